Background: an optimization exercise with open tools, aiming at small area and few clock cycles per item. Do not read the settings as production practice. At most, simulation tests tie the RTL to the original design; equivalence was not proved. Order is by start time. A run may have started before the one above it ended, and the first run may already hold edits. The series may have gaps, and a smaller design here may also do less where the tests do not look. Only the layout flow was run in run 4; the RTL was not checked for function there. Power figures rest on the tool's default switching activity, not on a simulated workload.

===== flow/run.sh =====
#!/bin/bash
# synth_recipe.tcl (not shown) runs the flow's synth.tcl, then flattens the netlist and writes it again
# the make line also repeats each setting of config.mk as NAME=value (left out here)
make -C /OpenROAD-flow-scripts/flow DESIGN_CONFIG=/design/flow/config.mk WORK_HOME=/design/flow/orfs CLKGATE_MAP_FILE= SYNTH_SCRIPT=/design/flow/synth_recipe.tcl finish

===== flow/config.mk =====
export PLATFORM = sky130hd
export DESIGN_NAME = dblcordicpll
export DESIGN_NICKNAME = dblcordicpll
export VERILOG_FILES = /design/flow/design.v
export SDC_FILE = /design/flow/constraint.sdc
export NUM_CORES = 4
export LEC_CHECK = 0
export CAP_MARGIN = 20
export CORE_MARGIN = 2
export CORE_UTILIZATION = 40
export PLACE_DENSITY = 0.6
export SLEW_MARGIN = 20

===== flow/constraint.sdc =====
create_clock -name core_clock -period 10.0 [get_ports {i_clk}]
set_input_delay 2.0000 -clock core_clock [delete_from_list [all_inputs] [get_ports {i_clk}]]
set_output_delay 2.0000 -clock core_clock [all_outputs]
set_load 0.01 [all_outputs]

===== flow/design.v =====
module	seqcordic (
		input	wire				i_clk, i_reset, i_stb,
		input	wire	signed	[15:0]	i_xval, i_yval,
		input	wire		[31:0]	i_phase,
		output	wire				o_busy,
		output	reg				o_done,
		output	reg	signed	[15:0]	o_xval, o_yval
	);
	parameter	IW = 16;	 
	parameter	OW = 16;	 
	parameter	WW = 19;	 
	parameter	PW = 32;	 
	parameter	itercnt = 19; 
	wire	signed [18:0]	e_xval, e_yval;
	assign	e_xval = { {i_xval[15]}, i_xval, 2'b00 };
	assign	e_yval = { {i_yval[15]}, i_yval, 2'b00 };
	reg	signed	[18:0]	xv, prex, yv, prey;
	reg		[31:0]	ph, preph;
	reg				idle, pre_valid;
	reg		[4:0]		state;
	wire [31:0] cordic_angle [0:31];
	assign cordic_angle[ 0] = 32'h12e4051d;  
	assign cordic_angle[ 1] = 32'h09fb385b;  
	assign cordic_angle[ 2] = 32'h051111d4;  
	assign cordic_angle[ 3] = 32'h028b0d43;  
	assign cordic_angle[ 4] = 32'h0145d7e1;  
	assign cordic_angle[ 5] = 32'h00a2f61e;  
	assign cordic_angle[ 6] = 32'h00517c55;  
	assign cordic_angle[ 7] = 32'h0028be53;  
	assign cordic_angle[ 8] = 32'h00145f2e;  
	assign cordic_angle[ 9] = 32'h000a2f98;  
	assign cordic_angle[10] = 32'h000517cc;  
	assign cordic_angle[11] = 32'h00028be6;  
	assign cordic_angle[12] = 32'h000145f3;  
	assign cordic_angle[13] = 32'h0000a2f9;  
	assign cordic_angle[14] = 32'h0000517c;  
	assign cordic_angle[15] = 32'h000028be;  
	assign cordic_angle[16] = 32'h0000145f;  
	assign cordic_angle[17] = 32'h00000a2f;  
	assign cordic_angle[18] = 32'h00000517;  
	assign cordic_angle[19] = 32'h0000028b;  
	assign cordic_angle[20] = 32'h00000145;  
	assign cordic_angle[21] = 32'h000000a2;  
	assign cordic_angle[22] = 32'h00000051;  
	assign cordic_angle[23] = 32'h00000028;  
	assign cordic_angle[24] = 32'h00000014;  
	assign cordic_angle[25] = 32'h0000000a;  
	assign cordic_angle[26] = 32'h00000005;  
	assign cordic_angle[27] = 32'h00000002;  
	assign cordic_angle[28] = 32'h00000001;  
	assign cordic_angle[29] = 32'h00000000;  
	assign cordic_angle[30] = 32'h00000000;  
	assign cordic_angle[31] = 32'h00000000;  
	reg [31:0] cangle;
	always @(posedge i_clk) begin
		case(i_phase[31:29])
		3'b000: begin	 
			prex  <=  e_xval;
			prey  <=  e_yval;
			preph <= i_phase;
			end
		3'b001: begin	 
			prex  <= -e_yval;
			prey  <=  e_xval;
			preph <= i_phase - 32'h40000000;
			end
		3'b010: begin	 
			prex  <= -e_yval;
			prey  <=  e_xval;
			preph <= i_phase - 32'h40000000;
			end
		3'b011: begin	 
			prex  <= -e_xval;
			prey  <= -e_yval;
			preph <= i_phase - 32'h80000000;
			end
		3'b100: begin	 
			prex  <= -e_xval;
			prey  <= -e_yval;
			preph <= i_phase - 32'h80000000;
			end
		3'b101: begin	 
			prex  <=  e_yval;
			prey  <= -e_xval;
			preph <= i_phase - 32'hc0000000;
			end
		3'b110: begin	 
			prex  <=  e_yval;
			prey  <= -e_xval;
			preph <= i_phase - 32'hc0000000;
			end
		3'b111: begin	 
			prex  <=  e_xval;
			prey  <=  e_yval;
			preph <= i_phase;
			end
		endcase
	end
	always @(posedge i_clk) begin
		if (i_reset) begin
			idle <= 1'b1;
		end else if (i_stb) begin
			idle <= 1'b0;
		end else if (state == itercnt - 1) begin
			idle <= 1'b1;
		end
	end
	always @(posedge i_clk) begin
		if (i_reset) begin
			pre_valid <= 1'b0;
		end else begin
			pre_valid <= (i_stb) && (idle);
		end
	end
    always @(posedge i_clk) begin
        case (state)
            5'd0:  cangle <= cordic_angle[0];
            5'd1:  cangle <= cordic_angle[1];
            5'd2:  cangle <= cordic_angle[2];
            5'd3:  cangle <= cordic_angle[3];
            5'd4:  cangle <= cordic_angle[4];
            5'd5:  cangle <= cordic_angle[5];
            5'd6:  cangle <= cordic_angle[6];
            5'd7:  cangle <= cordic_angle[7];
            5'd8:  cangle <= cordic_angle[8];
            5'd9:  cangle <= cordic_angle[9];
            5'd10: cangle <= cordic_angle[10];
            5'd11: cangle <= cordic_angle[11];
            5'd12: cangle <= cordic_angle[12];
            5'd13: cangle <= cordic_angle[13];
            5'd14: cangle <= cordic_angle[14];
            5'd15: cangle <= cordic_angle[15];
            5'd16: cangle <= cordic_angle[16];
            5'd17: cangle <= cordic_angle[17];
            5'd18: cangle <= cordic_angle[18];
            default: cangle <= 32'h00000000;
        endcase
    end
	always @(posedge i_clk) begin
		if (i_reset) begin
			state <= 5'd0;
		end else if (idle) begin
			state <= 5'd0;
		end else if (state == itercnt - 1) begin
			state <= 5'd0;
		end else begin
			state <= state + 5'd1;
		end
	end
	always @(posedge i_clk)
	if (pre_valid)
	begin
		xv <= prex;
		yv <= prey;
		ph <= preph;
	end else if (ph[PW-1])
	begin
		xv <= xv + (yv >>> state);
		yv <= yv - (xv >>> state);
		ph <= ph + (cangle);
	end else begin
		xv <= xv - (yv >>> state);
		yv <= yv + (xv >>> state);
		ph <= ph - (cangle);
	end
	wire	[(WW-1):0]	final_xv, final_yv;
	assign	final_xv = xv + $signed({{(OW){1'b0}},
				xv[(WW-OW)],
				{(WW-OW-1){!xv[WW-OW]}} });
	assign	final_yv = yv + $signed({{(OW){1'b0}},
				yv[(WW-OW)],
				{(WW-OW-1){!yv[WW-OW]}} });
	always @(posedge i_clk) begin
		if (i_reset) begin
			o_done <= 1'b0;
		end else begin
			o_done <= (state >= itercnt - 1);
		end
	end
	always @(posedge i_clk) begin
		if (state >= itercnt - 1) begin
			o_xval <= final_xv[18:3];
			o_yval <= final_yv[18:3];
		end
	end
	assign	o_busy = !idle;
endmodule
module	seqpolar (
		input	wire				i_clk, i_reset, i_stb,
		input	wire	signed	[15:0]	i_xval, i_yval,
		output	wire				o_busy,
		output	reg				o_done,
		output	reg	signed	[15:0]	o_mag,
		output	reg		[31:0]	o_phase
	);
	parameter	IW = 16;	 
	parameter	OW = 16;	 
	parameter	WW = 24;	 
	parameter	PW = 32;	 
	wire	signed [23:0]	e_xval, e_yval;
	assign	e_xval = { {2{i_xval[15]}}, i_xval, 6'b000000 };
	assign	e_yval = { {2{i_yval[15]}}, i_yval, 6'b000000 };
	reg	signed	[23:0]	xv, yv, prex, prey;
	reg		[31:0]	ph, preph;
	reg		idle, pre_valid;
	reg	[4:0]	state;
	wire		last_state;
	always @(posedge i_clk) begin
		case({i_xval[15], i_yval[15]})
		2'b01: begin  
			prex <=  e_xval - e_yval;
			prey <=  e_xval + e_yval;
			preph <= 32'he0000000;
			end
		2'b10: begin  
			prex <= -e_xval + e_yval;
			prey <= -e_xval - e_yval;
			preph <= 32'h60000000;
			end
		2'b11: begin  
			prex <= -e_xval - e_yval;
			prey <=  e_xval - e_yval;
			preph <= 32'ha0000000;
			end
		default: begin  
			prex <=  e_xval + e_yval;
			prey <= -e_xval + e_yval;
			preph <= 32'h20000000;
			end
		endcase
	end
	wire [31:0] cordic_angle [0:31];
	assign cordic_angle[ 0] = 32'h12e4051d;  
	assign cordic_angle[ 1] = 32'h09fb385b;  
	assign cordic_angle[ 2] = 32'h051111d4;  
	assign cordic_angle[ 3] = 32'h028b0d43;  
	assign cordic_angle[ 4] = 32'h0145d7e1;  
	assign cordic_angle[ 5] = 32'h00a2f61e;  
	assign cordic_angle[ 6] = 32'h00517c55;  
	assign cordic_angle[ 7] = 32'h0028be53;  
	assign cordic_angle[ 8] = 32'h00145f2e;  
	assign cordic_angle[ 9] = 32'h000a2f98;  
	assign cordic_angle[10] = 32'h000517cc;  
	assign cordic_angle[11] = 32'h00028be6;  
	assign cordic_angle[12] = 32'h000145f3;  
	assign cordic_angle[13] = 32'h0000a2f9;  
	assign cordic_angle[14] = 32'h0000517c;  
	assign cordic_angle[15] = 32'h000028be;  
	assign cordic_angle[16] = 32'h0000145f;  
	assign cordic_angle[17] = 32'h00000a2f;  
	assign cordic_angle[18] = 32'h00000517;  
	assign cordic_angle[19] = 32'h0000028b;  
	assign cordic_angle[20] = 32'h00000145;  
	assign cordic_angle[21] = 32'h000000a2;  
	assign cordic_angle[22] = 32'h00000051;  
	assign cordic_angle[23] = 32'h00000028;  
	assign cordic_angle[24] = 32'h00000014;  
	assign cordic_angle[25] = 32'h0000000a;  
	assign cordic_angle[26] = 32'h00000005;  
	assign cordic_angle[27] = 32'h00000002;  
	assign cordic_angle[28] = 32'h00000001;  
	assign cordic_angle[29] = 32'h00000000;  
	assign cordic_angle[30] = 32'h00000000;  
	assign cordic_angle[31] = 32'h00000000;  
	reg [31:0] cangle;
	assign	last_state = (state >= 30);
	always @(posedge i_clk) begin
		if (i_reset) begin
			idle <= 1'b1;
		end else if (i_stb) begin
			idle <= 1'b0;
		end else if (last_state) begin
			idle <= 1'b1;
		end
	end
	always @(posedge i_clk) begin
		if (i_reset) begin
			pre_valid <= 1'b0;
		end else begin
			pre_valid <= (i_stb) && (idle);
		end
	end
	always @(posedge i_clk) begin
		if (i_reset) begin
			state <= 5'd0;
		end else if (idle) begin
			state <= 5'd0;
		end else if (last_state) begin
			state <= 5'd0;
		end else begin
			state <= state + 5'd1;
		end
	end
	always @(*) begin
		case (state)
			5'd0:  cangle = cordic_angle[0];
			5'd1:  cangle = cordic_angle[1];
			5'd2:  cangle = cordic_angle[2];
			5'd3:  cangle = cordic_angle[3];
			5'd4:  cangle = cordic_angle[4];
			5'd5:  cangle = cordic_angle[5];
			5'd6:  cangle = cordic_angle[6];
			5'd7:  cangle = cordic_angle[7];
			5'd8:  cangle = cordic_angle[8];
			5'd9:  cangle = cordic_angle[9];
			5'd10: cangle = cordic_angle[10];
			5'd11: cangle = cordic_angle[11];
			5'd12: cangle = cordic_angle[12];
			5'd13: cangle = cordic_angle[13];
			5'd14: cangle = cordic_angle[14];
			5'd15: cangle = cordic_angle[15];
			5'd16: cangle = cordic_angle[16];
			5'd17: cangle = cordic_angle[17];
			5'd18: cangle = cordic_angle[18];
			5'd19: cangle = cordic_angle[19];
			5'd20: cangle = cordic_angle[20];
			5'd21: cangle = cordic_angle[21];
			5'd22: cangle = cordic_angle[22];
			5'd23: cangle = cordic_angle[23];
			5'd24: cangle = cordic_angle[24];
			5'd25: cangle = cordic_angle[25];
			5'd26: cangle = cordic_angle[26];
			5'd27: cangle = cordic_angle[27];
			5'd28: cangle = cordic_angle[28];
			5'd29: cangle = cordic_angle[29];
			5'd30: cangle = cordic_angle[30];
			5'd31: cangle = cordic_angle[31];
			default: cangle = 32'h00000000;
		endcase
	end
	always @(posedge i_clk)
	if (pre_valid)
	begin
		xv <= prex;
		yv <= prey;
		ph <= preph;
	end else if (yv[(WW-1)])  
	begin
		xv <= xv - (yv>>>state);
		yv <= yv + (xv>>>state);
		ph <= ph - cangle;
	end else begin
		xv <= xv + (yv>>>state);
		yv <= yv - (xv>>>state);
		ph <= ph + cangle;
	end
	always @(posedge i_clk) begin
		if (i_reset) begin
			o_done <= 1'b0;
		end else begin
			o_done <= (last_state);
		end
	end
	wire	[(WW-1):0]	final_mag;
	assign	final_mag = xv + $signed({{(OW){1'b0}},
				xv[(WW-OW)],
				{(WW-OW-1){!xv[WW-OW]}} });
	always @(posedge i_clk) begin
		if (last_state) begin
			o_mag   <= final_mag[23:8];
			o_phase <= ph;
		end
	end
	assign	o_busy = !idle;
	/*verilator lint_off UNUSED*/
	wire	 unused_val;
	assign	unused_val = &{ 1'b0,  final_mag[WW-1],
			final_mag[(WW-OW-1):0] };
	/*verilator lint_on UNUSED*/
endmodule
module	dblcordicpll (
		input	wire				i_clk,
		input	wire				i_reset,  
		input	wire				i_ld,
		input	wire		[31:0]	i_step,
		input	wire				i_ce,
		input	wire	signed	[15:0]	i_input,
		input	wire	[4:0]			i_lgcoeff,
		output	wire	[15:0]			o_err,
		output	wire	[31:0]			o_phase,
        output  wire                pd_done
	);
	parameter	IW = 16;  
	parameter	PW = 32;  
	parameter	OW = 16;  
	parameter	OPT_TRACK_FREQUENCY = 1'b1;
	parameter	OPT_FILTER = 1'b1;
	reg	[31:0]		r_phase, r_step;
	wire			pm_busy, pm_done;
	wire	signed	[15:0]	pm_sin, pm_cos;
	wire			fil_ce;
	reg	signed	[15:0]	fil_sin, fil_cos;
	wire			pd_busy;
	wire	[15:0]		pd_mag;
	wire	signed [31:0]	pd_phase;
	reg	[4:0]		log_gamma;
	reg	signed [31:0]	phase_correction;
	wire s_reset = i_reset;
	seqcordic phasemultiply (
		.i_clk(i_clk),
		.i_reset(s_reset),
		.i_stb(i_ce),
		.i_xval(16'd0),
		.i_yval(i_input),
		.i_phase(~r_phase),   
		.o_busy(pm_busy),
		.o_done(pm_done),
		.o_xval(pm_cos),
		.o_yval(pm_sin)
	);
	generate if (OPT_FILTER && OPT_TRACK_FREQUENCY)
	begin : TRACKING_SIN_COS
		reg		[2:0]		shift_ce;
		reg	signed	[15:0]	diff_sin, diff_cos,
						tripl_sin, tripl_cos;
		reg	[5:0]			log_alpha;
		always @(*) begin
			log_alpha = i_lgcoeff - 1;
		end
		always @(posedge i_clk) begin
			if (s_reset) begin
				shift_ce <= 3'b000;
			end else begin
				shift_ce <= { shift_ce[1:0], pm_done };
			end
		end
		always @(posedge i_clk) begin
			if (s_reset) begin
				diff_sin <= 16'd0;
				diff_cos <= 16'd0;
			end else if (pm_done) begin
				diff_sin <= pm_sin - fil_sin;
				diff_cos <= pm_cos - fil_cos;
			end
		end
		always @(posedge i_clk) begin
			if (s_reset) begin
				tripl_sin <= 16'd0;
				tripl_cos <= 16'd0;
			end else if (shift_ce[0]) begin
				tripl_sin <= diff_sin + (diff_sin >>> 1);
				tripl_cos <= diff_cos + (diff_cos >>> 1);
			end
		end
		always @(posedge i_clk) begin
			if (s_reset) begin
				fil_sin <= 16'd0;
				fil_cos <= 16'd0;
			end else if (shift_ce[1]) begin
				fil_sin <= fil_sin + (tripl_sin >>> log_alpha);
				fil_cos <= fil_cos + (tripl_cos >>> log_alpha);
			end
		end
		assign	fil_ce = shift_ce[2];
	end else if (OPT_FILTER)
	begin : FILTER_SIN_COS
		reg		[1:0]		shift_ce;
		reg	signed	[15:0]	diff_sin, diff_cos;
		reg	[5:0]			log_alpha;
		always @(*) begin
			log_alpha = i_lgcoeff - 2;
		end
		always @(posedge i_clk) begin
			if (s_reset) begin
				shift_ce <= 2'b00;
			end else begin
				shift_ce <= { shift_ce[0], pm_done };
			end
		end
		always @(posedge i_clk) begin
			if (s_reset) begin
				diff_sin <= 16'd0;
				diff_cos <= 16'd0;
			end else if (pm_done) begin
				diff_sin <= pm_sin - fil_sin;
				diff_cos <= pm_cos - fil_cos;
			end
		end
		wire signed [16:0] diff_sin_rnd = diff_sin + (1 << (log_alpha - 1));
		wire signed [16:0] diff_cos_rnd = diff_cos + (1 << (log_alpha - 1));
		always @(posedge i_clk) begin
			if (s_reset) begin
				fil_sin <= 16'd0;
				fil_cos <= 16'd0;
			end else if (shift_ce[0]) begin
				fil_sin <= fil_sin + (diff_sin_rnd >>> log_alpha);
				fil_cos <= fil_cos + (diff_cos_rnd >>> log_alpha);
			end
		end
		assign	fil_ce = shift_ce[1];
	end else begin : OTHER
		assign	fil_ce  = pm_done;
		always @(posedge i_clk) begin
			if (s_reset) begin
				fil_sin <= 16'd0;
				fil_cos <= 16'd0;
			end else begin
				fil_sin <= pm_sin;
				fil_cos <= pm_cos;
			end
		end
	end endgenerate
	seqpolar phasedet (
		.i_clk(i_clk),
		.i_reset(s_reset),
		.i_stb(fil_ce),
		.i_xval(fil_cos),
		.i_yval(fil_sin),
		.o_busy(pd_busy),
		.o_done(pd_done),
		.o_mag(pd_mag),
		.o_phase(pd_phase)
	);
	always @(*) begin
		log_gamma = i_lgcoeff;
	end
	generate if (OPT_TRACK_FREQUENCY)
	begin : FREQ_CORRECTION
		reg	[5:0]			log_beta;
		reg	signed [31:0]		freq_correction;
		always @(*) begin
			log_beta = { i_lgcoeff, 1'b0 } + 2;
		end
		always @(*) begin
			freq_correction = pd_phase >>> log_beta;
		end
		always @(posedge i_clk) begin
			if (s_reset) begin
				r_step <= 32'd0;
			end else if (i_ld) begin
				r_step <= i_step;
			end else if (pd_done) begin
				r_step <= r_step - freq_correction;
			end
		end
	end else begin : PHASE_CORRECTION_ONLY
		always @(posedge i_clk) begin
			if (s_reset) begin
				r_step <= 32'd0;
			end else if (i_ld) begin
				r_step <= i_step;
			end
		end
	end endgenerate
	assign	o_err = pd_phase[31:16];
	always @(*) begin
		phase_correction = pd_phase >>> log_gamma;
	end
	always @(posedge i_clk) begin
		if (s_reset) begin
			r_phase <= 32'd0;
		end else if (pd_done) begin
			r_phase <= r_phase + r_step - phase_correction;
		end
	end
	/*verilator lint_off UNUSED*/
	wire	unused;
	assign	unused = &{ 1'b0, pm_busy, pd_busy, pd_mag };
	/*verilator lint_on UNUSED*/
	assign o_phase = r_phase;
endmodule

==> flow_metrics.env, run 1 <==
export IMPL_grtUsageMet2=0.379
export IMPL_skew_ns=0.0467
export IMPL_rows=129
export IMPL_drtPass1Iterations=6
export IMPL_antenna_cells=0
export IMPL_gr_usage_met3=0.0297
export IMPL_die_x_um=356
export IMPL_fin_nets=6619
export IMPL_synth_seq_cells=524
export IMPL_num_fill_cells=12400
export IMPL_hold_buffers=0
export IMPL_p_comb_frac=0.595
export IMPL_tightest_slew_ns=1.07
export IMPL_fp_dieArea_sq_um=127000
export IMPL_final_common_cell="nor2_1"
export IMPL_met1_usage=0.331
export IMPL_power_density_nw_per_um2=263
export IMPL_p_leak_nw=21.7
export IMPL_io_pins=106
export IMPL_p_total_w=0.0142
export IMPL_tns_ns=0
export IMPL_routabilityCongestion=0.953
export IMPL_cts_setup_buffers=0
export IMPL_start_util=0.402
export IMPL_synth_async_reset_ratio=0
export IMPL_cts_buffers=67
export IMPL_drt_initial_drc_count=3873
export IMPL_startpoint_type="primary input"
export IMPL_fin_crit_sh=0.770
export IMPL_cts_sink_count=524
export IMPL_syn_num_nets=6747
export IMPL_grt_busiest_layer="met2"
export IMPL_clkPwrFrac=0.180
export IMPL_hpwl_mm=119
export IMPL_synth_area_top_cells="dfxtp_1 (19%), ha_1 (10%), a21oi_1 (5.2%)"
export IMPL_port_buffers=105
export IMPL_crit_fanout=36
export IMPL_antenna_found_initial=1
export IMPL_root_buffer="clkbuf_16"
export IMPL_drive_gt1_frac=0.0727
export IMPL_grt_pass1_wl_mm=241
export IMPL_drc=0
export IMPL_dr_total_vias=45500
export IMPL_fmax_ghz=0.130
export IMPL_htree_levels=3
export IMPL_avgSynthCellArea_sq_um=7.94
export IMPL_yosysUniqueCellTypes=103
export IMPL_required_ns=10.55
export IMPL_setup_violations=0
export IMPL_synth_top_area_share=0.186
export IMPL_power_internal_w=0.00791
export IMPL_ctsResizeCount=0
export IMPL_syn_instance_count=6247
export IMPL_yosys_warnings=3
export IMPL_path_class="primary input to flip-flop"
export IMPL_wl_per_cell_um=19.9
export IMPL_critical_path_arrival_ns=8.25
export IMPL_synthFlopType="dfxtp_1"
export IMPL_synth_edf_count=64
export IMPL_layout_min_cycle_time_ns=7.70
export IMPL_hold_viol=0
export IMPL_crit_path_end_kind="flip-flop"
export IMPL_irDropWorstVdd_mv=0.195
export IMPL_syn_area_sq_um=49600
export IMPL_grt_max_degree=76
export IMPL_grt_pass1_vias=42600
export IMPL_routed_wl_mm=156
export IMPL_max_slew_margin_rel=0.283
export IMPL_p_seq_frac=0.225
export IMPL_status="timing/DRC/antenna clean"
export IMPL_tritoncts="yes"
export IMPL_final_max_slew_viol_count=0
export IMPL_worstSkewPairLatency_ns=0.68
export IMPL_rsz0062_at_grt="no"
export IMPL_coreArea_sq_um=123000
export IMPL_grt_overflow=0
export IMPL_vias_per_cell=5.82
export IMPL_syn_to_final_growth_pct=9.01
export IMPL_cts_buffer_depth=3
export IMPL_final_cell_mix="nor2_1 (600), nand2_1 (576), a21oi_1 (516)"
export IMPL_dieHeight_um=356
export IMPL_hold_path_class="flip-flop to flip-flop"
export IMPL_maxCapViolations=0
export IMPL_clk_pin_slew_worst_paths_ns=0.06
export IMPL_synth_top_cell_by_area="dfxtp_1"
export IMPL_p_sw_frac=0.444
export IMPL_ys_seq_area_frac=0.225
export IMPL_ant_nets=0
export IMPL_p_sw_w=0.00632
export IMPL_grt_total_usage=0.237
[through the flow]
| stage | hold slack [ns] | instances | area [sq um] | util | worst slack [ns] |
|---|---|---|---|---|---|
| global route | 0.446 | 7811 | 54000 | 0.438 | 1.89 |
| global placement | 0.413 | 7686 | 51700 | 0.419 | 1.87 |
| CTS | 0.433 | 7810 | 54000 | 0.438 | 2.44 |
| floorplan | 0.406 | 6247 | 49600 | - | 2.57 |
| detailed placement | 0.419 | 7686 | 51700 | 0.419 | 1.72 |
| finish | 0.429 | 7811 | 54000 | 0.438 | 2.30 |
[critical path: stages]
cell             delay [ns]
clkdlybuf4s50_1        0.46
buf_4                  0.35
clkinv_1               0.77
nand3_1                0.53
o21ai_0                0.16
mux4_2                 0.51
fa_1                   0.38
inv_1                  0.07
ha_1                   0.27
a21o_1                 0.20
a21oi_1                0.30
o21ai_0                0.20
o2111a_1               0.29
a2111oi_0              0.55
o31a_1                 0.32
o21ai_0                0.20
mux2i_1                0.15
or4_1                  0.51
[Yosys cell counts, types with 21 or more instances]
library cell  instances
xor2_1              149
or2_2                32
and2_1               38
o21a_1               57
nand3_1             142
nor3_1              184
edfxtp_1             64
dfxtp_1             460
fa_1                 48
clkbuf_1            260
nor2_1              603
mux4_2              111
o21ai_0             409
a211oi_1            102
nor2b_1              89
a31oi_1              85
mux2i_1             234
or3_1                54
a221oi_1             39
o21bai_1             38
nand3b_1             29
nand2_1             576
a21o_1              102
o31ai_1              42
nand2b_1             77
ha_1                395
nand4_1              27
buf_1                52
a21boi_0             26
o211ai_1             39
a22oi_1              21
a21oi_1             517
inv_1               342
buf_2                24
mux2_2               57
and3_1               56
o22ai_1              32
nor3b_1              32
xnor2_1             278
[cell type report]
| cell class | instances | area, sq um | area share |
|---|---|---|---|
| multi-input combinational | 5013 | 35700 | 0.660 |
| clock buffer | 81 | 1850 | 0.0343 |
| clock inverter | 43 | 494 | 0.00914 |
| timing repair buffer | 165 | 1510 | 0.0279 |
| inverter | 348 | 1310 | 0.0242 |
| tap | 1637 | 2050 | 0.0379 |
| sequential | 524 | 11200 | 0.206 |
[logic make-up after synthesis]
logic type                 synth area share
AOI/OAI and AO/OA                     0.222
xor gates and xnor gates             0.0754
adders and majority gates             0.119
buffers and inverters                0.0567
DFF                                   0.225
muxes                                 0.113
and+or+nand+nor                       0.190
[state kept, by name (all words and copies together) (netlist names), 17 cells and up]
register              flops
r_step                   32
phasedet.prex            17
phasedet.ph              32
phasemultiply.prey       17
phasedet.yv              24
phasedet.xv              24
phasemultiply.cangle     29
phasemultiply.prex       17
phasemultiply.preph      31
phasemultiply.yv         19
r_phase                  32
phasedet.o_phase         32
phasemultiply.ph         32
phasemultiply.xv         19
phasedet.prey            18
[worst paths after layout]
kind	to	depth (start not counted)	slack, ns	start
worst max-delay path	r_phase[31]	18	2.30	i_lgcoeff[2]
worst min-delay path	phasemultiply.xv[5]	2	0.43	phasemultiply.prex[5]
worst max register to register	phasedet.ph[24]	20	2.85	phasedet.state[0]
worst min register to register	phasemultiply.xv[5]	2	0.43	phasemultiply.prex[5]
[power groups by stage]
stage	sequential [W]	clock, W	combinational, W
2_1_floorplan	0.00294	0	0.00677
3_3_place_gp	0.00323	0	0.00821
3_5_place_dp	0.00323	0	0.00832
4_1_cts	0.00319	0.00263	0.00838
5_1_grt	0.00325	0.00270	0.00948
6_report	0.00321	0.00256	0.00846
[metal layers]
layer / up-vias / routed length [um] / share of wire
met4: 0 / 4140 / 0.027
met3: 215 / 9640 / 0.062
met1: 21500 / 71800 / 0.46
met5: - / 0 / 0
met2: 1451 / 70100 / 0.45
li1: 22400 / - / -
Testbench counts, summed over its fixed seeds: cycles 215,040, items 3,840.
==> run 2: changes to the inputs <==
==> flow/design.v (replaced) <==
module	dblcordicpll (
		input	wire			i_clk,
		input	wire			i_reset,
		input	wire			i_ld,
		input	wire	[31:0]		i_step,
		input	wire			i_ce,
		input	wire	signed	[15:0]	i_input,
		input	wire	[4:0]		i_lgcoeff,
		output	wire	[15:0]		o_err,
		output	wire	[31:0]		o_phase,
		output	wire			pd_done
	);
	reg	[31:0]		r_phase, r_step;
	reg	signed	[15:0]	fil_sin, fil_cos;
	reg	[3:0]		lg;
	reg			st_rot, st_fil, st_vpre, st_vec, st_done, st_post;
	reg	[4:0]		cnt;
	reg	signed	[23:0]	xv, yv;
	reg	signed	[31:0]	ph;
	wire	last_rot = (cnt == 5'd17);
	wire	last_vec = (cnt == 5'd23);
	always @(posedge i_clk)
	if (i_reset)
	begin
		st_rot  <= 1'b0;
		st_fil  <= 1'b0;
		st_vpre <= 1'b0;
		st_vec  <= 1'b0;
		st_done <= 1'b0;
		st_post <= 1'b0;
	end else begin
		st_rot  <= i_ce || (st_rot && !last_rot);
		st_fil  <= st_rot && last_rot;
		st_vpre <= st_fil;
		st_vec  <= st_vpre || (st_vec && !last_vec);
		st_done <= st_vec && last_vec;
		st_post <= st_done;
	end
	always @(posedge i_clk)
	if (i_ce || st_vpre || (st_rot && last_rot))
		cnt <= 5'd1;
	else
		cnt <= cnt + 5'd1;
	always @(posedge i_clk)
	if (i_ce)
		lg <= i_lgcoeff[3:0];
	reg	[31:0]	cangle;
	always @(*)
	case ({ st_rot, cnt })
	6'h21: cangle = 32'h12e4051d;
	6'h22: cangle = 32'h09fb385b;
	6'h23: cangle = 32'h051111d4;
	6'h24: cangle = 32'h028b0d43;
	6'h25: cangle = 32'h0145d7e1;
	6'h26: cangle = 32'h00a2f61e;
	6'h27: cangle = 32'h00517c55;
	6'h28: cangle = 32'h0028be53;
	6'h29: cangle = 32'h00145f2e;
	6'h2a: cangle = 32'h000a2f98;
	6'h2b: cangle = 32'h000517cc;
	6'h2c: cangle = 32'h00028be6;
	6'h2d: cangle = 32'h000145f3;
	6'h2e: cangle = 32'h0000a2f9;
	6'h2f: cangle = 32'h0000517c;
	6'h30: cangle = 32'h000028be;
	6'h31: cangle = 32'h0000145f;
	6'h01: cangle = 32'h09fb385b;
	6'h02: cangle = 32'h051111d4;
	6'h03: cangle = 32'h028b0d43;
	6'h04: cangle = 32'h0145d7e1;
	6'h05: cangle = 32'h00a2f61e;
	6'h06: cangle = 32'h00517c55;
	6'h07: cangle = 32'h0028be53;
	6'h08: cangle = 32'h00145f2e;
	6'h09: cangle = 32'h000a2f98;
	6'h0a: cangle = 32'h000517cc;
	6'h0b: cangle = 32'h00028be6;
	6'h0c: cangle = 32'h000145f3;
	6'h0d: cangle = 32'h0000a2f9;
	6'h0e: cangle = 32'h0000517c;
	6'h0f: cangle = 32'h000028be;
	6'h10: cangle = 32'h0000145f;
	6'h11: cangle = 32'h00000a2f;
	6'h12: cangle = 32'h00000517;
	6'h13: cangle = 32'h0000028b;
	6'h14: cangle = 32'h00000145;
	6'h15: cangle = 32'h000000a2;
	6'h16: cangle = 32'h00000051;
	6'h17: cangle = 32'h0000004e;
	default: cangle = 32'h0;
	endcase
	wire		e = st_rot ? !ph[31] : yv[23];
	wire	signed [23:0]	xshf = xv >>> cnt;
	wire	signed [23:0]	yshf = yv >>> cnt;
	wire	signed [23:0]	xsh = { xshf[23:5], st_rot ? 5'd0 : xshf[4:0] };
	wire	signed [23:0]	ysh = { yshf[23:5], st_rot ? 5'd0 : yshf[4:0] };
	wire	signed [23:0]	cx = e ? (xv - ysh) : (xv + ysh);
	wire	signed [23:0]	cy = e ? (yv + xsh) : (yv - xsh);
	wire	signed [31:0]	cp = e ? (ph - cangle) : (ph + cangle);
	wire	[31:0]	nco = ~r_phase;
	wire	[2:0]	q = nco[31:29];
	wire	[3:0]	q1 = { 1'b0, q } + 4'd1;
	wire	[1:0]	qk = q1[2:1];
	wire	signed [23:0]	ey = { i_input[15], i_input, 7'd0 };
	wire	signed [23:0]	ney = -ey;
	reg	signed [23:0]	rx, ry;
	always @(*)
	case (q)
	3'b001, 3'b010: begin rx = ney; ry = 24'd0; end
	3'b011, 3'b100: begin rx = 24'd0; ry = ney; end
	3'b101, 3'b110: begin rx = ey; ry = 24'd0; end
	default:        begin rx = 24'd0; ry = ey; end
	endcase
	wire	[31:0]	rp = { nco[31:30] - qk, nco[29:0] };
	wire	[18:0]	x19 = xv[23:5];
	wire	[18:0]	y19 = yv[23:5];
	wire	[18:0]	rnd_x = x19 + { 16'd0, x19[3], {2{!x19[3]}} };
	wire	[18:0]	rnd_y = y19 + { 16'd0, y19[3], {2{!y19[3]}} };
	wire	signed [15:0]	diff_cos = rnd_x[18:3] - fil_cos;
	wire	signed [15:0]	diff_sin = rnd_y[18:3] - fil_sin;
	wire	signed [15:0]	tripl_cos = diff_cos + (diff_cos >>> 1);
	wire	signed [15:0]	tripl_sin = diff_sin + (diff_sin >>> 1);
	wire	[3:0]		lg_alpha = lg - 4'd1;
	wire	signed [15:0]	nfil_cos = fil_cos + (tripl_cos >>> lg_alpha);
	wire	signed [15:0]	nfil_sin = fil_sin + (tripl_sin >>> lg_alpha);
	always @(posedge i_clk)
	if (i_reset)
	begin
		fil_cos <= 16'd0;
		fil_sin <= 16'd0;
	end else if (st_fil)
	begin
		fil_cos <= nfil_cos;
		fil_sin <= nfil_sin;
	end
	wire	signed [23:0]	fx = { {2{fil_cos[15]}}, fil_cos, 6'd0 };
	wire	signed [23:0]	fy = { {2{fil_sin[15]}}, fil_sin, 6'd0 };
	reg	signed [23:0]	vx, vy;
	reg	[2:0]		vp;
	always @(*)
	case ({ fil_cos[15], fil_sin[15] })
	2'b01: begin vx =  fx - fy; vy =  fx + fy; vp = 3'h7; end
	2'b10: begin vx = -fx + fy; vy = -fx - fy; vp = 3'h3; end
	2'b11: begin vx = -fx - fy; vy =  fx - fy; vp = 3'h5; end
	default: begin vx = fx + fy; vy = -fx + fy; vp = 3'h1; end
	endcase
	wire	signed [31:0]	pcorr = ph >>> lg;
	always @(posedge i_clk)
	if (i_ce)
	begin
		xv <= rx;
		yv <= ry;
		ph <= rp;
	end else if (st_vpre)
	begin
		xv <= vx;
		yv <= vy;
		ph <= { vp, 29'd0 };
	end else if (st_done)
		ph <= pcorr >>> 2;
	else begin
		xv <= cx;
		yv <= cy;
		ph <= cp;
	end
	always @(posedge i_clk)
	if (i_reset)
		r_phase <= 32'd0;
	else if (st_done)
		r_phase <= r_phase + r_step - pcorr;
	always @(posedge i_clk)
	if (i_reset)
		r_step <= 32'd0;
	else if (i_ld)
		r_step <= i_step;
	else if (st_post)
		r_step <= r_step - pcorr;
	assign	pd_done = st_done;
	assign	o_err   = ph[31:16];
	assign	o_phase = r_phase;
endmodule
==> flow_metrics.env, run 2 <==
export IMPL_synthTopCellsByCount="nor2_1 (432), a21oi_1 (402), nand2_1 (330), ha_1 (320), o21ai_0 (264)"
export IMPL_syn_num_nets=4650
export IMPL_hold_viol=0
export IMPL_syn_instance_count=4228
export IMPL_grt_total_usage=0.271
export IMPL_dieHeight_um=288
export IMPL_rsz0062_at_grt="no"
export IMPL_skew_ns=0.0199
export IMPL_fp_dieArea_sq_um=82700
export IMPL_r2r_end="fil_cos[15]"
export IMPL_coreArea_sq_um=79300
export IMPL_root_buffer="clkbuf_16"
export IMPL_dp_cells=5173
export IMPL_critical_path_buf_inv_count=1
export IMPL_grt_overflow=0
export IMPL_gr_usage_met3=0.0512
export IMPL_grt_max_degree=82
export IMPL_yosysUniqueCellTypes=89
export IMPL_synthFlopType="dfxtp_1"
export IMPL_synth_top_cell_by_area="ha_1"
export IMPL_hpwl_mm=87.8
export IMPL_crit_family="compound AO/OA/AOI/OAI gates"
export IMPL_ctsResizeCount=0
export IMPL_layout_min_cycle_time_ns=9.23
export IMPL_vias_per_cell=6.13
export IMPL_tritoncts="yes"
export IMPL_cts_sink_count=191
export IMPL_io_pins=106
export IMPL_syn_to_final_growth_pct=7.02
export IMPL_antenna_cells=0
export IMPL_start_util=0.406
export IMPL_whs_path_depth=1
export IMPL_crit_path_end_kind="flip-flop"
export IMPL_max_slew_margin_rel=0.250
export IMPL_final_cell_mix="nor2_1 (430), a21oi_1 (401), nand2_1 (328)"
export IMPL_ant_nets=0
export IMPL_drt_initial_drc_count=3548
export IMPL_grt_pass1_wl_mm=175
export IMPL_cts_buffers=17
export IMPL_min_to="st_done"
export IMPL_fmax_ghz=0.108
export IMPL_cp_common_cell="o21ai_0"
export IMPL_drc=0
export IMPL_routed_wl_mm=114
export IMPL_synth_area_top_cells="ha_1 (12%), dfxtp_1 (8.6%), xnor2_1 (6.8%)"
export IMPL_critical_path_arrival_ns=9.60
export IMPL_routabilityCongestion=0.953
export IMPL_tns_ns=0
export IMPL_rows=103
export IMPL_setup_violations=0
export IMPL_hold_start="st_vec"
export IMPL_port_buffers=104
export IMPL_regToRegSetupSlack_ns=0.77
export IMPL_tightest_slew_ns=1.13
export IMPL_ys_seq_area_frac=0.135
export IMPL_grt_pass1_vias=29100
export IMPL_drtPass1Iterations=8
export IMPL_dr_total_vias=31900
export IMPL_synth_seq_cells=191
export IMPL_top_regs="ph: 32 flops, r_phase: 32 flops, r_step: 32 flops"
export IMPL_fin_nets=4567
export IMPL_met1_usage=0.383
export IMPL_hold_path_class="flip-flop to flip-flop"
export IMPL_final_max_slew_viol_count=0
export IMPL_path_class="flip-flop to flip-flop"
export IMPL_status="timing/DRC/antenna clean"
export IMPL_antenna_found_initial=1
export IMPL_final_common_cell="nor2_1"
export IMPL_avgSynthCellArea_sq_um=7.61
export IMPL_slowest_delay_ns=0.66
export IMPL_worstSkewPairLatency_ns=0.52
export IMPL_htree_levels=4
export IMPL_reg2regPathDepth=37
export IMPL_clk_pin_slew_worst_paths_ns=0.09
export IMPL_wl_per_cell_um=21.9
export IMPL_grtUsageMet2=0.413
export IMPL_die_x_um=288
export IMPL_crit_fanout=12
export IMPL_maxCapViolations=0
export IMPL_synth_edf_count=53
export IMPL_yosys_warnings=1
export IMPL_r2r_start="xv[8]"
export IMPL_syn_area_sq_um=32200
export IMPL_fin_crit_sh=0.923
export IMPL_cts_buffer_depth=2
export IMPL_layout_cells_non_filler=5208
export IMPL_required_ns=10.37
export IMPL_synth_most_common_cell="nor2_1"
export IMPL_grt_busiest_layer="met2"
export IMPL_synth_top_area_share=0.124
export IMPL_cp_slowest_cell="edfxtp_1"
export IMPL_startpoint_type="flip-flop"
export IMPL_drive_gt1_frac=0.0589
export IMPL_synth_async_reset_ratio=0
[run 2: area by class of cell]
cell class | count | area [sq um]
clock inverters | 14 | 146
fillers | 8062 | 44800
well taps | 1050 | 1310
flip-flops and latches | 191 | 4370
multi-input cells | 3583 | 26000
inverters | 195 | 732
clock buffers | 18 | 429
repair buffers | 157 | 1430
[run 2: per-stage QoR]
| stage | area [sq um] | hold slack, ns | util | worst slack [ns] |
|---|---|---|---|---|
| 2_1_floorplan | 32200 | 0.448 | - | 2.17 |
| 3_5_place_dp | 33800 | 0.467 | 0.427 | 0.829 |
| 3_3_place_gp | 33800 | 0.460 | 0.427 | 0.946 |
| 4_1_cts | 34400 | 0.474 | 0.434 | 0.769 |
| 5_1_grt | 34400 | 0.497 | 0.434 | 0.0649 |
| 6_report | 34400 | 0.473 | 0.434 | 0.768 |
[run 2: worst max path at each step]
stage                      from          end  depth (start not counted)
after CTS                 yv[8]  fil_sin[14]                         41
after global routing      xv[8]  fil_cos[15]                         39
final                     xv[8]  fil_cos[15]                         37
after global placement    yv[8]  fil_sin[14]                         41
after detailed placement  yv[8]  fil_sin[14]                         41
after floorplan           xv[8]  fil_cos[15]                         39
[run 2: worst reg2reg max path, delay by kind of cell, from the launching register on]
kind                     cells  cell delay (ns)
buffers and inverters        1             0.17
XOR/XNOR                     3             0.60
AND/OR/NAND/NOR             10             1.65
flip-flops                   1             0.66
multiplexers                 1             0.53
AO/OA/AOI/OAI               18             4.25
adder cells (fa/ha/maj)      4             1.24
[run 2: kinds of logic (layout without fill, tap and decap cells)]
group	after synthesis	in the layout	synth area share
AO/OA/AOI/OAI	1345	1345	0.269
AND/OR/NAND/NOR	1234	1234	0.176
buffers and inverters	454	384	0.0573
XOR/XNOR	376	376	0.102
adder cells (fa/ha/maj)	365	365	0.152
multiplexers	263	263	0.107
flip-flops	191	191	0.135
[run 2: timing repair]
action	CTS	global route
setup buffers	0	3
endpoints found under the setup margin	0	1
hold buffers	0	0
[run 2: layer usage]
layer  vias to the layer above  share of wire  routed length (um)
met1                     15300           0.46               52500
met2                      1201           0.43               49300
met3                       179          0.080                9120
li1                      15300              -                   -
met5                         -              0                   0
met4                         0          0.030                3440
Testbench counts for the RTL of run 2, summed over its fixed seeds: cycles 168,960, items 3,840.
Power of run 2 is not shown: the default activity estimate is doubtful for this run.
==> run 3: changes to the inputs <==
==> flow/design.v (replaced) <==
module	dblcordicpll (
		input	wire			i_clk,
		input	wire			i_reset,
		input	wire			i_ld,
		input	wire	[31:0]		i_step,
		input	wire			i_ce,
		input	wire	signed	[15:0]	i_input,
		input	wire	[4:0]		i_lgcoeff,
		output	wire	[15:0]		o_err,
		output	wire	[31:0]		o_phase,
		output	wire			pd_done
	);
	reg	[31:0]		r_phase, r_step;
	reg	signed	[15:0]	fil_sin, fil_cos;
	reg	[3:0]		lg;
	reg			st_rot, st_f1, st_f2, st_vld, st_vec, st_done, st_post;
	reg	[4:0]		cnt;
	reg	signed	[23:0]	xv, yv;
	reg	signed	[31:0]	ph;
	wire	last_rot = (cnt == 5'd17);
	wire	last_vec = (cnt == 5'd23);
	always @(posedge i_clk)
	if (i_reset)
	begin
		st_rot  <= 1'b0;
		st_f1   <= 1'b0;
		st_f2   <= 1'b0;
		st_vld  <= 1'b0;
		st_vec  <= 1'b0;
		st_done <= 1'b0;
		st_post <= 1'b0;
	end else begin
		st_rot  <= i_ce || (st_rot && !last_rot);
		st_f1   <= st_rot && last_rot;
		st_f2   <= st_f1;
		st_vld  <= st_f2;
		st_vec  <= st_vld || (st_vec && !last_vec);
		st_done <= st_vec && last_vec;
		st_post <= st_done;
	end
	always @(posedge i_clk)
	if (i_ce)
		cnt <= 5'd1;
	else if (st_f1)
		cnt <= { 1'b0, lg - 4'd1 };
	else if (st_vld)
		cnt <= 5'd0;
	else
		cnt <= cnt + 5'd1;
	always @(posedge i_clk)
	if (i_ce)
		lg <= i_lgcoeff[3:0];
	wire	[4:0]	aidx = cnt - { 4'd0, st_rot };
	reg	[29:0]	cangle;
	always @(*)
	case (aidx)
	5'd0:  cangle = st_rot ? 30'h12e4051d : 30'h0;
	5'd1:  cangle = 30'h09fb385b;
	5'd2:  cangle = 30'h051111d4;
	5'd3:  cangle = 30'h028b0d43;
	5'd4:  cangle = 30'h0145d7e1;
	5'd5:  cangle = 30'h00a2f61e;
	5'd6:  cangle = 30'h00517c55;
	5'd7:  cangle = 30'h0028be53;
	5'd8:  cangle = 30'h00145f2e;
	5'd9:  cangle = 30'h000a2f98;
	5'd10: cangle = 30'h000517cc;
	5'd11: cangle = 30'h00028be6;
	5'd12: cangle = 30'h000145f3;
	5'd13: cangle = 30'h0000a2f9;
	5'd14: cangle = 30'h0000517c;
	5'd15: cangle = 30'h000028be;
	5'd16: cangle = 30'h0000145f;
	5'd17: cangle = 30'h00000a2f;
	5'd18: cangle = 30'h00000517;
	5'd19: cangle = 30'h0000028b;
	5'd20: cangle = 30'h00000145;
	5'd21: cangle = 30'h000000a2;
	5'd22: cangle = 30'h00000051;
	5'd23: cangle = 30'h0000004e;
	default: cangle = 30'h0;
	endcase
	wire		e = st_rot ? !ph[31] : yv[23];
	wire	signed [23:0]	xshf = xv >>> cnt;
	wire	signed [23:0]	yshf = yv >>> cnt;
	wire	[23:0]	xsh = { xshf[23:4], st_rot ? 4'd0 : xshf[3:0] };
	wire	[23:0]	ysh = { yshf[23:4], st_rot ? 4'd0 : yshf[3:0] };
	wire	[23:0]	cx, cy;
	wire	[31:0]	cp;
	csadd #(.W(24), .S(12)) addx (.a(xv), .b(ysh ^ {24{e}}),  .ci(e),  .s(cx));
	csadd #(.W(24), .S(12)) addy (.a(yv), .b(xsh ^ {24{!e}}), .ci(!e), .s(cy));
	csadd #(.W(32), .S(11)) addp (.a(ph), .b({ 2'b00, cangle } ^ {32{e}}), .ci(e), .s(cp));
	wire	[31:0]	nco = ~r_phase;
	wire	[2:0]	q = nco[31:29];
	wire	[3:0]	q1 = { 1'b0, q } + 4'd1;
	wire	[31:0]	rp = { nco[31:30] - q1[2:1], nco[29:0] };
	wire	[1:0]	vq = { fil_cos[15], fil_sin[15] };
	wire	signed [15:0]	nsrc = i_ce ? i_input : (vq == 2'b10) ? fil_cos : fil_sin;
	wire	signed [17:0]	nval = -{ {2{nsrc[15]}}, nsrc };
	wire	signed [23:0]	nv = { nval, 6'd0 };
	wire	signed [23:0]	ey = { {2{i_input[15]}}, i_input, 6'd0 };
	wire	signed [23:0]	fx = { {2{fil_cos[15]}}, fil_cos, 6'd0 };
	wire	signed [23:0]	fy = { {2{fil_sin[15]}}, fil_sin, 6'd0 };
	reg	signed [23:0]	lx, ly;
	always @(*)
	if (i_ce)
		case (q)
		3'b001, 3'b010: begin lx = nv;    ly = 24'd0; end
		3'b011, 3'b100: begin lx = 24'd0; ly = nv; end
		3'b101, 3'b110: begin lx = ey;    ly = 24'd0; end
		default:        begin lx = 24'd0; ly = ey; end
		endcase
	else
		case (vq)
		2'b10:   begin lx = fy; ly = nv; end
		2'b11:   begin lx = nv; ly = fx; end
		default: begin lx = fx; ly = fy; end
		endcase
	reg	[2:0]	vp;
	always @(*)
	case (vq)
	2'b01: vp = 3'h7;
	2'b10: vp = 3'h3;
	2'b11: vp = 3'h5;
	default: vp = 3'h1;
	endcase
	wire	[15:0]	tr_cos, tr_sin;
	filt1 fc (.v(xv), .f(fil_cos), .t(tr_cos));
	filt1 fs (.v(yv), .f(fil_sin), .t(tr_sin));
	wire	[15:0]	nfil_cos, nfil_sin;
	rcadd #(.W(16)) afc (.a(fil_cos), .b(xshf[23:8]), .ci(1'b0), .s(nfil_cos));
	rcadd #(.W(16)) afs (.a(fil_sin), .b(yshf[23:8]), .ci(1'b0), .s(nfil_sin));
	always @(posedge i_clk)
	if (i_reset)
	begin
		fil_cos <= 16'd0;
		fil_sin <= 16'd0;
	end else if (st_f2)
	begin
		fil_cos <= nfil_cos;
		fil_sin <= nfil_sin;
	end
	wire	signed [31:0]	pcorr = ph >>> lg;
	always @(posedge i_clk)
	if (i_ce || st_vld)
	begin
		xv <= lx;
		yv <= ly;
	end else if (st_f1)
	begin
		xv <= { tr_cos, 8'd0 };
		yv <= { tr_sin, 8'd0 };
	end else begin
		xv <= cx;
		yv <= cy;
	end
	always @(posedge i_clk)
	if (i_ce)
		ph <= rp;
	else if (st_vld)
		ph <= { vp, 29'd0 };
	else if (st_done)
		ph <= pcorr >>> 2;
	else
		ph <= cp;
	wire		lsub = st_done || st_post;
	wire	[31:0]	la = st_post ? r_step : r_phase;
	wire	[31:0]	lb = lsub ? ~pcorr : r_step;
	wire	[31:0]	lsum;
	csadd #(.W(32), .S(11)) aloop (.a(la), .b(lb), .ci(lsub), .s(lsum));
	always @(posedge i_clk)
	if (i_reset)
		r_phase <= 32'd0;
	else if (st_done || st_f1)
		r_phase <= lsum;
	always @(posedge i_clk)
	if (i_reset)
		r_step <= 32'd0;
	else if (i_ld)
		r_step <= i_step;
	else if (st_post)
		r_step <= lsum;
	assign	pd_done = st_done;
	assign	o_err   = ph[31:16];
	assign	o_phase = r_phase;
endmodule
module	filt1 (
		input	wire	[23:0]	v,
		input	wire	[15:0]	f,
		output	wire	[15:0]	t
	);
	wire		c = v[6] & (v[7] | v[5] | v[4]);
	wire	[15:0]	pm, d;
	rcadd #(.W(16)) ar (.a(v[22:7]), .b(16'd0), .ci(c), .s(pm));
	rcadd #(.W(16)) ad (.a(pm), .b(~f), .ci(1'b1), .s(d));
	rcadd #(.W(16)) at (.a(d), .b({ d[15], d[15:1] }), .ci(1'b0), .s(t));
endmodule
module rcadd #(parameter W = 16) (input [W-1:0] a, b, input ci, output [W-1:0] s, output co);
	wire [W:0] c; assign c[0] = ci;
	genvar i;
	generate for (i = 0; i < W; i = i + 1) begin : BIT
		assign s[i] = a[i] ^ b[i] ^ c[i];
		assign c[i+1] = (a[i] & b[i]) | (c[i] & (a[i] ^ b[i]));
	end endgenerate
	assign co = c[W];
endmodule
module rcaddn #(parameter W = 16) (input [W-1:0] a, b, input ci, output [W-1:0] s, output co);
	wire [W:0] cn; assign cn[0] = !ci;
	genvar i;
	generate for (i = 0; i < W; i = i + 1) begin : BIT
		assign s[i] = ~(a[i] ^ b[i] ^ cn[i]);
		assign cn[i+1] = (~a[i] & ~b[i]) | (cn[i] & ~(a[i] & b[i]));
	end endgenerate
	assign co = !cn[W];
endmodule
module csadd #(parameter W = 24, parameter S = 8) (input [W-1:0] a, b, input ci, output [W-1:0] s);
	localparam N = (W + S - 1) / S;
	wire [N:0] c; assign c[0] = ci;
	genvar k;
	generate for (k = 0; k < N; k = k + 1) begin : BLK
		localparam LO = k * S;
		localparam WB = (W - LO < S) ? (W - LO) : S;
		if (k == 0) begin : FIRST
			rcadd #(.W(WB)) a0 (.a(a[LO +: WB]), .b(b[LO +: WB]), .ci(c[0]), .s(s[LO +: WB]), .co(c[1]));
		end else begin : SEL
			wire [WB-1:0] r0, r1; wire c0, c1;
			rcadd  #(.W(WB)) a0 (.a(a[LO +: WB]), .b(b[LO +: WB]), .ci(1'b0), .s(r0), .co(c0));
			rcaddn #(.W(WB)) a1 (.a(a[LO +: WB]), .b(b[LO +: WB]), .ci(1'b1), .s(r1), .co(c1));
			assign s[LO +: WB] = c[k] ? r1 : r0;
			assign c[k+1] = c[k] ? c1 : c0;
		end
	end endgenerate
endmodule
==> flow_metrics.env, run 3 <==
export IMPL_p_seq_frac=0.175
export IMPL_p_sw_frac=0.490
export IMPL_tns_ns=0
export IMPL_hold_buffers=0
export IMPL_dp_cells=3083
export IMPL_cp_slowest_cell="dfxtp_2"
export IMPL_avgSynthCellArea_sq_um=9.13
export IMPL_top_regs="ph: 32 flops, r_phase: 32 flops, r_step: 32 flops"
export IMPL_setup_violations=0
export IMPL_htree_levels=4
export IMPL_start_util=0.407
export IMPL_regToRegSetupSlack_ns=0.72
export IMPL_root_buffer="clkbuf_16"
export IMPL_syn_area_sq_um=22000
export IMPL_startpoint_type="flip-flop"
export IMPL_grt_pass1_vias=18900
export IMPL_layout_cells_non_filler=3116
export IMPL_synth_top_cell_by_area="fa_1"
export IMPL_cts_buffer_depth=2
export IMPL_clkPwrFrac=0.099
export IMPL_routed_wl_mm=73.2
export IMPL_grt_overflow=0
export IMPL_crit_path_end_kind="flip-flop"
export IMPL_grt_max_degree=68
export IMPL_crit_fanout=22
export IMPL_wl_per_cell_um=23.5
export IMPL_slowest_delay_ns=0.78
export IMPL_power_density_nw_per_um2=308
export IMPL_synth_async_reset_ratio=0
export IMPL_yosysUniqueCellTypes=76
export IMPL_power_internal_w=0.00381
export IMPL_max_slew_margin_rel=0.240
export IMPL_drt_initial_drc_count=1438
export IMPL_dr_total_vias=18500
export IMPL_port_buffers=104
export IMPL_p_leak_nw=9.25
export IMPL_skew_ns=0.0141
export IMPL_path_class="flip-flop to flip-flop"
export IMPL_drive_gt1_frac=0.117
export IMPL_hold_path_class="flip-flop to flip-flop"
export IMPL_place_area_sq_um=23600
export IMPL_rsz0062_at_grt="no"
export IMPL_fin_nets=2766
export IMPL_ys_seq_area_frac=0.177
export IMPL_synthTopCellsByCount="nor2_1 (295), fa_1 (235), dfxtp_1 (187), nand2_1 (176), inv_1 (167)"
export IMPL_maxCapViolations=0
export IMPL_grt_pass1_wl_mm=113
export IMPL_layout_min_cycle_time_ns=9.28
export IMPL_vias_per_cell=5.93
export IMPL_design_area_sq_um=24200
export IMPL_critical_path_arrival_ns=9.61
export IMPL_final_cell_mix="nor2_1 (294), fa_1 (235), dfxtp_1 (180)"
export IMPL_synth_top_area_share=0.214
export IMPL_worstSkewPairLatency_ns=0.48
export IMPL_synth_seq_cells=192
export IMPL_cts_buffers=17
export IMPL_multi_input_area_sq_um=16700
export IMPL_hold_viol=0
export IMPL_syn_num_nets=2771
export IMPL_fp_dieArea_sq_um=56900
export IMPL_io_pins=106
export IMPL_die_x_um=239
export IMPL_yosys_warnings=1
export IMPL_drtPass1Iterations=7
export IMPL_required_ns=10.33
export IMPL_status="timing/DRC/antenna clean"
export IMPL_clk_pin_slew_worst_paths_ns=0.08
export IMPL_cts_setup_buffers=0
export IMPL_fmax_ghz=0.108
export IMPL_pre_cts_slack_ns=0.747
export IMPL_routabilityCongestion=0.979
export IMPL_synth_most_common_cell="nor2_1"
export IMPL_grt_total_usage=0.262
export IMPL_rows=85
export IMPL_synth_edf_count=5
export IMPL_crit_family="adder cells"
export IMPL_seqCellArea_sq_um=3910
export IMPL_dieHeight_um=239
export IMPL_irDropWorstVdd_mv=0.216
export IMPL_synth_area_top_cells="fa_1 (21%), dfxtp_1 (17%), mux4_2 (7.3%)"
export IMPL_fin_crit_sh=0.928
export IMPL_synthFlopType="dfxtp_1"
export IMPL_final_common_cell="nor2_1"
export IMPL_num_fill_cells=5250
export IMPL_cts_sink_count=192
export IMPL_p_comb_frac=0.726
export IMPL_syn_instance_count=2411
export IMPL_tritoncts="yes"
export IMPL_hpwl_mm=56.8
export IMPL_cp_common_cell="fa_1"
export IMPL_ctsResizeCount=0
export IMPL_p_sw_w=0.00366
export IMPL_antenna_found_initial=1
export IMPL_final_max_slew_viol_count=0
export IMPL_syn_to_final_growth_pct=10.0
export IMPL_drc=0
export IMPL_coreArea_sq_um=54100
export IMPL_critical_path_buf_inv_count=3
export IMPL_setup_ws_ns=0.718
export IMPL_ant_nets=0
export IMPL_tightest_slew_ns=1.11
[run 3: cell count changes after synthesis, moves of 154 or more]
| cell | before | now |
|---|---|---|
| a21oi_1 | 402 | 162 |
| nand2_1 | 330 | 176 |
| o21ai_0 | 264 | 107 |
| fa_1 | 45 | 235 |
| ha_1 | 320 | 68 |
| xnor2_1 | 251 | 70 |
[run 3: path summary, 6_finish.rpt]
check	start	cells after the start	to
worst max-delay path	cnt[0]	25	fil_sin[15]
worst min-delay path	st_vec	2	st_done
worst max register to register	cnt[0]	25	fil_sin[15]
worst min register to register	st_vec	2	st_done
[run 3: logic make-up (layout without fill, tap and decap cells)]
| logic type | Yosys count | in the layout | share of synthesized area |
|---|---|---|---|
| other | 0 | 1 | 0 |
| AND/OR/NAND/NOR | 588 | 588 | 0.113 |
| multiplexers | 314 | 314 | 0.189 |
| buffers and inverters | 363 | 371 | 0.0657 |
| XOR/XNOR | 128 | 128 | 0.0509 |
| AO/OA/AOI/OAI | 523 | 523 | 0.152 |
| flip-flops | 192 | 192 | 0.177 |
| adder cells (fa/ha/maj) | 303 | 303 | 0.252 |
[run 3: area by class of cell]
cell class                      instances  area share
Timing Repair Buffer                  167      0.0622
Inverter                              172      0.0267
Sequential cell                       192       0.161
Multi-Input combinational cell       1856       0.690
Clock buffer                           19      0.0183
Clock inverter                         13     0.00599
Antenna cell                            1    0.000103
Tap cell                              696      0.0360
[run 3: metal layers]
layer	wire, um	global-route usage	vias up
met5	0	0	-
met1	27900	0.309	9175
met2	37100	0.459	720
met4	4400	0.150	0
met3	3890	0.0307	189
li1	-	-	8397
[run 3: metrics by stage]
| step | hold slack, ns | total power [W] | utilization |
|---|---|---|---|
| finish | 0.494 | 0.00747 | 0.447 |
| global route | 0.515 | 0.00824 | 0.447 |
| CTS | 0.496 | 0.00751 | 0.447 |
| detailed placement | 0.488 | 0.00675 | 0.436 |
| global placement | 0.476 | 0.00652 | 0.436 |
| floorplan | 0.444 | 0.00517 | - |
[run 3: power by group through the flow]
stage          sequential (W)  clock [W]  combinational, W
2_1_floorplan         0.00115          0           0.00402
3_3_place_gp          0.00130          0           0.00522
3_5_place_dp          0.00132          0           0.00543
4_1_cts               0.00130   0.000744           0.00546
5_1_grt               0.00133   0.000774           0.00613
6_report              0.00131   0.000737           0.00542
[run 3: worst reg2reg max path: cells and delay by family (launching register included)]
kind | cells | cell delay (ns)
buf+inv | 3 | 0.44
mux | 2 | 0.73
simple gates | 2 | 0.13
fa+ha+maj | 14 | 6.29
xor+xnor | 2 | 0.34
compound gates | 2 | 0.41
flops | 1 | 0.78
Testbench counts for the RTL of run 3, summed over its fixed seeds: cycles 176,640, items 3,840.
==> run 4: changes to the inputs <==
--- a/flow/design.v
+++ b/flow/design.v
@@ -14,11 +14,13 @@
 	reg	signed	[15:0]	fil_sin, fil_cos;
 	reg	[3:0]		lg;
 	reg			st_rot, st_f1, st_f2, st_vld, st_vec, st_done, st_post;
-	reg	[4:0]		cnt;
+	reg	[3:0]		cm;	 
 	reg	signed	[23:0]	xv, yv;
 	reg	signed	[31:0]	ph;
-	wire	last_rot = (cnt == 5'd17);
-	wire	last_vec = (cnt == 5'd23);
+	wire	idle = !(st_rot || st_f1 || st_f2 || st_vld || st_vec || st_done);
+	wire	last_rot = (cm == 4'd8);
+	wire	last_vec = (cm == 4'd11);
+	wire	[3:0]	lga = lg - 4'd1;	 
 	always @(posedge i_clk)
 	if (i_reset)
 	begin
@@ -40,80 +42,95 @@
 	end
 	always @(posedge i_clk)
 	if (i_ce)
-		cnt <= 5'd1;
+		cm <= 4'd1;
 	else if (st_f1)
-		cnt <= { 1'b0, lg - 4'd1 };
+		cm <= { 1'b0, lga[3:1] };
 	else if (st_vld)
-		cnt <= 5'd0;
+		cm <= 4'd0;
 	else
-		cnt <= cnt + 5'd1;
+		cm <= cm + 4'd1;
 	always @(posedge i_clk)
 	if (i_ce)
 		lg <= i_lgcoeff[3:0];
-	wire	[4:0]	aidx = cnt - { 4'd0, st_rot };
-	reg	[29:0]	cangle;
-	always @(*)
-	case (aidx)
-	5'd0:  cangle = st_rot ? 30'h12e4051d : 30'h0;
-	5'd1:  cangle = 30'h09fb385b;
-	5'd2:  cangle = 30'h051111d4;
-	5'd3:  cangle = 30'h028b0d43;
-	5'd4:  cangle = 30'h0145d7e1;
-	5'd5:  cangle = 30'h00a2f61e;
-	5'd6:  cangle = 30'h00517c55;
-	5'd7:  cangle = 30'h0028be53;
-	5'd8:  cangle = 30'h00145f2e;
-	5'd9:  cangle = 30'h000a2f98;
-	5'd10: cangle = 30'h000517cc;
-	5'd11: cangle = 30'h00028be6;
-	5'd12: cangle = 30'h000145f3;
-	5'd13: cangle = 30'h0000a2f9;
-	5'd14: cangle = 30'h0000517c;
-	5'd15: cangle = 30'h000028be;
-	5'd16: cangle = 30'h0000145f;
-	5'd17: cangle = 30'h00000a2f;
-	5'd18: cangle = 30'h00000517;
-	5'd19: cangle = 30'h0000028b;
-	5'd20: cangle = 30'h00000145;
-	5'd21: cangle = 30'h000000a2;
-	5'd22: cangle = 30'h00000051;
-	5'd23: cangle = 30'h0000004e;
-	default: cangle = 30'h0;
+	reg	[29:0]	ca, cb;
+	always @(*)
+	case ({ idle, st_rot, cm })
+	6'h20, 6'h21, 6'h22, 6'h23, 6'h24, 6'h25, 6'h26, 6'h27, 6'h28, 6'h29,
+	6'h2a, 6'h2b, 6'h2c, 6'h2d, 6'h2e, 6'h2f,
+	6'h30, 6'h31, 6'h32, 6'h33, 6'h34, 6'h35, 6'h36, 6'h37, 6'h38, 6'h39,
+	6'h3a, 6'h3b, 6'h3c, 6'h3d, 6'h3e, 6'h3f: ca = 30'h12e4051d;
+	6'h11: ca = 30'h09fb385b;
+	6'h12: ca = 30'h028b0d43;
+	6'h13: ca = 30'h00a2f61e;
+	6'h14: ca = 30'h0028be53;
+	6'h15: ca = 30'h000a2f98;
+	6'h16: ca = 30'h00028be6;
+	6'h17: ca = 30'h0000a2f9;
+	6'h18: ca = 30'h000028be;
+	6'h01: ca = 30'h051111d4;
+	6'h02: ca = 30'h0145d7e1;
+	6'h03: ca = 30'h00517c55;
+	6'h04: ca = 30'h00145f2e;
+	6'h05: ca = 30'h000517cc;
+	6'h06: ca = 30'h000145f3;
+	6'h07: ca = 30'h0000517c;
+	6'h08: ca = 30'h0000145f;
+	6'h09: ca = 30'h00000517;
+	6'h0a: ca = 30'h00000145;
+	6'h0b: ca = 30'h00000051;
+	default: ca = 30'h0;
 	endcase
-	wire		e = st_rot ? !ph[31] : yv[23];
-	wire	signed [23:0]	xshf = xv >>> cnt;
-	wire	signed [23:0]	yshf = yv >>> cnt;
-	wire	[23:0]	xsh = { xshf[23:4], st_rot ? 4'd0 : xshf[3:0] };
-	wire	[23:0]	ysh = { yshf[23:4], st_rot ? 4'd0 : yshf[3:0] };
-	wire	[23:0]	cx, cy;
-	wire	[31:0]	cp;
-	csadd #(.W(24), .S(12)) addx (.a(xv), .b(ysh ^ {24{e}}),  .ci(e),  .s(cx));
-	csadd #(.W(24), .S(12)) addy (.a(yv), .b(xsh ^ {24{!e}}), .ci(!e), .s(cy));
-	csadd #(.W(32), .S(11)) addp (.a(ph), .b({ 2'b00, cangle } ^ {32{e}}), .ci(e), .s(cp));
+	always @(*)
+	case ({ st_rot, cm })
+	5'h11: cb = 30'h051111d4;
+	5'h12: cb = 30'h0145d7e1;
+	5'h13: cb = 30'h00517c55;
+	5'h14: cb = 30'h00145f2e;
+	5'h15: cb = 30'h000517cc;
+	5'h16: cb = 30'h000145f3;
+	5'h17: cb = 30'h0000517c;
+	5'h18: cb = 30'h0000145f;
+	5'h00: cb = 30'h09fb385b;
+	5'h01: cb = 30'h028b0d43;
+	5'h02: cb = 30'h00a2f61e;
+	5'h03: cb = 30'h0028be53;
+	5'h04: cb = 30'h000a2f98;
+	5'h05: cb = 30'h00028be6;
+	5'h06: cb = 30'h0000a2f9;
+	5'h07: cb = 30'h000028be;
+	5'h08: cb = 30'h00000a2f;
+	5'h09: cb = 30'h0000028b;
+	5'h0a: cb = 30'h000000a2;
+	5'h0b: cb = 30'h0000004e;
+	default: cb = 30'h0;
+	endcase
 	wire	[31:0]	nco = ~r_phase;
 	wire	[2:0]	q = nco[31:29];
 	wire	[3:0]	q1 = { 1'b0, q } + 4'd1;
 	wire	[31:0]	rp = { nco[31:30] - q1[2:1], nco[29:0] };
+	wire		re = !rp[31];	 
 	wire	[1:0]	vq = { fil_cos[15], fil_sin[15] };
-	wire	signed [15:0]	nsrc = i_ce ? i_input : (vq == 2'b10) ? fil_cos : fil_sin;
+	wire	signed [15:0]	nsrc = idle ? i_input : (vq == 2'b10) ? fil_cos : fil_sin;
 	wire	signed [17:0]	nval = -{ {2{nsrc[15]}}, nsrc };
-	wire	signed [23:0]	nv = { nval, 6'd0 };
-	wire	signed [23:0]	ey = { {2{i_input[15]}}, i_input, 6'd0 };
+	wire	signed [23:0]	n4 = { nval, 6'd0 };
+	wire	signed [23:0]	n2 = { nval[17], nval, 5'd0 };
+	wire	signed [23:0]	p4 = { {2{i_input[15]}}, i_input, 6'd0 };
+	wire	signed [23:0]	p2 = { {3{i_input[15]}}, i_input, 5'd0 };
 	wire	signed [23:0]	fx = { {2{fil_cos[15]}}, fil_cos, 6'd0 };
 	wire	signed [23:0]	fy = { {2{fil_sin[15]}}, fil_sin, 6'd0 };
 	reg	signed [23:0]	lx, ly;
 	always @(*)
-	if (i_ce)
+	if (idle)
 		case (q)
-		3'b001, 3'b010: begin lx = nv;    ly = 24'd0; end
-		3'b011, 3'b100: begin lx = 24'd0; ly = nv; end
-		3'b101, 3'b110: begin lx = ey;    ly = 24'd0; end
-		default:        begin lx = 24'd0; ly = ey; end
+		3'b001, 3'b010: begin lx = n4; ly = re ? n2 : p2; end
+		3'b011, 3'b100: begin lx = re ? p2 : n2; ly = n4; end
+		3'b101, 3'b110: begin lx = p4; ly = re ? p2 : n2; end
+		default:        begin lx = re ? n2 : p2; ly = p4; end
 		endcase
 	else
 		case (vq)
-		2'b10:   begin lx = fy; ly = nv; end
-		2'b11:   begin lx = nv; ly = fx; end
+		2'b10:   begin lx = fy; ly = n4; end
+		2'b11:   begin lx = n4; ly = fx; end
 		default: begin lx = fx; ly = fy; end
 		endcase
 	reg	[2:0]	vp;
@@ -124,12 +141,34 @@
 	2'b11: vp = 3'h5;
 	default: vp = 3'h1;
 	endcase
+	wire	[4:0]	sa = { cm, 1'b0 };
+	wire	[4:0]	sb = { cm, 1'b1 };
+	wire		ea = idle ? re : st_rot ? !ph[31] : yv[23];
+	wire	signed [23:0]	xsfa = xv >>> sa;
+	wire	signed [23:0]	ysfa = yv >>> sa;
+	wire	[23:0]	xsa = { xsfa[23:4], st_rot ? 4'd0 : xsfa[3:0] };
+	wire	[23:0]	ysa = { ysfa[23:4], st_rot ? 4'd0 : ysfa[3:0] };
+	wire	[23:0]	xa, ya;
+	wire	[31:0]	pa;
+	fadd #(.W(24)) axa (.a(xv), .b(ysa ^ {24{ea}}),  .ci(ea),  .s(xa));
+	fadd #(.W(24)) aya (.a(yv), .b(xsa ^ {24{!ea}}), .ci(!ea), .s(ya));
+	fadd #(.W(32)) apa (.a(idle ? rp : ph), .b({ 2'b00, ca } ^ {32{ea}}), .ci(ea), .s(pa));
+	wire		eb = st_rot ? !pa[31] : ya[23];
+	wire	signed [23:0]	xsfb = $signed(xa) >>> sb;
+	wire	signed [23:0]	ysfb = $signed(ya) >>> sb;
+	wire	[23:0]	xsb = { xsfb[23:4], st_rot ? 4'd0 : xsfb[3:0] };
+	wire	[23:0]	ysb = { ysfb[23:4], st_rot ? 4'd0 : ysfb[3:0] };
+	wire	[23:0]	xb, yb;
+	wire	[31:0]	pb;
+	csadd #(.W(24), .S(8)) axb (.a(xa), .b(ysb ^ {24{eb}}),  .ci(eb),  .s(xb));
+	csadd #(.W(24), .S(8)) ayb (.a(ya), .b(xsb ^ {24{!eb}}), .ci(!eb), .s(yb));
+	csadd #(.W(32), .S(8)) apb (.a(pa), .b({ 2'b00, cb } ^ {32{eb}}), .ci(eb), .s(pb));
 	wire	[15:0]	tr_cos, tr_sin;
 	filt1 fc (.v(xv), .f(fil_cos), .t(tr_cos));
 	filt1 fs (.v(yv), .f(fil_sin), .t(tr_sin));
 	wire	[15:0]	nfil_cos, nfil_sin;
-	rcadd #(.W(16)) afc (.a(fil_cos), .b(xshf[23:8]), .ci(1'b0), .s(nfil_cos));
-	rcadd #(.W(16)) afs (.a(fil_sin), .b(yshf[23:8]), .ci(1'b0), .s(nfil_sin));
+	rcadd #(.W(16)) afc (.a(fil_cos), .b(xsfa[23:8]), .ci(1'b0), .s(nfil_cos));
+	rcadd #(.W(16)) afs (.a(fil_sin), .b(ysfa[23:8]), .ci(1'b0), .s(nfil_sin));
 	always @(posedge i_clk)
 	if (i_reset)
 	begin
@@ -148,21 +187,21 @@
 		yv <= ly;
 	end else if (st_f1)
 	begin
-		xv <= { tr_cos, 8'd0 };
-		yv <= { tr_sin, 8'd0 };
+		xv <= lga[0] ? { tr_cos[15], tr_cos, 7'd0 } : { tr_cos, 8'd0 };
+		yv <= lga[0] ? { tr_sin[15], tr_sin, 7'd0 } : { tr_sin, 8'd0 };
 	end else begin
-		xv <= cx;
-		yv <= cy;
+		xv <= xb;
+		yv <= yb;
 	end
 	always @(posedge i_clk)
 	if (i_ce)
-		ph <= rp;
+		ph <= pa;
 	else if (st_vld)
 		ph <= { vp, 29'd0 };
 	else if (st_done)
 		ph <= pcorr >>> 2;
 	else
-		ph <= cp;
+		ph <= pb;
 	wire		lsub = st_done || st_post;
 	wire	[31:0]	la = st_post ? r_step : r_phase;
 	wire	[31:0]	lb = lsub ? ~pcorr : r_step;
@@ -183,6 +222,13 @@
 	assign	pd_done = st_done;
 	assign	o_err   = ph[31:16];
 	assign	o_phase = r_phase;
+endmodule
+module	fadd #(parameter W = 24) (
+		input	wire	[W-1:0]	a, b,
+		input	wire		ci,
+		output	wire	[W-1:0]	s
+	);
+	assign	s = a + b + { {(W-1){1'b0}}, ci };
 endmodule
 module	filt1 (
 		input	wire	[23:0]	v,
==> flow_metrics.env, run 4 <==
export IMPL_tns_ns=0
export IMPL_synthMuxAreaShare=0.121
export IMPL_whs_path_depth=2
export IMPL_fp_dieArea_sq_um=79500
export IMPL_skew_ns=0.0191
export IMPL_vias_per_cell=6.03
export IMPL_htree_levels=4
export IMPL_synth_most_common_cell="nor2_1"
export IMPL_drtPass1Iterations=8
export IMPL_ant_nets=0
export IMPL_synth_xor_area_frac=0.0758
export IMPL_r2r_end="yv[19]"
export IMPL_dieHeight_um=282
export IMPL_synth_top_cell_by_area="fa_1"
export IMPL_final_max_slew_viol_count=0
export IMPL_synth_top_family_by_area="compound AO/OA/AOI/OAI gates"
export IMPL_tightest_slew_ns=1.03
export IMPL_grt_pass1_wl_mm=183
export IMPL_crit_family="adder cells"
export IMPL_clk_pin_slew_worst_paths_ns=0.09
export IMPL_ys_seq_area_frac=0.125
export IMPL_min_to="st_done"
export IMPL_grt_overflow=0
export IMPL_port_buffers=104
export IMPL_wl_per_cell_um=24.4
export IMPL_routabilityCongestion=1.01
export IMPL_yosys_warnings=1
export IMPL_worst_path_stages=33
export IMPL_syn_area_sq_um=30900
export IMPL_routed_wl_mm=123
export IMPL_critical_path_arrival_ns=9.99
export IMPL_worst_hold_slack_ns=0.502
export IMPL_avgSynthCellArea_sq_um=7.91
export IMPL_syn_to_final_growth_pct=13.2
export IMPL_grt_max_degree=84
export IMPL_synth_seq_cells=191
export IMPL_synthSimpleGateAreaFrac=0.150
export IMPL_grt_pass1_vias=28700
export IMPL_hold_viol=0
export IMPL_regToRegSetupSlack_ns=0.37
export IMPL_required_ns=10.36
export IMPL_die_x_um=282
export IMPL_fin_nets=4445
export IMPL_slowest_delay_ns=0.52
export IMPL_met1_usage=0.388
export IMPL_drc=0
export IMPL_hold_buffers=0
export IMPL_cts_sink_count=191
export IMPL_drive_gt1_frac=0.122
export IMPL_synth_async_reset_ratio=0
export IMPL_synthTopCellsByCount="nor2_1 (399), nand2_1 (363), a21oi_1 (323), o21ai_0 (271), fa_1 (243)"
export IMPL_cp_slowest_cell="a2111o_1"
export IMPL_syn_instance_count=3905
export IMPL_synth_edf_count=5
export IMPL_synthFlopType="dfxtp_1"
export IMPL_synth_compound_area_frac=0.243
export IMPL_hold_path_class="flip-flop to flip-flop"
export IMPL_crit_fanout=42
export IMPL_setup_violations=0
export IMPL_max_slew_margin_rel=0.313
export IMPL_grt_busiest_layer="met2"
export IMPL_r2r_start="cm[0]"
export IMPL_dr_total_vias=30400
export IMPL_final_common_cell="nor2_1"
export IMPL_gr_usage_met3=0.0457
export IMPL_synth_area_top_cells="fa_1 (16%), dfxtp_1 (12%), mux2i_1 (7.4%)"
export IMPL_grtUsageMet2=0.492
export IMPL_critical_path_buf_inv_count=7
export IMPL_io_pins=106
export IMPL_rows=101
export IMPL_layout_min_cycle_time_ns=9.63
export IMPL_hpwl_mm=98.5
export IMPL_top_regs="ph: 32 flops, r_phase: 32 flops, r_step: 32 flops"
export IMPL_place_area_sq_um=34000
export IMPL_cts_buffers=17
export IMPL_drt_initial_drc_count=3361
export IMPL_coreArea_sq_um=76200
export IMPL_antenna_cells=0
export IMPL_crit_path_end_kind="flip-flop"
export IMPL_path_class="flip-flop to flip-flop"
export IMPL_tritoncts="yes"
export IMPL_startpoint_type="flip-flop"
export IMPL_fin_crit_sh=0.963
export IMPL_grt_total_usage=0.308
export IMPL_yosysUniqueCellTypes=104
export IMPL_synth_fa_ha_area_frac=0.220
export IMPL_cp_common_cell="fa_1"
export IMPL_syn_num_nets=4359
export IMPL_fmax_ghz=0.104
export IMPL_cts_buffer_depth=2
export IMPL_worstSkewPairLatency_ns=0.51
export IMPL_antenna_found_initial=0
export IMPL_status="timing/DRC/antenna clean"
export IMPL_reg2regPathDepth=33
export IMPL_maxCapViolations=0
export IMPL_start_util=0.406
export IMPL_final_cell_mix="nor2_1 (394), nand2_1 (361), a21oi_1 (320)"
export IMPL_synth_top_area_share=0.157
export IMPL_design_area_sq_um=35000
export IMPL_root_buffer="clkbuf_16"
export IMPL_hold_start="st_vec"
==> run 4: metrics by stage <==
| step | setup WS [ns] | std cells | utilization |
|---|---|---|---|
| 2_1_floorplan | 0.0337 | 3905 | - |
| 3_3_place_gp | -0.168 | 4987 | 0.446 |
| 3_5_place_dp | -0.191 | 4987 | 0.446 |
| 4_1_cts | 0.100 | 5020 | 0.455 |
| 5_1_grt | -0.0165 | 5034 | 0.459 |
| 6_report | 0.366 | 5034 | 0.459 |
==> run 4: cell type report <==
type / count / area (sq um)
Fill cell: 7611 / 41200
Multi-Input combinational cell: 3208 / 25300
Sequential cell: 191 / 3890
Timing Repair Buffer: 366 / 3150
Tap cell: 1030 / 1290
Inverter: 207 / 783
Clock buffer: 17 / 425
Clock inverter: 15 / 184
==> run 4: tightest hold or removal path: stages, from the launching register on <==
cell,delay (ns)
dfxtp_1,0.36
nand2_1,0.07
nor3_1,0.04
==> run 4: worst max path at each step <==
stage | start | endpoint | slack (ns)
finish | cm[0] | yv[19] | 0.37
floorplan | cm[1] | xv[23] | 0.03
global placement | cm[1] | yv[20] | -0.17
detailed placement | cm[1] | yv[23] | -0.19
CTS | cm[1] | yv[23] | 0.10
global route | cm[0] | yv[19] | -0.02
==> run 4: logic make-up (layout without fill, tap and decap cells) <==
logic type,after synthesis,count (layout)
fa+ha+maj,398,398
simple gates,1049,1049
compound gates,1167,1167
mux,328,328
buf+inv,506,605
xor+xnor,266,266
flops,191,191
==> run 4: per-layer routing <==
metal	vias up	part of all wire	wire length, um
li1	14100	-	-
met1	14600	0.40	48900
met2	1433	0.45	55800
met3	302	0.075	9240
met4	0	0.073	9010
met5	-	0	0
==> run 4: timing repair <==
action,4_1_cts,5_1_grt
resized for setup,1,37
gates cloned,0,1
endpoints found under the setup margin,9,28
buffers inserted,1,13
pin swaps,0,7
Power of run 4 is not shown: default switching activity piles up to over one toggle a cycle in this logic, so the estimate is an artifact.
==> run 5: changes to the inputs <==
--- a/flow/design.v
+++ b/flow/design.v
@@ -106,9 +106,8 @@
 	endcase
 	wire	[31:0]	nco = ~r_phase;
 	wire	[2:0]	q = nco[31:29];
-	wire	[3:0]	q1 = { 1'b0, q } + 4'd1;
-	wire	[31:0]	rp = { nco[31:30] - q1[2:1], nco[29:0] };
-	wire		re = !rp[31];	 
+	wire	[31:0]	rp = { {2{nco[29]}}, nco[29:0] };
+	wire		re = !nco[29];	 
 	wire	[1:0]	vq = { fil_cos[15], fil_sin[15] };
 	wire	signed [15:0]	nsrc = idle ? i_input : (vq == 2'b10) ? fil_cos : fil_sin;
 	wire	signed [17:0]	nval = -{ {2{nsrc[15]}}, nsrc };
==> flow_metrics.env, run 5 <==
export IMPL_synth_xor_area_frac=0.0758
export IMPL_synth_edf_count=5
export IMPL_max_slew_margin_rel=0.327
export IMPL_routabilityCongestion=1.01
export IMPL_path_class="flip-flop to flip-flop"
export IMPL_avgSynthCellArea_sq_um=8.08
export IMPL_synthTopCellsByCount="nor2_1 (376), a21oi_1 (363), nand2_1 (341), o21ai_0 (255), fa_1 (243)"
export IMPL_synth_fa_ha_area_frac=0.218
export IMPL_fmax_ghz=0.104
export IMPL_hold_buffers=0
export IMPL_rows=102
export IMPL_min_to="r_phase[0]"
export IMPL_die_x_um=282
export IMPL_synth_area_top_cells="fa_1 (16%), dfxtp_1 (12%), mux2i_1 (6.2%)"
export IMPL_worstSkewPairLatency_ns=0.49
export IMPL_fin_crit_sh=0.962
export IMPL_yosysUniqueCellTypes=113
export IMPL_syn_area_sq_um=31000
export IMPL_ys_seq_area_frac=0.125
export IMPL_syn_instance_count=3838
export IMPL_startpoint_type="flip-flop"
export IMPL_status="timing/DRC/antenna clean"
export IMPL_cts_buffer_depth=2
export IMPL_cp_slowest_cell="mux4_2"
export IMPL_slowest_delay_ns=0.60
export IMPL_hold_viol=0
export IMPL_whs_path_depth=2
export IMPL_crit_fanout=9
export IMPL_htree_levels=4
export IMPL_reg2regPathDepth=37
export IMPL_grt_total_usage=0.302
export IMPL_synthMuxAreaShare=0.139
export IMPL_crit_path_end_kind="flip-flop"
export IMPL_synthSimpleGateAreaFrac=0.144
export IMPL_r2r_end="xv[16]"
export IMPL_antenna_cells=0
export IMPL_tritoncts="yes"
export IMPL_synthFlopType="dfxtp_1"
export IMPL_grt_overflow=0
export IMPL_drtPass1Iterations=6
export IMPL_routed_wl_mm=121
export IMPL_antenna_found_initial=0
export IMPL_clk_pin_slew_worst_paths_ns=0.08
export IMPL_dieHeight_um=282
export IMPL_synth_async_reset_ratio=0
export IMPL_io_pins=106
export IMPL_hold_path_class="flip-flop to flip-flop"
export IMPL_fp_dieArea_sq_um=79700
export IMPL_rsz0062_at_grt="yes"
export IMPL_grt_max_degree=84
export IMPL_vias_per_cell=5.97
export IMPL_layout_min_cycle_time_ns=9.62
export IMPL_synth_seq_cells=191
export IMPL_yosys_warnings=1
export IMPL_top_regs="ph: 32 flops, r_phase: 32 flops, r_step: 32 flops"
export IMPL_critical_path_arrival_ns=10.03
export IMPL_port_buffers=104
export IMPL_drive_gt1_frac=0.139
export IMPL_cp_common_cell="fa_1"
export IMPL_grt_pass1_vias=28100
export IMPL_coreArea_sq_um=77100
export IMPL_start_util=0.402
export IMPL_syn_num_nets=4288
export IMPL_synth_compound_area_frac=0.232
export IMPL_cts_buffers=17
export IMPL_final_cell_mix="nor2_1 (373), a21oi_1 (358), nand2_1 (341)"
export IMPL_synth_most_common_cell="nor2_1"
export IMPL_maxCapViolations=0
export IMPL_drc=0
export IMPL_hold_start="r_phase[0]"
export IMPL_synth_top_family_by_area="compound AO/OA/AOI/OAI gates"
export IMPL_final_max_slew_viol_count=0
export IMPL_drt_initial_drc_count=3326
export IMPL_hpwl_mm=95.9
export IMPL_syn_to_final_growth_pct=12.7
export IMPL_ant_nets=0
export IMPL_wl_per_cell_um=24.3
export IMPL_final_util=0.453
export IMPL_num_fill_cells=7839
export IMPL_cts_sink_count=191
export IMPL_fin_nets=4371
export IMPL_dr_total_vias=29700
export IMPL_synth_top_area_share=0.157
export IMPL_setup_violations=0
export IMPL_r2r_start="cm[1]"
export IMPL_grt_pass1_wl_mm=181
export IMPL_regToRegSetupSlack_ns=0.38
export IMPL_required_ns=10.41
export IMPL_skew_ns=0.0177
export IMPL_synth_top_cell_by_area="fa_1"
export IMPL_root_buffer="clkbuf_16"
export IMPL_tightest_slew_ns=1.01
export IMPL_final_common_cell="nor2_1"
==> run 5: changes by cell type in the layout (fill, tap and decap cells not counted), moves of 17 or more <==
cell     change
o21ai_0     -17
a21o_1      -24
nor2_1      -21
mux2i_1     -30
nand2_1     -20
mux4_2      +37
a21oi_1     +38
a22oi_1     -17
==> run 5: worst max-delay path by stage <==
stage | start | to | slack [ns] | cells past startpoint
global placement | cm[1] | xv[16] | 0.12 | 38
detailed placement | cm[1] | xv[16] | 0.05 | 38
global route | cm[1] | xv[16] | -0.03 | 37
floorplan | cm[0] | yv[17] | 0.12 | 39
CTS | cm[0] | yv[19] | 0.13 | 34
finish | cm[1] | xv[16] | 0.38 | 37
==> run 5: routing by layer <==
layer | up-vias | track usage | routed length [um]
met4 | 0 | 0.181 | 8440
met2 | 1274 | 0.492 | 56200
met5 | - | 0 | 0
li1 | 13800 | - | -
met3 | 274 | 0.0362 | 8070
met1 | 14300 | 0.385 | 48200
==> run 5: critical path: cells and delay by family, from the launching register on <==
kind                     cells  cell delay [ns]
XOR/XNOR                     3             0.63
adder cells (fa/ha/maj)      8             3.37
AND/OR/NAND/NOR              2             0.15
buffers and inverters        8             1.20
flip-flops                   1             0.46
multiplexers                 4             1.44
AO/OA/AOI/OAI               12             2.27
==> run 5: metrics by stage <==
stage,TNS [ns],hold WS (ns),setup slack [ns],cells,instance area [sq um]
floorplan,0,0.480,0.123,3838,31000
global placement,0,0.492,0.115,4930,34100
detailed placement,0,0.500,0.0481,4930,34100
CTS,0,0.512,0.130,4962,34700
global route,-0.0463,0.563,-0.0261,4974,34900
finish,0,0.509,0.376,4974,34900
==> run 5: logic make-up (layout without fill, tap and decap cells) <==
family,after synthesis,after routing
xor+xnor,265,265
compound gates,1130,1130
simple gates,1003,1003
buf+inv,521,617
mux,335,335
fa+ha+maj,393,393
flops,191,191
==> run 5: final cells by class <==
cell class              count  area, sq um  share of cell area
repair buffers            368         3080              0.0882
clock buffers              17          425              0.0122
clock inverters            15          188             0.00537
multi-input cells        3126        25200               0.722
inverters                 217          816              0.0233
well taps                1040         1300              0.0372
flip-flops and latches    191         3900               0.112
==> run 5: timing repair <==
action | in CTS | in global routing
endpoints found under the setup margin | 1 | 23
resized for setup | 1 | 37
buffers inserted | 0 | 12
gates cloned | 0 | 0
pin swaps | 0 | 3
Testbench counts for the RTL of run 5, summed over its fixed seeds: cycles 96,000, items 3,840.
Power of run 5 is left out for the same reason.
==> run 6: changes to the inputs <==
--- a/flow/config.mk
+++ b/flow/config.mk
@@ -5,6 +5,7 @@
 export SDC_FILE = /design/flow/constraint.sdc
 export NUM_CORES = 4
 export LEC_CHECK = 0
+export ABC_AREA = 1
 export CAP_MARGIN = 20
 export CORE_MARGIN = 2
 export CORE_UTILIZATION = 40
==> flow_metrics.env, run 6 <==
export IMPL_status="timing/DRC/antenna clean"
export IMPL_synth_top_cell_by_area="fa_1"
export IMPL_crit_fanout=21
export IMPL_avgSynthCellArea_sq_um=6.49
export IMPL_cts_setup_buffers=0
export IMPL_rsz0062_at_grt="no"
export IMPL_grt_max_degree=82
export IMPL_final_common_cell="nand2_1"
export IMPL_hold_path_class="flip-flop to flip-flop"
export IMPL_synth_top_area_share=0.163
export IMPL_tritoncts="yes"
export IMPL_grtUsageMet2=0.537
export IMPL_layout_min_cycle_time_ns=9.44
export IMPL_drt_initial_drc_count=2987
export IMPL_fp_dieArea_sq_um=76700
export IMPL_grt_pass1_wl_mm=186
export IMPL_synthFlopType="dfxtp_1"
export IMPL_whs_path_depth=2
export IMPL_htree_levels=4
export IMPL_cts_buffer_depth=2
export IMPL_final_cell_mix="nand2_1 (1187), o21ai_0 (589), inv_1 (491)"
export IMPL_maxCapViolations=0
export IMPL_top_regs="ph: 32 flops, r_phase: 32 flops, r_step: 32 flops"
export IMPL_cts_sink_count=191
export IMPL_synth_area_top_cells="fa_1 (16%), nand2_1 (15%), dfxtp_1 (12%)"
export IMPL_slowest_delay_ns=0.51
export IMPL_met1_usage=0.393
export IMPL_gr_usage_met3=0.0337
export IMPL_syn_instance_count=4589
export IMPL_crit_path_end_kind="flip-flop"
export IMPL_synth_seq_cells=191
export IMPL_io_pins=106
export IMPL_drtPass1Iterations=6
export IMPL_r2r_end="xv[16]"
export IMPL_ant_nets=0
export IMPL_critical_path_arrival_ns=9.88
export IMPL_yosys_warnings=1
export IMPL_required_ns=10.45
export IMPL_drc=0
export IMPL_tns_ns=0
export IMPL_wl_per_cell_um=22.2
export IMPL_routabilityCongestion=1.01
export IMPL_port_buffers=104
export IMPL_root_buffer="clkbuf_16"
export IMPL_min_to="st_done"
export IMPL_worstSkewPairLatency_ns=0.53
export IMPL_cp_common_cell="fa_1"
export IMPL_grt_total_usage=0.319
export IMPL_syn_to_final_growth_pct=8.74
export IMPL_synth_edf_count=5
export IMPL_antenna_found_initial=0
export IMPL_grt_overflow=0
export IMPL_hold_start="st_vec"
export IMPL_reg2regPathDepth=41
export IMPL_vias_per_cell=5.69
export IMPL_synth_most_common_cell="nand2_1"
export IMPL_dieHeight_um=277
export IMPL_fin_crit_sh=0.944
export IMPL_cp_slowest_cell="fa_1"
export IMPL_tightest_slew_ns=1.16
export IMPL_yosysUniqueCellTypes=68
export IMPL_die_x_um=277
export IMPL_grt_busiest_layer="met2"
export IMPL_setup_violations=0
export IMPL_start_util=0.402
export IMPL_fmax_ghz=0.106
export IMPL_fin_nets=5008
export IMPL_syn_num_nets=5039
export IMPL_startpoint_type="flip-flop"
export IMPL_dr_total_vias=31500
export IMPL_clk_pin_slew_worst_paths_ns=0.09
export IMPL_skew_ns=0.0178
export IMPL_regToRegSetupSlack_ns=0.56
export IMPL_cts_buffers=17
export IMPL_synth_async_reset_ratio=0
export IMPL_drive_gt1_frac=0.0534
export IMPL_num_fill_cells=8052
export IMPL_rows=100
export IMPL_routed_wl_mm=123
export IMPL_max_slew_margin_rel=0.217
export IMPL_hold_viol=0
export IMPL_r2r_start="cm[0]"
export IMPL_ys_seq_area_frac=0.130
export IMPL_coreArea_sq_um=74100
export IMPL_antenna_cells=0
export IMPL_final_max_slew_viol_count=0
export IMPL_path_class="flip-flop to flip-flop"
export IMPL_grt_pass1_vias=30000
export IMPL_synthTopCellsByCount="nand2_1 (1187), o21ai_0 (597), inv_1 (493), nor2_1 (291), a21oi_1 (254)"
export IMPL_hpwl_mm=99.5
export IMPL_syn_area_sq_um=29800
run 6: changes by cell type after synthesis, sizes merged, moves of 113 or more:
cell,previous run,this run
nand3,56,242
o21ai,264,642
mux2i,195,29
inv,213,513
a21oi,367,254
xnor2,214,31
nand2,342,1214
a211oi,126,11
run 6: through the flow:
| stage | worst slack (ns) | instances | hold WS (ns) | instance area, sq um | utilization |
|---|---|---|---|---|---|
| finish | 0.565 | 5540 | 0.453 | 32400 | 0.437 |
| global route | 0.0189 | 5540 | 0.474 | 32400 | 0.437 |
| CTS | 0.459 | 5540 | 0.448 | 32400 | 0.437 |
| detailed placement | 0.510 | 5508 | 0.434 | 31700 | 0.429 |
| global placement | 0.609 | 5508 | 0.440 | 31700 | 0.429 |
| floorplan | 1.22 | 4589 | 0.428 | 29800 | - |
run 6: area by class of cell:
class | count | area [sq um] | share of cell area
Inverter | 519 | 1950 | 0.0602
Multi-Input combinational cell | 3624 | 22900 | 0.707
Timing Repair Buffer | 205 | 1820 | 0.0563
Sequential cell | 191 | 3880 | 0.120
Clock buffer | 17 | 425 | 0.0131
Tap cell | 969 | 1210 | 0.0374
Clock inverter | 15 | 215 | 0.00664
run 6: repair_timing:
item / 4_1_cts / 5_1_grt
setup endpoints to repair: 0 / 16
hold buffers: 0 / 0
resized for setup: 0 / 15
run 6: worst max-delay path by stage:
| stage | to | startpoint |
|---|---|---|
| final | xv[16] | cm[0] |
| after detailed placement | xv[16] | cm[1] |
| after global placement | xv[16] | cm[0] |
| after CTS | xv[16] | cm[1] |
| after floorplan | yv[22] | yv[7] |
| after global routing | xv[16] | cm[0] |
run 6: logic make-up after synthesis:
group                      Yosys count  share of synthesized area
AOI/OAI and AO/OA                 1175                      0.220
DFF                                191                      0.130
xor gates and xnor gates           181                     0.0534
muxes                               36                     0.0124
and+or+nand+nor                   1839                      0.255
buffers and inverters              774                      0.103
adders and majority gates          393                      0.226
run 6: metal layers:
metal	routed length [um]	up-vias
li1	-	15100
met1	49300	14900
met2	58500	1289
met3	7020	278
met4	8350	0
met5	0	-
run 6: worst max-delay path, delay by kind of cell, from the launching register on:
family          cells  cell delay [ns]
fa+ha+maj           8             3.34
compound gates     10             1.94
buf+inv            10             1.61
simple gates       12             1.60
flops               1             0.45
xor+xnor            1             0.42
Power of run 6 is left out for the same reason.
==> run 7: changes to the inputs <==
--- a/flow/config.mk
+++ b/flow/config.mk
@@ -8,6 +8,6 @@
 export ABC_AREA = 1
 export CAP_MARGIN = 20
 export CORE_MARGIN = 2
-export CORE_UTILIZATION = 40
-export PLACE_DENSITY = 0.6
+export CORE_UTILIZATION = 60
+export PLACE_DENSITY = 0.75
 export SLEW_MARGIN = 20
==> flow_metrics.env, run 7 <==
export IMPL_status="timing/DRC/antenna clean"
export IMPL_worstSkewPairLatency_ns=0.54
export IMPL_antenna_found_initial=1
export IMPL_hpwl_mm=93.0
export IMPL_crit_fanout=5
export IMPL_crit_family="adder cells"
export IMPL_routabilityCongestion=1.05
export IMPL_root_buffer="clkbuf_16"
export IMPL_synth_compound_area_frac=0.220
export IMPL_synth_top_area_share=0.163
export IMPL_drive_gt1_frac=0.0551
export IMPL_final_cell_mix="nand2_1 (1185), o21ai_0 (594), inv_1 (491)"
export IMPL_yosysUniqueCellTypes=68
export IMPL_synth_edf_count=5
export IMPL_cp_slowest_cell="fa_1"
export IMPL_port_buffers=104
export IMPL_path_class="flip-flop to flip-flop"
export IMPL_grt_total_usage=0.460
export IMPL_setup_violations=0
export IMPL_worst_hold_slack_ns=0.454
export IMPL_synthFlopType="dfxtp_1"
export IMPL_vias_per_cell=6.18
export IMPL_cp_common_cell="fa_1"
export IMPL_ant_nets=0
export IMPL_slowest_delay_ns=0.52
export IMPL_startpoint_type="flip-flop"
export IMPL_cts_sink_count=191
export IMPL_grt_overflow=0
export IMPL_antenna_cells=0
export IMPL_synthSimpleGateAreaFrac=0.255
export IMPL_drc=0
export IMPL_maxCapViolations=0
export IMPL_htree_levels=4
export IMPL_synth_fa_ha_area_frac=0.226
export IMPL_synthTopCellsByCount="nand2_1 (1187), o21ai_0 (597), inv_1 (493), nor2_1 (291), a21oi_1 (254)"
export IMPL_yosys_warnings=1
export IMPL_die_x_um=227
export IMPL_synth_most_common_cell="nand2_1"
export IMPL_syn_instance_count=4589
export IMPL_rows=81
export IMPL_avgSynthCellArea_sq_um=6.49
export IMPL_clk_pin_slew_worst_paths_ns=0.10
export IMPL_syn_area_sq_um=29800
export IMPL_fin_nets=5011
export IMPL_final_max_slew_viol_count=0
export IMPL_wl_per_cell_um=22.4
export IMPL_critical_path_arrival_ns=9.92
export IMPL_max_slew_margin_rel=0.252
export IMPL_tightest_slew_ns=1.11
export IMPL_cts_buffers=17
export IMPL_critical_path_buf_inv_count=3
export IMPL_cts_buffer_depth=2
export IMPL_synth_seq_cells=191
export IMPL_io_pins=106
export IMPL_crit_path_end_kind="flip-flop"
export IMPL_final_common_cell="nand2_1"
export IMPL_start_util=0.609
export IMPL_routed_wl_mm=118
export IMPL_syn_to_final_growth_pct=7.61
export IMPL_syn_num_nets=5039
export IMPL_synth_top_family_by_area="simple AND/OR/NAND/NOR gates"
export IMPL_synth_area_top_cells="fa_1 (16%), nand2_1 (15%), dfxtp_1 (12%)"
export IMPL_coreArea_sq_um=49000
export IMPL_layout_min_cycle_time_ns=9.54
export IMPL_dr_total_vias=32400
export IMPL_hold_viol=0
export IMPL_hold_path_class="flip-flop to flip-flop"
export IMPL_synth_xor_area_frac=0.0534
export IMPL_synthMuxAreaShare=0.0124
export IMPL_top_regs="ph: 32 flops, r_phase: 32 flops, r_step: 32 flops"
export IMPL_synth_async_reset_ratio=0
export IMPL_rsz0062_at_grt="no"
export IMPL_fin_crit_sh=0.954
export IMPL_ys_seq_area_frac=0.130
export IMPL_skew_ns=0.0222
export IMPL_fp_dieArea_sq_um=51500
export IMPL_grt_pass1_vias=29900
export IMPL_tritoncts="yes"
export IMPL_fmax_ghz=0.105
export IMPL_grt_pass1_wl_mm=177
export IMPL_grt_max_degree=86
export IMPL_tns_ns=0
export IMPL_synth_top_cell_by_area="fa_1"
export IMPL_required_ns=10.38
export IMPL_hold_buffers=0
export IMPL_drt_initial_drc_count=4114
export IMPL_drtPass1Iterations=9
export IMPL_dieHeight_um=227
-- run 7: per-layer routing --
layer,share of wire,wire [um],vias to the layer above,GRT usage
li1,-,-,15100,-
met1,0.36,42100,14900,0.539
met2,0.44,51200,1911,0.707
met3,0.096,11300,528,0.0963
met4,0.11,13000,0,0.417
met5,0,0,-,0
-- run 7: path summary, 6_finish.rpt --
path               start      end  slack [ns]  depth (start not counted)
hold reg to reg   st_vec  st_done        0.45                          2
hold / removal    st_vec  st_done        0.45                          2
setup reg to reg   yv[4]   yv[22]        0.46                         28
setup / recovery   yv[4]   yv[22]        0.46                         28
-- run 7: layout make-up --
class                      instances  area [sq um]
tap                              664           831
inverter                         519          1950
fill                            4720         16900
clock buffer                      18           450
sequential                       191          3880
timing repair buffer             208          1890
clock inverter                    14           155
multi-input combinational       3624         22900
-- run 7: timing repair --
item	CTS	global route
endpoints found under the hold margin	0	0
setup endpoints to repair	0	21
resized for setup	0	17
setup buffers	0	0
-- run 7: worst register-to-register path, delay by kind of cell, from the launching register on --
family,cells,cell delay [ns]
fa+ha+maj,18,7.83
simple gates,4,0.58
buf+inv,3,0.21
flops,1,0.47
compound gates,3,0.32
-- run 7: logic make-up (layout without fill, tap and decap cells) --
group / count (synthesis) / after routing
and+or+nand+nor: 1839 / 1839
AOI/OAI and AO/OA: 1175 / 1175
buffers and inverters: 774 / 759
adders and majority gates: 393 / 393
DFF: 191 / 191
xor gates and xnor gates: 181 / 181
muxes: 36 / 36
-- run 7: through the flow --
| stage | util | std cells | cell area [sq um] | setup WS (ns) |
|---|---|---|---|---|
| 2_1_floorplan | - | 4589 | 29800 | 1.22 |
| 3_3_place_gp | 0.641 | 5204 | 31400 | 0.504 |
| 3_5_place_dp | 0.641 | 5204 | 31400 | 0.283 |
| 4_1_cts | 0.653 | 5236 | 32000 | 0.219 |
| 5_1_grt | 0.655 | 5238 | 32100 | 0.0430 |
| 6_report | 0.655 | 5238 | 32100 | 0.456 |
Power of run 7 is left out for the same reason.
==> run 8: changes to the inputs <==
--- a/flow/design.v
+++ b/flow/design.v
@@ -19,7 +19,7 @@
 	reg	signed	[31:0]	ph;
 	wire	idle = !(st_rot || st_f1 || st_f2 || st_vld || st_vec || st_done);
 	wire	last_rot = (cm == 4'd8);
-	wire	last_vec = (cm == 4'd11);
+	wire	last_vec = (cm == 4'd10);
 	wire	[3:0]	lga = lg - 4'd1;	 
 	always @(posedge i_clk)
 	if (i_reset)
@@ -52,33 +52,35 @@
 	always @(posedge i_clk)
 	if (i_ce)
 		lg <= i_lgcoeff[3:0];
-	reg	[29:0]	ca, cb;
+	wire	e23 = yv[23] ? !((&yv) && xv[22]) : ((~|yv) && xv[22]);
+	wire	same = st_done && (yv[23] == e23);
+	wire	[29:0]	ca = ctab | { 22'd0, same, 2'b00, {3{same}}, {2{st_done}} };
+	reg	[29:0]	cb, ctab;
 	always @(*)
 	case ({ idle, st_rot, cm })
 	6'h20, 6'h21, 6'h22, 6'h23, 6'h24, 6'h25, 6'h26, 6'h27, 6'h28, 6'h29,
 	6'h2a, 6'h2b, 6'h2c, 6'h2d, 6'h2e, 6'h2f,
 	6'h30, 6'h31, 6'h32, 6'h33, 6'h34, 6'h35, 6'h36, 6'h37, 6'h38, 6'h39,
-	6'h3a, 6'h3b, 6'h3c, 6'h3d, 6'h3e, 6'h3f: ca = 30'h12e4051d;
-	6'h11: ca = 30'h09fb385b;
-	6'h12: ca = 30'h028b0d43;
-	6'h13: ca = 30'h00a2f61e;
-	6'h14: ca = 30'h0028be53;
-	6'h15: ca = 30'h000a2f98;
-	6'h16: ca = 30'h00028be6;
-	6'h17: ca = 30'h0000a2f9;
-	6'h18: ca = 30'h000028be;
-	6'h01: ca = 30'h051111d4;
-	6'h02: ca = 30'h0145d7e1;
-	6'h03: ca = 30'h00517c55;
-	6'h04: ca = 30'h00145f2e;
-	6'h05: ca = 30'h000517cc;
-	6'h06: ca = 30'h000145f3;
-	6'h07: ca = 30'h0000517c;
-	6'h08: ca = 30'h0000145f;
-	6'h09: ca = 30'h00000517;
-	6'h0a: ca = 30'h00000145;
-	6'h0b: ca = 30'h00000051;
-	default: ca = 30'h0;
+	6'h3a, 6'h3b, 6'h3c, 6'h3d, 6'h3e, 6'h3f: ctab = 30'h12e4051d;
+	6'h11: ctab = 30'h09fb385b;
+	6'h12: ctab = 30'h028b0d43;
+	6'h13: ctab = 30'h00a2f61e;
+	6'h14: ctab = 30'h0028be53;
+	6'h15: ctab = 30'h000a2f98;
+	6'h16: ctab = 30'h00028be6;
+	6'h17: ctab = 30'h0000a2f9;
+	6'h18: ctab = 30'h000028be;
+	6'h01: ctab = 30'h051111d4;
+	6'h02: ctab = 30'h0145d7e1;
+	6'h03: ctab = 30'h00517c55;
+	6'h04: ctab = 30'h00145f2e;
+	6'h05: ctab = 30'h000517cc;
+	6'h06: ctab = 30'h000145f3;
+	6'h07: ctab = 30'h0000517c;
+	6'h08: ctab = 30'h0000145f;
+	6'h09: ctab = 30'h00000517;
+	6'h0a: ctab = 30'h00000145;
+		default: ctab = 30'h0;
 	endcase
 	always @(*)
 	case ({ st_rot, cm })
@@ -149,9 +151,9 @@
 	wire	[23:0]	ysa = { ysfa[23:4], st_rot ? 4'd0 : ysfa[3:0] };
 	wire	[23:0]	xa, ya;
 	wire	[31:0]	pa;
-	fadd #(.W(24)) axa (.a(xv), .b(ysa ^ {24{ea}}),  .ci(ea),  .s(xa));
-	fadd #(.W(24)) aya (.a(yv), .b(xsa ^ {24{!ea}}), .ci(!ea), .s(ya));
-	fadd #(.W(32)) apa (.a(idle ? rp : ph), .b({ 2'b00, ca } ^ {32{ea}}), .ci(ea), .s(pa));
+	bkadd #(.W(24)) axa (.a(xv), .b(ysa ^ {24{ea}}),  .ci(ea),  .s(xa));
+	bkadd #(.W(24)) aya (.a(yv), .b(xsa ^ {24{!ea}}), .ci(!ea), .s(ya));
+	bkadd #(.W(32)) apa (.a(idle ? rp : ph), .b({ 2'b00, ca } ^ {32{ea}}), .ci(ea), .s(pa));
 	wire		eb = st_rot ? !pa[31] : ya[23];
 	wire	signed [23:0]	xsfb = $signed(xa) >>> sb;
 	wire	signed [23:0]	ysfb = $signed(ya) >>> sb;
@@ -159,9 +161,9 @@
 	wire	[23:0]	ysb = { ysfb[23:4], st_rot ? 4'd0 : ysfb[3:0] };
 	wire	[23:0]	xb, yb;
 	wire	[31:0]	pb;
-	csadd #(.W(24), .S(8)) axb (.a(xa), .b(ysb ^ {24{eb}}),  .ci(eb),  .s(xb));
-	csadd #(.W(24), .S(8)) ayb (.a(ya), .b(xsb ^ {24{!eb}}), .ci(!eb), .s(yb));
-	csadd #(.W(32), .S(8)) apb (.a(pa), .b({ 2'b00, cb } ^ {32{eb}}), .ci(eb), .s(pb));
+	bkadd #(.W(24)) axb (.a(xa), .b(ysb ^ {24{eb}}),  .ci(eb),  .s(xb));
+	bkadd #(.W(24)) ayb (.a(ya), .b(xsb ^ {24{!eb}}), .ci(!eb), .s(yb));
+	bkadd #(.W(32)) apb (.a(pa), .b({ 2'b00, cb } ^ {32{eb}}), .ci(eb), .s(pb));
 	wire	[15:0]	tr_cos, tr_sin;
 	filt1 fc (.v(xv), .f(fil_cos), .t(tr_cos));
 	filt1 fs (.v(yv), .f(fil_sin), .t(tr_sin));
@@ -178,7 +180,8 @@
 		fil_cos <= nfil_cos;
 		fil_sin <= nfil_sin;
 	end
-	wire	signed [31:0]	pcorr = ph >>> lg;
+	wire	signed [31:0]	pfin = st_post ? ph : pa;
+	wire	signed [31:0]	pcorr = pfin >>> lg;
 	always @(posedge i_clk)
 	if (i_ce || st_vld)
 	begin
@@ -205,7 +208,7 @@
 	wire	[31:0]	la = st_post ? r_step : r_phase;
 	wire	[31:0]	lb = lsub ? ~pcorr : r_step;
 	wire	[31:0]	lsum;
-	csadd #(.W(32), .S(11)) aloop (.a(la), .b(lb), .ci(lsub), .s(lsum));
+	bkadd #(.W(32)) aloop (.a(la), .b(lb), .ci(lsub), .s(lsum));
 	always @(posedge i_clk)
 	if (i_reset)
 		r_phase <= 32'd0;
@@ -219,15 +222,46 @@
 	else if (st_post)
 		r_step <= lsum;
 	assign	pd_done = st_done;
-	assign	o_err   = ph[31:16];
+	assign	o_err   = pa[31:16];
 	assign	o_phase = r_phase;
 endmodule
-module	fadd #(parameter W = 24) (
+module	bkadd #(parameter W = 24) (
 		input	wire	[W-1:0]	a, b,
 		input	wire		ci,
 		output	wire	[W-1:0]	s
 	);
-	assign	s = a + b + { {(W-1){1'b0}}, ci };
+	localparam N = W + 1;			 
+	localparam L = (N > 32) ? 6 : (N > 16) ? 5 : (N > 8) ? 4 : (N > 4) ? 3 : (N > 2) ? 2 : 1;
+	wire [N-1:0] g [0:2*L];
+	wire [N-1:0] p [0:2*L];
+	assign g[0] = { a & b, ci };
+	assign p[0] = { a ^ b, 1'b0 };
+	genvar i, j;
+	generate
+	for (i = 0; i < L; i = i + 1) begin : UP
+		for (j = 0; j < N; j = j + 1) begin : N_
+			if ((j % (2 << i)) == (2 << i) - 1) begin : OP
+				assign g[i+1][j] = g[i][j] | (p[i][j] & g[i][j - (1 << i)]);
+				assign p[i+1][j] = p[i][j] & p[i][j - (1 << i)];
+			end else begin : PASS
+				assign g[i+1][j] = g[i][j];
+				assign p[i+1][j] = p[i][j];
+			end
+		end
+	end
+	for (i = L - 2; i >= 0; i = i - 1) begin : DN
+		for (j = 0; j < N; j = j + 1) begin : N_
+			if ((j >= (3 << i) - 1) && ((j - ((3 << i) - 1)) % (2 << i) == 0)) begin : OP
+				assign g[2*L-1-i][j] = g[2*L-2-i][j] | (p[2*L-2-i][j] & g[2*L-2-i][j - (1 << i)]);
+				assign p[2*L-1-i][j] = p[2*L-2-i][j] & p[2*L-2-i][j - (1 << i)];
+			end else begin : PASS
+				assign g[2*L-1-i][j] = g[2*L-2-i][j];
+				assign p[2*L-1-i][j] = p[2*L-2-i][j];
+			end
+		end
+	end
+	endgenerate
+	assign s = p[0][N-1:1] ^ g[2*L-1][N-2:0];
 endmodule
 module	filt1 (
 		input	wire	[23:0]	v,
@@ -249,30 +283,3 @@
 	end endgenerate
 	assign co = c[W];
 endmodule
-module rcaddn #(parameter W = 16) (input [W-1:0] a, b, input ci, output [W-1:0] s, output co);
-	wire [W:0] cn; assign cn[0] = !ci;
-	genvar i;
-	generate for (i = 0; i < W; i = i + 1) begin : BIT
-		assign s[i] = ~(a[i] ^ b[i] ^ cn[i]);
-		assign cn[i+1] = (~a[i] & ~b[i]) | (cn[i] & ~(a[i] & b[i]));
-	end endgenerate
-	assign co = !cn[W];
-endmodule
-module csadd #(parameter W = 24, parameter S = 8) (input [W-1:0] a, b, input ci, output [W-1:0] s);
-	localparam N = (W + S - 1) / S;
-	wire [N:0] c; assign c[0] = ci;
-	genvar k;
-	generate for (k = 0; k < N; k = k + 1) begin : BLK
-		localparam LO = k * S;
-		localparam WB = (W - LO < S) ? (W - LO) : S;
-		if (k == 0) begin : FIRST
-			rcadd #(.W(WB)) a0 (.a(a[LO +: WB]), .b(b[LO +: WB]), .ci(c[0]), .s(s[LO +: WB]), .co(c[1]));
-		end else begin : SEL
-			wire [WB-1:0] r0, r1; wire c0, c1;
-			rcadd  #(.W(WB)) a0 (.a(a[LO +: WB]), .b(b[LO +: WB]), .ci(1'b0), .s(r0), .co(c0));
-			rcaddn #(.W(WB)) a1 (.a(a[LO +: WB]), .b(b[LO +: WB]), .ci(1'b1), .s(r1), .co(c1));
-			assign s[LO +: WB] = c[k] ? r1 : r0;
-			assign c[k+1] = c[k] ? c1 : c0;
-		end
-	end endgenerate
-endmodule
--- a/flow/config.mk
+++ b/flow/config.mk
@@ -8,6 +8,6 @@
 export ABC_AREA = 1
 export CAP_MARGIN = 20
 export CORE_MARGIN = 2
-export CORE_UTILIZATION = 60
-export PLACE_DENSITY = 0.75
+export CORE_UTILIZATION = 40
+export PLACE_DENSITY = 0.6
 export SLEW_MARGIN = 20
==> flow_metrics.env, run 8 <==
export IMPL_crit_path_end_kind="flip-flop"
export IMPL_rows=98
export IMPL_path_class="flip-flop to flip-flop"
export IMPL_cp_slowest_cell="buf_4"
export IMPL_top_regs="ph: 32 flops, r_phase: 32 flops, r_step: 32 flops"
export IMPL_setup_ws_ns=0.851
export IMPL_dieHeight_um=272
export IMPL_drtPass1Iterations=6
export IMPL_drive_gt1_frac=0.0689
export IMPL_r2r_start="cm[1]"
export IMPL_ys_seq_area_frac=0.135
export IMPL_cts_buffers=17
export IMPL_hold_path_class="flip-flop to flip-flop"
export IMPL_start_util=0.402
export IMPL_synth_compound_area_frac=0.234
export IMPL_htree_levels=4
export IMPL_root_buffer="clkbuf_16"
export IMPL_tightest_slew_ns=1.11
export IMPL_hpwl_mm=89.8
export IMPL_required_ns=10.41
export IMPL_synth_xor_area_frac=0.0718
export IMPL_final_common_cell="nand2_1"
export IMPL_fin_nets=4826
export IMPL_fmax_ghz=0.109
export IMPL_pre_cts_slack_ns=0.577
export IMPL_port_buffers=104
export IMPL_vias_per_cell=5.74
export IMPL_synth_seq_cells=191
export IMPL_io_pins=106
export IMPL_syn_num_nets=4797
export IMPL_grt_pass1_wl_mm=172
export IMPL_status="timing/DRC/antenna clean"
export IMPL_reg2regPathDepth=42
export IMPL_drt_initial_drc_count=3455
export IMPL_min_to="st_done"
export IMPL_synth_top_family_by_area="compound AO/OA/AOI/OAI gates"
export IMPL_cp_common_cell="nand2_1"
export IMPL_hold_viol=0
export IMPL_cts_buffer_depth=2
export IMPL_maxCapViolations=0
export IMPL_worstSkewPairLatency_ns=0.53
export IMPL_max_slew_margin_rel=0.256
export IMPL_grt_pass1_vias=27800
export IMPL_grt_overflow=0
export IMPL_tritoncts="yes"
export IMPL_drc=0
export IMPL_die_x_um=272
export IMPL_synthSimpleGateAreaFrac=0.230
export IMPL_critical_path_arrival_ns=9.56
export IMPL_slowest_delay_ns=0.54
export IMPL_routabilityCongestion=1.00
export IMPL_dr_total_vias=30600
export IMPL_final_max_slew_viol_count=0
export IMPL_hold_start="st_vec"
export IMPL_synth_top_cell_by_area="nand2_1"
export IMPL_startpoint_type="flip-flop"
export IMPL_antenna_found_initial=6
export IMPL_r2r_end="yv[22]"
export IMPL_final_cell_mix="nand2_1 (1017), o21ai_0 (625), inv_1 (483)"
export IMPL_num_fill_cells=7508
export IMPL_synth_fa_ha_area_frac=0.221
export IMPL_synthTopCellsByCount="nand2_1 (1017), o21ai_0 (629), inv_1 (486), nor2_1 (267), ha_1 (228)"
export IMPL_yosysUniqueCellTypes=79
export IMPL_synth_top_area_share=0.133
export IMPL_avgSynthCellArea_sq_um=6.61
export IMPL_whs_path_depth=2
export IMPL_cts_sink_count=191
export IMPL_setup_violations=0
export IMPL_synthFlopType="dfxtp_1"
export IMPL_seqCellArea_sq_um=3870
export IMPL_layout_min_cycle_time_ns=9.15
export IMPL_multi_input_area_sq_um=22000
export IMPL_ant_nets=0
export IMPL_skew_ns=0.0248
export IMPL_coreArea_sq_um=71200
export IMPL_clk_pin_slew_worst_paths_ns=0.09
export IMPL_fp_dieArea_sq_um=73800
export IMPL_crit_fanout=59
export IMPL_synthMuxAreaShare=0.00768
export IMPL_synth_most_common_cell="nand2_1"
export IMPL_routed_wl_mm=114
export IMPL_synth_edf_count=4
export IMPL_grt_max_degree=117
export IMPL_crit_family="compound AO/OA/AOI/OAI gates"
export IMPL_synth_area_top_cells="nand2_1 (13%), dfxtp_1 (13%), fa_1 (12%)"
export IMPL_fin_crit_sh=0.915
export IMPL_syn_to_final_growth_pct=10.7
export IMPL_yosys_warnings=3
export IMPL_grt_total_usage=0.305
export IMPL_synth_async_reset_ratio=0
export IMPL_critical_path_buf_inv_count=7
export IMPL_hold_buffers=0
export IMPL_regToRegSetupSlack_ns=0.85
export IMPL_syn_area_sq_um=28700
export IMPL_wl_per_cell_um=21.5
export IMPL_syn_instance_count=4338
==> run 8: final cells by class <==
class / count / area share
Timing Repair Buffer: 249 / 0.0675
Inverter: 504 / 0.0601
Multi-Input combinational cell: 3404 / 0.692
Clock buffer: 17 / 0.0134
Sequential cell: 191 / 0.122
Clock inverter: 15 / 0.00686
Tap cell: 950 / 0.0375
Antenna cell: 3 / 0.000237
==> run 8: worst register-to-register path: cells and delay by family (launching register included) <==
kind / cells / cell delay, ns
AOI/OAI and AO/OA: 11 / 2.48
xor gates and xnor gates: 4 / 1.53
adders and majority gates: 4 / 1.31
buffers and inverters: 7 / 1.32
DFF: 1 / 0.34
muxes: 1 / 0.27
and+or+nand+nor: 15 / 1.79
==> run 8: kinds of logic after synthesis <==
| kind of cell | count (synthesis) |
|---|---|
| adders and majority gates | 402 |
| and+or+nand+nor | 1570 |
| xor gates and xnor gates | 234 |
| AOI/OAI and AO/OA | 1176 |
| buffers and inverters | 743 |
| muxes | 22 |
| DFF | 191 |
==> run 8: per-stage QoR <==
stage	hold WS, ns	instance area, sq um	util	instances	setup TNS [ns]
after floorplan	0.417	28700	-	4338	0
after global placement	0.426	31000	0.436	5298	0
after detailed placement	0.429	31000	0.436	5298	0
after CTS	0.442	31700	0.445	5330	0
after global routing	0.473	31700	0.445	5330	-0.0346
final	0.443	31700	0.445	5333	0
==> run 8: worst max path at each step <==
stage,slack (ns),endpoint,startpoint,cells after the start
2_1_floorplan,0.88,r_step[29],cm[0],58
3_3_place_gp,0.63,r_phase[29],yv[15],52
3_5_place_dp,0.58,r_step[30],yv[15],52
4_1_cts,0.52,r_step[30],yv[15],52
5_1_grt,-0.03,r_phase[29],yv[4],52
6_report,0.85,yv[22],cm[1],42
==> run 8: routing by layer <==
layer	up-vias	global-route usage	wire (um)
met4	2	0.0946	3720
met5	-	0	13
met2	1569	0.441	46700
met1	14300	0.447	50900
li1	14500	-	-
met3	190	0.0678	13100
==> run 8: timing repair <==
action                                  in CTS  in global routing
buffers inserted                             0                  0
endpoints found under the setup margin       0                 15
resized for setup                            0                 10
Testbench counts for the RTL of run 8, summed over its fixed seeds: cycles 92,160, items 3,840.
Power of run 8 is left out for the same reason.
==> run 9: changes to the inputs <==
--- a/flow/config.mk
+++ b/flow/config.mk
@@ -6,8 +6,8 @@
 export NUM_CORES = 4
 export LEC_CHECK = 0
 export ABC_AREA = 1
-export CAP_MARGIN = 20
+export CAP_MARGIN = 0
 export CORE_MARGIN = 2
 export CORE_UTILIZATION = 40
 export PLACE_DENSITY = 0.6
-export SLEW_MARGIN = 20
+export SLEW_MARGIN = 0
==> flow_metrics.env, run 9 <==
export IMPL_status="timing/DRC/antenna clean"
export IMPL_final_cell_mix="nand2_1 (1017), o21ai_0 (625), inv_1 (483)"
export IMPL_synthSimpleGateAreaFrac=0.230
export IMPL_synth_most_common_cell="nand2_1"
export IMPL_ant_nets=0
export IMPL_tns_ns=0
export IMPL_final_max_slew_viol_count=0
export IMPL_synthMuxAreaShare=0.00768
export IMPL_dieHeight_um=272
export IMPL_avgSynthCellArea_sq_um=6.61
export IMPL_maxCapViolations=0
export IMPL_start_util=0.402
export IMPL_drive_gt1_frac=0.0687
export IMPL_wl_per_cell_um=21.4
export IMPL_skew_ns=0.0239
export IMPL_syn_num_nets=4797
export IMPL_whs_path_depth=2
export IMPL_tritoncts="yes"
export IMPL_hold_start="st_vec"
export IMPL_port_buffers=104
export IMPL_ys_seq_area_frac=0.135
export IMPL_syn_instance_count=4338
export IMPL_design_area_sq_um=31700
export IMPL_dp_cells=5298
export IMPL_grt_pass1_wl_mm=172
export IMPL_setup_violations=0
export IMPL_worstSetupStartpoint="yv[4]"
export IMPL_yosysUniqueCellTypes=79
export IMPL_hold_buffers=0
export IMPL_fmax_ghz=0.109
export IMPL_hold_viol=0
export IMPL_hold_path_class="flip-flop to flip-flop"
export IMPL_synth_top_area_share=0.133
export IMPL_synth_top_family_by_area="compound AO/OA/AOI/OAI gates"
export IMPL_top_regs="ph: 32 flops, r_phase: 32 flops, r_step: 32 flops"
export IMPL_layout_cells_non_filler=5333
export IMPL_reg2regPathDepth=52
export IMPL_synth_xor_area_frac=0.0718
export IMPL_drt_initial_drc_count=3416
export IMPL_synth_compound_area_frac=0.234
export IMPL_grt_overflow=0
export IMPL_fin_nets=4826
export IMPL_syn_area_sq_um=28700
export IMPL_routed_wl_mm=114
export IMPL_worstSkewPairLatency_ns=0.53
export IMPL_synth_top_cell_by_area="nand2_1"
export IMPL_root_buffer="clkbuf_16"
export IMPL_crit_path_end_kind="flip-flop"
export IMPL_layout_min_cycle_time_ns=9.14
export IMPL_io_pins=106
export IMPL_antenna_found_initial=6
export IMPL_fin_crit_sh=0.914
export IMPL_rows=98
export IMPL_synth_seq_cells=191
export IMPL_dr_total_vias=30500
export IMPL_drtPass1Iterations=8
export IMPL_clk_pin_slew_worst_paths_ns=0.09
export IMPL_critical_path_arrival_ns=9.59
export IMPL_synth_area_top_cells="nand2_1 (13%), dfxtp_1 (13%), fa_1 (12%)"
export IMPL_die_x_um=272
export IMPL_synth_edf_count=4
export IMPL_grt_max_degree=117
export IMPL_cts_buffer_depth=2
export IMPL_max_slew_margin_rel=0.220
export IMPL_synth_async_reset_ratio=0
export IMPL_cp_slowest_cell="fa_1"
export IMPL_syn_to_final_growth_pct=10.7
export IMPL_synthTopCellsByCount="nand2_1 (1017), o21ai_0 (629), inv_1 (486), nor2_1 (267), ha_1 (228)"
export IMPL_final_common_cell="nand2_1"
export IMPL_tightest_slew_ns=1.17
export IMPL_fp_dieArea_sq_um=73800
export IMPL_startpoint_type="flip-flop"
export IMPL_grt_pass1_vias=27800
export IMPL_cts_buffers=17
export IMPL_path_class="flip-flop to flip-flop"
export IMPL_yosys_warnings=3
export IMPL_vias_per_cell=5.73
export IMPL_cts_setup_buffers=0
export IMPL_crit_fanout=5
export IMPL_grt_total_usage=0.305
export IMPL_drc=0
export IMPL_required_ns=10.46
export IMPL_r2r_start="yv[4]"
export IMPL_coreArea_sq_um=71200
export IMPL_synth_fa_ha_area_frac=0.221
export IMPL_htree_levels=4
export IMPL_cts_sink_count=191
export IMPL_routabilityCongestion=1.00
export IMPL_synthFlopType="dfxtp_1"
export IMPL_cp_common_cell="o21ai_0"
export IMPL_place_area_sq_um=31000
export IMPL_hpwl_mm=89.8
export IMPL_worst_hold_slack_ns=0.441
export IMPL_slowest_delay_ns=0.52
run 9: cell types whose count changed in the layout (fill, tap and decap cells not counted):
cell | previous run | this run
nor2_1 | 261 | 262
nor2_2 | 7 | 6
run 9: path summary, 6_finish.rpt:
check	end	slack (ns)
worst max-delay path	r_step[30]	0.86
worst min-delay path	st_done	0.44
worst max register to register	r_step[30]	0.86
worst min register to register	st_done	0.44
run 9: cells by family after synthesis:
logic type / after synthesis
simple gates: 1570
compound gates: 1176
buf+inv: 743
fa+ha+maj: 402
xor+xnor: 234
flops: 191
mux: 22
run 9: critical path, delay by kind of cell, from the launching register on:
family	cells	cell delay, ns
buf+inv	7	0.80
xor+xnor	2	0.48
flops	1	0.41
compound gates	24	4.15
simple gates	15	1.71
fa+ha+maj	4	1.52
run 9: cell type report:
class	count	area [sq um]
multi-input cells	3404	22000
inverters	504	1910
fillers	7509	39500
flip-flops and latches	191	3870
well taps	950	1190
clock buffers	17	425
clock inverters	15	218
repair buffers	249	2140
diodes	3	7.51
run 9: per-stage QoR:
stage	worst slack (ns)	utilization
floorplan	0.878	-
global placement	0.627	0.436
detailed placement	0.577	0.436
CTS	0.521	0.445
global route	-0.0346	0.445
finish	0.864	0.445
run 9: timing repair:
| item | 4_1_cts | 5_1_grt |
|---|---|---|
| gates resized for setup | 0 | 10 |
| endpoints found under the setup margin | 0 | 15 |
| endpoints found under the hold margin | 0 | 0 |
run 9: routing by layer:
layer	GRT usage	part of all wire
met2	0.441	0.41
met4	0.0946	0.033
met3	0.0678	0.11
met5	0	0.00011
met1	0.447	0.45
Power of run 9 is left out for the same reason.
==> run 10: changes to the inputs <==
--- a/flow/design.v
+++ b/flow/design.v
@@ -143,7 +143,8 @@
 	default: vp = 3'h1;
 	endcase
 	wire	[4:0]	sa = { cm, 1'b0 };
-	wire	[4:0]	sb = { cm, 1'b1 };
+	wire		lshift = st_done || st_post;
+	wire	[4:0]	sb = { lshift ? lga[3:1] : cm, 1'b1 };
 	wire		ea = idle ? re : st_rot ? !ph[31] : yv[23];
 	wire	signed [23:0]	xsfa = xv >>> sa;
 	wire	signed [23:0]	ysfa = yv >>> sa;
@@ -155,8 +156,9 @@
 	bkadd #(.W(24)) aya (.a(yv), .b(xsa ^ {24{!ea}}), .ci(!ea), .s(ya));
 	bkadd #(.W(32)) apa (.a(idle ? rp : ph), .b({ 2'b00, ca } ^ {32{ea}}), .ci(ea), .s(pa));
 	wire		eb = st_rot ? !pa[31] : ya[23];
-	wire	signed [23:0]	xsfb = $signed(xa) >>> sb;
-	wire	signed [23:0]	ysfb = $signed(ya) >>> sb;
+	wire	[31:0]	pfs;
+	wire	signed [23:0]	xsfb = $signed(lshift ? pfs[31:8] : xa) >>> sb;
+	wire	signed [23:0]	ysfb = $signed(lshift ? pfs[23:0] : ya) >>> sb;
 	wire	[23:0]	xsb = { xsfb[23:4], st_rot ? 4'd0 : xsfb[3:0] };
 	wire	[23:0]	ysb = { ysfb[23:4], st_rot ? 4'd0 : ysfb[3:0] };
 	wire	[23:0]	xb, yb;
@@ -181,7 +183,8 @@
 		fil_sin <= nfil_sin;
 	end
 	wire	signed [31:0]	pfin = st_post ? ph : pa;
-	wire	signed [31:0]	pcorr = pfin >>> lg;
+	assign	pfs = lg[0] ? pfin : (pfin >>> 1);
+	wire	signed [31:0]	pcorr = { xsfb, ysfb[7:0] };
 	always @(posedge i_clk)
 	if (i_ce || st_vld)
 	begin
--- a/flow/config.mk
+++ b/flow/config.mk
@@ -6,8 +6,8 @@
 export NUM_CORES = 4
 export LEC_CHECK = 0
 export ABC_AREA = 1
-export CAP_MARGIN = 0
+export CAP_MARGIN = 20
 export CORE_MARGIN = 2
 export CORE_UTILIZATION = 40
 export PLACE_DENSITY = 0.6
-export SLEW_MARGIN = 0
+export SLEW_MARGIN = 20
==> flow_metrics.env, run 10 <==
export IMPL_clk_pin_slew_worst_paths_ns=0.08
export IMPL_start_util=0.404
export IMPL_die_x_um=270
export IMPL_maxCapViolations=0
export IMPL_syn_area_sq_um=28200
export IMPL_syn_num_nets=4709
export IMPL_port_buffers=104
export IMPL_worstSkewPairLatency_ns=0.52
export IMPL_final_max_slew_viol_count=0
export IMPL_place_area_sq_um=30400
export IMPL_status="timing/DRC/antenna clean"
export IMPL_synthTopCellsByCount="nand2_1 (935), o21ai_0 (567), inv_1 (503), nor2_1 (271), a21oi_1 (234)"
export IMPL_cts_buffer_depth=2
export IMPL_grt_max_degree=79
export IMPL_max_slew_margin_rel=0.199
export IMPL_hpwl_mm=95.6
export IMPL_syn_to_final_growth_pct=9.94
export IMPL_drc=0
export IMPL_hold_buffers=0
export IMPL_final_common_cell="nand2_1"
export IMPL_ant_nets=0
export IMPL_crit_path_end_kind="flip-flop"
export IMPL_setup_violations=0
export IMPL_worst_hold_slack_ns=0.474
export IMPL_fp_dieArea_sq_um=72700
export IMPL_drive_gt1_frac=0.0701
export IMPL_grt_pass1_vias=27900
export IMPL_drt_initial_drc_count=3367
export IMPL_hold_path_class="flip-flop to flip-flop"
export IMPL_synth_most_common_cell="nand2_1"
export IMPL_avgSynthCellArea_sq_um=6.64
export IMPL_synth_async_reset_ratio=0
export IMPL_reg2regPathDepth=52
export IMPL_rows=97
export IMPL_regToRegSetupSlack_ns=0.72
export IMPL_grt_overflow=0
export IMPL_vias_per_cell=5.74
export IMPL_crit_fanout=29
export IMPL_htree_levels=4
export IMPL_fin_nets=4710
export IMPL_hold_viol=0
export IMPL_synth_top_area_share=0.133
export IMPL_startpoint_type="flip-flop"
export IMPL_tns_ns=0
export IMPL_cp_slowest_cell="o21ai_0"
export IMPL_io_pins=106
export IMPL_fin_crit_sh=0.928
export IMPL_layout_min_cycle_time_ns=9.28
export IMPL_r2r_start="cm[1]"
export IMPL_worstSetupStartpoint="cm[1]"
export IMPL_tightest_slew_ns=1.19
export IMPL_yosysUniqueCellTypes=68
export IMPL_synth_edf_count=4
export IMPL_cts_buffers=17
export IMPL_synth_area_top_cells="dfxtp_1 (13%), nand2_1 (12%), fa_1 (12%)"
export IMPL_final_cell_mix="nand2_1 (933), o21ai_0 (551), inv_1 (500)"
export IMPL_routed_wl_mm=120
export IMPL_endpoint="yv[14]"
export IMPL_cts_sink_count=191
export IMPL_grt_total_usage=0.327
export IMPL_fmax_ghz=0.108
export IMPL_rsz0062_at_grt="no"
export IMPL_critical_path_arrival_ns=9.64
export IMPL_routabilityCongestion=1.08
export IMPL_dr_total_vias=29900
export IMPL_grt_pass1_wl_mm=180
export IMPL_synthFlopType="dfxtp_1"
export IMPL_ys_seq_area_frac=0.137
export IMPL_skew_ns=0.0182
export IMPL_coreArea_sq_um=69900
export IMPL_design_area_sq_um=31000
export IMPL_antenna_found_initial=5
export IMPL_root_buffer="clkbuf_16"
export IMPL_syn_instance_count=4251
export IMPL_wl_per_cell_um=23.1
export IMPL_yosys_warnings=3
export IMPL_tritoncts="yes"
export IMPL_required_ns=10.36
export IMPL_synth_seq_cells=191
export IMPL_cp_common_cell="nand2_1"
export IMPL_r2r_end="yv[14]"
export IMPL_path_class="flip-flop to flip-flop"
export IMPL_top_regs="ph: 32 flops, r_phase: 32 flops, r_step: 32 flops"
export IMPL_dieHeight_um=270
export IMPL_slowest_delay_ns=0.51
export IMPL_synth_top_cell_by_area="dfxtp_1"
export IMPL_drtPass1Iterations=8
## run 10: changes by cell type in the layout (fill, tap and decap cells not counted), sizes merged, moves of 16 or more
| cell | change |
|---|---|
| a21oi | +26 |
| buf | -36 |
| inv | +19 |
| nand2 | -77 |
| o211ai | +16 |
| o21a | +19 |
| o21ai | -61 |
## run 10: worst min path at each step
stage | from | to | slack [ns] | cells after the start
final | st_vec | st_done | 0.47 | 2
after global routing | st_vec | st_done | 0.49 | 2
after detailed placement | st_vec | st_done | 0.46 | 2
after global placement | st_vec | st_done | 0.46 | 2
after CTS | st_vec | st_done | 0.47 | 2
after floorplan | st_vec | st_done | 0.45 | 2
## run 10: timing repair
action / CTS / global route
setup endpoints to repair: 0 / 36
resized for setup: 0 / 32
setup buffers: 0 / 1
## run 10: per-stage QoR
stage	utilization	instances	setup WS, ns
floorplan	-	4251	1.63
global placement	0.434	5171	0.309
detailed placement	0.434	5171	0.332
CTS	0.443	5203	0.273
global route	0.444	5205	0.0231
finish	0.444	5208	0.720
## run 10: kinds of logic after synthesis
kind of cell             count (synthesis)  share of synthesized area
buffers and inverters                  756                      0.104
flip-flops                             191                      0.137
AND/OR/NAND/NOR                       1500                      0.224
adder cells (fa/ha/maj)                401                      0.224
AO/OA/AOI/OAI                         1170                      0.239
XOR/XNOR                               222                     0.0689
multiplexers                            11                    0.00390
## run 10: final cells by class
class / count / area [sq um]
antenna: 3 / 7.51
clock buffer: 19 / 453
clock inverter: 13 / 160
fill: 7504 / 38900
inverter: 524 / 1970
multi-input combinational: 3304 / 21500
sequential: 191 / 3870
tap: 940 / 1180
timing repair buffer: 214 / 1870
## run 10: worst max-delay path: cells and delay by family (launching register included)
kind,cells,cell delay [ns]
compound gates,18,3.34
simple gates,18,2.43
fa+ha+maj,5,1.56
buf+inv,9,0.94
xor+xnor,2,0.53
flops,1,0.34
## run 10: layer usage
layer	up-vias	global-route usage	wire length, um
met1	14200	0.462	52900
met5	-	0	0
met3	176	0.0812	12700
met4	0	0.104	3880
met2	1389	0.486	50700
li1	14200	-	-
Testbench counts for the RTL of run 10, summed over its fixed seeds: cycles 92,160, items 3,840.
Power of run 10 is left out for the same reason.
==> run 11: changes to the inputs <==
--- a/flow/design.v
+++ b/flow/design.v
@@ -13,11 +13,12 @@
 	reg	[31:0]		r_phase, r_step;
 	reg	signed	[15:0]	fil_sin, fil_cos;
 	reg	[3:0]		lg;
-	reg			st_rot, st_f1, st_f2, st_vld, st_vec, st_done, st_post;
+	reg			st_rot, st_f1, st_vld, st_vec, st_done, st_post;
 	reg	[3:0]		cm;	 
+	wire	[15:0]		nfil_cos, nfil_sin;	 
 	reg	signed	[23:0]	xv, yv;
 	reg	signed	[31:0]	ph;
-	wire	idle = !(st_rot || st_f1 || st_f2 || st_vld || st_vec || st_done);
+	wire	idle = !(st_rot || st_f1 || st_vld || st_vec || st_done);
 	wire	last_rot = (cm == 4'd8);
 	wire	last_vec = (cm == 4'd10);
 	wire	[3:0]	lga = lg - 4'd1;	 
@@ -26,7 +27,6 @@
 	begin
 		st_rot  <= 1'b0;
 		st_f1   <= 1'b0;
-		st_f2   <= 1'b0;
 		st_vld  <= 1'b0;
 		st_vec  <= 1'b0;
 		st_done <= 1'b0;
@@ -34,8 +34,7 @@
 	end else begin
 		st_rot  <= i_ce || (st_rot && !last_rot);
 		st_f1   <= st_rot && last_rot;
-		st_f2   <= st_f1;
-		st_vld  <= st_f2;
+		st_vld  <= st_f1;
 		st_vec  <= st_vld || (st_vec && !last_vec);
 		st_done <= st_vec && last_vec;
 		st_post <= st_done;
@@ -110,15 +109,15 @@
 	wire	[2:0]	q = nco[31:29];
 	wire	[31:0]	rp = { {2{nco[29]}}, nco[29:0] };
 	wire		re = !nco[29];	 
-	wire	[1:0]	vq = { fil_cos[15], fil_sin[15] };
-	wire	signed [15:0]	nsrc = idle ? i_input : (vq == 2'b10) ? fil_cos : fil_sin;
+	wire	[1:0]	vq = { nfil_cos[15], nfil_sin[15] };
+	wire	signed [15:0]	nsrc = idle ? i_input : (vq == 2'b10) ? nfil_cos : nfil_sin;
 	wire	signed [17:0]	nval = -{ {2{nsrc[15]}}, nsrc };
 	wire	signed [23:0]	n4 = { nval, 6'd0 };
 	wire	signed [23:0]	n2 = { nval[17], nval, 5'd0 };
 	wire	signed [23:0]	p4 = { {2{i_input[15]}}, i_input, 6'd0 };
 	wire	signed [23:0]	p2 = { {3{i_input[15]}}, i_input, 5'd0 };
-	wire	signed [23:0]	fx = { {2{fil_cos[15]}}, fil_cos, 6'd0 };
-	wire	signed [23:0]	fy = { {2{fil_sin[15]}}, fil_sin, 6'd0 };
+	wire	signed [23:0]	fx = { {2{nfil_cos[15]}}, nfil_cos, 6'd0 };
+	wire	signed [23:0]	fy = { {2{nfil_sin[15]}}, nfil_sin, 6'd0 };
 	reg	signed [23:0]	lx, ly;
 	always @(*)
 	if (idle)
@@ -169,15 +168,14 @@
 	wire	[15:0]	tr_cos, tr_sin;
 	filt1 fc (.v(xv), .f(fil_cos), .t(tr_cos));
 	filt1 fs (.v(yv), .f(fil_sin), .t(tr_sin));
-	wire	[15:0]	nfil_cos, nfil_sin;
-	rcadd #(.W(16)) afc (.a(fil_cos), .b(xsfa[23:8]), .ci(1'b0), .s(nfil_cos));
-	rcadd #(.W(16)) afs (.a(fil_sin), .b(ysfa[23:8]), .ci(1'b0), .s(nfil_sin));
+	bkadd #(.W(16)) afc (.a(fil_cos), .b(xsfa[23:8]), .ci(1'b0), .s(nfil_cos));
+	bkadd #(.W(16)) afs (.a(fil_sin), .b(ysfa[23:8]), .ci(1'b0), .s(nfil_sin));
 	always @(posedge i_clk)
 	if (i_reset)
 	begin
 		fil_cos <= 16'd0;
 		fil_sin <= 16'd0;
-	end else if (st_f2)
+	end else if (st_vld)
 	begin
 		fil_cos <= nfil_cos;
 		fil_sin <= nfil_sin;
==> flow_metrics.env, run 11 <==
export IMPL_status="timing/DRC/antenna clean"
export IMPL_rows=98
export IMPL_synth_edf_count=4
export IMPL_clk_pin_slew_worst_paths_ns=0.08
export IMPL_avgSynthCellArea_sq_um=6.59
export IMPL_cts_buffers=17
export IMPL_synth_top_cell_by_area="nand2_1"
export IMPL_grt_max_degree=72
export IMPL_crit_fanout=6
export IMPL_routed_wl_mm=120
export IMPL_dr_total_vias=30900
export IMPL_cts_buffer_depth=2
export IMPL_reg2regPathDepth=52
export IMPL_hpwl_mm=95.6
export IMPL_coreArea_sq_um=71200
export IMPL_synth_xor_area_frac=0.0725
export IMPL_hold_path_class="flip-flop to flip-flop"
export IMPL_drc=0
export IMPL_routabilityCongestion=1.05
export IMPL_skew_ns=0.0270
export IMPL_synth_top_area_share=0.134
export IMPL_worstSkewPairLatency_ns=0.54
export IMPL_path_class="flip-flop to flip-flop"
export IMPL_place_area_sq_um=30900
export IMPL_final_max_slew_viol_count=0
export IMPL_wl_per_cell_um=22.6
export IMPL_final_common_cell="nand2_1"
export IMPL_htree_levels=4
export IMPL_synthFlopType="dfxtp_1"
export IMPL_synth_top_family_by_area="simple AND/OR/NAND/NOR gates"
export IMPL_min_to="st_vec"
export IMPL_synth_fa_ha_area_frac=0.224
export IMPL_setup_violations=0
export IMPL_yosys_warnings=4
export IMPL_r2r_start="yv[8]"
export IMPL_fmax_ghz=0.106
export IMPL_syn_instance_count=4349
export IMPL_top_regs="ph: 32 flops, r_phase: 32 flops, r_step: 32 flops"
export IMPL_critical_path_arrival_ns=9.84
export IMPL_r2r_end="yv[14]"
export IMPL_grt_overflow=0
export IMPL_synth_async_reset_ratio=0
export IMPL_tns_ns=0
export IMPL_grt_pass1_vias=28300
export IMPL_syn_area_sq_um=28600
export IMPL_synthMuxAreaShare=0.00315
export IMPL_design_area_sq_um=31700
export IMPL_cp_slowest_cell="dfxtp_1"
export IMPL_whs_path_depth=2
export IMPL_tritoncts="yes"
export IMPL_drtPass1Iterations=9
export IMPL_final_util=0.444
export IMPL_maxCapViolations=0
export IMPL_port_buffers=104
export IMPL_synthSimpleGateAreaFrac=0.233
export IMPL_regToRegSetupSlack_ns=0.57
export IMPL_yosysUniqueCellTypes=70
export IMPL_cts_sink_count=190
export IMPL_io_pins=106
export IMPL_required_ns=10.40
export IMPL_dieHeight_um=272
export IMPL_synth_seq_cells=190
export IMPL_hold_start="st_vec"
export IMPL_syn_to_final_growth_pct=10.5
export IMPL_ys_seq_area_frac=0.134
export IMPL_cp_common_cell="nand2_1"
export IMPL_layout_min_cycle_time_ns=9.43
export IMPL_root_buffer="clkbuf_16"
export IMPL_final_cell_mix="nand2_1 (1023), o21ai_0 (558), inv_1 (483)"
export IMPL_die_x_um=272
export IMPL_synth_area_top_cells="nand2_1 (13%), dfxtp_1 (13%), fa_1 (11%)"
export IMPL_worstSetupStartpoint="yv[8]"
export IMPL_slowest_delay_ns=0.54
export IMPL_synth_compound_area_frac=0.233
export IMPL_fin_nets=4843
export IMPL_fin_crit_sh=0.943
export IMPL_crit_path_end_kind="flip-flop"
export IMPL_startpoint_type="flip-flop"
export IMPL_syn_num_nets=4821
export IMPL_synth_most_common_cell="nand2_1"
export IMPL_tightest_slew_ns=1.23
export IMPL_start_util=0.402
export IMPL_drive_gt1_frac=0.0682
export IMPL_ant_nets=0
export IMPL_grt_pass1_wl_mm=180
export IMPL_vias_per_cell=5.79
export IMPL_rsz0062_at_grt="no"
export IMPL_max_slew_margin_rel=0.179
export IMPL_synthTopCellsByCount="nand2_1 (1023), o21ai_0 (562), inv_1 (486), nor2_1 (303), ha_1 (255)"
export IMPL_drt_initial_drc_count=3849
export IMPL_hold_viol=0
export IMPL_fp_dieArea_sq_um=73800
export IMPL_antenna_found_initial=4
export IMPL_grt_total_usage=0.322
## run 11: metrics by stage
| step | hold WS [ns] | setup WS (ns) | instances |
|---|---|---|---|
| 5_1_grt | 0.502 | 0.00223 | 5335 |
| 6_report | 0.488 | 0.568 | 5335 |
| 2_1_floorplan | 0.451 | 1.59 | 4349 |
| 3_3_place_gp | 0.461 | 0.433 | 5300 |
| 4_1_cts | 0.486 | 0.349 | 5332 |
| 3_5_place_dp | 0.474 | 0.377 | 5300 |
## run 11: worst max-delay path by stage
stage                       end  slack (ns)  cells past startpoint
floorplan           r_phase[29]        1.59                     57
global placement         yv[14]        0.43                     51
detailed placement  r_phase[29]        0.38                     54
CTS                 r_phase[29]        0.35                     54
global route         r_step[26]       0.002                     56
finish                   yv[14]        0.57                     52
## run 11: area by class of cell
cell class,instances,area (sq um)
fillers,7464,39600
well taps,950,1190
flip-flops and latches,190,3850
clock inverters,15,209
diodes,1,2.50
clock buffers,17,425
multi-input cells,3417,22000
repair buffers,228,2000
inverters,517,1960
## run 11: worst max-delay path, delay by kind of cell, from the launching register on
kind	cells	cell delay, ns
AO/OA/AOI/OAI	17	3.41
AND/OR/NAND/NOR	18	2.11
XOR/XNOR	3	0.66
flip-flops	1	0.54
buffers and inverters	10	1.24
adder cells (fa/ha/maj)	4	1.32
## run 11: timing repair
item                                   CTS  global route
hold buffers                             0             0
setup endpoints to repair                0            35
resized for setup                        0            23
endpoints found under the hold margin    0             0
buffers inserted                         0             0
## run 11: cell families (layout without fill, tap and decap cells)
logic type / Yosys count / in the layout
muxes: 9 / 9
DFF: 190 / 190
xor gates and xnor gates: 237 / 237
buffers and inverters: 742 / 777
AOI/OAI and AO/OA: 1150 / 1150
other: 0 / 1
adders and majority gates: 416 / 416
and+or+nand+nor: 1605 / 1605
## run 11: layer usage
layer | global-route usage | up-vias | share of wire
met1 | 0.445 | 14600 | 0.43
met2 | 0.484 | 1540 | 0.42
met5 | 0 | - | 0.00022
met3 | 0.0752 | 239 | 0.11
li1 | - | 14500 | -
met4 | 0.125 | 4 | 0.040
Testbench counts for the RTL of run 11, summed over its fixed seeds: cycles 88,320, items 3,840.
Power of run 11 is left out for the same reason.
==> run 12: changes to the inputs <==
--- a/flow/design.v
+++ b/flow/design.v
@@ -16,6 +16,7 @@
 	reg			st_rot, st_f1, st_vld, st_vec, st_done, st_post;
 	reg	[3:0]		cm;	 
 	wire	[15:0]		nfil_cos, nfil_sin;	 
+	wire	signed [31:0]	pcorr;			 
 	reg	signed	[23:0]	xv, yv;
 	reg	signed	[31:0]	ph;
 	wire	idle = !(st_rot || st_f1 || st_vld || st_vec || st_done);
@@ -151,8 +152,10 @@
 	wire	[23:0]	ysa = { ysfa[23:4], st_rot ? 4'd0 : ysfa[3:0] };
 	wire	[23:0]	xa, ya;
 	wire	[31:0]	pa;
-	bkadd #(.W(24)) axa (.a(xv), .b(ysa ^ {24{ea}}),  .ci(ea),  .s(xa));
-	bkadd #(.W(24)) aya (.a(yv), .b(xsa ^ {24{!ea}}), .ci(!ea), .s(ya));
+	wire		eax = !st_vld && ea;
+	wire		eay = st_vld || ea;
+	bkadd #(.W(24)) axa (.a(st_vld ? { fil_sin, 8'd0 } : xv), .b(ysa ^ {24{eax}}),  .ci(eax),  .s(xa));
+	bkadd #(.W(24)) aya (.a(st_vld ? { fil_cos, 8'd0 } : yv), .b(xsa ^ {24{!eay}}), .ci(!eay), .s(ya));
 	bkadd #(.W(32)) apa (.a(idle ? rp : ph), .b({ 2'b00, ca } ^ {32{ea}}), .ci(ea), .s(pa));
 	wire		eb = st_rot ? !pa[31] : ya[23];
 	wire	[31:0]	pfs;
@@ -164,12 +167,15 @@
 	wire	[31:0]	pb;
 	bkadd #(.W(24)) axb (.a(xa), .b(ysb ^ {24{eb}}),  .ci(eb),  .s(xb));
 	bkadd #(.W(24)) ayb (.a(ya), .b(xsb ^ {24{!eb}}), .ci(!eb), .s(yb));
-	bkadd #(.W(32)) apb (.a(pa), .b({ 2'b00, cb } ^ {32{eb}}), .ci(eb), .s(pb));
+	wire		lsub = st_done || st_post;
+	wire	[31:0]	pba = (st_f1 || st_done) ? r_phase : st_post ? r_step : pa;
+	wire	[31:0]	pbb = st_f1 ? r_step : lsub ? ~pcorr : ({ 2'b00, cb } ^ {32{eb}});
+	bkadd #(.W(32)) apb (.a(pba), .b(pbb), .ci(lsub || (eb && !st_f1)), .s(pb));
 	wire	[15:0]	tr_cos, tr_sin;
 	filt1 fc (.v(xv), .f(fil_cos), .t(tr_cos));
 	filt1 fs (.v(yv), .f(fil_sin), .t(tr_sin));
-	bkadd #(.W(16)) afc (.a(fil_cos), .b(xsfa[23:8]), .ci(1'b0), .s(nfil_cos));
-	bkadd #(.W(16)) afs (.a(fil_sin), .b(ysfa[23:8]), .ci(1'b0), .s(nfil_sin));
+	assign	nfil_cos = ya[23:8];
+	assign	nfil_sin = xa[23:8];
 	always @(posedge i_clk)
 	if (i_reset)
 	begin
@@ -182,7 +188,7 @@
 	end
 	wire	signed [31:0]	pfin = st_post ? ph : pa;
 	assign	pfs = lg[0] ? pfin : (pfin >>> 1);
-	wire	signed [31:0]	pcorr = { xsfb, ysfb[7:0] };
+	assign	pcorr = { xsfb, ysfb[7:0] };
 	always @(posedge i_clk)
 	if (i_ce || st_vld)
 	begin
@@ -205,23 +211,18 @@
 		ph <= pcorr >>> 2;
 	else
 		ph <= pb;
-	wire		lsub = st_done || st_post;
-	wire	[31:0]	la = st_post ? r_step : r_phase;
-	wire	[31:0]	lb = lsub ? ~pcorr : r_step;
-	wire	[31:0]	lsum;
-	bkadd #(.W(32)) aloop (.a(la), .b(lb), .ci(lsub), .s(lsum));
 	always @(posedge i_clk)
 	if (i_reset)
 		r_phase <= 32'd0;
 	else if (st_done || st_f1)
-		r_phase <= lsum;
+		r_phase <= pb;
 	always @(posedge i_clk)
 	if (i_reset)
 		r_step <= 32'd0;
 	else if (i_ld)
 		r_step <= i_step;
 	else if (st_post)
-		r_step <= lsum;
+		r_step <= pb;
 	assign	pd_done = st_done;
 	assign	o_err   = pa[31:16];
 	assign	o_phase = r_phase;
==> flow_metrics.env, run 12 <==
export IMPL_yosysUniqueCellTypes=67
export IMPL_slowest_delay_ns=0.40
export IMPL_final_max_slew_viol_count=0
export IMPL_status="timing/DRC/antenna clean"
export IMPL_synth_seq_cells=190
export IMPL_min_to="st_vec"
export IMPL_required_ns=10.45
export IMPL_coreArea_sq_um=67300
export IMPL_grt_pass1_vias=28600
export IMPL_critical_path_arrival_ns=10.02
export IMPL_synth_compound_area_frac=0.271
export IMPL_synth_top_area_share=0.137
export IMPL_fmax_ghz=0.105
export IMPL_synth_top_family_by_area="compound AO/OA/AOI/OAI gates"
export IMPL_whs_path_depth=2
export IMPL_avgSynthCellArea_sq_um=6.40
export IMPL_syn_area_sq_um=27300
export IMPL_ys_seq_area_frac=0.141
export IMPL_top_regs="ph: 32 flops, r_phase: 32 flops, r_step: 32 flops"
export IMPL_critical_path_buf_inv_count=13
export IMPL_reg2regPathDepth=58
export IMPL_syn_num_nets=4643
export IMPL_routabilityCongestion=1.04
export IMPL_crit_fanout=64
export IMPL_ant_nets=0
export IMPL_r2r_start="cm[0]"
export IMPL_synthSimpleGateAreaFrac=0.227
export IMPL_rows=95
export IMPL_final_common_cell="nand2_1"
export IMPL_max_slew_margin_rel=0.256
export IMPL_synth_xor_area_frac=0.0614
export IMPL_synth_edf_count=4
export IMPL_grt_overflow=0
export IMPL_start_util=0.405
export IMPL_regToRegSetupSlack_ns=0.44
export IMPL_startpoint_type="flip-flop"
export IMPL_clk_pin_slew_worst_paths_ns=0.10
export IMPL_synth_most_common_cell="nand2_1"
export IMPL_path_class="flip-flop to flip-flop"
export IMPL_final_cell_mix="nand2_1 (899), o21ai_0 (586), inv_1 (508)"
export IMPL_cp_slowest_cell="fa_1"
export IMPL_synthFlopType="dfxtp_1"
export IMPL_drive_gt1_frac=0.112
export IMPL_htree_levels=4
export IMPL_synthTopCellsByCount="nand2_1 (900), o21ai_0 (610), inv_1 (513), nor2_1 (306), a21oi_1 (278)"
export IMPL_grt_pass1_wl_mm=185
export IMPL_skew_ns=0.0216
export IMPL_routed_wl_mm=125
export IMPL_syn_to_final_growth_pct=15.0
export IMPL_drtPass1Iterations=6
export IMPL_antenna_found_initial=5
export IMPL_syn_instance_count=4259
export IMPL_synth_async_reset_ratio=0
export IMPL_fp_dieArea_sq_um=70200
export IMPL_hold_path_class="flip-flop to flip-flop"
export IMPL_wl_per_cell_um=23.5
export IMPL_hold_start="st_vec"
export IMPL_layout_cells_non_filler=5313
export IMPL_crit_family="compound AO/OA/AOI/OAI gates"
export IMPL_synth_fa_ha_area_frac=0.186
export IMPL_yosys_warnings=3
export IMPL_dr_total_vias=30900
export IMPL_dieHeight_um=265
export IMPL_hold_buffers=0
export IMPL_fin_crit_sh=0.956
export IMPL_worstSkewPairLatency_ns=0.53
export IMPL_grt_total_usage=0.351
export IMPL_vias_per_cell=5.81
export IMPL_drt_initial_drc_count=3129
export IMPL_dp_cells=5272
export IMPL_synthMuxAreaShare=0.00220
export IMPL_drc=0
export IMPL_root_buffer="clkbuf_16"
export IMPL_r2r_end="ph[30]"
export IMPL_synth_top_cell_by_area="dfxtp_1"
export IMPL_cts_buffer_depth=2
export IMPL_die_x_um=265
export IMPL_hpwl_mm=100
export IMPL_fin_nets=4808
export IMPL_cts_sink_count=190
export IMPL_tightest_slew_ns=1.11
export IMPL_maxCapViolations=0
export IMPL_grt_max_degree=81
export IMPL_crit_path_end_kind="flip-flop"
export IMPL_worst_hold_slack_ns=0.479
export IMPL_cts_buffers=17
export IMPL_tritoncts="yes"
export IMPL_hold_viol=0
export IMPL_setup_violations=0
export IMPL_num_fill_cells=7200
export IMPL_synth_area_top_cells="dfxtp_1 (14%), nand2_1 (12%), o21ai_0 (11%)"
export IMPL_final_util=0.466
export IMPL_layout_min_cycle_time_ns=9.56
export IMPL_io_pins=106
export IMPL_port_buffers=104
run 12: cell types whose count changed in the layout (fill, tap and decap cells not counted), moves of 28 or more:
| cell | before | now |
|---|---|---|
| a21oi_1 | 238 | 273 |
| buf_4 | 121 | 293 |
| fa_1 | 160 | 131 |
| ha_1 | 255 | 196 |
| nand2_1 | 1023 | 899 |
| o21ai_0 | 558 | 586 |
| xnor2_1 | 69 | 39 |
run 12: worst max path at each step:
| stage | start | end | slack, ns | cells after the start |
|---|---|---|---|---|
| floorplan | cm[1] | ph[30] | 1.12 | 61 |
| global placement | yv[8] | ph[30] | -0.12 | 56 |
| detailed placement | yv[8] | ph[30] | -0.13 | 57 |
| CTS | yv[7] | ph[30] | 0.0006 | 57 |
| global route | yv[6] | ph[30] | -0.11 | 58 |
| finish | cm[0] | ph[30] | 0.44 | 58 |
run 12: stage by stage:
step / setup slack, ns / instance area (sq um) / TNS [ns]
5_1_grt: -0.114 / 31300 / -0.153
3_3_place_gp: -0.117 / 30600 / -0.117
6_report: 0.438 / 31300 / 0
3_5_place_dp: -0.126 / 30600 / -0.126
2_1_floorplan: 1.12 / 27300 / 0
4_1_cts: 0.000612 / 31200 / 0
run 12: what timing repair did:
action	4_1_cts	5_1_grt
pin swaps	0	10
cloned	0	0
endpoints found under the setup margin	3	38
resized for setup	4	45
setup buffers	0	6
run 12: worst min-delay path: stages, from the launching register on:
cell	delay [ns]
dfxtp_1	0.31
o21ai_0	0.06
a21oi_1	0.06
run 12: cell families after synthesis:
kind of cell,count (synthesis)
adder cells (fa/ha/maj),327
buffers and inverters,788
AND/OR/NAND/NOR,1473
flip-flops,190
multiplexers,6
AO/OA/AOI/OAI,1284
XOR/XNOR,191
run 12: per-layer routing:
layer / vias to the layer above / routed length (um) / GRT usage
li1: 14600 / - / -
met1: 14600 / 53300 / 0.479
met2: 1476 / 55200 / 0.555
met3: 243 / 11100 / 0.0559
met4: 4 / 5090 / 0.136
met5: - / 25 / 0
run 12: area by class of cell:
class	instances	area [sq um]	area share
Tap cell	873	1090	0.0349
Clock inverter	14	143	0.00455
Sequential cell	190	3850	0.123
Inverter	536	2020	0.0644
Clock buffer	18	429	0.0137
Timing Repair Buffer	398	3260	0.104
Antenna cell	3	7.51	0.000240
Multi-Input combinational cell	3281	20500	0.655
Testbench counts for the RTL of run 12, summed over its fixed seeds: cycles 88,320, items 3,840.
Power of run 12 is left out for the same reason.
==> run 13: changes to the inputs <==
==> flow/design.v: back to that of run 11 <==
--- a/flow/config.mk
+++ b/flow/config.mk
@@ -9,5 +9,7 @@
 export CAP_MARGIN = 20
 export CORE_MARGIN = 2
 export CORE_UTILIZATION = 40
+export GPL_TIMING_DRIVEN = 0
 export PLACE_DENSITY = 0.6
+export SETUP_SLACK_MARGIN = 0.3
 export SLEW_MARGIN = 20
==> flow_metrics.env, run 13 <==
export IMPL_fmax_ghz=0.105
export IMPL_final_util=0.456
export IMPL_syn_area_sq_um=28600
export IMPL_synth_top_area_share=0.134
export IMPL_htree_levels=4
export IMPL_syn_instance_count=4349
export IMPL_dr_total_vias=33200
export IMPL_status="timing/DRC/antenna clean"
export IMPL_io_pins=106
export IMPL_startpoint_type="flip-flop"
export IMPL_required_ns=10.26
export IMPL_synth_most_common_cell="nand2_1"
export IMPL_cts_buffers=17
export IMPL_fp_dieArea_sq_um=73800
export IMPL_final_max_slew_viol_count=0
export IMPL_routed_wl_mm=159
export IMPL_final_cell_mix="nand2_1 (1016), inv_1 (484), o21ai_0 (479)"
export IMPL_fin_crit_sh=0.952
export IMPL_drc=0
export IMPL_synth_edf_count=4
export IMPL_grt_total_usage=0.421
export IMPL_routabilityCongestion=1.04
export IMPL_hpwl_mm=132
export IMPL_port_buffers=103
export IMPL_rows=98
export IMPL_cp_slowest_cell="o221ai_1"
export IMPL_critical_path_arrival_ns=9.78
export IMPL_wl_met3_mm=20.5
export IMPL_wl_met1_mm=65.5
export IMPL_drtPass1Iterations=7
export IMPL_fin_nets=4965
export IMPL_yosysUniqueCellTypes=70
export IMPL_yosys_warnings=4
export IMPL_ys_seq_area_frac=0.134
export IMPL_num_fill_cells=7708
export IMPL_setup_violations=0
export IMPL_skew_ns=0.0312
export IMPL_rsz0062_at_grt="no"
export IMPL_cts_sink_count=190
export IMPL_drt_initial_drc_count=4162
export IMPL_hold_viol=0
export IMPL_drive_gt1_frac=0.0794
export IMPL_vias_per_cell=6.08
export IMPL_place_area_sq_um=30900
export IMPL_grt_overflow=0
export IMPL_crit_fanout=14
export IMPL_synth_async_reset_ratio=0
export IMPL_maxCapViolations=0
export IMPL_synthTopCellsByCount="nand2_1 (1023), o21ai_0 (562), inv_1 (486), nor2_1 (303), ha_1 (255)"
export IMPL_final_common_cell="nand2_1"
export IMPL_syn_to_final_growth_pct=13.5
export IMPL_dieHeight_um=272
export IMPL_grt_max_degree=25
export IMPL_grt_pass1_vias=30600
export IMPL_tns_ns=0
export IMPL_crit_path_end_kind="flip-flop"
export IMPL_grt_pass1_wl_mm=222
export IMPL_antenna_found_initial=11
export IMPL_design_area_sq_um=32500
export IMPL_die_x_um=272
export IMPL_worstSkewPairLatency_ns=0.55
export IMPL_tightest_slew_ns=1.33
export IMPL_top_regs="ph: 32 flops, r_phase: 32 flops, r_step: 32 flops"
export IMPL_hold_buffers=0
export IMPL_wl_met2_mm=63.6
export IMPL_tritoncts="yes"
export IMPL_synth_area_top_cells="nand2_1 (13%), dfxtp_1 (13%), fa_1 (11%)"
export IMPL_synthFlopType="dfxtp_1"
export IMPL_crit_family="compound AO/OA/AOI/OAI gates"
export IMPL_clk_pin_slew_worst_paths_ns=0.10
export IMPL_avgSynthCellArea_sq_um=6.59
export IMPL_root_buffer="clkbuf_16"
export IMPL_critical_path_buf_inv_count=11
export IMPL_start_util=0.402
export IMPL_layout_min_cycle_time_ns=9.52
export IMPL_slowest_delay_ns=0.52
export IMPL_coreArea_sq_um=71200
export IMPL_synth_top_cell_by_area="nand2_1"
export IMPL_cts_buffer_depth=2
export IMPL_worst_hold_slack_ns=0.484
export IMPL_max_slew_margin_rel=0.111
export IMPL_wl_per_cell_um=29.1
export IMPL_ant_nets=0
export IMPL_synth_seq_cells=190
export IMPL_top_layer_used="met5"
export IMPL_path_class="flip-flop to flip-flop"
export IMPL_syn_num_nets=4821
export IMPL_hold_path_class="flip-flop to flip-flop"
==> run 13: cell types whose count changed after synthesis, sizes merged, moves of 21 or more <==
cell / previous run / this run
a21oi: 278 / 239
a22oi: 30 / 6
clkbuf: 202 / 175
fa: 131 / 160
ha: 196 / 255
inv: 527 / 506
nand2: 947 / 1067
nand3: 119 / 144
o21ai: 628 / 576
o22ai: 57 / 35
xnor2: 39 / 69
==> run 13: kinds of logic (layout without fill, tap and decap cells) <==
group / after synthesis / count (layout) / share of synthesized area
multiplexers: 9 / 9 / 0.00315
adder cells (fa/ha/maj): 416 / 416 / 0.224
AND/OR/NAND/NOR: 1605 / 1605 / 0.233
XOR/XNOR: 237 / 237 / 0.0725
buffers and inverters: 742 / 899 / 0.100
AO/OA/AOI/OAI: 1150 / 1150 / 0.233
other: 0 / 3 / 0
flip-flops: 190 / 190 / 0.134
==> run 13: final timing paths <==
path | startpoint | end | slack (ns) | cells after the start
hold reg to reg | st_vec | st_vec | 0.48 | 2
setup reg to reg | cm[1] | xv[7] | 0.48 | 46
hold / removal | st_vec | st_vec | 0.48 | 2
setup / recovery | cm[1] | xv[7] | 0.48 | 46
==> run 13: area by class of cell <==
class / count / area, sq um / area share
multi-input cells: 3417 / 22600 / 0.695
flip-flops and latches: 190 / 3850 / 0.118
inverters: 517 / 1960 / 0.0602
repair buffers: 126 / 1210 / 0.0372
well taps: 950 / 1190 / 0.0366
plain buffers: 224 / 1050 / 0.0323
clock buffers: 17 / 425 / 0.0131
clock inverters: 15 / 228 / 0.00701
diodes: 3 / 7.51 / 0.000231
==> run 13: stage by stage <==
step | setup slack (ns) | std cells
after floorplan | 1.59 | 4349
after global placement | -3.20 | 5402
after detailed placement | -3.13 | 5406
after CTS | 0.238 | 5441
after global routing | 0.248 | 5456
final | 0.478 | 5459
==> run 13: repair_timing <==
action | CTS | global route
pin swaps | 9 | 19
resized for setup | 141 | 157
hold endpoints to repair | 0 | 0
setup buffers | 4 | 14
endpoints found under the setup margin | 145 | 69
==> run 13: worst register-to-register path, delay by kind of cell, from the launching register on <==
| kind | cells | cell delay, ns |
|---|---|---|
| compound gates | 11 | 3.18 |
| simple gates | 17 | 1.89 |
| fa+ha+maj | 5 | 1.82 |
| buf+inv | 11 | 1.38 |
| xor+xnor | 2 | 0.54 |
| flops | 1 | 0.43 |
==> run 13: per-layer routing <==
| metal | track usage | up-vias |
|---|---|---|
| li1 | - | 14800 |
| met1 | 0.573 | 15800 |
| met2 | 0.605 | 2123 |
| met3 | 0.132 | 448 |
| met4 | 0.194 | 10 |
| met5 | 0 | - |
Testbench counts for the RTL of run 13, summed over its fixed seeds: cycles 88,320, items 3,840.
Power of run 13 is left out for the same reason.
==> run 14: changes to the inputs <==
--- a/flow/design.v
+++ b/flow/design.v
@@ -16,6 +16,7 @@
 	reg			st_rot, st_f1, st_vld, st_vec, st_done, st_post;
 	reg	[3:0]		cm;	 
 	wire	[15:0]		nfil_cos, nfil_sin;	 
+	wire	signed [31:0]	pcorr;			 
 	reg	signed	[23:0]	xv, yv;
 	reg	signed	[31:0]	ph;
 	wire	idle = !(st_rot || st_f1 || st_vld || st_vec || st_done);
@@ -164,7 +165,10 @@
 	wire	[31:0]	pb;
 	bkadd #(.W(24)) axb (.a(xa), .b(ysb ^ {24{eb}}),  .ci(eb),  .s(xb));
 	bkadd #(.W(24)) ayb (.a(ya), .b(xsb ^ {24{!eb}}), .ci(!eb), .s(yb));
-	bkadd #(.W(32)) apb (.a(pa), .b({ 2'b00, cb } ^ {32{eb}}), .ci(eb), .s(pb));
+	wire		lsub = st_done || st_post;
+	wire	[31:0]	pba = (st_f1 || st_done) ? r_phase : st_post ? r_step : pa;
+	wire	[31:0]	pbb = st_f1 ? r_step : lsub ? ~pcorr : ({ 2'b00, cb } ^ {32{eb}});
+	bkadd #(.W(32)) apb (.a(pba), .b(pbb), .ci(lsub || (eb && !st_f1)), .s(pb));
 	wire	[15:0]	tr_cos, tr_sin;
 	filt1 fc (.v(xv), .f(fil_cos), .t(tr_cos));
 	filt1 fs (.v(yv), .f(fil_sin), .t(tr_sin));
@@ -182,7 +186,7 @@
 	end
 	wire	signed [31:0]	pfin = st_post ? ph : pa;
 	assign	pfs = lg[0] ? pfin : (pfin >>> 1);
-	wire	signed [31:0]	pcorr = { xsfb, ysfb[7:0] };
+	assign	pcorr = { xsfb, ysfb[7:0] };
 	always @(posedge i_clk)
 	if (i_ce || st_vld)
 	begin
@@ -205,23 +209,18 @@
 		ph <= pcorr >>> 2;
 	else
 		ph <= pb;
-	wire		lsub = st_done || st_post;
-	wire	[31:0]	la = st_post ? r_step : r_phase;
-	wire	[31:0]	lb = lsub ? ~pcorr : r_step;
-	wire	[31:0]	lsum;
-	bkadd #(.W(32)) aloop (.a(la), .b(lb), .ci(lsub), .s(lsum));
 	always @(posedge i_clk)
 	if (i_reset)
 		r_phase <= 32'd0;
 	else if (st_done || st_f1)
-		r_phase <= lsum;
+		r_phase <= pb;
 	always @(posedge i_clk)
 	if (i_reset)
 		r_step <= 32'd0;
 	else if (i_ld)
 		r_step <= i_step;
 	else if (st_post)
-		r_step <= lsum;
+		r_step <= pb;
 	assign	pd_done = st_done;
 	assign	o_err   = pa[31:16];
 	assign	o_phase = r_phase;
--- a/flow/config.mk
+++ b/flow/config.mk
@@ -9,7 +9,5 @@
 export CAP_MARGIN = 20
 export CORE_MARGIN = 2
 export CORE_UTILIZATION = 40
-export GPL_TIMING_DRIVEN = 0
 export PLACE_DENSITY = 0.6
-export SETUP_SLACK_MARGIN = 0.3
 export SLEW_MARGIN = 20
==> flow_metrics.env, run 14 <==
export IMPL_hold_buffers=0
export IMPL_die_x_um=267
export IMPL_wl_per_cell_um=23.3
export IMPL_fin_crit_sh=0.945
export IMPL_antenna_found_initial=1
export IMPL_min_to="st_vec"
export IMPL_regToRegSetupSlack_ns=0.55
export IMPL_crit_family="compound AO/OA/AOI/OAI gates"
export IMPL_synth_seq_cells=190
export IMPL_crit_fanout=5
export IMPL_synthFlopType="dfxtp_1"
export IMPL_grt_max_degree=74
export IMPL_syn_area_sq_um=27600
export IMPL_drive_gt1_frac=0.115
export IMPL_ys_seq_area_frac=0.139
export IMPL_cp_slowest_cell="dfxtp_2"
export IMPL_synth_top_cell_by_area="dfxtp_1"
export IMPL_coreArea_sq_um=68500
export IMPL_avgSynthCellArea_sq_um=6.54
export IMPL_synth_edf_count=4
export IMPL_ant_nets=0
export IMPL_routabilityCongestion=1.03
export IMPL_whs_path_depth=2
export IMPL_grt_pass1_vias=28600
export IMPL_layout_min_cycle_time_ns=9.45
export IMPL_rows=96
export IMPL_synth_most_common_cell="nand2_1"
export IMPL_grt_total_usage=0.348
export IMPL_final_max_slew_viol_count=0
export IMPL_hpwl_mm=99.8
export IMPL_final_util=0.468
export IMPL_setup_violations=0
export IMPL_dr_total_vias=30900
export IMPL_status="timing/DRC/antenna clean"
export IMPL_fin_nets=4852
export IMPL_tritoncts="yes"
export IMPL_clk_pin_slew_worst_paths_ns=0.10
export IMPL_crit_path_end_kind="flip-flop"
export IMPL_synth_top_area_share=0.135
export IMPL_final_cell_mix="nand2_1 (912), o21ai_0 (555), inv_1 (453)"
export IMPL_drc=0
export IMPL_r2r_start="yv[20]"
export IMPL_synthTopCellsByCount="nand2_1 (913), o21ai_0 (581), inv_1 (458), a21oi_1 (310), nor2_1 (285)"
export IMPL_yosysUniqueCellTypes=62
export IMPL_r2r_end="ph[30]"
export IMPL_htree_levels=4
export IMPL_syn_instance_count=4225
export IMPL_startpoint_type="flip-flop"
export IMPL_fmax_ghz=0.106
export IMPL_worstSkewPairLatency_ns=0.54
export IMPL_dieHeight_um=267
export IMPL_required_ns=10.45
export IMPL_rsz0062_at_grt="no"
export IMPL_start_util=0.404
export IMPL_critical_path_arrival_ns=9.90
export IMPL_vias_per_cell=5.80
export IMPL_cts_buffers=17
export IMPL_yosys_warnings=4
export IMPL_hold_viol=0
export IMPL_cp_common_cell="nand2_1"
export IMPL_critical_path_buf_inv_count=8
export IMPL_hold_path_class="flip-flop to flip-flop"
export IMPL_skew_ns=0.0354
export IMPL_io_pins=106
export IMPL_cts_sink_count=190
export IMPL_syn_to_final_growth_pct=16.0
export IMPL_reg2regPathDepth=62
export IMPL_maxCapViolations=0
export IMPL_path_class="flip-flop to flip-flop"
export IMPL_max_slew_margin_rel=0.125
export IMPL_top_regs="ph: 32 flops, r_phase: 32 flops, r_step: 32 flops"
export IMPL_slowest_delay_ns=0.42
export IMPL_hold_start="st_vec"
export IMPL_drt_initial_drc_count=3524
export IMPL_final_common_cell="nand2_1"
export IMPL_tightest_slew_ns=1.30
export IMPL_root_buffer="clkbuf_16"
export IMPL_drtPass1Iterations=6
export IMPL_cts_buffer_depth=2
export IMPL_grt_overflow=0
export IMPL_synth_async_reset_ratio=0
export IMPL_fp_dieArea_sq_um=71200
export IMPL_syn_num_nets=4653
export IMPL_routed_wl_mm=124
export IMPL_grt_pass1_wl_mm=185
export IMPL_port_buffers=104
export IMPL_synth_area_top_cells="dfxtp_1 (13%), nand2_1 (12%), o21ai_0 (11%)"
==> run 14: cell types whose count changed in the layout (fill, tap and decap cells not counted), moves of 18 or more <==
cell      delta
o21ai_2     -34
ha_1        -28
clkbuf_2    -23
buf_4      +287
nand2_1    -104
buf_1       -18
buf_2       -19
o21ai_1     -22
inv_1       -31
clkbuf_1   -141
o21ai_0     +76
a21oi_1     +78
==> run 14: per-layer routing <==
layer | wire (um) | vias to the layer above | track usage
li1 | - | 14600 | -
met1 | 55600 | 14700 | 0.493
met2 | 53700 | 1356 | 0.531
met3 | 10700 | 189 | 0.0602
met4 | 4050 | 0 | 0.114
met5 | 0 | - | 0
==> run 14: worst reg2reg max path, delay by kind of cell (launching register included) <==
kind | cells | cell delay, ns
AO/OA/AOI/OAI | 18 | 3.04
flip-flops | 1 | 0.42
buffers and inverters | 8 | 0.94
AND/OR/NAND/NOR | 29 | 2.93
XOR/XNOR | 3 | 0.64
adder cells (fa/ha/maj) | 4 | 1.38
==> run 14: final cells by class <==
class                      count  area [sq um]
sequential                   190          3850
tap                          882          1100
inverter                     476          1790
fill                        7219         36400
clock inverter                14           199
antenna                        1          2.50
multi-input combinational   3317         21200
clock buffer                  18           429
timing repair buffer         422          3490
==> run 14: per-stage QoR <==
| stage | hold WS [ns] | setup WS (ns) | cells | TNS, ns | cell area (sq um) |
|---|---|---|---|---|---|
| after floorplan | 0.451 | 1.17 | 4225 | 0 | 27600 |
| after global placement | 0.466 | -0.394 | 5282 | -1.12 | 31200 |
| after detailed placement | 0.471 | -0.393 | 5282 | -0.963 | 31200 |
| after CTS | 0.487 | 0.00492 | 5314 | 0 | 31900 |
| after global routing | 0.517 | 0.00227 | 5319 | 0 | 32100 |
| final | 0.492 | 0.553 | 5320 | 0 | 32100 |
==> run 14: worst max path at each step <==
stage,from,end,slack [ns],cells past startpoint
2_1_floorplan,cm[1],ph[30],1.17,66
3_3_place_gp,yv[20],ph[30],-0.39,63
3_5_place_dp,yv[20],ph[30],-0.39,61
4_1_cts,yv[22],ph[30],0.005,60
5_1_grt,cm[1],ph[30],0.002,68
6_report,yv[20],ph[30],0.55,62
==> run 14: timing repair <==
action                     CTS  global route
hold endpoints to repair     0             0
setup endpoints to repair    7            30
cloned                       0             0
pin swaps                    0            17
setup buffers                0             5
resized for setup            6            56
==> run 14: logic make-up after synthesis <==
group           Yosys count  share of synthesized area
simple gates           1473                      0.222
compound gates         1250                      0.260
xor+xnor                213                     0.0675
mux                      10                    0.00362
flops                   190                      0.139
fa+ha+maj               371                      0.207
buf+inv                 718                      0.101
Testbench counts for the RTL of run 14, summed over its fixed seeds: cycles 88,320, items 3,840.
Power of run 14 is left out for the same reason.
==> run 15: changes to the inputs <==
--- a/flow/design.v
+++ b/flow/design.v
@@ -15,6 +15,7 @@
 	reg	[3:0]		lg;
 	reg			st_rot, st_f1, st_vld, st_vec, st_done, st_post;
 	reg	[3:0]		cm;	 
+	reg	[3:0]		cmy;	 
 	wire	[15:0]		nfil_cos, nfil_sin;	 
 	wire	signed [31:0]	pcorr;			 
 	reg	signed	[23:0]	xv, yv;
@@ -49,6 +50,15 @@
 		cm <= 4'd0;
 	else
 		cm <= cm + 4'd1;
+	always @(posedge i_clk)
+	if (i_ce)
+		cmy <= 4'd1;
+	else if (st_f1)
+		cmy <= { 1'b0, lga[3:1] };
+	else if (st_vld)
+		cmy <= 4'd0;
+	else
+		cmy <= cmy + 4'd1;
 	always @(posedge i_clk)
 	if (i_ce)
 		lg <= i_lgcoeff[3:0];
@@ -147,13 +157,15 @@
 	wire	[4:0]	sb = { lshift ? lga[3:1] : cm, 1'b1 };
 	wire		ea = idle ? re : st_rot ? !ph[31] : yv[23];
 	wire	signed [23:0]	xsfa = xv >>> sa;
-	wire	signed [23:0]	ysfa = yv >>> sa;
+	wire	signed [23:0]	ysfa = yv >>> { cmy, 1'b0 };
 	wire	[23:0]	xsa = { xsfa[23:4], st_rot ? 4'd0 : xsfa[3:0] };
 	wire	[23:0]	ysa = { ysfa[23:4], st_rot ? 4'd0 : ysfa[3:0] };
 	wire	[23:0]	xa, ya;
 	wire	[31:0]	pa;
-	bkadd #(.W(24)) axa (.a(xv), .b(ysa ^ {24{ea}}),  .ci(ea),  .s(xa));
-	bkadd #(.W(24)) aya (.a(yv), .b(xsa ^ {24{!ea}}), .ci(!ea), .s(ya));
+	wire		eax = !st_vld && ea;
+	wire		eay = st_vld || ea;
+	bkadd #(.W(24)) axa (.a(st_vld ? { fil_sin, 8'd0 } : xv), .b(ysa ^ {24{eax}}),  .ci(eax),  .s(xa));
+	bkadd #(.W(24)) aya (.a(st_vld ? { fil_cos, 8'd0 } : yv), .b(xsa ^ {24{!eay}}), .ci(!eay), .s(ya));
 	bkadd #(.W(32)) apa (.a(idle ? rp : ph), .b({ 2'b00, ca } ^ {32{ea}}), .ci(ea), .s(pa));
 	wire		eb = st_rot ? !pa[31] : ya[23];
 	wire	[31:0]	pfs;
@@ -172,8 +184,8 @@
 	wire	[15:0]	tr_cos, tr_sin;
 	filt1 fc (.v(xv), .f(fil_cos), .t(tr_cos));
 	filt1 fs (.v(yv), .f(fil_sin), .t(tr_sin));
-	bkadd #(.W(16)) afc (.a(fil_cos), .b(xsfa[23:8]), .ci(1'b0), .s(nfil_cos));
-	bkadd #(.W(16)) afs (.a(fil_sin), .b(ysfa[23:8]), .ci(1'b0), .s(nfil_sin));
+	assign	nfil_cos = ya[23:8];
+	assign	nfil_sin = xa[23:8];
 	always @(posedge i_clk)
 	if (i_reset)
 	begin
==> flow_metrics.env, run 15 <==
export IMPL_io_pins=106
export IMPL_root_buffer="clkbuf_16"
export IMPL_top_regs="ph: 32 flops, r_phase: 32 flops, r_step: 32 flops"
export IMPL_wl_per_cell_um=23.5
export IMPL_fin_crit_sh=0.938
export IMPL_final_cell_mix="nand2_1 (905), o21ai_0 (582), inv_1 (503)"
export IMPL_fin_nets=4731
export IMPL_dieHeight_um=266
export IMPL_path_class="flip-flop to flip-flop"
export IMPL_drt_initial_drc_count=3479
export IMPL_startpoint_type="flip-flop"
export IMPL_final_util=0.453
export IMPL_grt_overflow=0
export IMPL_tns_ns=0
export IMPL_synth_seq_cells=194
export IMPL_pre_cts_slack_ns=0.117
export IMPL_final_common_cell="nand2_1"
export IMPL_hold_buffers=0
export IMPL_yosys_warnings=3
export IMPL_setup_ws_ns=0.617
export IMPL_worstSkewPairLatency_ns=0.53
export IMPL_cp_common_cell="o21ai_0"
export IMPL_syn_num_nets=4655
export IMPL_cp_slowest_cell="fa_1"
export IMPL_design_area_sq_um=31000
export IMPL_start_util=0.403
export IMPL_clk_pin_slew_worst_paths_ns=0.11
export IMPL_tightest_slew_ns=1.15
export IMPL_routed_wl_mm=123
export IMPL_rows=96
export IMPL_synth_async_reset_ratio=0
export IMPL_place_area_sq_um=30200
export IMPL_status="timing/DRC/antenna clean"
export IMPL_cts_sink_count=194
export IMPL_crit_path_end_kind="flip-flop"
export IMPL_layout_min_cycle_time_ns=9.38
export IMPL_synth_top_area_share=0.138
export IMPL_hold_path_class="flip-flop to flip-flop"
export IMPL_grt_total_usage=0.342
export IMPL_synthTopCellsByCount="nand2_1 (907), o21ai_0 (597), inv_1 (508), nor2_1 (306), a21oi_1 (282)"
export IMPL_synth_area_top_cells="dfxtp_1 (14%), nand2_1 (12%), o21ai_0 (11%)"
export IMPL_avgSynthCellArea_sq_um=6.45
export IMPL_num_fill_cells=7242
export IMPL_crit_family="compound AO/OA/AOI/OAI gates"
export IMPL_grt_pass1_wl_mm=182
export IMPL_synth_top_cell_by_area="dfxtp_1"
export IMPL_hold_viol=0
export IMPL_drc=0
export IMPL_max_slew_margin_rel=0.228
export IMPL_dr_total_vias=30500
export IMPL_crit_fanout=5
export IMPL_syn_instance_count=4268
export IMPL_fmax_ghz=0.107
export IMPL_syn_to_final_growth_pct=12.5
export IMPL_tritoncts="yes"
export IMPL_drive_gt1_frac=0.0948
export IMPL_cts_buffer_depth=2
export IMPL_drtPass1Iterations=6
export IMPL_antenna_found_initial=5
export IMPL_die_x_um=266
export IMPL_syn_area_sq_um=27500
export IMPL_critical_path_buf_inv_count=12
export IMPL_slowest_delay_ns=0.49
export IMPL_final_max_slew_viol_count=0
export IMPL_required_ns=10.47
export IMPL_synthFlopType="dfxtp_1"
export IMPL_synth_most_common_cell="nand2_1"
export IMPL_ant_nets=0
export IMPL_setup_violations=0
export IMPL_yosysUniqueCellTypes=66
export IMPL_critical_path_arrival_ns=9.85
export IMPL_grt_pass1_vias=29000
export IMPL_skew_ns=0.0349
export IMPL_grt_max_degree=141
export IMPL_coreArea_sq_um=68300
export IMPL_port_buffers=104
export IMPL_vias_per_cell=5.83
export IMPL_hpwl_mm=97.6
export IMPL_cts_buffers=17
export IMPL_maxCapViolations=0
export IMPL_htree_levels=4
export IMPL_fp_dieArea_sq_um=70900
export IMPL_ys_seq_area_frac=0.143
export IMPL_synth_edf_count=4
export IMPL_routabilityCongestion=1.06
==> run 15: cell types whose count changed in the layout (fill, tap and decap cells not counted), sizes merged, moves of 10 or more <==
cell,before,now
or2,20,39
a21oi,311,282
nor2,296,314
ha,226,199
o21ai,597,628
xor2,167,157
inv,479,536
nand3,138,109
o21a,9,20
fa,145,131
buf,319,198
==> run 15: cell type report <==
type	instances	area, sq um	share of cell area
clock buffers	19	443	0.0143
well taps	882	1100	0.0356
repair buffers	302	2560	0.0828
diodes	1	2.50	0.0000808
inverters	536	2030	0.0655
clock inverters	13	163	0.00525
multi-input cells	3293	20700	0.669
flip-flops and latches	194	3930	0.127
==> run 15: per-layer routing <==
| metal | track usage | part of all wire | wire, um | vias to the layer above |
|---|---|---|---|---|
| met3 | 0.0791 | 0.095 | 11600 | 305 |
| li1 | - | - | - | 14400 |
| met1 | 0.443 | 0.42 | 51200 | 14300 |
| met4 | 0.180 | 0.057 | 7000 | 6 |
| met5 | 0 | 0.00030 | 37 | - |
| met2 | 0.529 | 0.43 | 53300 | 1480 |
==> run 15: what timing repair did <==
item	in CTS	in global routing
endpoints found under the setup margin	0	38
buffers inserted	0	4
resized for setup	0	47
==> run 15: through the flow <==
step | instances | hold slack, ns
after floorplan | 4268 | 0.451
after global placement | 5203 | 0.465
after detailed placement | 5203 | 0.480
after CTS | 5235 | 0.489
after global routing | 5240 | 0.519
final | 5240 | 0.486
==> run 15: kinds of logic after synthesis <==
kind of cell / synth area share
flops: 0.143
fa+ha+maj: 0.186
buf+inv: 0.110
mux: 0.00327
simple gates: 0.226
xor+xnor: 0.0618
compound gates: 0.271
==> run 15: final timing paths <==
kind / start / to / slack [ns] / cells after the start
min: st_vec / st_vec / 0.49 / 2
max reg2reg: cm[1] / ph[30] / 0.62 / 54
min reg2reg: st_vec / st_vec / 0.49 / 2
max: cm[1] / ph[30] / 0.62 / 54
==> run 15: worst register-to-register path: cells and delay by family, from the launching register on <==
kind / cells / cell delay, ns
flops: 1 / 0.39
simple gates: 10 / 1.11
buf+inv: 12 / 1.54
compound gates: 25 / 4.18
fa+ha+maj: 5 / 1.59
xor+xnor: 2 / 0.52
Testbench counts for the RTL of run 15, summed over its fixed seeds: cycles 88,320, items 3,840.
Power of run 15 is left out for the same reason.
==> run 16: changes to the inputs <==
--- a/flow/design.v
+++ b/flow/design.v
@@ -15,7 +15,7 @@
 	reg	[3:0]		lg;
 	reg			st_rot, st_f1, st_vld, st_vec, st_done, st_post;
 	reg	[3:0]		cm;	 
-	reg	[3:0]		cmy;	 
+	reg	[3:0]		cmx, cmy, cmb;
 	wire	[15:0]		nfil_cos, nfil_sin;	 
 	wire	signed [31:0]	pcorr;			 
 	reg	signed	[23:0]	xv, yv;
@@ -61,6 +61,24 @@
 		cmy <= cmy + 4'd1;
 	always @(posedge i_clk)
 	if (i_ce)
+		cmx <= 4'd1;
+	else if (st_f1)
+		cmx <= { 1'b0, lga[3:1] };
+	else if (st_vld)
+		cmx <= 4'd0;
+	else
+		cmx <= cmx + 4'd1;
+	always @(posedge i_clk)
+	if (i_ce)
+		cmb <= 4'd1;
+	else if (st_f1)
+		cmb <= { 1'b0, lga[3:1] };
+	else if (st_vld)
+		cmb <= 4'd0;
+	else
+		cmb <= cmb + 4'd1;
+	always @(posedge i_clk)
+	if (i_ce)
 		lg <= i_lgcoeff[3:0];
 	wire	e23 = yv[23] ? !((&yv) && xv[22]) : ((~|yv) && xv[22]);
 	wire	same = st_done && (yv[23] == e23);
@@ -152,9 +170,9 @@
 	2'b11: vp = 3'h5;
 	default: vp = 3'h1;
 	endcase
-	wire	[4:0]	sa = { cm, 1'b0 };
+	wire	[4:0]	sa = { cmx, 1'b0 };
 	wire		lshift = st_done || st_post;
-	wire	[4:0]	sb = { lshift ? lga[3:1] : cm, 1'b1 };
+	wire	[4:0]	sb = { lshift ? lga[3:1] : cmb, 1'b1 };
 	wire		ea = idle ? re : st_rot ? !ph[31] : yv[23];
 	wire	signed [23:0]	xsfa = xv >>> sa;
 	wire	signed [23:0]	ysfa = yv >>> { cmy, 1'b0 };
==> flow_metrics.env, run 16 <==
export IMPL_status="timing/DRC/antenna clean"
export IMPL_clk_pin_slew_worst_paths_ns=0.07
export IMPL_layout_min_cycle_time_ns=9.32
export IMPL_multi_input_area_sq_um=20800
export IMPL_synth_top_area_share=0.143
export IMPL_wl_per_cell_um=22.7
export IMPL_worst_path_stages=53
export IMPL_setup_ws_ns=0.677
export IMPL_grt_overflow=0
export IMPL_synthSimpleGateAreaFrac=0.229
export IMPL_slowest_delay_ns=0.50
export IMPL_synthTopCellsByCount="nand2_1 (928), o21ai_0 (631), inv_1 (501), nor2_1 (327), a21oi_1 (275)"
export IMPL_layout_cells_non_filler=5446
export IMPL_regToRegSetupSlack_ns=0.68
export IMPL_avgSynthCellArea_sq_um=6.43
export IMPL_required_ns=10.53
export IMPL_io_pins=106
export IMPL_hold_path_class="flip-flop to flip-flop"
export IMPL_dr_total_vias=31200
export IMPL_tritoncts="yes"
export IMPL_critical_path_arrival_ns=9.85
export IMPL_r2r_end="ph[30]"
export IMPL_routabilityCongestion=1.07
export IMPL_grt_total_usage=0.340
export IMPL_drt_initial_drc_count=3178
export IMPL_synth_most_common_cell="nand2_1"
export IMPL_hold_viol=0
export IMPL_synth_async_reset_ratio=0
export IMPL_path_class="flip-flop to flip-flop"
export IMPL_startpoint_type="flip-flop"
export IMPL_routed_wl_mm=124
export IMPL_num_fill_cells=7333
export IMPL_max_slew_margin_rel=0.270
export IMPL_critical_path_buf_inv_count=8
export IMPL_grt_pass1_wl_mm=184
export IMPL_drive_gt1_frac=0.112
export IMPL_vias_per_cell=5.73
export IMPL_drc=0
export IMPL_port_buffers=104
export IMPL_synth_seq_cells=202
export IMPL_synth_xor_area_frac=0.0605
export IMPL_synthMuxAreaShare=0.00432
export IMPL_skew_ns=0.0379
export IMPL_cts_buffer_depth=3
export IMPL_worst_hold_slack_ns=0.478
export IMPL_cp_slowest_cell="o21ai_0"
export IMPL_worstSkewPairLatency_ns=0.60
export IMPL_cts_sink_count=202
export IMPL_crit_family="compound AO/OA/AOI/OAI gates"
export IMPL_synth_fa_ha_area_frac=0.184
export IMPL_coreArea_sq_um=68700
export IMPL_rows=96
export IMPL_drtPass1Iterations=6
export IMPL_htree_levels=1
export IMPL_synth_edf_count=4
export IMPL_synth_top_cell_by_area="dfxtp_1"
export IMPL_syn_to_final_growth_pct=16.0
export IMPL_fin_nets=4883
export IMPL_synthFlopType="dfxtp_1"
export IMPL_setup_violations=0
export IMPL_top_regs="ph: 32 flops, r_phase: 32 flops, r_step: 32 flops"
export IMPL_grt_pass1_vias=29200
export IMPL_hpwl_mm=97.7
export IMPL_grt_max_degree=83
export IMPL_r2r_start="yv[15]"
export IMPL_cts_buffers=27
export IMPL_dieHeight_um=268
export IMPL_yosys_warnings=3
export IMPL_cp_common_cell="o21ai_0"
export IMPL_final_common_cell="nand2_1"
export IMPL_synth_area_top_cells="dfxtp_1 (14%), nand2_1 (13%), o21ai_0 (11%)"
export IMPL_worstSetupStartpoint="yv[15]"
export IMPL_reg2regPathDepth=53
export IMPL_die_x_um=268
export IMPL_synth_top_family_by_area="compound AO/OA/AOI/OAI gates"
export IMPL_crit_path_end_kind="flip-flop"
export IMPL_fin_crit_sh=0.932
export IMPL_ant_nets=0
export IMPL_final_cell_mix="nand2_1 (928), o21ai_0 (614), inv_1 (496)"
export IMPL_maxCapViolations=0
export IMPL_fp_dieArea_sq_um=71600
export IMPL_root_buffer="clkbuf_16"
export IMPL_endpoint="ph[30]"
export IMPL_pre_cts_slack_ns=0.123
export IMPL_dp_cells=5396
export IMPL_syn_area_sq_um=27800
export IMPL_start_util=0.404
export IMPL_syn_instance_count=4323
export IMPL_tightest_slew_ns=1.10
export IMPL_yosysUniqueCellTypes=68
export IMPL_ys_seq_area_frac=0.147
export IMPL_seqCellArea_sq_um=4090
export IMPL_syn_num_nets=4710
export IMPL_synth_compound_area_frac=0.267
export IMPL_antenna_found_initial=1
export IMPL_final_max_slew_viol_count=0
export IMPL_crit_fanout=4
export IMPL_fmax_ghz=0.107
[run 16: cell types whose count changed after synthesis, sizes merged, moves of 5 or more]
cell / previous run / this run
nand2: 951 / 973
a31oi: 61 / 74
o21ai: 628 / 656
inv: 528 / 517
xor2: 157 / 151
a211oi: 9 / 15
nor2: 314 / 337
o2111ai: 15 / 7
o21bai: 23 / 18
a22oi: 24 / 17
a21oi: 282 / 277
dfxtp: 190 / 198
o32ai: 7 / 1
o22ai: 51 / 59
[run 16: tightest hold or removal path, stage by stage, from the launching register on]
cell and delay [ns]:
dfxtp_1 0.33, nand2_1 0.07, nor2_1 0.04
[run 16: metal layers]
metal / wire [um] / GRT usage
met1: 52400 / 0.454
met3: 9880 / 0.0461
met4: 6250 / 0.152
met2: 55100 / 0.547
met5: 13 / 0
[run 16: logic make-up (layout without fill, tap and decap cells)]
group	count (synthesis)	count (layout)
simple gates	1519	1519
compound gates	1297	1297
buf+inv	772	963
fa+ha+maj	330	330
flops	202	202
xor+xnor	191	191
mux	12	12
other cells	0	1
[run 16: cell type report]
cell class	instances	area share
multi-input cells	3349	0.647
flip-flops and latches	202	0.127
repair buffers	390	0.101
inverters	526	0.0614
well taps	931	0.0362
clock buffers	39	0.0249
clock inverters	8	0.00295
diodes	1	0.0000777
[run 16: how the worst min path moves through the flow]
stage	from	to	slack (ns)	depth (start not counted)
2_1_floorplan	cmb[3]	cmb[3]	0.45	2
3_3_place_gp	st_vec	st_done	0.46	2
3_5_place_dp	st_vec	st_done	0.46	2
4_1_cts	st_vec	st_done	0.47	2
5_1_grt	st_vec	st_done	0.50	2
6_report	st_vec	st_done	0.48	2
[run 16: repair_timing]
item	in CTS	in global routing
gates resized for setup	0	46
hold buffers	0	0
setup buffers	0	2
endpoints found under the setup margin	0	36
[run 16: metrics by stage]
stage / setup TNS (ns) / area [sq um] / util
final: 0 / 32200 / 0.469
after global routing: -0.121 / 32200 / 0.469
after CTS: 0 / 32100 / 0.467
after detailed placement: 0 / 31200 / 0.454
after global placement: 0 / 31200 / 0.454
after floorplan: 0 / 27800 / -
Testbench counts for the RTL of run 16, summed over its fixed seeds: cycles 88,320, items 3,840.
Power of run 16 is left out for the same reason.

-- afterwards: timing with drivers on the ports --
The flow's constraints put no driver on any port. The routed layouts listed below were extracted and timed again, unchanged, in two steps. Step 1 (the two cells are an assumption about what drives the block):
set clk [get_ports {i_clk}]
set_driving_cell -lib_cell sky130_fd_sc_hd__clkbuf_16 $clk
set_driving_cell -lib_cell sky130_fd_sc_hd__buf_2 [delete_from_list [all_inputs] $clk]
Step 2 adds t to the input delays and takes it off the output delays; t is the mean of the earliest and latest rising clock arrival at the registers after step 1. Input paths then give back, and output paths get back, about the clock's delay inside the block. a / b / c = ideal ports / drivers / drivers and shift; a / b = the first two.
run	t (ns)	slack for setup (ns)	hold WS [ns]
run 1	0.730	2.303 / 2.343 / 1.613	0.429 / 0.429 / 0.429
run 2	0.572	0.768 / 0.768 / 0.768	0.473 / 0.473 / 0.473
run 3	0.530	0.718 / 0.718 / 0.718	0.494 / 0.494 / 0.494
run 4	0.570	0.366 / 0.366 / 0.366	0.502 / 0.502 / 0.502
run 5	0.545	0.376 / 0.376 / 0.376	0.509 / 0.509 / 0.509
run 6	0.584	0.565 / 0.565 / 0.565	0.453 / 0.453 / 0.453
run 7	0.591	0.456 / 0.456 / 0.456	0.454 / 0.454 / 0.454
run 8	0.581	0.851 / 0.851 / 0.851	0.443 / 0.443 / 0.443
run 9	0.583	0.864 / 0.864 / 0.864	0.441 / 0.441 / 0.441
run 10	0.567	0.720 / 0.720 / 0.720	0.474 / 0.474 / 0.474
run 11	0.589	0.568 / 0.568 / 0.568	0.488 / 0.488 / 0.488
run 12	0.584	0.438 / 0.438 / 0.438	0.479 / 0.479 / 0.479
run 13	0.605	0.478 / 0.478 / 0.478	0.484 / 0.484 / 0.484
run 14	0.583	0.553 / 0.553 / 0.553	0.492 / 0.492 / 0.492
run 15	0.576	0.617 / 0.617 / 0.617	0.486 / 0.486 / 0.486
run 16	0.645	0.677 / 0.677 / 0.677	0.478 / 0.478 / 0.478
After both steps every run listed still meets setup and hold. The setup slack of run 1, which loses most, moves by +0.040 ns with the drivers and by -0.690 ns with both steps.
